Background: an optimization exercise with open tools, aiming at small area and a short achievable clock period. Do not read the settings as production practice. RTL that was checked went through simulation tests only; none was proved equivalent to the original. Runs are listed by start time; runs that overlapped did not see each other's results, and the first one shown may already differ from the original design. Some runs may be left out. An edit can pass the tests and still lose a function that they never use. The RTL of run 2 was laid out without a check of its function. No driver is modelled on the clock port, so clocking that relies on it looks cheaper here than on a real chip. Power figures rest on the tool's default switching activity, not on a simulated workload.

$ cat design/flow/design.v
module rv6_alu_top (
    input             clk,
    input      [63:0] a,
    input      [63:0] b,
    input      [ 6:0] opcode,
    input      [ 2:0] op,
    input             mod,
    output reg [63:0] alu_out
);
    reg [63:0] a_q;
    reg [63:0] b_q;
    reg [ 6:0] opcode_q;
    reg [ 2:0] op_q;
    reg        mod_q;
    wire [63:0] alu_res;
    always @(posedge clk) begin
        a_q      <= a;
        b_q      <= b;
        opcode_q <= opcode;
        op_q     <= op;
        mod_q    <= mod;
        alu_out  <= alu_res;
    end
    alu u_alu (
        .a       (a_q      ),
        .b       (b_q      ),
        .alu_out (alu_res  ),
        .opcode  (opcode_q ),
        .op      (op_q     ),
        .mod     (mod_q    )
    );
endmodule

module alu (
    input      [63:0] a,
    input      [63:0] b,
    output reg [63:0] alu_out,
    input      [ 6:0] opcode,
    input      [ 2:0] op,
    input             mod
);
    wire w = opcode[3];
    wire mod_sub = mod && opcode[5];
    wire [63:0] op1 = w ? {{32{a[31]}}, a[31:0]} : a;
    wire [63:0] op2 = w ? {{32{b[31]}}, b[31:0]} : b;
    wire [5:0] shamt = {op2[5] & ~w, op2[4:0]};
    wire [63:0] d_add = mod_sub ? op1 - op2 : op1 + op2;
    wire [31:0] add_ext = w ? {32{d_add[31]}} : d_add[63:32];
    wire [63:0] d_sll = op1 << shamt;
    wire [31:0] sll_ext = w ? {32{d_sll[31]}} : d_sll[63:32];
    wire signed [63:0] op1_s = op1;
    wire signed [63:0] op2_s = op2;
    wire slt = op1_s < op2_s;
    wire [63:0] d_slt = {63'b0, slt};
    wire [31:0] slt_ext = 32'b0;
    wire [63:0] d_sltu = {63'b0, op1 < op2};
    wire [31:0] sltu_ext = 32'b0;
    wire [63:0] d_xor = op1 ^ op2;
    wire [31:0] xor_ext = d_xor[63:32];
    wire signed [63:0] op1_sd = a;
    wire signed [63:0] op2_sd = b;
    wire signed [31:0] op1_sw = a[31:0];
    wire signed [31:0] op2_sw = b[31:0];
    wire [63:0] srl     = op1_sd >>  shamt;
    wire [63:0] sra     = op1_sd >>> shamt;
    wire [31:0] srlw    = op1_sw >>  shamt;
    wire [31:0] sraw    = op1_sw >>> shamt;
    wire [63:0] shr_d   = mod ? sra  : srl;
    wire [31:0] shr_w   = mod ? sraw : srlw;
    wire [63:0] d_shr   = w ? shr_w : shr_d;
    wire [31:0] shr_ext = w ? {32{mod ? sraw[31] : srlw[31]}} : d_shr[63:32];
    wire [63:0] d_or = op1 | op2;
    wire [31:0] or_ext = d_or[63:32];
    wire [63:0] d_and = op1 & op2;
    wire [31:0] and_ext = d_and[63:32];
    wire [63:0] alu_out_mux [0:7];
    assign alu_out_mux[0] = d_add;
    assign alu_out_mux[1] = d_sll;
    assign alu_out_mux[2] = d_slt;
    assign alu_out_mux[3] = d_sltu;
    assign alu_out_mux[4] = d_xor;
    assign alu_out_mux[5] = d_shr;
    assign alu_out_mux[6] = d_or;
    assign alu_out_mux[7] = d_and;
    wire [31:0] alu_ext_mux [0:7];
    assign alu_ext_mux[0] = add_ext;
    assign alu_ext_mux[1] = sll_ext;
    assign alu_ext_mux[2] = slt_ext;
    assign alu_ext_mux[3] = sltu_ext;
    assign alu_ext_mux[4] = xor_ext;
    assign alu_ext_mux[5] = shr_ext;
    assign alu_ext_mux[6] = or_ext;
    assign alu_ext_mux[7] = and_ext;
    always @(*) begin
        case(opcode)
            7'b0010011, 7'b0110011, 7'b0011011, 7'b0111011: alu_out = {alu_ext_mux[op], alu_out_mux[op][31:0]};
            7'b0110111: alu_out = b;
            default: alu_out = a + b;
        endcase
    end
endmodule
$ cat design/flow/run.sh
#!/bin/bash
# synth_recipe.tcl (not shown) runs the flow's synth.tcl, then flattens the netlist and writes it again
# the make line also repeats each setting of config.mk as NAME=value (left out here)
make -C /OpenROAD-flow-scripts/flow DESIGN_CONFIG=/design/flow/config.mk WORK_HOME=/design/flow/orfs CLKGATE_MAP_FILE= SYNTH_SCRIPT=/design/flow/synth_recipe.tcl finish
$ cat design/flow/config.mk
export PLATFORM = sky130hd
export DESIGN_NAME = rv6_alu_top
export DESIGN_NICKNAME = rv6_alu_top
export VERILOG_FILES = /design/flow/design.v
export SDC_FILE = /design/flow/constraint.sdc
export NUM_CORES = 4
export LEC_CHECK = 0
export CAP_MARGIN = 20
export CORE_MARGIN = 2
export CORE_UTILIZATION = 30
export SETUP_SLACK_MARGIN = 0.5
export SLEW_MARGIN = 20
$ cat design/flow/constraint.sdc
create_clock -name core_clock -period 5.5 [get_ports {clk}]
set_input_delay 1.1000 -clock core_clock [delete_from_list [all_inputs] [get_ports {clk}]]
set_output_delay 1.1000 -clock core_clock [all_outputs]
set_load 0.01 [all_outputs]
==> results of run 1 <==
[cell type report]
type	instances	area (µm²)
Sequential cell	203	4090
Timing Repair Buffer	327	3040
Fill cell	10200	61000
Antenna cell	4	10.0
Tap cell	1254	1570
Inverter	228	858
Clock inverter	15	150
Clock buffer	36	802
Multi-Input combinational cell	3186	22100
[power by group through the flow]
stage / Sequential (mW) / Combinational, mW / Clock (mW)
final: 1.82 / 3.80 / 1.95
after global routing: 1.83 / 3.98 / 2.06
after CTS: 1.82 / 3.67 / 2.01
after detailed placement: 1.84 / 3.65 / 0
after global placement: 1.85 / 3.68 / 0
after floorplan: 1.81 / 2.22 / 0
[path summary, 6_finish.rpt]
check | endpoint | slack, ns | depth (start not counted)
hold reg to reg | alu_out[56]$_DFF_P_ | 0.52 | 1
hold / removal | alu_out[56]$_DFF_P_ | 0.52 | 1
setup / recovery | alu_out[63]$_DFF_P_ | 0.53 | 14
setup reg to reg | alu_out[63]$_DFF_P_ | 0.53 | 14
[logic make-up after synthesis]
family | Yosys count | synth area share, %
adders and majority gates | 227 | 10.0
and+or+nand+nor | 1065 | 16.7
muxes | 287 | 14.5
xor gates and xnor gates | 115 | 3.54
DFF | 203 | 14.3
AOI/OAI and AO/OA | 1492 | 32.8
buffers and inverters | 540 | 8.15
[per-stage QoR]
step                utilization (%)  cells  hold WS [ns]  cell area [µm²]
floorplan                         -   3929         0.467            28500
global placement               33.8   5198         0.517            31700
detailed placement             33.8   5198         0.512            31700
CTS                            34.8   5249         0.523            32600
global route                   34.9   5249         0.540            32600
finish                         34.9   5253         0.522            32600
[cell usage after synthesis, types with 10 or more instances]
cell type / count
sky130_fd_sc_hd__a211o_1: 13
sky130_fd_sc_hd__a211oi_1: 43
sky130_fd_sc_hd__a21boi_0: 13
sky130_fd_sc_hd__a21o_1: 50
sky130_fd_sc_hd__a21oi_1: 482
sky130_fd_sc_hd__a221o_1: 28
sky130_fd_sc_hd__a221oi_1: 38
sky130_fd_sc_hd__a22oi_1: 25
sky130_fd_sc_hd__a31oi_1: 43
sky130_fd_sc_hd__and2_1: 15
sky130_fd_sc_hd__and3_1: 12
sky130_fd_sc_hd__buf_1: 51
sky130_fd_sc_hd__buf_2: 28
sky130_fd_sc_hd__clkbuf_1: 199
sky130_fd_sc_hd__clkbuf_8: 19
sky130_fd_sc_hd__dfxtp_1: 203
sky130_fd_sc_hd__ha_1: 225
sky130_fd_sc_hd__inv_1: 221
sky130_fd_sc_hd__mux2_2: 62
sky130_fd_sc_hd__mux2i_1: 130
sky130_fd_sc_hd__mux4_2: 95
sky130_fd_sc_hd__nand2_1: 312
sky130_fd_sc_hd__nand2b_1: 23
sky130_fd_sc_hd__nand3_1: 56
sky130_fd_sc_hd__nand4_1: 36
sky130_fd_sc_hd__nor2_1: 414
sky130_fd_sc_hd__nor2b_1: 28
sky130_fd_sc_hd__nor3_1: 77
sky130_fd_sc_hd__nor4_1: 37
sky130_fd_sc_hd__o2111ai_1: 12
sky130_fd_sc_hd__o211ai_1: 49
sky130_fd_sc_hd__o21a_1: 19
sky130_fd_sc_hd__o21ai_0: 404
sky130_fd_sc_hd__o21bai_1: 43
sky130_fd_sc_hd__o221ai_1: 68
sky130_fd_sc_hd__o22ai_1: 28
sky130_fd_sc_hd__o31a_1: 11
sky130_fd_sc_hd__o31ai_1: 30
sky130_fd_sc_hd__or2_2: 13
sky130_fd_sc_hd__or3_1: 10
sky130_fd_sc_hd__xnor2_1: 95
sky130_fd_sc_hd__xor2_1: 20
[cell usage in the layout, fill, tap and decap left out, types with 95 or more instances in the layout]
cell type,netlist,routed
sky130_fd_sc_hd__a21oi_1,482,482
sky130_fd_sc_hd__buf_4,7,117
sky130_fd_sc_hd__clkdlybuf4s50_1,0,203
sky130_fd_sc_hd__dfxtp_1,203,194
sky130_fd_sc_hd__ha_1,225,224
sky130_fd_sc_hd__inv_1,221,219
sky130_fd_sc_hd__mux2i_1,130,130
sky130_fd_sc_hd__mux4_2,95,95
sky130_fd_sc_hd__nand2_1,312,310
sky130_fd_sc_hd__nor2_1,414,407
sky130_fd_sc_hd__o21ai_0,404,404
sky130_fd_sc_hd__xnor2_1,95,95
[registers in the layout (all words and copies together) (netlist names)]
register / cells
a_q: 64
op_q: 3
opcode_q: 7
alu_out: 64
mod_q: 1
b_q: 64
[timing repair]
| item | in CTS | in global routing |
|---|---|---|
| setup endpoints to repair | 0 | 3 |
| hold buffers | 0 | 0 |
| resized for setup | 0 | 4 |
[per-layer routing]
metal | routed length (µm) | part of all wire [%] | GRT usage (%) | vias up
met4 | 7790 | 4.8 | 13.0 | 12
li1 | - | - | - | 14600
met3 | 19800 | 12 | 8.40 | 376
met2 | 67400 | 42 | 46.5 | 2138
met5 | 69 | 0.043 | 0 | -
met1 | 66100 | 41 | 42.7 | 16100
==> summary.txt, run 1 <==
Setup path:
- The kind of cell adding the most delay to the critical path is compound AO/OA/AOI/OAI gates.
- The worst endpoint data arrival time is 5.46 ns.
- The launching instance or port of the critical path is a_q[8]$_DFF_P_.
- For the worst setup path, the data required time is 5.99 ns.
- The startpoint of the most critical register-to-register path is a_q[8]$_DFF_P_.
- STA classifies the critical path startpoint as a flop.
- The count of buffer and inverter cells on the critical path is 3.
- Walking the worst path, the cells encountered are inv_1 > ha_1 > or4_1 > a211oi_2 > o21ai_0 > buf_4 > a21oi_1 > a211oi_1 > buf_4 > o21ai_0 > o21ai_0 > xor2_1 > o221ai_1 > o221ai_1.
- The largest incremental delay on the critical path is 0.64 ns.
- The most prevalent standard cell on the critical path is sky130_fd_sc_hd__o21ai_0.
- The slowest stage of the critical path is the sky130_fd_sc_hd__dfxtp_1 cell.
- STA classifies the critical path endpoint as a flop.
- In this run the worst path has a maximum fanout of 11.
- The startpoint-to-endpoint class of the critical path is reg -> reg.

Placed design:
- The detailed placement HPWL is 125 mm.
- At the end of routability-driven placement, the weighted congestion stood at 1.06.
- The total of buffers placed on input and output ports is 203.
- At the placement stage, the worst setup path has a slack of 0.748 ns.

Worst hold path:
- The tightest min-delay check is of the reg -> reg type.
- The startpoint identified for the worst hold timing path is b_q[56]$_DFF_P_.

Route:
- After detailed routing, the average wire length per cell comes to 30.7 µm.
- The routed design has 161 mm of wire.
- After detailed routing, the number of vias per cell comes to 6.33.
- In this run the remaining antenna-violating nets after routing total 0.
- The vias after detailed routing is 33200.
- The pre-antenna-repair detailed-routing pass consisted of 8 iterations.
- After detailed routing, the number of remaining DRC violations is 0.
- The DRC marker count from the first detailed-route iteration is 4939.

Power:
- The switching power total is 3.42 mW.
- The share of power burned in registers is 24.1%.
- The switching fraction of total power is 45.1%.
- The worst-case IR drop observed on VDD is 255 µV.
- The internal power summed over all cells is 4.16 mW.
- The analysis attributes to cell leakage a power of 13.0 nW.
- Combinational logic is responsible for 50.2% of the overall power.
- The areal power density over the cells is 232 nW/µm².
- Power comes to 7.58 mW.
- The share of total power dissipated in the clock network is 25.8%.

Yosys:
- Yosys mapped a number of flops with a built-in enable equal to 0.
- Counting every net in the synthesized netlist gives 4296.
- The post-synth design cell area is 28500 µm².
- Yosys attributes the largest share of cell area to sky130_fd_sc_hd__dfxtp_1 14%, sky130_fd_sc_hd__ha_1 9.9%, sky130_fd_sc_hd__a21oi_1 8.5%, sky130_fd_sc_hd__mux4_2 7.5%, sky130_fd_sc_hd__o21ai_0 7.1%.
- Of the post-synthesis cell area, the dominant cell type holds 14.3%.
- The Yosys step of the flow raised 2 warnings.
- Yosys mapped the design onto 96 distinct sky130hd cell types.
- In the synthesized netlist the dominant register cell turns out to be sky130_fd_sc_hd__dfxtp_1.
- In this run the mean area of a mapped cell was 7.24 µm².
- The proportion of synthesized chip area in sequential cells is 14.3%.
- The post-synthesis instance total is 3929.
- For this run, asynchronously set or reset flops after synthesis account for 0%.
- Of all cell types, the one taking the most synthesized area is sky130_fd_sc_hd__dfxtp_1.
- The register bit count reported by yosys is 203.

Clock tree:
- The source-to-sink clock delay at the later pin of the worst-skew pair is 0.63 ns.
- The number of buffers on the longest clock path is 3.
- The clock tree from TritonCTS is built.
- After clock tree synthesis, the clock-pin slew on the worst setup and hold paths is 0.06 ns.
- The number of setup buffers added after CTS is 0.
- The CTS root buffer is sky130_fd_sc_hd__clkbuf_16.
- The clock net sink count is 203.
- CTS built an H-tree with a depth of 1.
- Counting the buffers created by CTS gives 29.

Timing:
- Setup repair after global routing left no endpoint under its margin.
- The worst path needs 4.97 ns of the cycle, external delays included.
- The final clock period utilization by the worst path is 90.3%.
- The pin slew with the least headroom to its limit is 1.10 ns.
- The least setup slack across all paths after layout is 0.533 ns.
- The final max-slew violation count is 0.
- The headroom to the max-slew limit is 26.0%.
- The sum of negative setup slack is 0 ns.
- The number of endpoints with negative hold slack in the final report is 0.
- The clock arrives with 0.0201 ns of skew.
- Setup violations remaining at the end of the flow were counted as 0.
- The peak clock frequency supported by timing is 201 MHz.

Floorplanning:
- The floorplan row count is 112.
- In this run the count of I/O pins placed on the die edge is 204.
- The floorplan die height is 312 µm.
- The area enclosed by the die boundary is 97300 µm².
- The effective utilization at floorplan is 30.4%.
- The horizontal die dimension is 312 µm.
- The core region is 93600 µm².

Global route:
- The number of global-route vias before repair came to 30800.
- The total overflow left after global routing is 0.
- The largest net degree at the start of global routing is 136.
- The global-route wire length before repair is 226 mm.
- Global routing consumed, over all layers together, 31.3% of the routing resources.
- The initial antenna violation count was 13.

Job:
- Max-cap violations in this run came to 0.

Finish:
- The area overhead of the layout relative to synthesis is 14.7%.
- In the final design database the tool counted 4342 nets.
- In the final layout, the share of cells above drive strength 1 is 10.0%.

Outcome:
- The flow ran to the end and the layout has no timing, DRC or antenna violations.
==> run 2: changes to the inputs <==
==> design/flow/design.v (replaced) <==
module rv6_alu_top (
    input             clk,
    input      [63:0] a,
    input      [63:0] b,
    input      [ 6:0] opcode,
    input      [ 2:0] op,
    input             mod,
    output reg [63:0] alu_out
);
    reg [63:0] a_q;
    reg [63:0] b_q;
    reg [ 6:0] opcode_q;
    reg [ 2:0] op_q;
    reg        mod_q;
    wire [63:0] alu_res;
    always @(posedge clk) begin
        a_q      <= a;
        b_q      <= b;
        opcode_q <= opcode;
        op_q     <= op;
        mod_q    <= mod;
        alu_out  <= alu_res;
    end
    alu u_alu (
        .a       (a_q      ),
        .b       (b_q      ),
        .alu_out (alu_res  ),
        .opcode  (opcode_q ),
        .op      (op_q     ),
        .mod     (mod_q    )
    );
endmodule

module alu (
    input      [63:0] a,
    input      [63:0] b,
    output     [63:0] alu_out,
    input      [ 6:0] opcode,
    input      [ 2:0] op,
    input             mod
);
    wire alu_op = ~opcode[6] & opcode[4] & ~opcode[2] & opcode[1] & opcode[0];
    wire lui    = (opcode == 7'b0110111);
    wire w      = opcode[3];
    wire wa     = alu_op & w;
    wire s_add  = alu_op ? (op == 3'd0) : ~lui;
    wire s_shl  = alu_op & (op == 3'd1);
    wire s_slt  = alu_op & (op[2:1] == 2'b01);
    wire s_xor  = alu_op & (op == 3'd4);
    wire s_shr  = alu_op & (op == 3'd5);
    wire s_or   = alu_op & (op == 3'd6);
    wire s_and  = alu_op & (op == 3'd7);
    wire s_lui  = ~alu_op & lui;
    wire sub = alu_op & (((op == 3'd0) & mod & opcode[5]) | (op[2:1] == 2'b01));
    wire [63:0] bx = b ^ {64{sub}};
    wire [65:0] s66 = {1'b0, a, 1'b1} + {1'b0, bx, sub};
    wire [63:0] sum = s66[64:1];
    wire        c64 = s66[65];
    wire        c32 = sum[32] ^ a[32] ^ bx[32];
    wire ltu = w ? ~c32 : ~c64;
    wire lt  = ltu ^ (op[0] ? 1'b0 : (w ? (a[31] ^ b[31]) : (a[63] ^ b[63])));
    wire [5:0] sh = {b[5] & ~w, b[4:0]};
    wire shl = ~op[2];
    wire [63:0] a_rev;
    genvar gi;
    generate
        for (gi = 0; gi < 64; gi = gi + 1) begin : g_rev
            assign a_rev[gi] = a[63 - gi];
        end
    endgenerate
    wire [31:0] hi_src = w ? {32{mod & a[31]}} : a[63:32];
    wire [63:0] src  = shl ? a_rev : {hi_src, a[31:0]};
    wire        fill = ~shl & mod & src[63];
    wire [63:0] t0 = sh[0] ? {fill,      src[63:1]}  : src;
    wire [63:0] t1 = sh[1] ? {{ 2{fill}}, t0[63:2]}  : t0;
    wire [63:0] t2 = sh[2] ? {{ 4{fill}}, t1[63:4]}  : t1;
    wire [63:0] t3 = sh[3] ? {{ 8{fill}}, t2[63:8]}  : t2;
    wire [63:0] t4 = sh[4] ? {{16{fill}}, t3[63:16]} : t3;
    wire [63:0] R  = sh[5] ? {{32{fill}}, t4[63:32]} : t4;
    wire [63:0] R_rev;
    generate
        for (gi = 0; gi < 64; gi = gi + 1) begin : g_rrev
            assign R_rev[gi] = R[63 - gi];
        end
    endgenerate
    wire [63:0] r = ({64{s_add}} & sum)
                  | ({64{s_shl}} & R_rev)
                  | ({64{s_shr}} & R)
                  | ({64{s_xor}} & (a ^ b))
                  | ({64{s_or }} & (a | b))
                  | ({64{s_and}} & (a & b))
                  | ({64{s_lui}} & b)
                  | {63'b0, s_slt & lt};
    assign alu_out = {wa ? {32{r[31]}} : r[63:32], r[31:0]};
endmodule
==> summary.txt, run 2 <==
Yosys:
- The commonest cells after synthesis are 243 x sky130_fd_sc_hd__nand2_1, 220 x sky130_fd_sc_hd__a21oi_1, 211 x sky130_fd_sc_hd__nor2_1.
- The post-synthesis instance total is 2456.
- The primary flip-flop cell chosen by synthesis mapping is sky130_fd_sc_hd__dfxtp_1.
- The share of synthesized registers carrying an async set or reset is 0%.
- The number of nets in the synthesized netlist is 2801.
- The synthesized design spends more area on one cell type than any other, namely sky130_fd_sc_hd__dfxtp_1.
- For this run, the register share of the synthesized area comes to 20.9%.
- The register bit count reported by yosys is 203.
- Yosys mapped a number of flops with a built-in enable equal to 0.
- The synthesized design devotes to its leading area cell type 20.9% of total area.
- For this run, the number of Yosys warnings is 1.
- Synthesis instantiated 78 different standard cells from the library.
- The synthesized area per cell is 7.93 µm².
- By area the synthesized netlist is led by sky130_fd_sc_hd__dfxtp_1 21%, sky130_fd_sc_hd__ha_1 13%, sky130_fd_sc_hd__mux4_2 7.7%, sky130_fd_sc_hd__a21oi_1 5.7%, sky130_fd_sc_hd__mux2i_1 5.6%.
- The most common cell in the netlist is sky130_fd_sc_hd__nand2_1.
- Summing every instance area after synthesis gives 19500 µm².

Power:
- The areal power density over the cells is 249 nW/µm².
- Overall power consumption after layout is estimated at 5.80 mW.
- The maximum ir drop on the vdd rail is 271 µV.
- The leakage power figure is 9.64 nW.

Timing:
- After layout, the worst path uses 87.2% of the clock period.
- Measured against its own limit, the worst slew margin works out to 31.1%.
- The clock arrives with 0.0320 ns of skew.
- The post-layout minimum cycle time is 4.80 ns.
- For the final routed database, the setup TNS stands at 0 ns.
- The hold slack is 0.645 ns.
- The number of endpoints with negative hold slack in the final report is 0.
- Based on the critical path, the design can be clocked at up to 208 MHz.
- For the pin with the worst max-slew slack, the measured transition is 1.03 ns.
- Setup repair after global routing left no endpoint under its margin.
- Setup violations remaining at the end of the flow were counted as 0.
- The final max-slew violation count came to 0.

Setup path:
- STA puts the critical path data required time at 5.97 ns.
- The largest incremental delay on the critical path is 0.47 ns.
- At the worst endpoint, the arrival time is 5.27 ns.
- The signal on the critical path passes through nand3b_1 > a2111oi_4 > buf_4 > buf_6 > xnor2_1 > ha_1 > a21o_1 > a21o_1 > a21oi_1 > o21ai_0 > a211o_1 > nor3_1 > a21oi_1 > o21ai_0 > a22oi_1 > xor2_1 > o21ai_0.
- Among the stages of the critical path, the cell type that occurs most often is sky130_fd_sc_hd__o21ai_0.
- The reg2reg setup slack is 0.70 ns.
- The endpoint of the most critical register-to-register path is alu_out[0]$_DFF_P_.
- STA classifies the critical path endpoint as a flop.
- The length in cells of the worst reg-to-reg path is 17.
- The critical path startpoint category is a flop.
- The worst setup path is of the reg -> reg kind.
- The startpoint of the most critical register-to-register path is mod_q$_DFF_P_.
- For this design, the slowest cell found on the critical path is sky130_fd_sc_hd__a2111oi_4.
- Of all nets on the critical path, the largest fanout is 17.

Global route:
- Global routing used 26.3% of the available tracks.
- Summed over all layers, the global routing overflow is 0.
- The global-route wire length before repair is 131 mm.
- The number of global-route vias before repair was 19200.
- The initial antenna violation count was 4.
- Entering global routing, the biggest net connects 72 pins.

Finish:
- The fraction of layout cells with a size suffix above 1 is 8.72%.
- The total non-filler cell area in the finished layout is 23300 µm².
- Fill cells in the final layout number 6741.
- 0 antenna diodes ended up in the layout.
- Leaving out fill and tap cells, the most frequent cell in the layout is sky130_fd_sc_hd__nand2_1.
- In the final layout, the registers with the most flip-flops are a_q (64), alu_out (64), b_q (64).
- The number of nets at the end of the flow is 2919.
- Leaving out fill and tap cells, the most frequent cells in the layout are 243 x sky130_fd_sc_hd__nand2_1, 218 x sky130_fd_sc_hd__a21oi_1, 208 x sky130_fd_sc_hd__nor2_1.
- The area overhead of the layout relative to synthesis is 19.4%.
- The finished layout holds 3448 standard cells, fillers aside.

Floorplanning:
- The die is 259 µm tall.
- The die covers 67000 µm².
- The initial utilization of the core area, before any placement, comes to 30.3%.
- Row generation in the floorplan step produced 93 rows.
- 204 I/O pins were placed.
- The core outline area is 64300 µm².
- The horizontal die dimension is 259 µm.

Route:
- After detailed routing, the total wire length is 90.5 mm.
- Dividing the detail-routed wire length by the instance count gives 26.3 µm.
- For this block, the initial DRC count from the detailed router was 2530.
- The detail route stage leaves a number of antenna-violating nets equal to 0.
- The number of design rule violations left after detail routing is 0.
- The first detailed-routing pass ran for 6 iterations.
- In the routed layout, each cell is associated on average with a via count of 5.88.
- The detailed router placed 20300 vias in this run.

Worst hold path:
- The depth of the worst hold-timing path is 2.
- The launch point of the worst hold path is b_q[24]$_DFF_P_.
- The kind of path behind the tightest hold check is reg -> reg.
- The destination of the worst hold path is alu_out[24]$_DFF_P_.

Placed design:
- The number of cells after detailed placement is 3402.
- The total of buffers placed on input and output ports is 203.
- The detailed placement HPWL is 71.3 mm.
- The instance area after placement is 22400 µm².
- The weighted congestion reported at the end of routability-driven placement is 1.03.

Outcome:
- The run finished with no timing, DRC or antenna violations.

Clock tree:
- After clock tree synthesis, the clock-pin slew on the worst setup and hold paths is 0.07 ns.
- The number of buffers on the longest clock path is 3.
- The quantity of hold-fixing buffers added after cts is 0.
- The CTS root buffer is sky130_fd_sc_hd__clkbuf_16.
- TritonCTS built the clock tree.
- The number of levels in the clock H-tree is 1.
- The number of buffers added by the clock tree synthesis step is 25.
- At the later pin of the worst-skew pair, clock insertion delay measures 0.58 ns.
- The number of setup buffers added after CTS is 0.
- CTS saw 203 sinks.

Job:
- The tool flagged a number of max-cap violations equal to 0.
-- run 2: cell count changes after synthesis, moves of 35 or more --
| cell | delta |
|---|---|
| sky130_fd_sc_hd__a21oi_1 | -262 |
| sky130_fd_sc_hd__nor2_1 | -203 |
| sky130_fd_sc_hd__o21ai_0 | -201 |
| sky130_fd_sc_hd__clkbuf_1 | -89 |
| sky130_fd_sc_hd__inv_1 | -71 |
| sky130_fd_sc_hd__nand2_1 | -69 |
| sky130_fd_sc_hd__nor3_1 | -54 |
| sky130_fd_sc_hd__o221ai_1 | -53 |
| sky130_fd_sc_hd__mux2_2 | -49 |
| sky130_fd_sc_hd__nand3_1 | -35 |
| sky130_fd_sc_hd__nor4_1 | -35 |
-- run 2: worst max path at each step --
stage / endpoint / startpoint / slack, ns / depth (start not counted)
after floorplan: alu_out[61]$_DFF_P_ / op_q[2]$_DFF_P_ / 0.86 / 18
after CTS: alu_out[57]$_DFF_P_ / mod_q$_DFF_P_ / 0.59 / 16
after global routing: alu_out[0]$_DFF_P_ / mod_q$_DFF_P_ / 0.50 / 17
final: alu_out[0]$_DFF_P_ / mod_q$_DFF_P_ / 0.70 / 17
after global placement: alu_out[0]$_DFF_P_ / mod_q$_DFF_P_ / 0.73 / 17
after detailed placement: alu_out[57]$_DFF_P_ / mod_q$_DFF_P_ / 0.64 / 16
-- run 2: logic make-up after synthesis --
kind of cell,count (synthesis),share of synthesized area [%]
simple gates,645,14.9
xor+xnor,114,5.13
buf+inv,328,6.79
mux,188,14.1
flops,203,20.9
fa+ha+maj,205,13.2
compound gates,773,25.1
-- run 2: timing repair --
item,CTS,global route
resized for setup,0,7
setup endpoints to repair,0,19
hold endpoints to repair,0,0
-- run 2: where the power goes --
group          switching (mW)  internal (mW)  leakage [nW]
clock network           0.738          0.956         0.418
logic                    1.35          0.940          7.51
registers               0.167           1.64          1.71
total                    2.26           3.54          9.64
-- run 2: layer usage --
metal / vias up / track usage, % / part of all wire (%) / wire length (µm)
met1: 9696 / 34.3 / 40 / 36400
met2: 1162 / 39.7 / 43 / 38800
met4: 4 / 15.6 / 6.7 / 6020
li1: 9190 / - / - / -
met5: - / 0 / 0.022 / 20
met3: 235 / 5.62 / 10 / 9230
-- run 2: stage by stage --
stage	worst slack, ns	utilization (%)
3_5_place_dp	0.637	34.8
5_1_grt	0.501	36.1
4_1_cts	0.595	36.1
3_3_place_gp	0.727	34.8
6_report	0.702	36.1
2_1_floorplan	0.857	-
-- run 2: final cells by class --
type                            count  area (µm²)  share of cell area (%)
Inverter                          153         574                    2.47
Sequential cell                   203        4080                    17.5
Timing Repair Buffer              266        2530                    10.9
Clock inverter                     15         145                   0.624
Multi-Input combinational cell   1925       14200                    60.9
Tap cell                          855        1070                    4.60
Clock buffer                       31         688                    2.96
-- run 2: worst max-delay path: cells and delay by family (launching register included) --
family | cells | cell delay (ns)
buffers and inverters | 2 | 0.62
adder cells (fa/ha/maj) | 1 | 0.32
XOR/XNOR | 2 | 0.35
AND/OR/NAND/NOR | 2 | 0.48
AO/OA/AOI/OAI | 10 | 2.42
flip-flops | 1 | 0.46
==> run 3: changes to the inputs <==
--- a/design/flow/design.v
+++ b/design/flow/design.v
@@ -40,25 +40,25 @@
     input             mod
 );
     wire alu_op = ~opcode[6] & opcode[4] & ~opcode[2] & opcode[1] & opcode[0];
-    wire lui    = (opcode == 7'b0110111);
+    wire lui    = ~opcode[6] & opcode[5] & opcode[4] & ~opcode[3] & opcode[2] & opcode[1] & opcode[0];
     wire w      = opcode[3];
     wire wa     = alu_op & w;
     wire s_add  = alu_op ? (op == 3'd0) : ~lui;
     wire s_shl  = alu_op & (op == 3'd1);
     wire s_slt  = alu_op & (op[2:1] == 2'b01);
-    wire s_xor  = alu_op & (op == 3'd4);
     wire s_shr  = alu_op & (op == 3'd5);
-    wire s_or   = alu_op & (op == 3'd6);
-    wire s_and  = alu_op & (op == 3'd7);
+    wire s_p    = alu_op & op[2] & ~op[0];           
+    wire s_g    = alu_op & op[2] & op[1];            
     wire s_lui  = ~alu_op & lui;
-    wire sub = alu_op & (((op == 3'd0) & mod & opcode[5]) | (op[2:1] == 2'b01));
-    wire [63:0] bx = b ^ {64{sub}};
-    wire [65:0] s66 = {1'b0, a, 1'b1} + {1'b0, bx, sub};
-    wire [63:0] sum = s66[64:1];
-    wire        c64 = s66[65];
-    wire        c32 = sum[32] ^ a[32] ^ bx[32];
-    wire ltu = w ? ~c32 : ~c64;
-    wire lt  = ltu ^ (op[0] ? 1'b0 : (w ? (a[31] ^ b[31]) : (a[63] ^ b[63])));
+    wire sub = alu_op & ~op[2] & (op[1] | (~op[0] & mod & opcode[5]));
+    wire [63:0] p  = a ^ b;
+    wire [63:0] g  = a & b;
+    wire [63:0] pa = p ^ {64{sub}};
+    wire [63:0] ga = sub ? (a & ~b) : g;
+    wire [64:0] c;
+    alu_carry u_carry (.p(pa), .g(ga), .cin(sub), .c(c));
+    wire ltu = w ? ~c[32] : ~c[64];
+    wire lt  = ltu ^ (~op[0] & (w ? p[31] : p[63]));
     wire [5:0] sh = {b[5] & ~w, b[4:0]};
     wire shl = ~op[2];
     wire [63:0] a_rev;
@@ -83,13 +83,323 @@
             assign R_rev[gi] = R[63 - gi];
         end
     endgenerate
-    wire [63:0] r = ({64{s_add}} & sum)
-                  | ({64{s_shl}} & R_rev)
+    wire [63:0] o = ({64{s_shl}} & R_rev)
                   | ({64{s_shr}} & R)
-                  | ({64{s_xor}} & (a ^ b))
-                  | ({64{s_or }} & (a | b))
-                  | ({64{s_and}} & (a & b))
+                  | ({64{s_p}} & p)
+                  | ({64{s_g}} & g)
                   | ({64{s_lui}} & b)
                   | {63'b0, s_slt & lt};
-    assign alu_out = {wa ? {32{r[31]}} : r[63:32], r[31:0]};
+    wire [63:0] r1 = o | ({64{s_add}} & ~pa);    
+    wire [63:0] r0 = o | ({64{s_add}} &  pa);    
+    wire [63:0] r  = c[63:0] & r1 | ~c[63:0] & r0;
+    wire [31:0] hi = wa ? (c[31] ? {32{r1[31]}} : {32{r0[31]}}) : r[63:32];
+    assign alu_out = {hi, r[31:0]};
 endmodule
+module alu_carry (input [63:0] p, g, input cin, output [64:0] c);
+    wire g0_0 = g[0] | (p[0] & cin);
+    wire g1_1 = g[1] | (p[1] & g0_0);
+    wire p1_1 = p[1] & p[0];
+    wire g1_3 = g[3] | (p[3] & g[2]);
+    wire p1_3 = p[3] & p[2];
+    wire g1_5 = g[5] | (p[5] & g[4]);
+    wire p1_5 = p[5] & p[4];
+    wire g1_7 = g[7] | (p[7] & g[6]);
+    wire p1_7 = p[7] & p[6];
+    wire g1_9 = g[9] | (p[9] & g[8]);
+    wire p1_9 = p[9] & p[8];
+    wire g1_11 = g[11] | (p[11] & g[10]);
+    wire p1_11 = p[11] & p[10];
+    wire g1_13 = g[13] | (p[13] & g[12]);
+    wire p1_13 = p[13] & p[12];
+    wire g1_15 = g[15] | (p[15] & g[14]);
+    wire p1_15 = p[15] & p[14];
+    wire g1_17 = g[17] | (p[17] & g[16]);
+    wire p1_17 = p[17] & p[16];
+    wire g1_19 = g[19] | (p[19] & g[18]);
+    wire p1_19 = p[19] & p[18];
+    wire g1_21 = g[21] | (p[21] & g[20]);
+    wire p1_21 = p[21] & p[20];
+    wire g1_23 = g[23] | (p[23] & g[22]);
+    wire p1_23 = p[23] & p[22];
+    wire g1_25 = g[25] | (p[25] & g[24]);
+    wire p1_25 = p[25] & p[24];
+    wire g1_27 = g[27] | (p[27] & g[26]);
+    wire p1_27 = p[27] & p[26];
+    wire g1_29 = g[29] | (p[29] & g[28]);
+    wire p1_29 = p[29] & p[28];
+    wire g1_31 = g[31] | (p[31] & g[30]);
+    wire p1_31 = p[31] & p[30];
+    wire g1_33 = g[33] | (p[33] & g[32]);
+    wire p1_33 = p[33] & p[32];
+    wire g1_35 = g[35] | (p[35] & g[34]);
+    wire p1_35 = p[35] & p[34];
+    wire g1_37 = g[37] | (p[37] & g[36]);
+    wire p1_37 = p[37] & p[36];
+    wire g1_39 = g[39] | (p[39] & g[38]);
+    wire p1_39 = p[39] & p[38];
+    wire g1_41 = g[41] | (p[41] & g[40]);
+    wire p1_41 = p[41] & p[40];
+    wire g1_43 = g[43] | (p[43] & g[42]);
+    wire p1_43 = p[43] & p[42];
+    wire g1_45 = g[45] | (p[45] & g[44]);
+    wire p1_45 = p[45] & p[44];
+    wire g1_47 = g[47] | (p[47] & g[46]);
+    wire p1_47 = p[47] & p[46];
+    wire g1_49 = g[49] | (p[49] & g[48]);
+    wire p1_49 = p[49] & p[48];
+    wire g1_51 = g[51] | (p[51] & g[50]);
+    wire p1_51 = p[51] & p[50];
+    wire g1_53 = g[53] | (p[53] & g[52]);
+    wire p1_53 = p[53] & p[52];
+    wire g1_55 = g[55] | (p[55] & g[54]);
+    wire p1_55 = p[55] & p[54];
+    wire g1_57 = g[57] | (p[57] & g[56]);
+    wire p1_57 = p[57] & p[56];
+    wire g1_59 = g[59] | (p[59] & g[58]);
+    wire p1_59 = p[59] & p[58];
+    wire g1_61 = g[61] | (p[61] & g[60]);
+    wire p1_61 = p[61] & p[60];
+    wire g1_63 = g[63] | (p[63] & g[62]);
+    wire p1_63 = p[63] & p[62];
+    wire g2_3 = g1_3 | (p1_3 & g1_1);
+    wire p2_3 = p1_3 & p1_1;
+    wire g2_7 = g1_7 | (p1_7 & g1_5);
+    wire p2_7 = p1_7 & p1_5;
+    wire g2_11 = g1_11 | (p1_11 & g1_9);
+    wire p2_11 = p1_11 & p1_9;
+    wire g2_15 = g1_15 | (p1_15 & g1_13);
+    wire p2_15 = p1_15 & p1_13;
+    wire g2_19 = g1_19 | (p1_19 & g1_17);
+    wire p2_19 = p1_19 & p1_17;
+    wire g2_23 = g1_23 | (p1_23 & g1_21);
+    wire p2_23 = p1_23 & p1_21;
+    wire g2_27 = g1_27 | (p1_27 & g1_25);
+    wire p2_27 = p1_27 & p1_25;
+    wire g2_31 = g1_31 | (p1_31 & g1_29);
+    wire p2_31 = p1_31 & p1_29;
+    wire g2_35 = g1_35 | (p1_35 & g1_33);
+    wire p2_35 = p1_35 & p1_33;
+    wire g2_39 = g1_39 | (p1_39 & g1_37);
+    wire p2_39 = p1_39 & p1_37;
+    wire g2_43 = g1_43 | (p1_43 & g1_41);
+    wire p2_43 = p1_43 & p1_41;
+    wire g2_47 = g1_47 | (p1_47 & g1_45);
+    wire p2_47 = p1_47 & p1_45;
+    wire g2_51 = g1_51 | (p1_51 & g1_49);
+    wire p2_51 = p1_51 & p1_49;
+    wire g2_55 = g1_55 | (p1_55 & g1_53);
+    wire p2_55 = p1_55 & p1_53;
+    wire g2_59 = g1_59 | (p1_59 & g1_57);
+    wire p2_59 = p1_59 & p1_57;
+    wire g2_63 = g1_63 | (p1_63 & g1_61);
+    wire p2_63 = p1_63 & p1_61;
+    wire g3_7 = g2_7 | (p2_7 & g2_3);
+    wire p3_7 = p2_7 & p2_3;
+    wire g3_15 = g2_15 | (p2_15 & g2_11);
+    wire p3_15 = p2_15 & p2_11;
+    wire g3_23 = g2_23 | (p2_23 & g2_19);
+    wire p3_23 = p2_23 & p2_19;
+    wire g3_31 = g2_31 | (p2_31 & g2_27);
+    wire p3_31 = p2_31 & p2_27;
+    wire g3_39 = g2_39 | (p2_39 & g2_35);
+    wire p3_39 = p2_39 & p2_35;
+    wire g3_47 = g2_47 | (p2_47 & g2_43);
+    wire p3_47 = p2_47 & p2_43;
+    wire g3_55 = g2_55 | (p2_55 & g2_51);
+    wire p3_55 = p2_55 & p2_51;
+    wire g3_63 = g2_63 | (p2_63 & g2_59);
+    wire p3_63 = p2_63 & p2_59;
+    wire g4_15 = g3_15 | (p3_15 & g3_7);
+    wire p4_15 = p3_15 & p3_7;
+    wire g4_31 = g3_31 | (p3_31 & g3_23);
+    wire p4_31 = p3_31 & p3_23;
+    wire g4_47 = g3_47 | (p3_47 & g3_39);
+    wire p4_47 = p3_47 & p3_39;
+    wire g4_63 = g3_63 | (p3_63 & g3_55);
+    wire p4_63 = p3_63 & p3_55;
+    wire g5_31 = g4_31 | (p4_31 & g4_15);
+    wire p5_31 = p4_31 & p4_15;
+    wire g5_63 = g4_63 | (p4_63 & g4_47);
+    wire p5_63 = p4_63 & p4_47;
+    wire g6_63 = g5_63 | (p5_63 & g5_31);
+    wire p6_63 = p5_63 & p5_31;
+    wire g7_47 = g4_47 | (p4_47 & g5_31);
+    wire p7_47 = p4_47 & p5_31;
+    wire g8_23 = g3_23 | (p3_23 & g4_15);
+    wire p8_23 = p3_23 & p4_15;
+    wire g8_39 = g3_39 | (p3_39 & g5_31);
+    wire p8_39 = p3_39 & p5_31;
+    wire g8_55 = g3_55 | (p3_55 & g7_47);
+    wire p8_55 = p3_55 & p7_47;
+    wire g9_11 = g2_11 | (p2_11 & g3_7);
+    wire p9_11 = p2_11 & p3_7;
+    wire g9_19 = g2_19 | (p2_19 & g4_15);
+    wire p9_19 = p2_19 & p4_15;
+    wire g9_27 = g2_27 | (p2_27 & g8_23);
+    wire p9_27 = p2_27 & p8_23;
+    wire g9_35 = g2_35 | (p2_35 & g5_31);
+    wire p9_35 = p2_35 & p5_31;
+    wire g9_43 = g2_43 | (p2_43 & g8_39);
+    wire p9_43 = p2_43 & p8_39;
+    wire g9_51 = g2_51 | (p2_51 & g7_47);
+    wire p9_51 = p2_51 & p7_47;
+    wire g9_59 = g2_59 | (p2_59 & g8_55);
+    wire p9_59 = p2_59 & p8_55;
+    wire g10_5 = g1_5 | (p1_5 & g2_3);
+    wire p10_5 = p1_5 & p2_3;
+    wire g10_9 = g1_9 | (p1_9 & g3_7);
+    wire p10_9 = p1_9 & p3_7;
+    wire g10_13 = g1_13 | (p1_13 & g9_11);
+    wire p10_13 = p1_13 & p9_11;
+    wire g10_17 = g1_17 | (p1_17 & g4_15);
+    wire p10_17 = p1_17 & p4_15;
+    wire g10_21 = g1_21 | (p1_21 & g9_19);
+    wire p10_21 = p1_21 & p9_19;
+    wire g10_25 = g1_25 | (p1_25 & g8_23);
+    wire p10_25 = p1_25 & p8_23;
+    wire g10_29 = g1_29 | (p1_29 & g9_27);
+    wire p10_29 = p1_29 & p9_27;
+    wire g10_33 = g1_33 | (p1_33 & g5_31);
+    wire p10_33 = p1_33 & p5_31;
+    wire g10_37 = g1_37 | (p1_37 & g9_35);
+    wire p10_37 = p1_37 & p9_35;
+    wire g10_41 = g1_41 | (p1_41 & g8_39);
+    wire p10_41 = p1_41 & p8_39;
+    wire g10_45 = g1_45 | (p1_45 & g9_43);
+    wire p10_45 = p1_45 & p9_43;
+    wire g10_49 = g1_49 | (p1_49 & g7_47);
+    wire p10_49 = p1_49 & p7_47;
+    wire g10_53 = g1_53 | (p1_53 & g9_51);
+    wire p10_53 = p1_53 & p9_51;
+    wire g10_57 = g1_57 | (p1_57 & g8_55);
+    wire p10_57 = p1_57 & p8_55;
+    wire g10_61 = g1_61 | (p1_61 & g9_59);
+    wire p10_61 = p1_61 & p9_59;
+    wire g11_2 = g[2] | (p[2] & g1_1);
+    wire p11_2 = p[2] & p1_1;
+    wire g11_4 = g[4] | (p[4] & g2_3);
+    wire p11_4 = p[4] & p2_3;
+    wire g11_6 = g[6] | (p[6] & g10_5);
+    wire p11_6 = p[6] & p10_5;
+    wire g11_8 = g[8] | (p[8] & g3_7);
+    wire p11_8 = p[8] & p3_7;
+    wire g11_10 = g[10] | (p[10] & g10_9);
+    wire p11_10 = p[10] & p10_9;
+    wire g11_12 = g[12] | (p[12] & g9_11);
+    wire p11_12 = p[12] & p9_11;
+    wire g11_14 = g[14] | (p[14] & g10_13);
+    wire p11_14 = p[14] & p10_13;
+    wire g11_16 = g[16] | (p[16] & g4_15);
+    wire p11_16 = p[16] & p4_15;
+    wire g11_18 = g[18] | (p[18] & g10_17);
+    wire p11_18 = p[18] & p10_17;
+    wire g11_20 = g[20] | (p[20] & g9_19);
+    wire p11_20 = p[20] & p9_19;
+    wire g11_22 = g[22] | (p[22] & g10_21);
+    wire p11_22 = p[22] & p10_21;
+    wire g11_24 = g[24] | (p[24] & g8_23);
+    wire p11_24 = p[24] & p8_23;
+    wire g11_26 = g[26] | (p[26] & g10_25);
+    wire p11_26 = p[26] & p10_25;
+    wire g11_28 = g[28] | (p[28] & g9_27);
+    wire p11_28 = p[28] & p9_27;
+    wire g11_30 = g[30] | (p[30] & g10_29);
+    wire p11_30 = p[30] & p10_29;
+    wire g11_32 = g[32] | (p[32] & g5_31);
+    wire p11_32 = p[32] & p5_31;
+    wire g11_34 = g[34] | (p[34] & g10_33);
+    wire p11_34 = p[34] & p10_33;
+    wire g11_36 = g[36] | (p[36] & g9_35);
+    wire p11_36 = p[36] & p9_35;
+    wire g11_38 = g[38] | (p[38] & g10_37);
+    wire p11_38 = p[38] & p10_37;
+    wire g11_40 = g[40] | (p[40] & g8_39);
+    wire p11_40 = p[40] & p8_39;
+    wire g11_42 = g[42] | (p[42] & g10_41);
+    wire p11_42 = p[42] & p10_41;
+    wire g11_44 = g[44] | (p[44] & g9_43);
+    wire p11_44 = p[44] & p9_43;
+    wire g11_46 = g[46] | (p[46] & g10_45);
+    wire p11_46 = p[46] & p10_45;
+    wire g11_48 = g[48] | (p[48] & g7_47);
+    wire p11_48 = p[48] & p7_47;
+    wire g11_50 = g[50] | (p[50] & g10_49);
+    wire p11_50 = p[50] & p10_49;
+    wire g11_52 = g[52] | (p[52] & g9_51);
+    wire p11_52 = p[52] & p9_51;
+    wire g11_54 = g[54] | (p[54] & g10_53);
+    wire p11_54 = p[54] & p10_53;
+    wire g11_56 = g[56] | (p[56] & g8_55);
+    wire p11_56 = p[56] & p8_55;
+    wire g11_58 = g[58] | (p[58] & g10_57);
+    wire p11_58 = p[58] & p10_57;
+    wire g11_60 = g[60] | (p[60] & g9_59);
+    wire p11_60 = p[60] & p9_59;
+    wire g11_62 = g[62] | (p[62] & g10_61);
+    wire p11_62 = p[62] & p10_61;
+    assign c[0] = cin;
+    assign c[1] = g0_0;
+    assign c[2] = g1_1;
+    assign c[3] = g11_2;
+    assign c[4] = g2_3;
+    assign c[5] = g11_4;
+    assign c[6] = g10_5;
+    assign c[7] = g11_6;
+    assign c[8] = g3_7;
+    assign c[9] = g11_8;
+    assign c[10] = g10_9;
+    assign c[11] = g11_10;
+    assign c[12] = g9_11;
+    assign c[13] = g11_12;
+    assign c[14] = g10_13;
+    assign c[15] = g11_14;
+    assign c[16] = g4_15;
+    assign c[17] = g11_16;
+    assign c[18] = g10_17;
+    assign c[19] = g11_18;
+    assign c[20] = g9_19;
+    assign c[21] = g11_20;
+    assign c[22] = g10_21;
+    assign c[23] = g11_22;
+    assign c[24] = g8_23;
+    assign c[25] = g11_24;
+    assign c[26] = g10_25;
+    assign c[27] = g11_26;
+    assign c[28] = g9_27;
+    assign c[29] = g11_28;
+    assign c[30] = g10_29;
+    assign c[31] = g11_30;
+    assign c[32] = g5_31;
+    assign c[33] = g11_32;
+    assign c[34] = g10_33;
+    assign c[35] = g11_34;
+    assign c[36] = g9_35;
+    assign c[37] = g11_36;
+    assign c[38] = g10_37;
+    assign c[39] = g11_38;
+    assign c[40] = g8_39;
+    assign c[41] = g11_40;
+    assign c[42] = g10_41;
+    assign c[43] = g11_42;
+    assign c[44] = g9_43;
+    assign c[45] = g11_44;
+    assign c[46] = g10_45;
+    assign c[47] = g11_46;
+    assign c[48] = g7_47;
+    assign c[49] = g11_48;
+    assign c[50] = g10_49;
+    assign c[51] = g11_50;
+    assign c[52] = g9_51;
+    assign c[53] = g11_52;
+    assign c[54] = g10_53;
+    assign c[55] = g11_54;
+    assign c[56] = g8_55;
+    assign c[57] = g11_56;
+    assign c[58] = g10_57;
+    assign c[59] = g11_58;
+    assign c[60] = g9_59;
+    assign c[61] = g11_60;
+    assign c[62] = g10_61;
+    assign c[63] = g11_62;
+    assign c[64] = g6_63;
+endmodule
--- a/design/flow/config.mk
+++ b/design/flow/config.mk
@@ -5,8 +5,9 @@
 export SDC_FILE = /design/flow/constraint.sdc
 export NUM_CORES = 4
 export LEC_CHECK = 0
+export ABC_AREA = 1
 export CAP_MARGIN = 20
 export CORE_MARGIN = 2
 export CORE_UTILIZATION = 30
-export SETUP_SLACK_MARGIN = 0.5
+export SETUP_SLACK_MARGIN = 2
 export SLEW_MARGIN = 20
==> summary.txt, run 3 <==
Outcome:
- The flow ran to the end and the layout has no timing, DRC or antenna violations.

Yosys:
- The share of synthesized registers carrying an async set or reset is 0%.
- By area the synthesized netlist is led by sky130_fd_sc_hd__dfxtp_1 24%, sky130_fd_sc_hd__nand2_1 19%, sky130_fd_sc_hd__ha_1 9.4%, sky130_fd_sc_hd__o21ai_0 7.4%, sky130_fd_sc_hd__nand3_1 6.5%.
- In this run, synthesis inferred 0 flip-flops with an integrated enable.
- Ranked by instance count, the synthesized netlist is headed by 874 x sky130_fd_sc_hd__nand2_1, 250 x sky130_fd_sc_hd__o21ai_0, 229 x sky130_fd_sc_hd__inv_1.
- The number of nets in the synthesized netlist is 2961.
- The primary flip-flop cell chosen by synthesis mapping is sky130_fd_sc_hd__dfxtp_1.
- By instance count, the leading cell after synthesis is sky130_fd_sc_hd__nand2_1.
- In the synthesized netlist, the number of instances is 2694.
- The average instance in the mapped netlist occupies 6.28 µm².
- The register bit count reported by yosys is 203.
- sky130_fd_sc_hd__dfxtp_1 takes more of the synthesized area than any other cell.
- After synthesis, the netlist uses 55 different library cells.
- After synthesis, the largest area contributor takes up 24.0% of total cell area.
- The proportion of synthesized chip area in sequential cells is 24.0%.
- The synthesized netlist occupies a cell area of 16900 µm².
- The yosys synthesis warning count is 1.

Timing:
- Across all setup checks in the final design, the least slack found is 2.11 ns.
- The largest clock skew in the final design is 0.0237 ns.
- The pin slew with the least headroom to its limit is 0.947 ns.
- Subtracting the final worst setup slack from the clock period gives 3.39 ns.
- Setup total negative slack on the finished layout was measured at 0 ns.
- Setup repair after global routing could not meet its margin everywhere.
- The number of endpoints with negative hold slack in the final report came to 0.
- The peak clock frequency supported by timing is 295 MHz.
- The headroom to the max-slew limit is 36.8%.
- In the finished design, the share of the clock period the worst path needs comes to 61.7%.
- The final max-slew violation count came to 0.
- The final count of negative-setup-slack endpoints is 0.

Route:
- The first detailed-routing pass took 7 iterations.
- The count of nets left with antenna violations once routing finished came out at 0.
- Detailed routing inserted a total of 19300 vias.
- The number of design rule violations left after detail routing is 0.
- The routed via count divided by cell count is 5.34.
- The DRC marker count from the first detailed-route iteration is 2148.
- Wires add up to 79.5 mm.
- The routed length per placed instance is 22.1 µm.

Global route:
- The number of global-route vias before repair came to 17600.
- For this run, the total global-route usage over all layers was measured as 25.9%.
- For this run the aggregate overflow at the end of global routing stands at 0.
- The first global-routing pass estimated 115 mm of wire.
- The initial antenna violation count is 5.
- The largest net degree at the start of global routing is 73.

Power:
- In this run the power density over the cells is 241 nW/µm².
- The leakage power figure is 10.1 nW.
- Across the VDD grid, the largest voltage drop is 221 µV.

Placed design:
- The total of buffers placed on input and output ports is 203.
- At the end of routability-driven placement, the weighted congestion stood at 1.08.
- The setup slack after placement is 1.35 ns.
- The detailed placement HPWL is 60.0 mm.

Finish:
- In the final layout, the registers with the most flip-flops are a_q (64), alu_out (64), b_q (64).
- The number of nets at the end of the flow is 3096.
- Leaving out fill and tap cells, the most frequent cells in the layout are 856 x sky130_fd_sc_hd__nand2_1, 226 x sky130_fd_sc_hd__o21ai_0, 225 x sky130_fd_sc_hd__inv_1.
- In the final layout, the share of cells above drive strength 1 is 8.57%.
- The area overhead of the layout relative to synthesis is 24.6%.
- The fill cell total of the finished layout is 6120.
- The library cell used most frequently in the layout, excluding fill and tap cells, is sky130_fd_sc_hd__nand2_1.
- The final core utilization is 37.6%.

Setup path:
- The required time of the critical path is 6.00 ns.
- In this run the worst path has a maximum fanout of 17.
- STA puts the critical path data arrival time at 3.89 ns.
- The critical path is of the reg -> reg type.
- The worst setup path is captured at a flop.
- STA classifies the critical path startpoint as a flop.

Floorplanning:
- The die covers 58300 µm².
- The effective utilization at floorplan is 30.2%.
- The floorplan step set the die width to 242 µm.
- The floorplan die height is 242 µm.
- The top-level I/O count is 204.
- The floorplan has 87 rows.
- The core outline area is 56100 µm².

Clock tree:
- The clock passes through at most 3 buffers.
- The tree is rooted in a sky130_fd_sc_hd__clkbuf_16.
- For this design, the sink count on the clock tree is 203.
- The number of levels in the clock H-tree is 1.
- The source-to-sink clock delay at the later pin of the worst-skew pair is 0.57 ns.
- TritonCTS built the clock tree.
- The number of clock buffers added by TritonCTS is 23.
- The clock transition time at the flip-flop clock pins of the worst setup and hold paths is 0.06 ns.

Worst hold path:
- The kind of path behind the tightest hold check is reg -> reg.

Job:
- Across the run, the number of max-cap violations was 0.
==> run 3: cell types whose count changed in the layout (fill, tap and decap cells not counted), sizes merged, moves of 67 or more <==
cell	before	now
nor2	212	143
a21oi	220	119
ha	205	127
nand2	243	889
mux4	67	0
mux2i	108	31
inv	161	238
xnor2	99	28
nand3	22	223
==> run 3: worst paths after layout <==
| check | start | cells after the start | slack [ns] | end |
|---|---|---|---|---|
| setup reg to reg | mod_q$_DFF_P_ | 16 | 2.11 | alu_out[45]$_DFF_P_ |
| setup / recovery | mod_q$_DFF_P_ | 16 | 2.11 | alu_out[45]$_DFF_P_ |
| hold reg to reg | b_q[12]$_DFF_P_ | 2 | 0.52 | alu_out[12]$_DFF_P_ |
| hold / removal | b_q[12]$_DFF_P_ | 2 | 0.52 | alu_out[12]$_DFF_P_ |
==> run 3: layout make-up <==
class	count	area, µm²	area share [%]
Clock buffer	32	649	3.08
Tap cell	756	946	4.48
Timing Repair inverter	1	5.00	0.0237
Timing Repair Buffer	271	2820	13.4
Inverter	241	918	4.35
Multi-Input combinational cell	2088	11500	54.6
Antenna cell	3	7.51	0.0356
Sequential cell	203	4080	19.3
Clock inverter	10	156	0.741
==> run 3: timing repair <==
item / CTS / global route
resized for setup: 18 / 94
cloned: 5 / 7
buffers inserted: 8 / 12
hold buffers: 0 / 0
setup endpoints to repair: 54 / 49
pin swaps: 2 / 14
==> run 3: cell families after synthesis <==
family | share of synthesized area [%]
and+or+nand+nor | 32.5
buffers and inverters | 9.97
muxes | 1.83
adders and majority gates | 9.39
AOI/OAI and AO/OA | 18.7
xor gates and xnor gates | 3.62
DFF | 24.0
==> run 3: worst max-delay path, stage by stage, from the launching register on <==
cell and delay (ns):
sky130_fd_sc_hd__dfxtp_2 0.36, sky130_fd_sc_hd__clkinvlp_4 0.25, sky130_fd_sc_hd__o21ai_4 0.31, sky130_fd_sc_hd__buf_12 0.19, sky130_fd_sc_hd__nand2_1 0.07, sky130_fd_sc_hd__nand3_1 0.07, sky130_fd_sc_hd__o21ai_0 0.13, sky130_fd_sc_hd__mux2i_1 0.34
sky130_fd_sc_hd__o21ai_0 0.18, sky130_fd_sc_hd__o21ai_0 0.42, sky130_fd_sc_hd__nand2_1 0.17, sky130_fd_sc_hd__nand3_1 0.23, sky130_fd_sc_hd__nand3_1 0.16, sky130_fd_sc_hd__nand3_1 0.16, sky130_fd_sc_hd__o21bai_1 0.16, sky130_fd_sc_hd__nand2_1 0.07
sky130_fd_sc_hd__nand2_1 0.06
==> run 3: per-layer routing <==
layer	global-route usage (%)	wire length (µm)
met1	32.5	32100
met5	0	28
met3	5.18	7190
met2	40.5	34100
met4	16.8	6020
==> run 3: stage by stage <==
step	cell area, µm²	total power [mW]	instances	hold slack, ns
2_1_floorplan	16900	2.66	2694	0.461
3_3_place_gp	19500	3.36	3528	0.526
3_5_place_dp	19500	3.35	3528	0.516
4_1_cts	20600	5.04	3583	0.535
5_1_grt	21100	5.36	3602	0.563
6_report	21100	5.08	3605	0.521
==> run 3: report_power, final <==
| group | leakage [nW] | switching (mW) | internal, mW |
|---|---|---|---|
| logic | 7.96 | 1.01 | 0.664 |
| registers | 1.71 | 0.138 | 1.62 |
| clock network | 0.393 | 0.669 | 0.977 |
| total | 10.1 | 1.82 | 3.26 |
==> run 4: changes to the inputs <==
==> design/flow/flow/run.sh (new file) <==
#!/bin/bash
# The standard layout, except that the port buffers are buf_1 cells
# instead of the delay buffers buffer_ports picks by itself.
set -euo pipefail
export BUFFER_PORTS_ARGS="-buffer_cell sky130_fd_sc_hd__buf_1"
bash standard.sh > standard_flow.log 2>&1
==> design/flow/standard.sh (new file) <==
#!/bin/bash
# synth_recipe.tcl (not shown) runs the flow's synth.tcl, then flattens the netlist and writes it again
# the make line also repeats each setting of config.mk as NAME=value (left out here)
make -C /OpenROAD-flow-scripts/flow DESIGN_CONFIG=/design/flow/config.mk WORK_HOME=/design/flow/orfs CLKGATE_MAP_FILE= SYNTH_SCRIPT=/design/flow/synth_recipe.tcl "${@:-finish}"
removed: design/flow/run.sh
==> summary.txt, run 4 <==
Clock tree:
- The clock passes through at most 3 buffers.
- The CTS root buffer is sky130_fd_sc_hd__clkbuf_16.
- TritonCTS built the clock tree.
- At the later pin of the worst-skew pair, clock insertion delay measures 0.58 ns.
- In this run the number of H-tree levels came out at 1.
- After clock tree synthesis, the clock-pin slew on the worst setup and hold paths is 0.07 ns.
- The clock net sink count is 203.
- The number of buffers added by the clock tree synthesis step is 23.

Timing:
- For the final database, setup skew stands at 0.0338 ns.
- The pin slew with the least headroom to its limit is 1.05 ns.
- The final max-slew violation count is 0.
- Setup repair after global routing could not meet its margin everywhere.
- The final clock period utilization by the worst path is 63.3%.
- Setup violations remaining at the end of the flow were counted as 0.
- Setup total negative slack on the finished layout was measured at 0 ns.
- The peak clock frequency supported by timing is 287 MHz.
- The number of endpoints with negative hold slack in the final report came to 0.
- The headroom to the max-slew limit is 29.8%.
- Counting I/O delays and the setup requirement, the final critical path takes 3.48 ns.

Yosys:
- The post-synth design cell area is 16900 µm².
- The post-synthesis instance total is 2694.
- By count the netlist is led by 874 x sky130_fd_sc_hd__nand2_1, 250 x sky130_fd_sc_hd__o21ai_0, 229 x sky130_fd_sc_hd__inv_1.
- The primary flip-flop cell chosen by synthesis mapping is sky130_fd_sc_hd__dfxtp_1.
- The yosys synthesis warning count is 1.
- The most common cell in the netlist is sky130_fd_sc_hd__nand2_1.
- Sequential elements use 24.0% of the synthesized area.
- The number of nets in the synthesized netlist is 2961.
- Counting flops with an async set or reset pin after synthesis yields a share of 0%.
- Counting distinct cell types in the post-synthesis netlist gives 55.
- The dominant cell type by area after synthesis is sky130_fd_sc_hd__dfxtp_1.
- The synthesized area per cell is 6.28 µm².
- Synthesis inferred 203 register bits.
- In this run, synthesis inferred 0 flip-flops with an integrated enable.
- After synthesis, the cell types taking the most area are sky130_fd_sc_hd__dfxtp_1 24%, sky130_fd_sc_hd__nand2_1 19%, sky130_fd_sc_hd__ha_1 9.4%, sky130_fd_sc_hd__o21ai_0 7.4%, sky130_fd_sc_hd__nand3_1 6.5%.
- The top cell type by area accounts for 24.0% of the synthesized area.

Power:
- The areal power density over the cells is 245 nW/µm².
- The design draws 4.89 mW.
- The leakage power figure is 9.55 nW.
- The maximum ir drop on the vdd rail is 206 µV.

Setup path:
- The worst register-to-register path ends at alu_out[62]$_DFF_P_.
- STA classifies the critical path startpoint as a flop.
- The reg2reg setup slack is 2.02 ns.
- In this run the critical register-to-register path is launched from a_q[31]$_DFF_P_.
- The required time of the critical path is 6.01 ns.
- The worst endpoint data arrival time is 3.99 ns.
- Of all nets on the critical path, the largest fanout is 6.
- The startpoint-to-endpoint class of the critical path is reg -> reg.
- STA classifies the critical path endpoint as a flop.
- The number of cells on the worst reg-to-reg path is 17.

Floorplanning:
- The horizontal die dimension is 242 µm.
- The initial utilization of the core area, before any placement, comes to 30.2%.
- The region available for standard cell placement spans 56100 µm².
- The floorplan die height is 242 µm.
- The die covers 58300 µm².
- Pin placement for this block handled 204 I/O pins.
- The floorplan row count is 87.

Finish:
- The fill cell total of the finished layout is 6205.
- The largest registers in the layout are a_q (64), alu_out (64), b_q (64).
- Cells with a size suffix above 1 make up 9.23% of the layout.
- Summing all flip-flop and latch instances after layout gives 4080 µm².
- The library cells used most frequently in the layout, excluding fill and tap cells, are 855 x sky130_fd_sc_hd__nand2_1, 225 x sky130_fd_sc_hd__inv_1, 221 x sky130_fd_sc_hd__o21ai_0.
- The area overhead of the layout relative to synthesis is 18.0%.
- The most common cell after layout, fill and taps aside is sky130_fd_sc_hd__nand2_1.
- The net count of the finished layout is 3111.
- Summing all multi-input logic gate instances after layout gives 11600 µm².

Global route:
- Entering global routing, the biggest net connects 71 pins.
- Global routing consumed, over all layers together, 26.1% of the routing resources.
- The global-route wire length before repair is 115 mm.
- The initial antenna violation count came to 2.
- For this run the aggregate overflow at the end of global routing stands at 0.
- The number of global-route vias before repair came to 17800.

Route:
- The detailed router placed 19500 vias in this run.
- The number of design rule violations left after detail routing is 0.
- The post-route antenna net violation count is 0.
- The routed length per placed instance is 22.2 µm.
- The sum of routed wire length over all layers is 80.4 mm.
- The detailed router finished its first iteration with 2504 violations.
- The routed via count divided by cell count is 5.40.
- The first-pass detailed-route iteration total is 7.

Job:
- The number of max-capacitance violations reported is 0.

Worst hold path:
- The path class of the tightest hold or removal check is reg -> reg.
- The destination of the worst hold path is alu_out[12]$_DFF_P_.
- The depth of the worst hold-timing path is 2.
- In this run the most critical hold path is launched from b_q[12]$_DFF_P_.

Placed design:
- Routability-driven placement finished with a final weighted congestion of 1.09.
- The total of buffers placed on input and output ports is 203.
- The detailed placement HPWL is 59.6 mm.

Outcome:
- The run finished with no timing, DRC or antenna violations.
-- run 4: worst max path at each step --
stage	startpoint	endpoint
6_report	a_q[31]$_DFF_P_	alu_out[62]$_DFF_P_
5_1_grt	op_q[2]$_DFF_P_	alu_out[11]$_DFF_P_
4_1_cts	op_q[2]$_DFF_P_	alu_out[50]$_DFF_P_
3_5_place_dp	op_q[2]$_DFF_P_	alu_out[63]$_DFF_P_
3_3_place_gp	op_q[2]$_DFF_P_	alu_out[63]$_DFF_P_
2_1_floorplan	b_q[2]$_DFF_P_	alu_out[46]$_DFF_P_
-- run 4: worst max-delay path, stage by stage, from the launching register on --
cell and delay [ns]:
sky130_fd_sc_hd__dfxtp_2 0.39, sky130_fd_sc_hd__clkinvlp_4 0.23, sky130_fd_sc_hd__o21ai_4 0.21, sky130_fd_sc_hd__buf_4 0.19, sky130_fd_sc_hd__nand2_1 0.08, sky130_fd_sc_hd__nor2_1 0.08, sky130_fd_sc_hd__inv_1 0.13, sky130_fd_sc_hd__nand2_1 0.24
sky130_fd_sc_hd__inv_1 0.17, sky130_fd_sc_hd__a21oi_1 0.41, sky130_fd_sc_hd__o21ai_0 0.24, sky130_fd_sc_hd__a21oi_2 0.34, sky130_fd_sc_hd__nand2_1 0.16, sky130_fd_sc_hd__nand3_1 0.15, sky130_fd_sc_hd__a21oi_1 0.05, sky130_fd_sc_hd__o21ai_1 0.16
sky130_fd_sc_hd__nand2_1 0.08, sky130_fd_sc_hd__nand2_1 0.08
-- run 4: cell families (layout without fill, tap and decap cells) --
| kind of cell | Yosys count | after routing | synth area share (%) |
|---|---|---|---|
| other cells | 0 | 2 | 0 |
| fa+ha+maj | 127 | 127 | 9.39 |
| compound gates | 546 | 548 | 18.7 |
| flops | 203 | 203 | 24.0 |
| xor+xnor | 58 | 58 | 3.62 |
| mux | 31 | 31 | 1.83 |
| buf+inv | 406 | 566 | 9.97 |
| simple gates | 1323 | 1328 | 32.5 |
-- run 4: per-layer routing --
metal,vias to the layer above,part of all wire [%],track usage [%],wire length (µm)
li1,9233,-,-,-
met1,8934,39,32.9,31600
met2,1121,43,39.8,34300
met3,254,9.7,4.62,7790
met4,2,8.4,19.4,6730
met5,-,0.016,0,13
-- run 4: layout make-up --
cell class	instances	share of cell area, %
multi-input cells	2092	57.9
inverters	241	4.68
clock buffers	28	3.13
clock inverters	14	0.808
repair buffers	282	8.22
well taps	756	4.74
flip-flops and latches	203	20.4
repair inverters	1	0.0376
diodes	2	0.0251
-- run 4: through the flow --
stage          util (%)  std cells  area (µm²)  hold slack [ns]  setup slack (ns)
3_3_place_gp       32.4       3524       18200            0.522              1.45
5_1_grt            35.6       3617       20000            0.560              1.94
4_1_cts            34.4       3582       19300            0.528              2.00
3_5_place_dp       32.4       3524       18200            0.506              1.43
6_report           35.6       3619       20000            0.526              2.02
2_1_floorplan         -       2694       16900            0.461              2.15
-- run 4: what timing repair did --
action,4_1_cts,5_1_grt
hold buffers,0,0
pin swaps,4,22
endpoints found under the setup margin,51,53
resized for setup,21,107
setup buffers,10,27
gates cloned,6,8
-- run 4: power by group --
group | switching (mW) | internal (mW)
clock | 0.685 | 0.917
combinational | 1.03 | 0.504
sequential | 0.137 | 1.62
==> run 5: changes to the inputs <==
--- a/design/flow/design.v
+++ b/design/flow/design.v
@@ -53,11 +53,13 @@
     wire sub = alu_op & ~op[2] & (op[1] | (~op[0] & mod & opcode[5]));
     wire [63:0] p  = a ^ b;
     wire [63:0] g  = a & b;
+    wire [63:0] gs = a & ~b;
+    wire [64:0] ca, cs;
+    alu_carry u_cadd (.p(p),  .g(g),  .cin(1'b0), .c(ca));
+    alu_carry u_csub (.p(~p), .g(gs), .cin(1'b1), .c(cs));
+    wire [64:0] c  = sub ? cs : ca;
     wire [63:0] pa = p ^ {64{sub}};
-    wire [63:0] ga = sub ? (a & ~b) : g;
-    wire [64:0] c;
-    alu_carry u_carry (.p(pa), .g(ga), .cin(sub), .c(c));
-    wire ltu = w ? ~c[32] : ~c[64];
+    wire ltu = w ? ~cs[32] : ~cs[64];
     wire lt  = ltu ^ (~op[0] & (w ? p[31] : p[63]));
     wire [5:0] sh = {b[5] & ~w, b[4:0]};
     wire shl = ~op[2];
@@ -76,15 +78,20 @@
     wire [63:0] t2 = sh[2] ? {{ 4{fill}}, t1[63:4]}  : t1;
     wire [63:0] t3 = sh[3] ? {{ 8{fill}}, t2[63:8]}  : t2;
     wire [63:0] t4 = sh[4] ? {{16{fill}}, t3[63:16]} : t3;
-    wire [63:0] R  = sh[5] ? {{32{fill}}, t4[63:32]} : t4;
-    wire [63:0] R_rev;
+    wire e0 = s_shr & ~sh[5];
+    wire e1 = s_shr &  sh[5];
+    wire e2 = s_shl & ~sh[5];
+    wire e3 = s_shl &  sh[5];
+    wire [63:0] sh_res;
     generate
-        for (gi = 0; gi < 64; gi = gi + 1) begin : g_rrev
-            assign R_rev[gi] = R[63 - gi];
+        for (gi = 0; gi < 32; gi = gi + 1) begin : g_sl
+            assign sh_res[gi] = e0 & t4[gi] | e1 & t4[gi + 32] | e2 & t4[63 - gi];
+        end
+        for (gi = 32; gi < 64; gi = gi + 1) begin : g_sh
+            assign sh_res[gi] = e0 & t4[gi] | e1 & fill | e2 & t4[63 - gi] | e3 & t4[95 - gi];
         end
     endgenerate
-    wire [63:0] o = ({64{s_shl}} & R_rev)
-                  | ({64{s_shr}} & R)
+    wire [63:0] o = sh_res
                   | ({64{s_p}} & p)
                   | ({64{s_g}} & g)
                   | ({64{s_lui}} & b)
--- a/design/flow/config.mk
+++ b/design/flow/config.mk
@@ -9,5 +9,5 @@
 export CAP_MARGIN = 20
 export CORE_MARGIN = 2
 export CORE_UTILIZATION = 30
-export SETUP_SLACK_MARGIN = 2
+export SETUP_SLACK_MARGIN = 2.5
 export SLEW_MARGIN = 20
==> summary.txt, run 5 <==
Outcome:
- The run finished with no timing, DRC or antenna violations.

Placed design:
- The weighted congestion reported at the end of routability-driven placement is 1.07.
- The HPWL after detailed placement is 69.2 mm.
- The instance area after placement is 19600 µm².
- The number of cells after detailed placement is 3750.
- Port buffering added 203 buffers.

Finish:
- The largest registers in the layout are a_q (64), alu_out (64), b_q (64).
- The layout has 6670 filler cells.
- Leaving out fill and tap cells, the most frequent cell in the layout is sky130_fd_sc_hd__nand2_1.
- The finished cells cover 21800 µm².
- The area growth from synthesis to layout is 18.6%.
- In the layout the commonest cells are 595 x sky130_fd_sc_hd__nand2_1, 480 x sky130_fd_sc_hd__nand3_1, 290 x sky130_fd_sc_hd__inv_1.
- Cells with a size suffix above 1 make up 13.5% of the layout.
- The number of nets at the end of the flow is 3316.
- After the flow finishes, the layout carries non-filler instances totaling 3850.

Yosys:
- Summing the areas of all compound-gate instances in the mapped netlist gives 20.5% of the synthesized area.
- The largest total area in the synthesized netlist belongs to sky130_fd_sc_hd__dfxtp_1.
- A synthesized cell averages 6.36 µm².
- The number of nets in the synthesized netlist is 3159.
- Measured against the total synthesized area, the mux share comes to 0.218%.
- The dominant combinational cell family by area after synthesis is simple AND/OR/NAND/NOR gates.
- The post-synthesis instance total is 2891.
- By area the synthesized netlist is led by sky130_fd_sc_hd__dfxtp_1 22%, sky130_fd_sc_hd__nand3_1 13%, sky130_fd_sc_hd__nand2_1 13%, sky130_fd_sc_hd__ha_1 8.7%, sky130_fd_sc_hd__inv_1 6.1%.
- The simple-gate area share of the yosys netlist is 35.1%.
- The xor and xnor fraction of the mapped netlist area is 1.57%.
- For this run, the leading register cell type out of synthesis is sky130_fd_sc_hd__dfxtp_1.
- The number of different library cells in the post-synthesis netlist is 71.
- The synthesized netlist devotes 8.71% of its cell area to adder and majority cells.
- Sorting the synthesized cells by how often they occur yields 620 x sky130_fd_sc_hd__nand2_1, 488 x sky130_fd_sc_hd__nand3_1, 299 x sky130_fd_sc_hd__inv_1.
- The yosys synthesis warning count is 1.
- In the synthesized netlist the async set-or-reset flop fraction comes to 0%.
- After synthesis the cells add up to 18400 µm².
- The share of the Yosys chip area taken by registers is 22.1%.
- sky130_fd_sc_hd__nand2_1 is the most common cell in the netlist.
- After synthesis the netlist holds a flip-flop and latch count of 203.
- The portion of synthesized cell area occupied by the leading cell type is 22.1%.
- In this run, synthesis inferred 0 flip-flops with an integrated enable.

Job:
- The number of max-capacitance violations reported is 0.

Global route:
- Entering global routing, the biggest net connects 66 pins.
- The global-route wire length before repair is 133 mm.
- The initial antenna violation count came to 3.
- The total global-route track usage is 28.2%.
- The overflow left after global routing is 0.
- The number of global-route vias before repair is 19800.

Route:
- The wire length on met1 is 36.8 mm.
- Detailed routing placed a total of 39.6 mm of wire on met2.
- The routed via count divided by cell count is 5.69.
- For this run, the detailed router's first-pass iteration total came to 9.
- The routed length per placed instance is 24.3 µm.
- After detailed routing, the number of remaining DRC violations is 0.
- The sum of routed wire length over all layers is 93.7 mm.
- The highest metal layer with signal wires is met5.
- The post-route antenna net violation count is 0.
- The detailed router finished its first iteration with 2734 violations.
- Summing over every cut layer, the via total after detailed routing is 21900.
- The routed wire length on met3 is 9.83 mm.

Setup path:
- The worst setup path is of the reg -> reg kind.
- The required time of the critical path is 5.93 ns.
- The startpoint identified for the worst register-to-register timing path is opcode_q[1]$_DFF_P_.
- The launching instance or port of the critical path is opcode_q[1]$_DFF_P_.
- STA classifies the critical path startpoint as a flop.
- The worst endpoint data arrival time is 3.53 ns.
- The largest incremental delay on the critical path is 0.56 ns.
- The signal on the critical path passes through nand2_1 > nor3_4 > buf_4 > nand2_4 > clkinv_1 > nand2_2 > nor2_2 > clkinvlp_4 > buf_4 > o22ai_1 > a21oi_1 > o21ai_0 > a311oi_1 > o21ai_0.
- Of all nets on the critical path, the largest fanout is 13.
- The cell with the largest stage delay on the worst path is sky130_fd_sc_hd__a311oi_1.
- STA classifies the critical path endpoint as a flop.

Worst hold path:
- The launch point of the worst hold path is b[20].
- The kind of path behind the tightest hold check is in -> reg.

Power:
- The areal power density over the cells is 237 nW/µm².
- The total power after layout is 5.18 mW.
- IR analysis of the VDD net gives a maximum drop of 233 µV.
- In this run the static leakage power is 9.98 nW.

Clock tree:
- The number of buffers on the longest clock path is 3.
- The CTS root buffer is sky130_fd_sc_hd__clkbuf_16.
- The number of buffers added by the clock tree synthesis step is 25.
- TritonCTS built the clock tree.
- Clock latency on the worst-skew pair, taken at its later pin, is 0.58 ns.
- The clock net sink count is 203.
- The clock transition time at the flip-flop clock pins of the worst setup and hold paths is 0.07 ns.
- The number of levels in the clock H-tree is 1.

Timing:
- Setup violations remaining at the end of the flow were counted as 0.
- Setup repair after global routing could not meet its margin everywhere.
- Between clock sinks in the finished design, the worst skew comes to 0.0312 ns.
- For the finished layout, the period the worst path requires is 3.10 ns.
- The hold slack is 0.606 ns.
- The pin slew with the least headroom to its limit is 0.984 ns.
- The number of endpoints with negative hold slack in the final report is 0.
- The peak clock frequency supported by timing is 322 MHz.
- In the final timing run, aggregate negative setup slack is 0 ns.
- The headroom to the max-slew limit is 34.3%.
- The final max-slew violation count was 0.
- The final critical path takes up 56.4% of the cycle.

Floorplanning:
- The floorplan row count is 90.
- The initial utilization of the core area, before any placement, comes to 30.4%.
- The floorplan step defined a die boundary enclosing 63300 µm².
- The top-level I/O count is 204.
- The horizontal die dimension is 252 µm.
- The core outline area is 60500 µm².
- The floorplan die height is 252 µm.
-- run 5: changes by cell type after synthesis, moves of 41 or more --
cell / delta
sky130_fd_sc_hd__inv_1: +70
sky130_fd_sc_hd__nand2_1: -254
sky130_fd_sc_hd__o211ai_1: +57
sky130_fd_sc_hd__nand3_1: +269
sky130_fd_sc_hd__o21ai_0: -69
sky130_fd_sc_hd__o21ai_1: +41
sky130_fd_sc_hd__nand2_2: +41
-- run 5: critical path, delay by kind of cell, from the launching register on --
family,cells,cell delay [ns]
AO/OA/AOI/OAI,5,1.40
buffers and inverters,4,0.80
AND/OR/NAND/NOR,5,0.43
flip-flops,1,0.29
-- run 5: cell families after synthesis --
family	count (synthesis)
and+or+nand+nor	1412
adders and majority gates	128
DFF	203
buffers and inverters	490
xor gates and xnor gates	33
muxes	4
AOI/OAI and AO/OA	621
-- run 5: per-stage QoR --
step / setup WS, ns / util [%]
final: 2.40 / 36.0
after global routing: 2.36 / 36.0
after global placement: 1.80 / 32.4
after floorplan: 2.51 / -
after detailed placement: 1.85 / 32.4
after CTS: 2.50 / 35.0
-- run 5: final timing paths --
check	end	slack, ns	cells past startpoint
max	alu_out[19]$_DFF_P_	2.40	14
min reg2reg	alu_out[29]$_DFF_P_	0.63	2
max reg2reg	alu_out[19]$_DFF_P_	2.40	14
min	b_q[20]$_DFF_P_	0.61	1
-- run 5: power by group --
group	internal, mW	switching [mW]	leakage, nW
combinational	0.560	1.14	7.85
clock	0.986	0.729	0.414
sequential	1.62	0.136	1.72
total	3.17	2.01	9.98
-- run 5: cell type report --
type | count | area, µm² | share of cell area [%]
sequential | 203 | 4140 | 19.0
multi-input combinational | 2203 | 12900 | 59.1
clock buffer | 31 | 678 | 3.11
tap | 782 | 978 | 4.49
antenna | 1 | 2.50 | 0.0115
timing repair buffer | 295 | 1700 | 7.78
timing repair inverter | 1 | 7.51 | 0.0344
clock inverter | 15 | 165 | 0.758
inverter | 319 | 1240 | 5.70
-- run 5: timing repair --
action,CTS,global route
hold buffers,0,0
setup buffers,24,17
gates cloned,9,3
pin swaps,6,16
setup endpoints to repair,64,51
resized for setup,91,123
hold endpoints to repair,0,0
-- run 5: metal layers --
metal | GRT usage (%) | up-vias
li1 | - | 10200
met1 | 36.6 | 10100
met2 | 43.1 | 1346
met3 | 5.33 | 314
met4 | 17.6 | 2
met5 | 0 | -
==> run 6: changes to the inputs <==
--- a/design/flow/config.mk
+++ b/design/flow/config.mk
@@ -9,5 +9,7 @@
 export CAP_MARGIN = 20
 export CORE_MARGIN = 2
 export CORE_UTILIZATION = 30
+export CTS_CLUSTER_DIAMETER = 100
+export CTS_CLUSTER_SIZE = 30
 export SETUP_SLACK_MARGIN = 2.5
 export SLEW_MARGIN = 20
==> summary.txt, run 6 <==
Yosys:
- The primary flip-flop cell chosen by synthesis mapping is sky130_fd_sc_hd__dfxtp_1.
- The number of synthesized flops with an enable pin is 0.
- The number of different library cells in the post-synthesis netlist is 71.
- The most common cell in the netlist is sky130_fd_sc_hd__nand2_1.
- The proportion of synthesized chip area in sequential cells is 22.1%.
- The dominant cell type by area after synthesis is sky130_fd_sc_hd__dfxtp_1.
- The post-synthesis instance total is 2891.
- In the synthesized netlist the async set-or-reset flop fraction comes to 0%.
- Yosys attributes the largest share of cell area to sky130_fd_sc_hd__dfxtp_1 22%, sky130_fd_sc_hd__nand3_1 13%, sky130_fd_sc_hd__nand2_1 13%, sky130_fd_sc_hd__ha_1 8.7%, sky130_fd_sc_hd__inv_1 6.1%.
- The number of nets in the synthesized netlist is 3159.
- In this run, synthesis produced a sequential element count of 203.
- The cell area that synthesis handed to floorplanning was 18400 µm².
- In this run the biggest area consumer among cell types represents 22.1% of the synthesized area.
- The yosys synthesis warning count is 1.
- The synthesized area per cell is 6.36 µm².
- Counting instances in the post-synthesis netlist gives the leading cell types as 620 x sky130_fd_sc_hd__nand2_1, 488 x sky130_fd_sc_hd__nand3_1, 299 x sky130_fd_sc_hd__inv_1.

Finish:
- In the final layout, the share of cells above drive strength 1 is 14.1%.
- The number of diodes added for antenna fixing is 0.
- Leaving out fill and tap cells, the most frequent cell in the layout is sky130_fd_sc_hd__nand2_1.
- Across the whole layout, storage elements account for 4160 µm².
- The filler cells instantiated in the layout total 6648.
- The footprint of the multi-input gates is 13000 µm².
- In the layout the commonest cells are 591 x sky130_fd_sc_hd__nand2_1, 476 x sky130_fd_sc_hd__nand3_1, 290 x sky130_fd_sc_hd__inv_1.
- The number of nets at the end of the flow is 3319.
- The final core utilization is 36.2%.
- The largest registers in the layout are a_q (64), alu_out (64), b_q (64).
- The area growth from synthesis to layout is 19.0%.
- After routing the design area is 21900 µm².
- After the flow finishes, the layout carries non-filler instances totaling 3843.

Placed design:
- The instance area after placement is 19600 µm².
- The congestion estimate from routability-driven global placement came to 1.07.
- After legalization and detailed placement, the total HPWL measured 69.2 mm.
- Port buffering added 203 buffers.
- The number of cells after detailed placement is 3750.
- Timing analysis after detailed placement gives a worst setup slack of 1.85 ns.

Timing:
- The final max-slew violation count is 0.
- The final clock period utilization by the worst path is 54.8%.
- Subtracting the final worst setup slack from the clock period gives 3.01 ns.
- The peak clock frequency supported by timing is 332 MHz.
- The sum of negative setup slack is 0 ns.
- Setup violations remaining at the end of the flow were counted as 0.
- The number of endpoints with negative hold slack in the final report is 0.
- The worst pin sits at a relative slew slack of 33.5%.
- Across the routed clock network, the largest skew measured is 0.0343 ns.
- The hold slack is 0.570 ns.
- The pin slew with the least headroom to its limit is 0.997 ns.
- The worst path meets setup with 2.49 ns of slack.
- Setup repair after global routing could not meet its margin everywhere.

Clock tree:
- The longest clock path from root to sink contains 3 buffers.
- The clock net sink count is 203.
- CTS built an H-tree with a depth of 1.
- The source-to-sink clock delay at the later pin of the worst-skew pair is 0.56 ns.
- The clock tree from TritonCTS is built.
- The clock transition time at the flip-flop clock pins of the worst setup and hold paths is 0.10 ns.
- Counting the buffers created by CTS gives 16.
- The root buffer cell chosen for the clock tree is sky130_fd_sc_hd__clkbuf_16.
- The quantity of hold-fixing buffers added after cts is 0.

Setup path:
- For the worst setup path, the data arrival time is 3.44 ns.
- Tracing the worst setup path back leads to its startpoint at a_q[31]$_DFF_P_.
- The critical path startpoint category is a flop.
- In this run the critical register-to-register path is launched from a_q[31]$_DFF_P_.
- For the worst flop-to-flop path, the logic depth is 13.
- Following the worst setup path forward leads to its endpoint at alu_out[1]$_DFF_P_.
- At the worst endpoint, the required time is 5.93 ns.
- Across all register-to-register paths, the minimum setup slack is 2.49 ns.
- The setup path with the least slack is of type reg -> reg.
- Along the worst path, the maximum fanout reaches 11.
- The endpoint of the most critical register-to-register path is alu_out[1]$_DFF_P_.
- STA classifies the critical path endpoint as a flop.

Power:
- Summed over all cells, the static leakage comes to 9.97 nW.
- The areal power density over the cells is 225 nW/µm².
- Summing internal, switching and leakage power gives 4.93 mW.
- The maximum ir drop on the vdd rail is 309 µV.

Floorplanning:
- The core region is 60500 µm².
- The floorplan die height is 252 µm.
- The die covers 63300 µm².
- The floorplan row count is 90.
- The top-level I/O count is 204.
- The effective utilization at floorplan is 30.4%.
- The horizontal die dimension is 252 µm.

Route:
- Using the TritonRoute via totals, the vias-per-cell ratio works out to 5.69.
- Once detail routing completed, the nets flagged for antenna violations numbered 0.
- Before antenna repair, the detailed router went through 6 iterations.
- In the final routed layout, each cell accounts on average for 24.4 µm.
- The vias after detailed routing is 21900.
- In this run, the number of DRC markers left after iteration 0 of detailed routing was 2649.
- The number of design rule violations left after detail routing is 0.
- Summed over all layers, the routed wires come to 93.8 mm.

Global route:
- For this run the aggregate overflow at the end of global routing stands at 0.
- The initial antenna violation count is 1.
- The first global-routing pass estimated 132 mm of wire.
- The total global-route track usage is 28.2%.
- The number of global-route vias before repair is 19900.
- The largest net degree at the start of global routing is 66.

Worst hold path:
- The kind of path behind the tightest hold check is reg -> reg.

Outcome:
- The run finished with no timing, DRC or antenna violations.

Job:
- Across the run, the number of max-cap violations was 0.
==> run 6: cell count changes in the layout (fill, tap and decap cells not counted), sizes merged <==
cell and change:
buf +11, bufinv -1, clkbuf -12, clkinv +2, clkinvlp -1, diode -1, inv -5
==> run 6: power by group <==
group	switching [mW]	internal, mW
clock network	0.744	0.701
registers	0.133	1.62
logic	1.16	0.577
total	2.04	2.89
==> run 6: per-layer routing <==
layer / wire length (µm) / global-route usage (%) / vias up
met5: 0 / 0 / -
met4: 6640 / 16.3 / 0
met3: 9940 / 5.58 / 278
met2: 40500 / 43.9 / 1360
met1: 36800 / 36.2 / 10100
li1: - / - / 10100
==> run 6: kinds of logic after synthesis <==
group / count (synthesis) / share of synthesized area, %
buffers and inverters: 490 / 11.7
adders and majority gates: 128 / 8.71
muxes: 4 / 0.218
DFF: 203 / 22.1
and+or+nand+nor: 1412 / 35.1
xor gates and xnor gates: 33 / 1.57
AOI/OAI and AO/OA: 621 / 20.5
==> run 6: critical path, cell delays in order (launching register included) <==
cell and delay (ns):
sky130_fd_sc_hd__dfxtp_4 0.40, sky130_fd_sc_hd__nand2_4 0.17, sky130_fd_sc_hd__nand2_8 0.14, sky130_fd_sc_hd__buf_4 0.24, sky130_fd_sc_hd__nand3_1 0.11, sky130_fd_sc_hd__o21ai_1 0.10, sky130_fd_sc_hd__o211ai_1 0.34, sky130_fd_sc_hd__nand3_1 0.24
sky130_fd_sc_hd__nand3_1 0.25, sky130_fd_sc_hd__nand3_1 0.15, sky130_fd_sc_hd__nand2_1 0.33, sky130_fd_sc_hd__o21ai_0 0.20, sky130_fd_sc_hd__inv_1 0.10, sky130_fd_sc_hd__nand4_1 0.11
==> run 6: how the worst min path moves through the flow <==
stage / startpoint / to / depth (start not counted)
6_report: b_q[29]$_DFF_P_ / alu_out[29]$_DFF_P_ / 2
5_1_grt: b[24] / b_q[24]$_DFF_P_ / 1
4_1_cts: b[35] / b_q[35]$_DFF_P_ / 1
3_5_place_dp: b_q[29]$_DFF_P_ / alu_out[29]$_DFF_P_ / 2
3_3_place_gp: b_q[29]$_DFF_P_ / alu_out[29]$_DFF_P_ / 2
2_1_floorplan: b_q[29]$_DFF_P_ / alu_out[29]$_DFF_P_ / 2
==> run 6: what timing repair did <==
action | in CTS | in global routing
resized for setup | 92 | 168
pin swaps | 9 | 32
setup endpoints to repair | 64 | 52
setup buffers | 28 | 24
gates cloned | 9 | 4
==> run 6: layout make-up <==
type	instances	area share [%]
inverters	319	5.73
clock buffers	19	2.03
well taps	782	4.47
multi-input cells	2203	59.2
clock inverters	9	1.10
repair inverters	2	0.0744
flip-flops and latches	203	19.0
repair buffers	306	8.31
==> run 7: changes to the inputs <==
==> design/flow/flow/run.sh (replaced) <==
#!/bin/bash
# The standard layout with two changes:
#  - the port buffers are buf_1 cells instead of the delay buffers that
#    buffer_ports picks by itself;
#  - after clock tree synthesis, flow/skew.tcl gives the result registers
#    (alu_out, the endpoint of every register-to-register path) a later
#    clock through a chain of three extra buffers, and timing repair then runs once
#    after global routing with that skew in place.
set -euo pipefail
here=$(pwd)
export BUFFER_PORTS_ARGS="-buffer_cell sky130_fd_sc_hd__buf_1"
export SKIP_CTS_REPAIR_TIMING=1
export POST_CTS_TCL="$here/flow/skew.tcl"
bash standard.sh > standard_flow.log 2>&1
==> design/flow/flow/skew.tcl (new file) <==
# Useful skew for the register-to-register paths: the result registers
# (alu_out) get their clock through extra buffers, later than the input
# registers, since every internal path ends at them.
# buffers from the clock tree's leaf net down to the registers; the last
# one drives the registers
set skew_cells {sky130_fd_sc_hd__clkbuf_2 sky130_fd_sc_hd__clkbuf_2 sky130_fd_sc_hd__clkbuf_8}
if { [info exists ::env(SKEW_CELLS)] } { set skew_cells $::env(SKEW_CELLS) }
set stages [llength $skew_cells]
set block [ord::get_db_block]
array set groups {}
foreach inst [$block getInsts] {
  if { [string match {alu_out*} [$inst getName]] } {
    set it [$inst findITerm CLK]
    if { $it == "NULL" } { continue }
    set net [$it getNet]
    if { $net == "NULL" } { puts "skew: [$inst getName] has no CLK net"; continue }
    lappend groups([$net getName]) $inst
  }
}
set k 0
foreach netname [array names groups] {
  set insts $groups($netname)
  set sx 0; set sy 0; set pins {}
  foreach inst $insts {
    set bb [$inst getBBox]
    set sx [expr {$sx + ([$bb xMin] + [$bb xMax]) / 2}]
    set sy [expr {$sy + ([$bb yMin] + [$bb yMax]) / 2}]
  }
  foreach pin [get_pins -of_objects [get_nets $netname]] {
    set nm [get_full_name $pin]
    if { [string match {alu_out*} $nm] && [string match {*/CLK} $nm] } { lappend pins $pin }
  }
  set n [llength $insts]
  set cx [expr {$sx / $n / 1000.0}]
  set cy [expr {$sy / $n / 1000.0}]
  set cur $netname
  for { set s 0 } { $s < $stages } { incr s } {
    insert_buffer -buffer_cell [lindex $skew_cells $s] -net [get_nets $cur] -load_pins $pins \
      -location [list $cx $cy] -buffer_name skewbuf_${k}_$s -net_name skewclk_${k}_$s
    set cur [get_full_name [get_nets -of_objects [lindex $pins 0]]]
    [$block findNet $cur] setSigType CLOCK
  }
  incr k
}
puts "skew: $k groups, $stages stages"
detailed_placement
check_placement -verbose
--- a/design/flow/config.mk
+++ b/design/flow/config.mk
@@ -6,10 +6,10 @@
 export NUM_CORES = 4
 export LEC_CHECK = 0
 export ABC_AREA = 1
-export CAP_MARGIN = 20
+export CAP_MARGIN = 40
 export CORE_MARGIN = 2
 export CORE_UTILIZATION = 30
 export CTS_CLUSTER_DIAMETER = 100
 export CTS_CLUSTER_SIZE = 30
-export SETUP_SLACK_MARGIN = 2.5
-export SLEW_MARGIN = 20
+export SETUP_SLACK_MARGIN = 3
+export SLEW_MARGIN = 40
==> summary.txt, run 7 <==
Outcome:
- The flow ran to the end and the layout has no timing, DRC or antenna violations.

Clock tree:
- The clock net sink count is 203.
- The clock tree from TritonCTS is built.
- After clock tree synthesis, the clock-pin slew on the worst setup and hold paths is 0.10 ns.
- Clock latency on the worst-skew pair, taken at its later pin, is 0.92 ns.

Setup path:
- The worst endpoint data arrival time is 3.39 ns.
- The largest incremental delay on the critical path is 0.37 ns.
- Among all stages on the critical path, the largest delay is contributed by sky130_fd_sc_hd__o21ai_0.
- For the worst setup path, the data required time is 6.26 ns.
- The kind of cell adding the most delay to the critical path is simple AND/OR/NAND/NOR gates.
- The critical path startpoint category is a flop.
- The startpoint-to-endpoint class of the critical path is reg -> reg.
- The count of buffer and inverter cells on the critical path is 4.
- The critical path goes through nand2_1 > nor3_4 > buf_4 > nand2_2 > clkinv_1 > nand2_2 > nor2_1 > nand2_2 > nor2_1 > inv_2 > buf_12 > o21ai_0 > a221oi_2 > nand4_1 > o21ai_0 > nand2_2.
- Of all nets on the critical path, the largest fanout is 18.
- The type of destination of the critical path is a flop.
- The most prevalent standard cell on the critical path is sky130_fd_sc_hd__nand2_2.

Timing:
- The post-layout minimum cycle time is 2.64 ns.
- Setup repair after global routing could not meet its margin everywhere.
- Setup total negative slack on the finished layout was measured at 0 ns.
- Setup violations remaining at the end of the flow were counted as 0.
- The hold slack is 0.229 ns.
- The number of endpoints with negative hold slack in the final report is 0.
- The largest clock skew in the final design is 0.403 ns.
- The pin slew with the least headroom to its limit is 1.02 ns.
- The peak clock frequency supported by timing is 379 MHz.
- The headroom to the max-slew limit is 32.2%.
- The final max-slew violation count was 0.
- The final clock period utilization by the worst path is 48.0%.

Yosys:
- Synthesis produced 2891 cells.
- Among all flip-flop cells after synthesis, the most frequent one is sky130_fd_sc_hd__dfxtp_1.
- In this run, synthesis inferred 0 flip-flops with an integrated enable.
- The netlist uses 71 different library cells.
- By area the synthesized netlist is led by sky130_fd_sc_hd__dfxtp_1 22%, sky130_fd_sc_hd__nand3_1 13%, sky130_fd_sc_hd__nand2_1 13%, sky130_fd_sc_hd__ha_1 8.7%, sky130_fd_sc_hd__inv_1 6.1%.
- The share of synthesized registers carrying an async set or reset is 0%.
- Of the post-synthesis cell area, the dominant cell type holds 22.1%.
- After synthesis the netlist holds a flip-flop and latch count of 203.
- Synthesis produced a netlist with a net count of 3159.
- The average instance in the mapped netlist occupies 6.36 µm².
- In this run the cell area of the synthesized design comes to 18400 µm².
- The yosys synthesis warning count is 1.
- Sequential elements use 22.1% of the synthesized area.
- The commonest cells after synthesis are 620 x sky130_fd_sc_hd__nand2_1, 488 x sky130_fd_sc_hd__nand3_1, 299 x sky130_fd_sc_hd__inv_1.
- sky130_fd_sc_hd__dfxtp_1 takes more of the synthesized area than any other cell.
- sky130_fd_sc_hd__nand2_1 is the most common cell in the netlist.

Global route:
- The number of global-route vias before repair is 19700.
- Global routing finished with a remaining overflow of 0.
- Global routing used 40.8% of the available met2 tracks.
- The first global-routing pass estimated 127 mm of wire.
- The busiest metal layer after global routing is met2.
- The initial antenna violation count came to 2.
- Global routing used 34.8% of the available met1 tracks.
- Entering global routing, the biggest net connects 80 pins.
- In the global route stage, met3 resource usage came out at 5.39%.
- The total global-route track usage is 26.9%.

Floorplanning:
- The top-level I/O count is 204.
- From bottom edge to top edge, the die measures 252 µm.
- The area enclosed by the die boundary is 63300 µm².
- The initial utilization of the core area, before any placement, comes to 30.4%.
- The floorplan step defined a core boundary enclosing 60500 µm².
- Measured along the x axis, the die boundary spans 252 µm.
- The floorplan row count is 90.

Route:
- In the routed design, unresolved DRC markers number 0.
- The DRC marker count from the first detailed-route iteration is 3161.
- The detailed router placed 22400 vias in this run.
- The sum of routed wire length over all layers is 95.4 mm.
- Dividing the detail-routed via count by the number of cells gives 5.75.
- In the final routed layout, each cell accounts on average for 24.5 µm.
- For this run, the detailed router's first-pass iteration total came to 10.
- The count of nets left with antenna violations once routing finished came out at 0.

Power:
- The maximum ir drop on the vdd rail is 247 µV.
- The combinational fraction of design power is 33.3%.
- Cell internal power was estimated by the tool at 3.24 mW.
- For this design the ratio of total power to cell area is 239 nW/µm².
- The total power after layout is 5.49 mW.
- The analysis attributes to net switching a power of 2.26 mW.
- The leakage power figure is 10.5 nW.
- The switching fraction of total power is 41.1%.
- Registers are responsible for 32.3% of the overall power.
- The clock power share is 34.3%.

Placed design:
- Once detailed placement completed, the half-perimeter wirelength came to 68.1 mm.
- The weighted congestion reported at the end of routability-driven placement is 1.10.
- Buffers placed on the I/O ports in this run total 203.

Finish:
- The fraction of layout cells with a size suffix above 1 is 19.6%.
- In the layout the commonest cells are 581 x sky130_fd_sc_hd__nand2_1, 466 x sky130_fd_sc_hd__nand3_1, 287 x sky130_fd_sc_hd__inv_1.
- The final layout contains 3368 nets.
- The most common cell after layout, fill and taps aside is sky130_fd_sc_hd__nand2_1.
- The largest registers in the layout are a_q (64), alu_out (64), b_q (64).
- The area overhead of the layout relative to synthesis is 24.9%.

Job:
- The number of max-capacitance violations reported is 0.

Worst hold path:
- The path class of the tightest hold or removal check is reg -> reg.
-- run 7: cell counts after synthesis --
Identical to the previous run, type by type.
-- run 7: worst min-delay path, delay by kind of cell (launching register included) --
kind | cells | cell delay [ns]
flip-flops | 1 | 0.37
AND/OR/NAND/NOR | 2 | 0.19
-- run 7: area by class of cell, without the clock buffers --
type	count	area, µm²
repair buffers	325	2280
flip-flops and latches	203	4230
clock inverters	13	309
repair inverters	2	17.5
well taps	782	978
inverters	319	1270
diodes	1	2.50
fillers	6449	37500
multi-input cells	2202	13200
-- run 7: cell families (layout without fill, tap and decap cells) --
logic type	Yosys count	count (layout)	share of synthesized area (%)
and+or+nand+nor	1412	1416	35.1
AOI/OAI and AO/OA	621	621	20.5
buffers and inverters	490	706	11.7
DFF	203	203	22.1
adders and majority gates	128	128	8.71
xor gates and xnor gates	33	33	1.57
muxes	4	4	0.218
other	0	1	0
-- run 7: power groups by stage --
stage	clock [mW]	sequential, mW	combinational, mW
floorplan	0	1.76	1.03
global placement	0	1.80	1.51
detailed placement	0	1.79	1.51
global route	1.99	1.78	1.97
finish	1.89	1.77	1.83
-- run 7: stage by stage --
stage,setup slack [ns],area (µm²),utilization (%),cells
2_1_floorplan,2.75,18500,-,2891
3_3_place_gp,1.63,19600,32.4,3742
3_5_place_dp,1.58,19600,32.4,3744
5_1_grt,2.81,23000,38.0,3893
6_report,2.86,23000,38.0,3894
-- run 7: worst paths after layout --
check                              to  slack, ns           startpoint  cells after the start
hold / removal    alu_out[29]$_DFF_P_       0.23      b_q[29]$_DFF_P_                      2
setup / recovery  alu_out[33]$_DFF_P_       2.86  opcode_q[1]$_DFF_P_                     16
hold reg to reg   alu_out[29]$_DFF_P_       0.23      b_q[29]$_DFF_P_                      2
setup reg to reg  alu_out[33]$_DFF_P_       2.86  opcode_q[1]$_DFF_P_                     16
-- run 7: routing by layer --
metal / share of wire, % / routed length (µm)
met1: 38 / 36100
met2: 42 / 39600
met3: 12 / 11900
met4: 8.1 / 7750
met5: 0.014 / 13
==> run 8: changes to the inputs <==
==> design/flow/design.v (replaced) <==
module rv6_alu_top (
    input             clk,
    input      [63:0] a,
    input      [63:0] b,
    input      [ 6:0] opcode,
    input      [ 2:0] op,
    input             mod,
    output reg [63:0] alu_out
);
    reg [63:0] a_q;
    reg [63:0] b_q;
    reg [ 6:0] opcode_q;
    reg [ 2:0] op_q;
    reg        mod_q;
    wire [63:0] alu_res;
    always @(posedge clk) begin
        a_q      <= a;
        b_q      <= b;
        opcode_q <= opcode;
        op_q     <= op;
        mod_q    <= mod;
        alu_out  <= alu_res;
    end
    alu u_alu (
        .a       (a_q      ),
        .b       (b_q      ),
        .alu_out (alu_res  ),
        .opcode  (opcode_q ),
        .op      (op_q     ),
        .mod     (mod_q    )
    );
endmodule

module alu (
    input      [63:0] a,
    input      [63:0] b,
    output     [63:0] alu_out,
    input      [ 6:0] opcode,
    input      [ 2:0] op,
    input             mod
);
    wire alu_op = ~opcode[6] & opcode[4] & ~opcode[2] & opcode[1] & opcode[0];
    wire lui    = ~opcode[6] & opcode[5] & opcode[4] & ~opcode[3] & opcode[2] & opcode[1] & opcode[0];
    wire w      = opcode[3];
    wire wa     = alu_op & w;
    wire s_add  = alu_op ? (op == 3'd0) : ~lui;
    wire s_shl  = alu_op & (op == 3'd1);
    wire s_slt  = alu_op & (op[2:1] == 2'b01);
    wire s_shr  = alu_op & (op == 3'd5);
    wire s_p    = alu_op & op[2] & ~op[0];           
    wire s_g    = alu_op & op[2] & op[1];            
    wire s_lui  = ~alu_op & lui;
    wire sub = alu_op & ~op[2] & (op[1] | (~op[0] & mod & opcode[5]));
    wire [63:0] p  = a ^ b;
    wire [63:0] g  = a & b;
    wire [63:0] gs = a & ~b;
    wire [64:0] ca, cs;
    alu_carry u_cadd (.p(p),  .g(g),  .cin(1'b0), .c(ca));
    alu_carry u_csub (.p(~p), .g(gs), .cin(1'b1), .c(cs));
    wire [64:0] c  = sub ? cs : ca;
    wire [63:0] pa = p ^ {64{sub}};
    wire ltu = w ? ~cs[32] : ~cs[64];
    wire lt  = ltu ^ (~op[0] & (w ? p[31] : p[63]));
    wire [5:0] sh = {b[5] & ~w, b[4:0]};
    wire shl = ~op[2];
    wire [63:0] a_rev;
    genvar gi;
    generate
        for (gi = 0; gi < 64; gi = gi + 1) begin : g_rev
            assign a_rev[gi] = a[63 - gi];
        end
    endgenerate
    wire [31:0] hi_src = w ? {32{mod & a[31]}} : a[63:32];
    wire [63:0] src  = shl ? a_rev : {hi_src, a[31:0]};
    wire        fill = ~shl & mod & src[63];
    wire [63:0] t0 = sh[0] ? {fill,      src[63:1]}  : src;
    wire [63:0] t1 = sh[1] ? {{ 2{fill}}, t0[63:2]}  : t0;
    wire [63:0] t2 = sh[2] ? {{ 4{fill}}, t1[63:4]}  : t1;
    wire [63:0] t3 = sh[3] ? {{ 8{fill}}, t2[63:8]}  : t2;
    wire [63:0] t4 = sh[4] ? {{16{fill}}, t3[63:16]} : t3;
    wire e0 = s_shr & ~sh[5];
    wire e1 = s_shr &  sh[5];
    wire e2 = s_shl & ~sh[5];
    wire e3 = s_shl &  sh[5];
    wire [63:0] sh_res;
    generate
        for (gi = 0; gi < 32; gi = gi + 1) begin : g_sl
            assign sh_res[gi] = e0 & t4[gi] | e1 & t4[gi + 32] | e2 & t4[63 - gi];
        end
        for (gi = 32; gi < 64; gi = gi + 1) begin : g_sh
            assign sh_res[gi] = e0 & t4[gi] | e1 & fill | e2 & t4[63 - gi] | e3 & t4[95 - gi];
        end
    endgenerate
    wire [63:0] o = sh_res
                  | ({64{s_p}} & p)
                  | ({64{s_g}} & g)
                  | ({64{s_lui}} & b)
                  | {63'b0, s_slt & lt};
    wire [63:0] r1 = o | ({64{s_add}} & ~pa);    
    wire [63:0] r0 = o | ({64{s_add}} &  pa);    
    wire [63:0] r  = c[63:0] & r1 | ~c[63:0] & r0;
    wire [31:0] hi = wa ? (c[31] ? {32{r1[31]}} : {32{r0[31]}}) : r[63:32];
    assign alu_out = {hi, r[31:0]};
endmodule
module alu_carry (input [63:0] p, g, input cin, output [64:0] c);
    wire g0_0 = g[0] | (p[0] & cin);
    wire g1_1 = g[1] | (p[1] & g0_0);
    wire p1_1 = p[1] & p[0];
    wire g1_3 = g[3] | (p[3] & g[2]);
    wire p1_3 = p[3] & p[2];
    wire g1_5 = g[5] | (p[5] & g[4]);
    wire p1_5 = p[5] & p[4];
    wire g1_7 = g[7] | (p[7] & g[6]);
    wire p1_7 = p[7] & p[6];
    wire g1_9 = g[9] | (p[9] & g[8]);
    wire p1_9 = p[9] & p[8];
    wire g1_11 = g[11] | (p[11] & g[10]);
    wire p1_11 = p[11] & p[10];
    wire g1_13 = g[13] | (p[13] & g[12]);
    wire p1_13 = p[13] & p[12];
    wire g1_15 = g[15] | (p[15] & g[14]);
    wire p1_15 = p[15] & p[14];
    wire g1_17 = g[17] | (p[17] & g[16]);
    wire p1_17 = p[17] & p[16];
    wire g1_19 = g[19] | (p[19] & g[18]);
    wire p1_19 = p[19] & p[18];
    wire g1_21 = g[21] | (p[21] & g[20]);
    wire p1_21 = p[21] & p[20];
    wire g1_23 = g[23] | (p[23] & g[22]);
    wire p1_23 = p[23] & p[22];
    wire g1_25 = g[25] | (p[25] & g[24]);
    wire p1_25 = p[25] & p[24];
    wire g1_27 = g[27] | (p[27] & g[26]);
    wire p1_27 = p[27] & p[26];
    wire g1_29 = g[29] | (p[29] & g[28]);
    wire p1_29 = p[29] & p[28];
    wire g1_31 = g[31] | (p[31] & g[30]);
    wire p1_31 = p[31] & p[30];
    wire g1_33 = g[33] | (p[33] & g[32]);
    wire p1_33 = p[33] & p[32];
    wire g1_35 = g[35] | (p[35] & g[34]);
    wire p1_35 = p[35] & p[34];
    wire g1_37 = g[37] | (p[37] & g[36]);
    wire p1_37 = p[37] & p[36];
    wire g1_39 = g[39] | (p[39] & g[38]);
    wire p1_39 = p[39] & p[38];
    wire g1_41 = g[41] | (p[41] & g[40]);
    wire p1_41 = p[41] & p[40];
    wire g1_43 = g[43] | (p[43] & g[42]);
    wire p1_43 = p[43] & p[42];
    wire g1_45 = g[45] | (p[45] & g[44]);
    wire p1_45 = p[45] & p[44];
    wire g1_47 = g[47] | (p[47] & g[46]);
    wire p1_47 = p[47] & p[46];
    wire g1_49 = g[49] | (p[49] & g[48]);
    wire p1_49 = p[49] & p[48];
    wire g1_51 = g[51] | (p[51] & g[50]);
    wire p1_51 = p[51] & p[50];
    wire g1_53 = g[53] | (p[53] & g[52]);
    wire p1_53 = p[53] & p[52];
    wire g1_55 = g[55] | (p[55] & g[54]);
    wire p1_55 = p[55] & p[54];
    wire g1_57 = g[57] | (p[57] & g[56]);
    wire p1_57 = p[57] & p[56];
    wire g1_59 = g[59] | (p[59] & g[58]);
    wire p1_59 = p[59] & p[58];
    wire g1_61 = g[61] | (p[61] & g[60]);
    wire p1_61 = p[61] & p[60];
    wire g1_63 = g[63] | (p[63] & g[62]);
    wire p1_63 = p[63] & p[62];
    wire g2_2 = g[2] | (p[2] & g1_1);
    wire p2_2 = p[2] & p1_1;
    wire g2_3 = g1_3 | (p1_3 & g1_1);
    wire p2_3 = p1_3 & p1_1;
    wire g2_6 = g[6] | (p[6] & g1_5);
    wire p2_6 = p[6] & p1_5;
    wire g2_7 = g1_7 | (p1_7 & g1_5);
    wire p2_7 = p1_7 & p1_5;
    wire g2_10 = g[10] | (p[10] & g1_9);
    wire p2_10 = p[10] & p1_9;
    wire g2_11 = g1_11 | (p1_11 & g1_9);
    wire p2_11 = p1_11 & p1_9;
    wire g2_14 = g[14] | (p[14] & g1_13);
    wire p2_14 = p[14] & p1_13;
    wire g2_15 = g1_15 | (p1_15 & g1_13);
    wire p2_15 = p1_15 & p1_13;
    wire g2_18 = g[18] | (p[18] & g1_17);
    wire p2_18 = p[18] & p1_17;
    wire g2_19 = g1_19 | (p1_19 & g1_17);
    wire p2_19 = p1_19 & p1_17;
    wire g2_22 = g[22] | (p[22] & g1_21);
    wire p2_22 = p[22] & p1_21;
    wire g2_23 = g1_23 | (p1_23 & g1_21);
    wire p2_23 = p1_23 & p1_21;
    wire g2_26 = g[26] | (p[26] & g1_25);
    wire p2_26 = p[26] & p1_25;
    wire g2_27 = g1_27 | (p1_27 & g1_25);
    wire p2_27 = p1_27 & p1_25;
    wire g2_30 = g[30] | (p[30] & g1_29);
    wire p2_30 = p[30] & p1_29;
    wire g2_31 = g1_31 | (p1_31 & g1_29);
    wire p2_31 = p1_31 & p1_29;
    wire g2_34 = g[34] | (p[34] & g1_33);
    wire p2_34 = p[34] & p1_33;
    wire g2_35 = g1_35 | (p1_35 & g1_33);
    wire p2_35 = p1_35 & p1_33;
    wire g2_38 = g[38] | (p[38] & g1_37);
    wire p2_38 = p[38] & p1_37;
    wire g2_39 = g1_39 | (p1_39 & g1_37);
    wire p2_39 = p1_39 & p1_37;
    wire g2_42 = g[42] | (p[42] & g1_41);
    wire p2_42 = p[42] & p1_41;
    wire g2_43 = g1_43 | (p1_43 & g1_41);
    wire p2_43 = p1_43 & p1_41;
    wire g2_46 = g[46] | (p[46] & g1_45);
    wire p2_46 = p[46] & p1_45;
    wire g2_47 = g1_47 | (p1_47 & g1_45);
    wire p2_47 = p1_47 & p1_45;
    wire g2_50 = g[50] | (p[50] & g1_49);
    wire p2_50 = p[50] & p1_49;
    wire g2_51 = g1_51 | (p1_51 & g1_49);
    wire p2_51 = p1_51 & p1_49;
    wire g2_54 = g[54] | (p[54] & g1_53);
    wire p2_54 = p[54] & p1_53;
    wire g2_55 = g1_55 | (p1_55 & g1_53);
    wire p2_55 = p1_55 & p1_53;
    wire g2_58 = g[58] | (p[58] & g1_57);
    wire p2_58 = p[58] & p1_57;
    wire g2_59 = g1_59 | (p1_59 & g1_57);
    wire p2_59 = p1_59 & p1_57;
    wire g2_62 = g[62] | (p[62] & g1_61);
    wire p2_62 = p[62] & p1_61;
    wire g2_63 = g1_63 | (p1_63 & g1_61);
    wire p2_63 = p1_63 & p1_61;
    wire g3_4 = g[4] | (p[4] & g2_3);
    wire p3_4 = p[4] & p2_3;
    wire g3_5 = g1_5 | (p1_5 & g2_3);
    wire p3_5 = p1_5 & p2_3;
    wire g3_6 = g2_6 | (p2_6 & g2_3);
    wire p3_6 = p2_6 & p2_3;
    wire g3_7 = g2_7 | (p2_7 & g2_3);
    wire p3_7 = p2_7 & p2_3;
    wire g3_12 = g[12] | (p[12] & g2_11);
    wire p3_12 = p[12] & p2_11;
    wire g3_13 = g1_13 | (p1_13 & g2_11);
    wire p3_13 = p1_13 & p2_11;
    wire g3_14 = g2_14 | (p2_14 & g2_11);
    wire p3_14 = p2_14 & p2_11;
    wire g3_15 = g2_15 | (p2_15 & g2_11);
    wire p3_15 = p2_15 & p2_11;
    wire g3_20 = g[20] | (p[20] & g2_19);
    wire p3_20 = p[20] & p2_19;
    wire g3_21 = g1_21 | (p1_21 & g2_19);
    wire p3_21 = p1_21 & p2_19;
    wire g3_22 = g2_22 | (p2_22 & g2_19);
    wire p3_22 = p2_22 & p2_19;
    wire g3_23 = g2_23 | (p2_23 & g2_19);
    wire p3_23 = p2_23 & p2_19;
    wire g3_28 = g[28] | (p[28] & g2_27);
    wire p3_28 = p[28] & p2_27;
    wire g3_29 = g1_29 | (p1_29 & g2_27);
    wire p3_29 = p1_29 & p2_27;
    wire g3_30 = g2_30 | (p2_30 & g2_27);
    wire p3_30 = p2_30 & p2_27;
    wire g3_31 = g2_31 | (p2_31 & g2_27);
    wire p3_31 = p2_31 & p2_27;
    wire g3_36 = g[36] | (p[36] & g2_35);
    wire p3_36 = p[36] & p2_35;
    wire g3_37 = g1_37 | (p1_37 & g2_35);
    wire p3_37 = p1_37 & p2_35;
    wire g3_38 = g2_38 | (p2_38 & g2_35);
    wire p3_38 = p2_38 & p2_35;
    wire g3_39 = g2_39 | (p2_39 & g2_35);
    wire p3_39 = p2_39 & p2_35;
    wire g3_44 = g[44] | (p[44] & g2_43);
    wire p3_44 = p[44] & p2_43;
    wire g3_45 = g1_45 | (p1_45 & g2_43);
    wire p3_45 = p1_45 & p2_43;
    wire g3_46 = g2_46 | (p2_46 & g2_43);
    wire p3_46 = p2_46 & p2_43;
    wire g3_47 = g2_47 | (p2_47 & g2_43);
    wire p3_47 = p2_47 & p2_43;
    wire g3_52 = g[52] | (p[52] & g2_51);
    wire p3_52 = p[52] & p2_51;
    wire g3_53 = g1_53 | (p1_53 & g2_51);
    wire p3_53 = p1_53 & p2_51;
    wire g3_54 = g2_54 | (p2_54 & g2_51);
    wire p3_54 = p2_54 & p2_51;
    wire g3_55 = g2_55 | (p2_55 & g2_51);
    wire p3_55 = p2_55 & p2_51;
    wire g3_60 = g[60] | (p[60] & g2_59);
    wire p3_60 = p[60] & p2_59;
    wire g3_61 = g1_61 | (p1_61 & g2_59);
    wire p3_61 = p1_61 & p2_59;
    wire g3_62 = g2_62 | (p2_62 & g2_59);
    wire p3_62 = p2_62 & p2_59;
    wire g3_63 = g2_63 | (p2_63 & g2_59);
    wire p3_63 = p2_63 & p2_59;
    wire g4_8 = g[8] | (p[8] & g3_7);
    wire p4_8 = p[8] & p3_7;
    wire g4_9 = g1_9 | (p1_9 & g3_7);
    wire p4_9 = p1_9 & p3_7;
    wire g4_10 = g2_10 | (p2_10 & g3_7);
    wire p4_10 = p2_10 & p3_7;
    wire g4_11 = g2_11 | (p2_11 & g3_7);
    wire p4_11 = p2_11 & p3_7;
    wire g4_12 = g3_12 | (p3_12 & g3_7);
    wire p4_12 = p3_12 & p3_7;
    wire g4_13 = g3_13 | (p3_13 & g3_7);
    wire p4_13 = p3_13 & p3_7;
    wire g4_14 = g3_14 | (p3_14 & g3_7);
    wire p4_14 = p3_14 & p3_7;
    wire g4_15 = g3_15 | (p3_15 & g3_7);
    wire p4_15 = p3_15 & p3_7;
    wire g4_24 = g[24] | (p[24] & g3_23);
    wire p4_24 = p[24] & p3_23;
    wire g4_25 = g1_25 | (p1_25 & g3_23);
    wire p4_25 = p1_25 & p3_23;
    wire g4_26 = g2_26 | (p2_26 & g3_23);
    wire p4_26 = p2_26 & p3_23;
    wire g4_27 = g2_27 | (p2_27 & g3_23);
    wire p4_27 = p2_27 & p3_23;
    wire g4_28 = g3_28 | (p3_28 & g3_23);
    wire p4_28 = p3_28 & p3_23;
    wire g4_29 = g3_29 | (p3_29 & g3_23);
    wire p4_29 = p3_29 & p3_23;
    wire g4_30 = g3_30 | (p3_30 & g3_23);
    wire p4_30 = p3_30 & p3_23;
    wire g4_31 = g3_31 | (p3_31 & g3_23);
    wire p4_31 = p3_31 & p3_23;
    wire g4_40 = g[40] | (p[40] & g3_39);
    wire p4_40 = p[40] & p3_39;
    wire g4_41 = g1_41 | (p1_41 & g3_39);
    wire p4_41 = p1_41 & p3_39;
    wire g4_42 = g2_42 | (p2_42 & g3_39);
    wire p4_42 = p2_42 & p3_39;
    wire g4_43 = g2_43 | (p2_43 & g3_39);
    wire p4_43 = p2_43 & p3_39;
    wire g4_44 = g3_44 | (p3_44 & g3_39);
    wire p4_44 = p3_44 & p3_39;
    wire g4_45 = g3_45 | (p3_45 & g3_39);
    wire p4_45 = p3_45 & p3_39;
    wire g4_46 = g3_46 | (p3_46 & g3_39);
    wire p4_46 = p3_46 & p3_39;
    wire g4_47 = g3_47 | (p3_47 & g3_39);
    wire p4_47 = p3_47 & p3_39;
    wire g4_56 = g[56] | (p[56] & g3_55);
    wire p4_56 = p[56] & p3_55;
    wire g4_57 = g1_57 | (p1_57 & g3_55);
    wire p4_57 = p1_57 & p3_55;
    wire g4_58 = g2_58 | (p2_58 & g3_55);
    wire p4_58 = p2_58 & p3_55;
    wire g4_59 = g2_59 | (p2_59 & g3_55);
    wire p4_59 = p2_59 & p3_55;
    wire g4_60 = g3_60 | (p3_60 & g3_55);
    wire p4_60 = p3_60 & p3_55;
    wire g4_61 = g3_61 | (p3_61 & g3_55);
    wire p4_61 = p3_61 & p3_55;
    wire g4_62 = g3_62 | (p3_62 & g3_55);
    wire p4_62 = p3_62 & p3_55;
    wire g4_63 = g3_63 | (p3_63 & g3_55);
    wire p4_63 = p3_63 & p3_55;
    wire g5_16 = g[16] | (p[16] & g4_15);
    wire p5_16 = p[16] & p4_15;
    wire g5_17 = g1_17 | (p1_17 & g4_15);
    wire p5_17 = p1_17 & p4_15;
    wire g5_18 = g2_18 | (p2_18 & g4_15);
    wire p5_18 = p2_18 & p4_15;
    wire g5_19 = g2_19 | (p2_19 & g4_15);
    wire p5_19 = p2_19 & p4_15;
    wire g5_20 = g3_20 | (p3_20 & g4_15);
    wire p5_20 = p3_20 & p4_15;
    wire g5_21 = g3_21 | (p3_21 & g4_15);
    wire p5_21 = p3_21 & p4_15;
    wire g5_22 = g3_22 | (p3_22 & g4_15);
    wire p5_22 = p3_22 & p4_15;
    wire g5_23 = g3_23 | (p3_23 & g4_15);
    wire p5_23 = p3_23 & p4_15;
    wire g5_24 = g4_24 | (p4_24 & g4_15);
    wire p5_24 = p4_24 & p4_15;
    wire g5_25 = g4_25 | (p4_25 & g4_15);
    wire p5_25 = p4_25 & p4_15;
    wire g5_26 = g4_26 | (p4_26 & g4_15);
    wire p5_26 = p4_26 & p4_15;
    wire g5_27 = g4_27 | (p4_27 & g4_15);
    wire p5_27 = p4_27 & p4_15;
    wire g5_28 = g4_28 | (p4_28 & g4_15);
    wire p5_28 = p4_28 & p4_15;
    wire g5_29 = g4_29 | (p4_29 & g4_15);
    wire p5_29 = p4_29 & p4_15;
    wire g5_30 = g4_30 | (p4_30 & g4_15);
    wire p5_30 = p4_30 & p4_15;
    wire g5_31 = g4_31 | (p4_31 & g4_15);
    wire p5_31 = p4_31 & p4_15;
    wire g5_48 = g[48] | (p[48] & g4_47);
    wire p5_48 = p[48] & p4_47;
    wire g5_49 = g1_49 | (p1_49 & g4_47);
    wire p5_49 = p1_49 & p4_47;
    wire g5_50 = g2_50 | (p2_50 & g4_47);
    wire p5_50 = p2_50 & p4_47;
    wire g5_51 = g2_51 | (p2_51 & g4_47);
    wire p5_51 = p2_51 & p4_47;
    wire g5_52 = g3_52 | (p3_52 & g4_47);
    wire p5_52 = p3_52 & p4_47;
    wire g5_53 = g3_53 | (p3_53 & g4_47);
    wire p5_53 = p3_53 & p4_47;
    wire g5_54 = g3_54 | (p3_54 & g4_47);
    wire p5_54 = p3_54 & p4_47;
    wire g5_55 = g3_55 | (p3_55 & g4_47);
    wire p5_55 = p3_55 & p4_47;
    wire g5_56 = g4_56 | (p4_56 & g4_47);
    wire p5_56 = p4_56 & p4_47;
    wire g5_57 = g4_57 | (p4_57 & g4_47);
    wire p5_57 = p4_57 & p4_47;
    wire g5_58 = g4_58 | (p4_58 & g4_47);
    wire p5_58 = p4_58 & p4_47;
    wire g5_59 = g4_59 | (p4_59 & g4_47);
    wire p5_59 = p4_59 & p4_47;
    wire g5_60 = g4_60 | (p4_60 & g4_47);
    wire p5_60 = p4_60 & p4_47;
    wire g5_61 = g4_61 | (p4_61 & g4_47);
    wire p5_61 = p4_61 & p4_47;
    wire g5_62 = g4_62 | (p4_62 & g4_47);
    wire p5_62 = p4_62 & p4_47;
    wire g5_63 = g4_63 | (p4_63 & g4_47);
    wire p5_63 = p4_63 & p4_47;
    wire g6_32 = g[32] | (p[32] & g5_31);
    wire p6_32 = p[32] & p5_31;
    wire g6_33 = g1_33 | (p1_33 & g5_31);
    wire p6_33 = p1_33 & p5_31;
    wire g6_34 = g2_34 | (p2_34 & g5_31);
    wire p6_34 = p2_34 & p5_31;
    wire g6_35 = g2_35 | (p2_35 & g5_31);
    wire p6_35 = p2_35 & p5_31;
    wire g6_36 = g3_36 | (p3_36 & g5_31);
    wire p6_36 = p3_36 & p5_31;
    wire g6_37 = g3_37 | (p3_37 & g5_31);
    wire p6_37 = p3_37 & p5_31;
    wire g6_38 = g3_38 | (p3_38 & g5_31);
    wire p6_38 = p3_38 & p5_31;
    wire g6_39 = g3_39 | (p3_39 & g5_31);
    wire p6_39 = p3_39 & p5_31;
    wire g6_40 = g4_40 | (p4_40 & g5_31);
    wire p6_40 = p4_40 & p5_31;
    wire g6_41 = g4_41 | (p4_41 & g5_31);
    wire p6_41 = p4_41 & p5_31;
    wire g6_42 = g4_42 | (p4_42 & g5_31);
    wire p6_42 = p4_42 & p5_31;
    wire g6_43 = g4_43 | (p4_43 & g5_31);
    wire p6_43 = p4_43 & p5_31;
    wire g6_44 = g4_44 | (p4_44 & g5_31);
    wire p6_44 = p4_44 & p5_31;
    wire g6_45 = g4_45 | (p4_45 & g5_31);
    wire p6_45 = p4_45 & p5_31;
    wire g6_46 = g4_46 | (p4_46 & g5_31);
    wire p6_46 = p4_46 & p5_31;
    wire g6_47 = g4_47 | (p4_47 & g5_31);
    wire p6_47 = p4_47 & p5_31;
    wire g6_48 = g5_48 | (p5_48 & g5_31);
    wire p6_48 = p5_48 & p5_31;
    wire g6_49 = g5_49 | (p5_49 & g5_31);
    wire p6_49 = p5_49 & p5_31;
    wire g6_50 = g5_50 | (p5_50 & g5_31);
    wire p6_50 = p5_50 & p5_31;
    wire g6_51 = g5_51 | (p5_51 & g5_31);
    wire p6_51 = p5_51 & p5_31;
    wire g6_52 = g5_52 | (p5_52 & g5_31);
    wire p6_52 = p5_52 & p5_31;
    wire g6_53 = g5_53 | (p5_53 & g5_31);
    wire p6_53 = p5_53 & p5_31;
    wire g6_54 = g5_54 | (p5_54 & g5_31);
    wire p6_54 = p5_54 & p5_31;
    wire g6_55 = g5_55 | (p5_55 & g5_31);
    wire p6_55 = p5_55 & p5_31;
    wire g6_56 = g5_56 | (p5_56 & g5_31);
    wire p6_56 = p5_56 & p5_31;
    wire g6_57 = g5_57 | (p5_57 & g5_31);
    wire p6_57 = p5_57 & p5_31;
    wire g6_58 = g5_58 | (p5_58 & g5_31);
    wire p6_58 = p5_58 & p5_31;
    wire g6_59 = g5_59 | (p5_59 & g5_31);
    wire p6_59 = p5_59 & p5_31;
    wire g6_60 = g5_60 | (p5_60 & g5_31);
    wire p6_60 = p5_60 & p5_31;
    wire g6_61 = g5_61 | (p5_61 & g5_31);
    wire p6_61 = p5_61 & p5_31;
    wire g6_62 = g5_62 | (p5_62 & g5_31);
    wire p6_62 = p5_62 & p5_31;
    wire g6_63 = g5_63 | (p5_63 & g5_31);
    wire p6_63 = p5_63 & p5_31;
    assign c[0] = cin;
    assign c[1] = g0_0;
    assign c[2] = g1_1;
    assign c[3] = g2_2;
    assign c[4] = g2_3;
    assign c[5] = g3_4;
    assign c[6] = g3_5;
    assign c[7] = g3_6;
    assign c[8] = g3_7;
    assign c[9] = g4_8;
    assign c[10] = g4_9;
    assign c[11] = g4_10;
    assign c[12] = g4_11;
    assign c[13] = g4_12;
    assign c[14] = g4_13;
    assign c[15] = g4_14;
    assign c[16] = g4_15;
    assign c[17] = g5_16;
    assign c[18] = g5_17;
    assign c[19] = g5_18;
    assign c[20] = g5_19;
    assign c[21] = g5_20;
    assign c[22] = g5_21;
    assign c[23] = g5_22;
    assign c[24] = g5_23;
    assign c[25] = g5_24;
    assign c[26] = g5_25;
    assign c[27] = g5_26;
    assign c[28] = g5_27;
    assign c[29] = g5_28;
    assign c[30] = g5_29;
    assign c[31] = g5_30;
    assign c[32] = g5_31;
    assign c[33] = g6_32;
    assign c[34] = g6_33;
    assign c[35] = g6_34;
    assign c[36] = g6_35;
    assign c[37] = g6_36;
    assign c[38] = g6_37;
    assign c[39] = g6_38;
    assign c[40] = g6_39;
    assign c[41] = g6_40;
    assign c[42] = g6_41;
    assign c[43] = g6_42;
    assign c[44] = g6_43;
    assign c[45] = g6_44;
    assign c[46] = g6_45;
    assign c[47] = g6_46;
    assign c[48] = g6_47;
    assign c[49] = g6_48;
    assign c[50] = g6_49;
    assign c[51] = g6_50;
    assign c[52] = g6_51;
    assign c[53] = g6_52;
    assign c[54] = g6_53;
    assign c[55] = g6_54;
    assign c[56] = g6_55;
    assign c[57] = g6_56;
    assign c[58] = g6_57;
    assign c[59] = g6_58;
    assign c[60] = g6_59;
    assign c[61] = g6_60;
    assign c[62] = g6_61;
    assign c[63] = g6_62;
    assign c[64] = g6_63;
endmodule
--- a/design/flow/flow/run.sh
+++ b/design/flow/flow/run.sh
@@ -4,7 +4,7 @@
 #    buffer_ports picks by itself;
 #  - after clock tree synthesis, flow/skew.tcl gives the result registers
 #    (alu_out, the endpoint of every register-to-register path) a later
-#    clock through a chain of three extra buffers, and timing repair then runs once
+#    clock through a chain of four extra buffers, and timing repair then runs once
 #    after global routing with that skew in place.
 set -euo pipefail
 here=$(pwd)
--- a/design/flow/flow/skew.tcl
+++ b/design/flow/flow/skew.tcl
@@ -3,7 +3,7 @@
 # registers, since every internal path ends at them.
 # buffers from the clock tree's leaf net down to the registers; the last
 # one drives the registers
-set skew_cells {sky130_fd_sc_hd__clkbuf_2 sky130_fd_sc_hd__clkbuf_2 sky130_fd_sc_hd__clkbuf_8}
+set skew_cells {sky130_fd_sc_hd__clkbuf_2 sky130_fd_sc_hd__clkbuf_2 sky130_fd_sc_hd__clkbuf_2 sky130_fd_sc_hd__clkbuf_8}
 if { [info exists ::env(SKEW_CELLS)] } { set skew_cells $::env(SKEW_CELLS) }
 set stages [llength $skew_cells]
 set block [ord::get_db_block]
--- a/design/flow/config.mk
+++ b/design/flow/config.mk
@@ -11,5 +11,5 @@
 export CORE_UTILIZATION = 30
 export CTS_CLUSTER_DIAMETER = 100
 export CTS_CLUSTER_SIZE = 30
-export SETUP_SLACK_MARGIN = 3
+export SETUP_SLACK_MARGIN = 2.9
 export SLEW_MARGIN = 40
==> summary.txt, run 8 <==
Outcome:
- The run finished with no timing, DRC or antenna violations.

Timing:
- The final count of negative-setup-slack endpoints is 0.
- The hold slack is 0.199 ns.
- The post-layout minimum cycle time is 2.61 ns.
- The largest clock skew in the final design is 0.477 ns.
- Setup repair after global routing could not meet its margin everywhere.
- The final clock period utilization by the worst path is 47.5%.
- The number of endpoints with negative hold slack in the final report is 0.
- The peak clock frequency supported by timing is 383 MHz.
- Setup total negative slack on the finished layout was measured at 0 ns.
- Headroom to the max-slew limit came out at 17.4%.
- For the pin with the worst max-slew slack, the measured transition is 1.24 ns.
- The final max-slew violation count came to 0.

Floorplanning:
- The floorplan die height is 259 µm.
- During I/O placement, the number of pins put on the boundary was 204.
- Measured along the x axis, the die boundary spans 259 µm.
- For this configuration, the core starts out at a cell density of 30.3%.
- After floorplanning, the core was sized to cover 64300 µm².
- The area enclosed by the die boundary is 67000 µm².
- In this run the core area contains 93 standard-cell rows.

Yosys:
- In the post-synthesis netlist, the cell with the most instances is sky130_fd_sc_hd__nand3_1.
- In the post-synthesis netlist, the biggest area contributors are sky130_fd_sc_hd__nand3_1 24%, sky130_fd_sc_hd__dfxtp_1 21%, sky130_fd_sc_hd__nand2_1 15%, sky130_fd_sc_hd__ha_1 8.2%, sky130_fd_sc_hd__inv_1 5.1%.
- Synthesis produced 3231 cells.
- The share of synthesized registers carrying an async set or reset is 0%.
- A synthesized cell averages 6.03 µm².
- The yosys synthesis warning count is 1.
- Synthesis produced a netlist with a net count of 3499.
- The proportion of synthesized chip area in sequential cells is 20.8%.
- The primary flip-flop cell chosen by synthesis mapping is sky130_fd_sc_hd__dfxtp_1.
- In this run the cell area of the synthesized design comes to 19500 µm².
- Of all cell types, the one taking the most synthesized area is sky130_fd_sc_hd__nand3_1.
- The number of synthesized flops with an enable pin is 0.
- The portion of synthesized cell area occupied by the leading cell type is 23.5%.
- The number of different library cells in the post-synthesis netlist is 56.
- The register bit count reported by yosys is 203.
- Ranked by instance count, the synthesized netlist is headed by 917 x sky130_fd_sc_hd__nand3_1, 760 x sky130_fd_sc_hd__nand2_1, 266 x sky130_fd_sc_hd__inv_1.

Route:
- For this run, the detailed router's first-pass iteration total came to 6.
- The number of design rule violations left after detail routing is 0.
- Using the TritonRoute via totals, the vias-per-cell ratio works out to 5.69.
- The detailed router finished its first iteration with 3070 violations.
- The vias after detailed routing is 24000.
- The post-route antenna net violation count is 0.
- Dividing the detail-routed wire length by the instance count gives 22.8 µm.
- The sum of routed wire length over all layers is 96.0 mm.

Clock tree:
- Clock tree synthesis found a total of 203 sinks.
- The source-to-sink clock delay at the later pin of the worst-skew pair is 0.98 ns.
- The clock tree from TritonCTS is built.
- The clock transition time at the flip-flop clock pins of the worst setup and hold paths is 0.12 ns.

Job:
- Max-cap violations in this run came to 0.

Global route:
- Global routing consumed, over all layers together, 26.9% of the routing resources.
- The first global-routing pass estimated 137 mm of wire.
- The overflow left after global routing is 0.
- The largest net degree at the start of global routing is 87.
- The number of global-route vias before repair is 21900.
- The initial antenna violation count is 0.

Power:
- Power spread over the standard cell area amounts to 237 nW/µm².
- In this run the static leakage power is 10.7 nW.
- The maximum ir drop on the vdd rail is 320 µV.
- Total power for the finished layout comes to 5.28 mW.

Finish:
- The area growth from synthesis to layout is 14.2%.
- The largest registers in the layout are a_q (64), alu_out (64), b_q (64).
- The post-route non-filler standard cell count is 4215.
- In the final design database the tool counted 3619 nets.
- The most common cell after layout, fill and taps aside is sky130_fd_sc_hd__nand3_1.
- The number of diodes added for antenna fixing is 0.
- The library cells used most frequently in the layout, excluding fill and tap cells, are 911 x sky130_fd_sc_hd__nand3_1, 749 x sky130_fd_sc_hd__nand2_1, 262 x sky130_fd_sc_hd__inv_1.
- The fraction of layout cells with a size suffix above 1 is 9.11%.

Placed design:
- The total of buffers placed on input and output ports is 203.
- Counting tap cells, the placed design contains a total of 4131 instances.
- The weighted congestion reported at the end of routability-driven placement is 1.05.
- The detailed placement HPWL is 70.6 mm.

Worst hold path:
- The kind of path behind the tightest hold check is reg -> reg.

Setup path:
- Data arrives at the worst endpoint at 3.49 ns.
- At the worst endpoint, the required time is 6.38 ns.
- The type of destination of the critical path is a flop.
- The startpoint-to-endpoint class of the critical path is reg -> reg.
- The critical path startpoint category is a flop.
- In this run the worst path has a maximum fanout of 16.
==> run 8: cell count changes in the layout (fill, tap and decap cells not counted), sizes merged, moves of 33 or more <==
cell and delta:
buf -70, inv -34, nand2 +87, nand3 +415
nor2 +33, o211ai -71, o21ai -137
==> run 8: worst max-delay path, stage by stage, from the launching register on <==
cell,delay (ns)
sky130_fd_sc_hd__dfxtp_1,0.36
sky130_fd_sc_hd__inv_1,0.21
sky130_fd_sc_hd__ha_4,0.37
sky130_fd_sc_hd__inv_1,0.09
sky130_fd_sc_hd__o21bai_1,0.21
sky130_fd_sc_hd__a21oi_1,0.09
sky130_fd_sc_hd__nand2_1,0.17
sky130_fd_sc_hd__nand2_1,0.12
sky130_fd_sc_hd__nand2_4,0.17
sky130_fd_sc_hd__nand2_4,0.17
sky130_fd_sc_hd__nand2_4,0.27
sky130_fd_sc_hd__nand2_1,0.11
sky130_fd_sc_hd__or3_1,0.37
sky130_fd_sc_hd__nand2_1,0.08
sky130_fd_sc_hd__nand2_1,0.05
sky130_fd_sc_hd__nand3_1,0.06
sky130_fd_sc_hd__nand2_1,0.07
==> run 8: cells by family (layout without fill, tap and decap cells) <==
family          Yosys count  count (layout)  share of synthesized area (%)
buf+inv                 470             596                           10.2
flops                   203             203                           20.8
compound gates          412             412                           12.6
simple gates           1966            1969                           45.7
fa+ha+maj               128             128                           8.22
mux                       1               1                         0.0513
xor+xnor                 51              51                           2.29
==> run 8: report_power, final <==
group,switching [mW],internal (mW)
clock network,0.826,0.941
registers,0.131,1.63
logic,1.19,0.570
total,2.15,3.14
==> run 8: final cells by class, without the clock buffers <==
| type | count | area (µm²) |
|---|---|---|
| sequential | 203 | 4130 |
| timing repair buffer | 244 | 1370 |
| clock inverter | 11 | 200 |
| tap | 855 | 1070 |
| multi-input combinational | 2561 | 13700 |
| fill | 7193 | 42100 |
| inverter | 282 | 1070 |
==> run 8: layer usage <==
layer  part of all wire (%)  vias to the layer above  GRT usage (%)  wire, µm
met5                      0                        -              0         0
met4                    7.1                        0           16.9      6830
met3                    9.4                      285           4.25      9060
met2                     43                     1376           41.4     40900
met1                     41                    11100           35.1     39200
li1                       -                    11200              -         -
==> run 8: final timing paths <==
path	from	slack, ns	cells past startpoint	end
max	b_q[5]$_DFF_P_	2.89	16	alu_out[0]$_DFF_P_
min	b_q[15]$_DFF_P_	0.20	2	alu_out[15]$_DFF_P_
max reg2reg	b_q[5]$_DFF_P_	2.89	16	alu_out[0]$_DFF_P_
min reg2reg	b_q[15]$_DFF_P_	0.20	2	alu_out[15]$_DFF_P_
==> run 8: per-stage QoR <==
| step | util (%) | worst slack, ns | instance area (µm²) |
|---|---|---|---|
| floorplan | - | 2.90 | 19500 |
| global placement | 32.1 | 1.94 | 20600 |
| detailed placement | 32.2 | 1.91 | 20700 |
| global route | 34.6 | 2.86 | 22300 |
| finish | 34.6 | 2.89 | 22300 |
==> run 9: changes to the inputs <==
--- a/design/flow/flow/run.sh
+++ b/design/flow/flow/run.sh
@@ -4,7 +4,7 @@
 #    buffer_ports picks by itself;
 #  - after clock tree synthesis, flow/skew.tcl gives the result registers
 #    (alu_out, the endpoint of every register-to-register path) a later
-#    clock through a chain of four extra buffers, and timing repair then runs once
+#    clock through a chain of three extra buffers, and timing repair then runs once
 #    after global routing with that skew in place.
 set -euo pipefail
 here=$(pwd)
--- a/design/flow/flow/skew.tcl
+++ b/design/flow/flow/skew.tcl
@@ -3,7 +3,7 @@
 # registers, since every internal path ends at them.
 # buffers from the clock tree's leaf net down to the registers; the last
 # one drives the registers
-set skew_cells {sky130_fd_sc_hd__clkbuf_2 sky130_fd_sc_hd__clkbuf_2 sky130_fd_sc_hd__clkbuf_2 sky130_fd_sc_hd__clkbuf_8}
+set skew_cells {sky130_fd_sc_hd__clkbuf_2 sky130_fd_sc_hd__clkbuf_2 sky130_fd_sc_hd__clkbuf_8}
 if { [info exists ::env(SKEW_CELLS)] } { set skew_cells $::env(SKEW_CELLS) }
 set stages [llength $skew_cells]
 set block [ord::get_db_block]
--- a/design/flow/config.mk
+++ b/design/flow/config.mk
@@ -8,8 +8,8 @@
 export ABC_AREA = 1
 export CAP_MARGIN = 40
 export CORE_MARGIN = 2
-export CORE_UTILIZATION = 30
+export CORE_UTILIZATION = 40
 export CTS_CLUSTER_DIAMETER = 100
 export CTS_CLUSTER_SIZE = 30
-export SETUP_SLACK_MARGIN = 2.9
+export SETUP_SLACK_MARGIN = 3
 export SLEW_MARGIN = 40
==> summary.txt, run 9 <==
Timing:
- The worst pin sits at a relative slew slack of 15.1%.
- At the pin with the least slew margin, the transition time is 1.27 ns.
- The largest clock skew in the final design is 0.430 ns.
- The number of endpoints with negative hold slack in the final report came to 0.
- The sum of negative setup slack is 0 ns.
- Of the available clock period, the critical path in the final layout requires 46.3%.
- The final count of negative-setup-slack endpoints is 0.
- The final max-slew violation count is 0.
- Counting I/O delays and the setup requirement, the final critical path takes 2.55 ns.
- Setup repair after global routing could not meet its margin everywhere.
- Based on the critical path, the design can be clocked at up to 392 MHz.

Worst hold path:
- The worst hold path passes through 2 cells.
- The launch point of the worst hold path is b_q[9]$_DFF_P_.
- The min-delay analysis places its worst path in the category reg -> reg.
- The path with the worst hold slack has its endpoint at alu_out[9]$_DFF_P_.

Yosys:
- Counting instances in the post-synthesis netlist gives the leading cell types as 917 x sky130_fd_sc_hd__nand3_1, 760 x sky130_fd_sc_hd__nand2_1, 266 x sky130_fd_sc_hd__inv_1.
- The primary flip-flop cell chosen by synthesis mapping is sky130_fd_sc_hd__dfxtp_1.
- The biggest area contributor in the post-synthesis netlist is sky130_fd_sc_hd__nand3_1.
- Counting every instance in the synthesized netlist gives 3231.
- The number of synthesized flops with an enable pin is 0.
- The synthesized design contains 203 register bits.
- By area the synthesized netlist is led by sky130_fd_sc_hd__nand3_1 24%, sky130_fd_sc_hd__dfxtp_1 21%, sky130_fd_sc_hd__nand2_1 15%, sky130_fd_sc_hd__ha_1 8.2%, sky130_fd_sc_hd__inv_1 5.1%.
- The yosys synthesis warning count is 1.
- Yosys instantiated no cell more often than sky130_fd_sc_hd__nand3_1.
- After synthesis, the share of flip-flops with an asynchronous set or reset is 0%.
- Averaged over all synthesized cells, the footprint is 6.03 µm².
- The share of synthesized area in the top cell type comes to 23.5%.
- The number of nets in the synthesized netlist is 3499.
- The number of different library cells in the post-synthesis netlist is 56.
- The proportion of synthesized chip area in sequential cells is 20.8%.
- The post-synth design cell area is 19500 µm².

Global route:
- Across every metal layer, demand over resource in global routing totals 37.7%.
- The initial antenna violation count came to 4.
- The largest net degree at the start of global routing is 97.
- The number of global-route vias before repair is 22300.
- The first global-routing pass estimated 143 mm of wire.
- The overflow left after global routing is 0.

Floorplanning:
- The core outline area is 47900 µm².
- For this configuration, the core starts out at a cell density of 40.7%.
- For this design the top-level I/O count stands at 204.
- The die is 225 µm wide.
- The die covers 50500 µm².
- The die is 225 µm tall.
- The floorplan row count is 80.

Setup path:
- The worst register-to-register path has a setup slack of 2.95 ns.
- Data on the critical path arrives at its endpoint at 3.35 ns.
- The type of destination of the critical path is a flop.
- The worst register-to-register path ends at alu_out[34]$_DFF_P_.
- The startpoint-to-endpoint class of the critical path is reg -> reg.
- The number of cells on the worst reg-to-reg path is 15.
- The required time of the critical path is 6.30 ns.
- The startpoint of the most critical register-to-register path is op_q[2]$_DFF_P_.
- The critical path startpoint category is a flop.
- Of all nets on the critical path, the largest fanout is 24.

Finish:
- Fill cells in the final layout number 5092.
- The fraction of layout cells with a size suffix above 1 is 14.7%.
- The largest registers in the layout are a_q (64), alu_out (64), b_q (64).
- The library cells used most frequently in the layout, excluding fill and tap cells, are 853 x sky130_fd_sc_hd__nand3_1, 721 x sky130_fd_sc_hd__nand2_1, 258 x sky130_fd_sc_hd__inv_1.
- 0 antenna diodes ended up in the layout.
- The post-route non-filler standard cell count is 3986.
- The number of nets at the end of the flow is 3633.
- Compared with the post-synthesis result, the final layout area differs by 17.4%.
- The sequential cells in the finished layout cover a total of 4150 µm².
- The total non-filler cell area in the finished layout is 22900 µm².
- Summing all multi-input logic gate instances after layout gives 14600 µm².
- The most common cell after layout, fill and taps aside is sky130_fd_sc_hd__nand3_1.

Route:
- The wire length on met2 is 43.0 mm.
- The routed wire length on met3 is 11.2 mm.
- The sum of routed wire length over all layers is 104 mm.
- After the first detailed-routing iteration, the DRC count stood at 3471.
- The vias after detailed routing is 24900.
- After detailed routing, the number of remaining DRC violations is 0.
- For this block, wires on met1 add up to 43.1 mm.
- After detailed routing, the number of vias per cell comes to 6.23.
- The highest metal layer carrying signal wires in the routed design is met5.
- The pre-antenna-repair detailed-routing pass consisted of 9 iterations.
- The post-route antenna net violation count is 0.
- After detailed routing, the average wire length per cell comes to 26.1 µm.

Placed design:
- The detailed placement HPWL is 74.6 mm.
- The instance area after placement is 20500 µm².
- The congestion estimate from routability-driven global placement came to 1.03.
- In this run, placement finished with an instance count of 3899.
- The total of buffers placed on input and output ports is 203.

Power:
- IR analysis of the VDD net gives a maximum drop of 271 µV.
- The areal power density over the cells is 222 nW/µm².
- The leakage power figure is 10.9 nW.

Clock tree:
- TritonCTS built the clock tree.
- Clock latency on the worst-skew pair, taken at its later pin, is 0.93 ns.
- The clock net sink count is 203.
- The clock transition time at the flip-flop clock pins of the worst setup and hold paths is 0.09 ns.

Outcome:
- The run finished with no timing, DRC or antenna violations.

Job:
- Max-cap violations in this run came to 0.
==> run 9: cell families after synthesis <==
group	synth area share, %
flops	20.8
compound gates	12.6
buf+inv	10.2
mux	0.0513
simple gates	45.7
xor+xnor	2.29
fa+ha+maj	8.22
==> run 9: per-stage QoR <==
step	util, %	worst slack [ns]	power, mW	hold WS, ns
floorplan	-	3.00	2.85	0.511
global route	47.7	2.87	5.31	0.259
global placement	42.7	1.77	3.40	0.570
detailed placement	42.7	1.72	3.41	0.557
finish	47.7	2.95	5.08	0.239
==> run 9: layout make-up, without the clock buffers <==
class / instances / share of cell area (%)
clock inverters: 7 / 0.394
repair buffers: 276 / 7.37
well taps: 615 / 3.36
multi-input cells: 2563 / 63.7
inverters: 282 / 4.76
flip-flops and latches: 203 / 18.1
==> run 9: worst max path at each step <==
| stage | from | endpoint | slack (ns) | cells after the start |
|---|---|---|---|---|
| finish | op_q[2]$_DFF_P_ | alu_out[34]$_DFF_P_ | 2.95 | 15 |
| global route | b_q[5]$_DFF_P_ | alu_out[61]$_DFF_P_ | 2.87 | 16 |
| detailed placement | b_q[2]$_DFF_P_ | alu_out[0]$_DFF_P_ | 1.72 | 16 |
| global placement | b_q[2]$_DFF_P_ | alu_out[0]$_DFF_P_ | 1.77 | 16 |
| floorplan | b_q[3]$_DFF_P_ | alu_out[41]$_DFF_P_ | 3.00 | 22 |
==> run 9: report_power, final <==
part | internal [mW] | total, mW | switching [mW]
Clock | 0.665 | 1.40 | 0.733
Sequential | 1.63 | 1.75 | 0.128
Combinational | 0.623 | 1.93 | 1.31
Total | 2.91 | 5.08 | 2.17
==> run 9: critical path: stages (launching register included) <==
cell and delay [ns]:
sky130_fd_sc_hd__dfxtp_4 0.40, sky130_fd_sc_hd__buf_12 0.19, sky130_fd_sc_hd__inv_6 0.09, sky130_fd_sc_hd__clkbuf_16 0.22
sky130_fd_sc_hd__o21ai_2 0.19, sky130_fd_sc_hd__nand2_1 0.09, sky130_fd_sc_hd__nand3_1 0.17, sky130_fd_sc_hd__nand3_1 0.14
sky130_fd_sc_hd__nand3_1 0.18, sky130_fd_sc_hd__nand3_1 0.19, sky130_fd_sc_hd__nand3_2 0.24, sky130_fd_sc_hd__nand2_1 0.20
sky130_fd_sc_hd__nor2_1 0.18, sky130_fd_sc_hd__nand3_1 0.13, sky130_fd_sc_hd__nand2_1 0.09, sky130_fd_sc_hd__nand2_1 0.06
==> run 9: per-layer routing <==
layer / vias to the layer above / global-route usage [%]
met5: - / 0
met4: 8 / 20.6
met3: 319 / 6.70
met2: 1631 / 56.0
met1: 11700 / 51.7
li1: 11200 / -
==> run 10: changes to the inputs <==
--- a/design/flow/config.mk
+++ b/design/flow/config.mk
@@ -8,8 +8,9 @@
 export ABC_AREA = 1
 export CAP_MARGIN = 40
 export CORE_MARGIN = 2
-export CORE_UTILIZATION = 40
-export CTS_CLUSTER_DIAMETER = 100
-export CTS_CLUSTER_SIZE = 30
+export CORE_UTILIZATION = 50
+export CTS_CLUSTER_DIAMETER = 80
+export CTS_CLUSTER_SIZE = 20
+export PLACE_DENSITY = 0.75
 export SETUP_SLACK_MARGIN = 3
 export SLEW_MARGIN = 40
==> summary.txt, run 10 <==
Outcome:
- The run finished with no timing, DRC or antenna violations.

Job:
- The number of max-capacitance violations reported is 0.

Finish:
- The library cells used most frequently in the layout, excluding fill and tap cells, are 896 x sky130_fd_sc_hd__nand3_1, 741 x sky130_fd_sc_hd__nand2_1, 252 x sky130_fd_sc_hd__inv_1.
- The number of nets at the end of the flow is 3631.
- The most common cell after layout, fill and taps aside is sky130_fd_sc_hd__nand3_1.
- Once layout is complete, the cells apart from fillers number 3889.
- The fraction of layout cells with a size suffix above 1 is 10.6%.
- The area overhead of the layout relative to synthesis is 14.9%.
- The largest registers in the layout are a_q (64), alu_out (64), b_q (64).
- Once layout is done, the placed cells without fillers occupy 22400 µm².

Global route:
- The met1 capacity usage during global routing is 54.3%.
- The busiest metal layer after global routing is met2.
- The global-route met3 utilization is 9.51%.
- For this run, global-route usage on met2 was measured as 59.8%.
- The global-route wire length before repair is 130 mm.
- Entering global routing, the biggest net connects 72 pins.
- The number of global-route vias before repair came to 21900.
- The total global-route track usage is 41.4%.
- The overflow left after global routing is 0.
- The initial antenna violation count was 1.

Yosys:
- After synthesis, the netlist uses 56 different library cells.
- Counting every instance in the synthesized netlist gives 3231.
- The share of synthesized registers carrying an async set or reset is 0%.
- The post-synth design cell area is 19500 µm².
- The number of synthesized flops with an enable pin is 0.
- For this run, the leading register cell type out of synthesis is sky130_fd_sc_hd__dfxtp_1.
- The yosys synthesis warning count is 1.
- By count the netlist is led by 917 x sky130_fd_sc_hd__nand3_1, 760 x sky130_fd_sc_hd__nand2_1, 266 x sky130_fd_sc_hd__inv_1.
- The proportion of synthesized chip area in sequential cells is 20.8%.
- The most common cell in the netlist is sky130_fd_sc_hd__nand3_1.
- After synthesis, the mean cell area works out to 6.03 µm².
- By area the synthesized netlist is led by sky130_fd_sc_hd__nand3_1 24%, sky130_fd_sc_hd__dfxtp_1 21%, sky130_fd_sc_hd__nand2_1 15%, sky130_fd_sc_hd__ha_1 8.2%, sky130_fd_sc_hd__inv_1 5.1%.
- The top cell type by area accounts for 23.5% of the synthesized area.
- The register bit count reported by yosys is 203.
- The number of nets in the synthesized netlist is 3499.
- The synthesized design spends more area on one cell type than any other, namely sky130_fd_sc_hd__nand3_1.

Floorplanning:
- The top-level I/O count is 204.
- The horizontal die dimension is 201 µm.
- From bottom edge to top edge, the die measures 201 µm.
- The area enclosed by the die boundary is 40600 µm².
- The floorplan step defined a core boundary enclosing 38600 µm².
- For this configuration, the core starts out at a cell density of 50.6%.
- The floorplan has 72 rows.

Setup path:
- The critical path is of the reg -> reg type.
- The reg2reg setup slack is 2.98 ns.
- The type of destination of the critical path is a flop.
- The worst setup path is launched from a flop.
- At the worst endpoint, the required time is 6.24 ns.
- The worst endpoint data arrival time is 3.26 ns.
- The top fanout value on the critical path is 59.

Worst hold path:
- The kind of path behind the tightest hold check is reg -> reg.

Route:
- In the final routed layout, each cell accounts on average for 23.4 µm.
- After the first detailed-routing iteration, the DRC count stood at 3504.
- The vias after detailed routing is 24700.
- The first TritonRoute pass finished after 8 iterations.
- The sum of routed wire length over all layers is 91.1 mm.
- The number of design rule violations left after detail routing is 0.
- The routed via count divided by cell count is 6.36.
- In this run the remaining antenna-violating nets after routing total 0.

Placed design:
- The instance area after placement is 20300 µm².
- Routability-driven placement finished with a final weighted congestion of 1.11.
- The setup slack after placement is 2.06 ns.
- The total of buffers placed on input and output ports is 203.
- The detailed placement HPWL is 64.7 mm.
- Including well taps, the total number of placed cells is 3795.

Timing:
- The least setup slack across all paths after layout is 2.98 ns.
- The pin slew with the least headroom to its limit is 1.38 ns.
- Subtracting the final worst setup slack from the clock period gives 2.52 ns.
- The number of endpoints with negative hold slack in the final report is 0.
- The final clock period utilization by the worst path is 45.8%.
- Headroom to the max-slew limit came out at 7.52%.
- The clock arrives with 0.353 ns of skew.
- In the final timing run, aggregate negative setup slack is 0 ns.
- Derived from the worst setup path, the maximum achievable clock frequency is 397 MHz.
- The final max-slew violation count is 0.
- Setup repair after global routing could not meet its margin everywhere.
- The final count of negative-setup-slack endpoints is 0.

Power:
- The leakage power figure is 10.7 nW.
- VDD sags by at most 299 µV.
- The total power after layout is 5.19 mW.
- The areal power density over the cells is 232 nW/µm².

Clock tree:
- The clock net sink count is 203.
- The clock tree from TritonCTS is built.
- After clock tree synthesis, the clock-pin slew on the worst setup and hold paths is 0.07 ns.
- The source-to-sink clock delay at the later pin of the worst-skew pair is 0.86 ns.
==> run 10: worst paths after layout <==
kind         depth (start not counted)            start             endpoint
max                                 17   b_q[3]$_DFF_P_  alu_out[61]$_DFF_P_
min                                  2  b_q[15]$_DFF_P_  alu_out[15]$_DFF_P_
max reg2reg                         17   b_q[3]$_DFF_P_  alu_out[61]$_DFF_P_
min reg2reg                          2  b_q[15]$_DFF_P_  alu_out[15]$_DFF_P_
==> run 10: per-stage QoR <==
step,utilization (%),hold slack (ns)
after floorplan,-,0.511
after global placement,52.6,0.551
after detailed placement,52.7,0.548
after global routing,58.1,0.222
final,58.1,0.221
==> run 10: report_power, final <==
| group | switching (mW) | leakage [nW] | internal (mW) |
|---|---|---|---|
| registers | 0.124 | 1.72 | 1.62 |
| logic | 1.23 | 8.60 | 0.585 |
| clock network | 0.742 | 0.430 | 0.890 |
| total | 2.09 | 10.7 | 3.10 |
==> run 10: kinds of logic (layout without fill, tap and decap cells) <==
logic type / after synthesis / in the layout / synth area share (%)
adder cells (fa/ha/maj): 128 / 128 / 8.22
buffers and inverters: 470 / 601 / 10.2
AND/OR/NAND/NOR: 1966 / 1973 / 45.7
multiplexers: 1 / 1 / 0.0513
other: 0 / 2 / 0
flip-flops: 203 / 203 / 20.8
AO/OA/AOI/OAI: 412 / 412 / 12.6
XOR/XNOR: 51 / 51 / 2.29
==> run 10: layout make-up, without the clock buffers <==
type                            instances  area [µm²]
Antenna cell                            2        5.00
Fill cell                            3878       16200
Multi-Input combinational cell       2565       14200
Clock inverter                          5        88.8
Sequential cell                       203        4130
Inverter                              282        1110
Tap cell                              518         648
Timing Repair Buffer                  261        1480
==> run 10: metal layers <==
layer	up-vias	wire [µm]
li1	11200	-
met1	11200	34000
met2	1860	36300
met3	447	12900
met4	2	7910
met5	-	97
==> run 10: critical path, stage by stage (launching register included) <==
cell,delay [ns]
sky130_fd_sc_hd__dfxtp_2,0.36
sky130_fd_sc_hd__buf_8,0.36
sky130_fd_sc_hd__ha_1,0.25
sky130_fd_sc_hd__a21oi_1,0.05
sky130_fd_sc_hd__nand2_1,0.14
sky130_fd_sc_hd__nand2_1,0.12
sky130_fd_sc_hd__nand2_4,0.14
sky130_fd_sc_hd__nand2_1,0.10
sky130_fd_sc_hd__nand2_4,0.16
sky130_fd_sc_hd__nand3_1,0.09
sky130_fd_sc_hd__nand2_1,0.08
sky130_fd_sc_hd__nand2_1,0.06
sky130_fd_sc_hd__nand3b_1,0.11
sky130_fd_sc_hd__nand3_2,0.16
sky130_fd_sc_hd__nand4_4,0.15
sky130_fd_sc_hd__buf_12,0.16
sky130_fd_sc_hd__nand2_8,0.09
sky130_fd_sc_hd__nand2_1,0.13

static timing again, ports no longer ideal:
The flow's constraints put no driver on any port. The routed layouts listed below were extracted and timed again, unchanged, in two steps. Step 1: set_driving_cell puts a clkbuf_16 on clk and a buf_2 on each other input, an assumption about the parent block. Step 2, shift: input delay + t, output delay - t, t = (earliest + latest rising clock arrival at the registers) / 2. This alone moves slack from input paths to output paths. a / b / c = no drivers / after step 1 / after step 2; a / b = the first two.
| run | t, ns | setup WS [ns] | clock arrival spread, ns | worst slew at a driven data input, ns |
|---|---|---|---|---|
| run 1 | 0.687 | 0.533 / 0.533 / 0.533 | 0.021 / 0.022 | 0.06 |
| run 2 | 0.627 | 0.702 / 0.702 / 0.702 | 0.032 / 0.032 | 0.06 |
| run 3 | 0.617 | 2.107 / 2.107 / 2.107 | 0.024 / 0.024 | 0.06 |
| run 4 | 0.619 | 2.019 / 2.019 / 2.019 | 0.034 / 0.033 | 0.05 |
| run 5 | 0.633 | 2.398 / 2.398 / 2.398 | 0.031 / 0.032 | 0.06 |
| run 6 | 0.605 | 2.486 / 2.486 / 2.486 | 0.034 / 0.034 | 0.06 |
| run 7 | 0.784 | 2.862 / 2.862 / 2.862 | 0.403 / 0.403 | 0.06 |
| run 8 | 0.803 | 2.889 / 2.842 / 2.889 | 0.477 / 0.477 | 0.06 |
| run 9 | 0.778 | 2.952 / 2.938 / 2.952 | 0.430 / 0.430 | 0.08 |
| run 10 | 0.741 | 2.982 / 2.951 / 2.982 | 0.353 / 0.352 | 0.06 |
Clock arrivals are far apart in run 7, run 8, run 9 and run 10, so t is only a midpoint there and step 2 fits no single register.
